What follows belongs to an exercise in optimizing a design on an open flow for small area; a production flow would make more cautious choices. The RTL was checked by simulation tests, not by an equivalence proof against the original design. Order is by start time. A run may have started before the one above it ended, and the first run may already hold edits. Not every run is shown, and edits may drop behaviour that the tests do not exercise. The clock cells of runs 11 to 18 come from the design's own scripts or RTL, not from TritonCTS. The clock port is modelled as an ideal driver, which makes a skipped or thinned clock tree look cheaper than it is; a real chip needs a root buffer or a tree.

**design/flow/run.sh**
```bash
#!/bin/bash
# synth_recipe.tcl (not shown) runs the flow's synth.tcl, then flattens the netlist and writes it again
# the make line also repeats each setting of config.mk as NAME=value (left out here)
make -C /OpenROAD-flow-scripts/flow DESIGN_CONFIG=/design/flow/config.mk WORK_HOME=/design/flow/orfs CLKGATE_MAP_FILE= SYNTH_SCRIPT=/design/flow/synth_recipe.tcl finish
```
**design/flow/config.mk**
```make
export PLATFORM = sky130hd
export DESIGN_NAME = top
export DESIGN_NICKNAME = top
export VERILOG_FILES = /design/flow/design.v
export SDC_FILE = /design/flow/constraint.sdc
export NUM_CORES = 4
export LEC_CHECK = 0
export CAP_MARGIN = 20
export CORE_MARGIN = 2
export CORE_UTILIZATION = 40
export SLEW_MARGIN = 20
```
**design/flow/constraint.sdc**
```tcl
create_clock -name core_clock -period 10.0 [get_ports {clock}]
set_input_delay 2.0000 -clock core_clock [delete_from_list [all_inputs] [get_ports {clock}]]
set_output_delay 2.0000 -clock core_clock [all_outputs]
set_load 0.01 [all_outputs]
```
**design/flow/design.v**
```verilog
module debounce #(
    parameter [31:0] DELAY = 500000
) (
    input wire clk_i,
    input wire rst_i,         
    input wire key_i,
    output wire debkey_o
);
    typedef enum logic [2:0] {
        IDLE = 0,
        PRESS_WAIT = 1, 
        PRESSED = 2,
        RELEASE_WAIT = 3,
        PULSE = 4
    } state_t;
    state_t state;
    logic intclock;
    logic [31:0] clockdiv;   
    always_ff @(posedge clk_i or posedge rst_i) begin
        if (rst_i) begin   
            state <= IDLE;
        end else begin
            case(state)
                IDLE: begin
                    if (intclock && key_i) begin
                        state <= PRESS_WAIT;
                    end
                end
                PRESS_WAIT: begin
                    if (intclock) begin
                        if (key_i) begin
                            state <= PRESSED;
                        end else begin
                            state <= IDLE;
                        end
                    end
                end
                PRESSED: begin
                    if (intclock && !key_i) begin
                        state <= RELEASE_WAIT;
                    end
                end
                RELEASE_WAIT: begin
                    if (intclock) begin
                        if (!key_i) begin
                            state <= PULSE;
                        end else begin
                            state <= PRESSED;
                        end
                    end
                end
                PULSE: begin
                    state <= IDLE;
                end
                default: state <= IDLE;
            endcase
        end
    end
    always_ff @(posedge clk_i or posedge rst_i) begin
        if (rst_i) begin   
            clockdiv <= 0;
            intclock <= 1'b0;
        end else begin
            if (clockdiv < DELAY) begin   
                clockdiv <= clockdiv + 1;
                intclock <= 1'b0;
            end else begin
                clockdiv <= 0;
                intclock <= 1'b1;   
            end
        end
    end
    assign debkey_o = (state == PULSE);
endmodule
module clock_divisor #(
    parameter int CLK_PER_SEC = 100000000
) (
    input  logic clk,         
    input  logic rst_i,       
    output logic pulse_1hz,   
    output logic pulse_500ms  
);
    localparam int COUNT_MAX    = CLK_PER_SEC - 1;
    localparam int COUNT_500MS  = CLK_PER_SEC / 2 - 1;
    logic [26:0] counter;
    always_ff @(posedge clk or posedge rst_i) begin
        if (rst_i) begin
            counter      <= 0;
            pulse_1hz    <= 0;
            pulse_500ms  <= 0;
        end else begin
            counter <= counter + 1;
            if (counter == COUNT_MAX) begin
                counter <= 0;
                pulse_1hz <= 1;
            end else begin
                pulse_1hz <= 0;
            end
            if (counter == COUNT_500MS || counter == 0) begin
                pulse_500ms <= ~pulse_500ms;
            end
        end
    end
endmodule
module watch_interface ( 
input logic clock,  
input logic reset,  
input logic pulse_1hz,  
input logic pulse_500ms,  
input logic mode_button,
input logic add_button,
input logic sub_button,
output logic[5:0] d1, d2, d3, d4, d5, d6, d7, d8  
);
typedef enum logic [2:0] {  
    RUN,
    SET_HOURS,
    SET_MINUTES,
    SET_SECONDS
} state_t;
state_t EA;
logic [3:0] U_seconds, D_seconds;
logic [3:0] U_minutes, D_minutes;
logic [3:0] U_hours, D_hours;
always_ff @(posedge clock, posedge reset)begin
    if(reset)begin
        EA <= RUN;
    end else begin
        case(EA)
            RUN:begin
                if(mode_button) begin   EA <= SET_HOURS;        
                end else EA <= RUN;
            end
            SET_HOURS:begin
                if(mode_button) begin   EA <= SET_MINUTES;        
                end else EA <= SET_HOURS;
            end
            SET_MINUTES:begin
                if(mode_button) begin   EA <= SET_SECONDS;        
                end else EA <= SET_MINUTES;
            end
            SET_SECONDS:begin
                if(mode_button) begin   EA <= RUN;        
                end else EA <= SET_SECONDS;
            end
        endcase
    end
end
always_ff @(posedge clock, posedge reset) begin  
    if(reset) begin
        U_hours <=0;
        U_minutes <=0;
        U_seconds <=0;
        D_hours <=0;
        D_minutes <=0;
        D_seconds <=0;
    end else begin
        case (EA)
            RUN: begin
                if(pulse_1hz) begin
                if (U_seconds < 9) begin
                    U_seconds <= U_seconds + 1;
                end else begin
                    U_seconds <= 0;
                    if (D_seconds < 5) begin
                        D_seconds <= D_seconds + 1;
                    end else begin
                        D_seconds <= 0;
                        if (U_minutes < 9) begin
                            U_minutes <= U_minutes + 1;
                        end else begin
                            U_minutes <= 0;
                            if (D_minutes < 5) begin
                                D_minutes <= D_minutes + 1;
                            end else begin
                                D_minutes <= 0;
                                if (D_hours < 2 || (D_hours == 2 && U_hours < 3)) begin
                                    if (U_hours < 9) begin
                                        U_hours <= U_hours + 1;
                                    end else begin
                                        U_hours <= 0;
                                        D_hours <= D_hours + 1;
                                    end
                                end else begin
                                    U_hours <= 0;
                                    D_hours <= 0;
                                end
                            end
                        end
                    end
                end
            end
            end
SET_HOURS: begin
    if (add_button) begin
        if (D_hours < 2 || (D_hours == 2 && U_hours < 3)) begin
            if (U_hours < 9)
                U_hours <= U_hours + 1;
            else begin
                U_hours <= 0;
                D_hours <= D_hours + 1;
            end
        end else begin
            U_hours <= 0;
            D_hours <= 0;
        end
    end else if (sub_button) begin
        if (D_hours > 0 || (D_hours == 0 && U_hours > 0)) begin
            if (U_hours > 0)
                U_hours <= U_hours - 1;
            else begin
                U_hours <= 9;
                D_hours <= D_hours - 1;
            end
        end else begin
            U_hours <= 3;
            D_hours <= 2;
        end
    end
end
SET_MINUTES: begin
    if (add_button) begin
        if (D_minutes < 5) begin
            if (U_minutes < 9)
                U_minutes <= U_minutes + 1;
            else begin
                U_minutes <= 0;
                D_minutes <= D_minutes + 1;
            end
        end else begin
            U_minutes <= 0;
            D_minutes <= 0;
        end
    end else if (sub_button) begin
        if (D_minutes > 0 || (D_minutes == 0 && U_minutes > 0)) begin
            if (U_minutes > 0)
                U_minutes <= U_minutes - 1;
            else begin
                U_minutes <= 9;
                D_minutes <= D_minutes - 1;
            end
        end else begin
            U_minutes <= 9;
            D_minutes <= 5;
        end
    end
end
SET_SECONDS: begin
    if (add_button) begin
        if (D_seconds < 5) begin
            if (U_seconds < 9)
                U_seconds <= U_seconds + 1;
            else begin
                U_seconds <= 0;
                D_seconds <= D_seconds + 1;
            end
        end else begin
            U_seconds <= 0;
            D_seconds <= 0;
        end
    end else if (sub_button) begin
        if (D_seconds > 0 || (D_seconds == 0 && U_seconds > 0)) begin
            if (U_seconds > 0)
                U_seconds <= U_seconds - 1;
            else begin
                U_seconds <= 9;
                D_seconds <= D_seconds - 1;
            end
        end else begin
            U_seconds <= 9;
            D_seconds <= 5;
        end
    end
end
            default: ; 
        endcase
    end
end
always_ff @(posedge clock)begin 
    case(EA)
        RUN: begin
            d8 <= {1'b1, D_hours, 1'b1};         
            d7 <= {1'b1, U_hours, 1'b1};         
            d6 <= {1'b0, 4'b0000, 1'b1};               
            d5 <= {1'b1, D_minutes , 1'b1};       
            d4 <= {1'b1, U_minutes , 1'b1};       
            d3 <= {1'b0, 4'b0000, 1'b1};               
            d2 <= {1'b1, D_seconds , 1'b1};       
            d1 <= {1'b1, U_seconds , 1'b1};       
        end
        SET_HOURS: begin
            d8 <= {pulse_500ms, D_hours , 1'b1};         
            d7 <= {pulse_500ms, U_hours , 1'b1};         
            d6 <= {1'b0, 4'b0000, 1'b1};               
            d5 <= {1'b1, D_minutes , 1'b1};       
            d4 <= {1'b1, U_minutes , 1'b1};       
            d3 <= {1'b0, 4'b0000, 1'b1};               
            d2 <= {1'b1, D_seconds , 1'b1};       
            d1 <= {1'b1, U_seconds , 1'b1};       
        end
        SET_MINUTES: begin
            d8 <= {1'b1, D_hours , 1'b1};         
            d7 <= {1'b1, U_hours , 1'b1};         
            d6 <= {1'b0, 4'b0000, 1'b1};               
            d5 <= {pulse_500ms, D_minutes , 1'b1};       
            d4 <= {pulse_500ms, U_minutes , 1'b1};       
            d3 <= {1'b0, 4'b0000, 1'b1};               
            d2 <= {1'b1, D_seconds , 1'b1};       
            d1 <= {1'b1, U_seconds , 1'b1};       
        end
        SET_SECONDS: begin
            d8 <= {1'b1, D_hours , 1'b1};         
            d7 <= {1'b1, U_hours , 1'b1};         
            d6 <= {1'b0, 4'b0000, 1'b1};               
            d5 <= {1'b1, D_minutes , 1'b1};       
            d4 <= {1'b1, U_minutes , 1'b1};       
            d3 <= {1'b0, 4'b0000, 1'b1};               
            d2 <= {pulse_500ms, D_seconds , 1'b1};       
            d1 <= {pulse_500ms, U_seconds , 1'b1};       
        end
    endcase
end
endmodule
module dspl_drv_8dig
(
	input wire clock,
	input wire reset,
	input wire [5:0] d8, d7, d6, d5, d4, d3, d2, d1,
	output reg [7:0] an, dec_ddp
);
	parameter [31:0] HALF_MS_COUNT=50000;
	reg ck_1KHz;
	reg ck_rise;  
	reg [2:0] dig_selection;
	reg [4:0] selected_dig;
	always @(posedge clock, posedge reset) begin : P1
		reg [31:0] count_50K;
		if (reset == 1'b1) begin
			count_50K = 0;
			ck_1KHz <= 1'b0;
			ck_rise <= 1'b0;
		end else begin
			count_50K = count_50K + 1;
			ck_rise <= 1'b0;
			if ((count_50K == (HALF_MS_COUNT - 1))) begin
				count_50K = 0;
				ck_1KHz <=  ~ck_1KHz;
				ck_rise <= ~ck_1KHz;
			end
		end
	end
	always @(posedge clock, posedge reset) begin
		if (reset == 1'b1) begin
			dig_selection <= {3{1'b0}};
			an <= {8{1'b1}};
		end else if (ck_rise) begin
			if (dig_selection == 3'b111) begin
				dig_selection <= {3{1'b0}};
			end
			else begin
				dig_selection <= dig_selection + 1;
			end
			if (dig_selection == 3'b000) begin
				selected_dig <= d1[4:0];
				an <= {7'b1111111, ~d1[5]};
			end
			else if (dig_selection == 3'b001) begin
				selected_dig <= d2[4:0];
				an <= {6'b111111, ~d2[5],1'b1};
			end
			else if (dig_selection == 3'b010) begin
				selected_dig <= d3[4:0];
				an <= {5'b11111, ~d3[5],2'b11};
			end
			else if (dig_selection == 3'b011) begin
				selected_dig <= d4[4:0];
				an <= {4'b1111, ~d4[5],3'b111};
			end
			else if (dig_selection == 3'b100) begin
				selected_dig <= d5[4:0];
				an <= {3'b111, ~d5[5],4'b1111};
			end
			else if (dig_selection == 3'b101) begin
				selected_dig <= d6[4:0];
				an <= {2'b11, ~d6[5],5'b11111};
			end
			else if (dig_selection == 3'b110) begin
				selected_dig <= d7[4:0];
				an <= {1'b1, ~d7[5],6'b111111};
			end
			else begin
				selected_dig <= d8[4:0];
				an <= { ~d8[5],7'b1111111};
			end
		end
	end
	always @(*) begin
		case (selected_dig[4:1])
		4'b0000 : dec_ddp[7:1] <= 7'b0000001;  
		4'b0001 : dec_ddp[7:1] <= 7'b1001111;  
		4'b0010 : dec_ddp[7:1] <= 7'b0010010;  
		4'b0011 : dec_ddp[7:1] <= 7'b0000110;  
		4'b0100 : dec_ddp[7:1] <= 7'b1001100;  
		4'b0101 : dec_ddp[7:1] <= 7'b0100100;  
		4'b0110 : dec_ddp[7:1] <= 7'b0100000;  
		4'b0111 : dec_ddp[7:1] <= 7'b0001111;  
		4'b1000 : dec_ddp[7:1] <= 7'b0000000;  
		4'b1001 : dec_ddp[7:1] <= 7'b0000100;  
		4'b1010 : dec_ddp[7:1] <= 7'b0001000;  
		4'b1011 : dec_ddp[7:1] <= 7'b1100000;  
		4'b1100 : dec_ddp[7:1] <= 7'b0110001;  
		4'b1101 : dec_ddp[7:1] <= 7'b1000010;  
		4'b1110 : dec_ddp[7:1] <= 7'b0110000;  
		default : dec_ddp[7:1] <= 7'b0111000;  
		endcase
		dec_ddp[0] <= selected_dig[0];
	end
endmodule
module top (
input logic clock,  
input logic reset,  
input logic mode_buttonBTNC,  
input logic add_buttonBTNR,  
input logic sub_buttonBTNL,  
output logic [7:0] AN,
output logic [7:0] DIGIT
);
parameter [31:0] DEB_DELAY = 1000;
parameter [31:0] HALF_MS_COUNT=50;
parameter [31:0] CLK_PER_SEC = 10000;
logic[5:0] d1, d2, d3, d4, d5, d6, d7, d8;  
logic pulse_1hz;  
logic pulse_500ms;  
logic mode_buttonDEBOUNCED;
logic add_buttonDEBOUNCED;
logic sub_buttonDEBOUNCED;
debounce #(
    .DELAY(DEB_DELAY)
    ) 
mode(
    .clk_i(clock),
    .rst_i(reset),
    .key_i(mode_buttonBTNC),
    .debkey_o(mode_buttonDEBOUNCED)
);
debounce #(
    .DELAY(DEB_DELAY)
    ) 
add(
    .clk_i(clock),
    .rst_i(reset),
    .key_i(add_buttonBTNR),
    .debkey_o(add_buttonDEBOUNCED)
);
debounce #(
    .DELAY(DEB_DELAY)
    ) 
sub(
    .clk_i(clock),
    .rst_i(reset),
    .key_i(sub_buttonBTNL),
    .debkey_o(sub_buttonDEBOUNCED)
);
dspl_drv_8dig #(
    .HALF_MS_COUNT(HALF_MS_COUNT)
    )
	display(
		.clock(clock),
		.reset(reset),
		.d1(d1),
		.d2(d2),
		.d3(d3),
		.d4(d4),
		.d5(d5),
		.d6(d6),
		.d7(d7),
		.d8(d8),
		.an(AN),
		.dec_ddp(DIGIT)
	);
clock_divisor #(
    .CLK_PER_SEC(CLK_PER_SEC)
    )
    divisor(
    .clk(clock),         
    .rst_i(reset),       
    .pulse_1hz(pulse_1hz),   
    .pulse_500ms(pulse_500ms)  
);
watch_interface  main( 
    .clock(clock),  
    .reset(reset),  
    .pulse_1hz(pulse_1hz),  
    .pulse_500ms(pulse_500ms),  
    .mode_button(mode_buttonDEBOUNCED),
    .add_button(add_buttonDEBOUNCED),
    .sub_button(sub_buttonDEBOUNCED),
    .d1(d1),
    .d2(d2),
    .d3(d3),
    .d4(d4),
    .d5(d5),
    .d6(d6),
    .d7(d7),
    .d8(d8)
);
endmodule
```
==> impl_results.md, run 1 <==
* Run status: finished clean
* Unrepaired setup endpoints after global routing: no
* Most frequent cells after synthesis: sky130_fd_sc_hd__dfrtp_1, sky130_fd_sc_hd__nor2_1, sky130_fd_sc_hd__nand2_1, sky130_fd_sc_hd__nand3_1, sky130_fd_sc_hd__inv_1
* Number of sinks handled by clock tree synthesis at about 240
* Startpoint kind of the worst setup timing path: input port
* Asr flop ratio synth at between 80% and 90%
* Initial antenna violation count at 0
* Post_cts resized at 0
* Max_slew headroom at approximately two fifths
* DR vias at between 7k and 8k
* Tot GR Track Use at 14.5%
* Clock-pin slew reported for the worst setup and hold paths after clock tree synthesis at about 0.06 ns
* Number of detailed-routing iterations run before antenna repair at 5
* Depth of the CTS H-tree at 1
* Netlist area before placement at roughly 11,000 µm²
* Post-synthesis to final-layout area growth at 14.8%
* Register-to-register setup slack at roughly 6.5 ns
* CTS Hold Buffers Added at 0
* Standard cell core area at 27,800 µm²
* Number of DRC markers after the initial detailed-route iteration at 430
* Non-filler cells, final at ~1.5k
* Final hold viol count at 0
* Clock tree from TritonCTS: built
* Most used flip-flop cell after synthesis: sky130_fd_sc_hd__dfrtp_1
* Global-route wire length before repair at 35.5 mm
* Standard cell with the maximum stage delay on the critical path: sky130_fd_sc_hd__o21ai_0
* Clock latency reported for the late side of the worst-skew pair at roughly 0.52 ns
* Number of buffers and inverters on the critical path at 3
* Buffers from clock root to sink, at most at 3
* Buffer cell driving the clock tree root: sky130_fd_sc_hd__clkbuf_16
* Clock Skew at ~0.011 ns
* Launching point of the worst reg2reg path: display.dig_selection[2]$_DFFE_PP0P_
* Die X-Extent at 172 µm
* Placer's final routability congestion estimate at between 0.8 and 0.9
* Capture point of the worst path: DIGIT[4]$_DFF_P_
* Net count reported at finish at about 1.2k
* Worst reg2reg path endpoint: DIGIT[4]$_DFF_P_
* Drt total wl at about 21 mm
* Number of standard cells after synthesis at approximately 1.1k
* Critical-path cell list: clkdlybuf4s50_1, inv_8, nand2_1, o21ai_0, inv_1, ha_1, mux2_2, mux2i_1
* Max-cap check violation count at 0
* Remaining antenna violation count after routing at 0
* Number of global-route vias before repair at 7,297
* Routed len/inst at 13.4 µm
* Mean cell area of the mapped netlist at 10.6 µm²
* Slew Limit Fails at 0
* Starting density of the core at 40.7%
* Die height at 172 µm
* Fin crit share at approximately 44%
* Start point of the worst hold path: display.ck_1KHz$_DFFE_PP0N_
* Cell count of the worst reg-to-reg path at 9
* Start point of the critical path: reset
* Critical path required time at ~10 ns
* Highest fanout seen on the critical path at around 90
* Number of rows in the core area at 61
* Fraction of layout instances using a drive strength above 1 at 6.72%
* Top-area cell type share of the netlist area at between 40 and 50%
* Depth of the critical timing path with buffers and inverters included at 8
* Cell with the most instances after synthesis: sky130_fd_sc_hd__dfrtp_1
* DIE AREA at just under 30,000 µm²
* Per-cell via count in the routed design at a little over 5
* Cell family contributing the most delay on the critical path: buffers and inverters
* Slew at the pin with the worst max-slew slack at approximately 0.9 ns
* Number of clock buffers inserted by TritonCTS at 27
* Number of distinct library cells after synthesis at 78
* Synth area leaders: sky130_fd_sc_hd__dfrtp_1, sky130_fd_sc_hd__edfxtp_1, sky130_fd_sc_hd__ha_1
* Final Critical Period at 4.41 ns
* Maximum number of pins on one net before global-route repair at 93
* WS Path Type: in -> reg
* Diode insertion count for antenna repair at 0
* Grt total ovfl at 0
* Total DRC errors in the routed layout at 0
* Crit path DAT at 4.85 ns
* Sequential cell area fraction in the yosys report at roughly 55%
* Port Buffers at 17
* Post-synthesis register bit count at approximately 240
* Setup Fix Bufs, Post-CTS at 0
* Largest area contributor in the synthesized netlist: sky130_fd_sc_hd__dfrtp_1
* HPWL Detailed at 14.0 mm
* Count of flip-flops with a built-in enable after synthesis at 31
* Total of warnings raised by yosys at 4
* Count of placed standard cells including taps at 1,493
* Final setup fails at 0
* Number of top-level pins at 21
* Max stage delay on crit path at approximately 0.55 ns
* Aggregate negative setup slack at 0 ns
* Tightest Hold Check Type: reg -> reg
* Category of the worst setup path capture point: flip-flop
* Maximum clock frequency at 0.227 GHz
[how the worst min path moves through the flow]
| stage | cells past startpoint | slack, ns | endpoint |
|---|---|---|---|
| floorplan | 1 | 0.42 | display.ck_rise$_DFF_PP0_ |
| global placement | 1 | 0.44 | display.ck_rise$_DFF_PP0_ |
| detailed placement | 1 | 0.44 | display.ck_rise$_DFF_PP0_ |
| CTS | 1 | 0.46 | display.ck_rise$_DFF_PP0_ |
| global route | 1 | 0.49 | display.ck_rise$_DFF_PP0_ |
| finish | 1 | 0.46 | display.ck_rise$_DFF_PP0_ |
[kinds of logic (layout without fill, tap and decap cells)]
kind of cell               Yosys count  in the layout  synth area share [%]
muxes                               13             13                  1.22
xor gates and xnor gates            82             82                  6.36
adders and majority gates           42             42                  4.65
and+or+nand+nor                    412            412                  19.1
other                                2             69                0.0665
AOI/OAI and AO/OA                  181            181                  10.5
buffers and inverters               85            118                  3.02
DFF                                244            244                  55.2
[sequential cells by signal, summed over array words and instances (netlist names), 5 cells and up]
register / cells
main.d2: 5
sub.clockdiv: 32
divisor.counter: 27
add.clockdiv: 32
main.d5: 5
DIGIT: 7
display.P1.count_50K: 32
display.an: 6
mode.clockdiv: 32
main.d8: 5
[metal layers]
| metal | wire [µm] | up-vias | track usage, % |
|---|---|---|---|
| met5 | 0 | - | 0 |
| met4 | 423 | 0 | 3.91 |
| met3 | 829 | 33 | 2.40 |
| met2 | 9370 | 143 | 22.9 |
| met1 | 9990 | 3725 | 20.8 |
| li1 | - | 3851 | - |
[cell usage in the layout (no fill, tap or decap), types with 5 or more instances in the layout]
master                            count
sky130_fd_sc_hd__dfrtp_1            200
sky130_fd_sc_hd__nor2_1              98
sky130_fd_sc_hd__nand2_1             92
sky130_fd_sc_hd__conb_1              69
sky130_fd_sc_hd__nand3_1             57
sky130_fd_sc_hd__inv_1               49
sky130_fd_sc_hd__o21ai_0             46
sky130_fd_sc_hd__a21oi_1             44
sky130_fd_sc_hd__xor2_1              43
sky130_fd_sc_hd__ha_1                42
sky130_fd_sc_hd__xnor2_1             39
sky130_fd_sc_hd__edfxtp_1            31
sky130_fd_sc_hd__clkbuf_16           27
sky130_fd_sc_hd__nor4_1              26
sky130_fd_sc_hd__and3_1              25
sky130_fd_sc_hd__nand4_1             18
sky130_fd_sc_hd__clkdlybuf4s50_1     17
sky130_fd_sc_hd__nor3_1              14
sky130_fd_sc_hd__nand2b_1            11
sky130_fd_sc_hd__o22ai_1             10
sky130_fd_sc_hd__or3_1               10
sky130_fd_sc_hd__a31oi_1              9
sky130_fd_sc_hd__nor2b_1              8
sky130_fd_sc_hd__dfxtp_1              7
sky130_fd_sc_hd__and4_1               7
sky130_fd_sc_hd__a211oi_1             7
sky130_fd_sc_hd__mux2i_1              7
sky130_fd_sc_hd__and2_1               7
sky130_fd_sc_hd__mux2_2               6
sky130_fd_sc_hd__or2_2                6
sky130_fd_sc_hd__nor4b_1              6
sky130_fd_sc_hd__a22oi_1              6
sky130_fd_sc_hd__clkbuf_8             6
sky130_fd_sc_hd__clkbuf_1             6
sky130_fd_sc_hd__dfstp_2              6
sky130_fd_sc_hd__o31ai_1              5
[stage by stage]
stage / util, % / cell area, µm² / hold WS, ns / setup WS [ns]
2_1_floorplan: - / 11600 / 0.422 / 1.10
3_3_place_gp: 43.4 / 12100 / 0.439 / 5.05
3_5_place_dp: 43.5 / 12100 / 0.443 / 5.01
4_1_cts: 46.7 / 13000 / 0.465 / 5.56
5_1_grt: 46.7 / 13000 / 0.487 / 5.22
6_report: 46.7 / 13000 / 0.460 / 5.59
[cell type report]
class                   count  area (µm²)
clock buffers              39         781
clock inverters             7         114
fillers                  2652       14800
inverters                  52         203
multi-input cells         799        4980
flip-flops and latches    244        6230
well taps                 378         473
repair buffers             20         193
Power of run 1 is not shown: the default activity estimate is doubtful for this run.
==> inputs of run 2 (changes only) <==
==> design/flow/design.v (replaced) <==
module debounce_tick (
    input  wire clk_i,
    input  wire rst_i,
    output wire tick,
    output wire tick2
);
    reg [9:0] q;
    assign tick  = (q == 10'b0011010001);
    assign tick2 = (q == 10'b1101000100);
    always @(posedge clk_i or posedge rst_i) begin
        if (rst_i) q <= 10'b1011010001;
        else       q <= {q[8:0], (q[9] ^ q[6]) & ~tick};
    end
endmodule
module debounce (
    input  wire clk_i,
    input  wire rst_i,
    input  wire tick,
    input  wire tick2,
    input  wire key_i,
    output wire debkey_o
);
    reg a, b, f;
    always @(posedge clk_i or posedge rst_i) begin
        if (rst_i) begin
            a <= 1'b0;
            b <= 1'b0;
            f <= 1'b0;
        end else if (tick) begin
            a <= (a & b) | (a & key_i) | (b & key_i);
            b <= key_i;
            f <= a & ~b & ~key_i;
        end
    end
    assign debkey_o = f & tick2;
endmodule
module clock_divisor (
    input  logic clk,
    input  logic rst_i,
    output logic pulse_1hz,
    output logic pulse_500ms
);
    logic [12:0] q;
    logic p, z;
    assign z = (q == 13'b0110111011100);
    assign pulse_1hz = z & ~p;
    assign pulse_500ms = p;
    always_ff @(posedge clk or posedge rst_i) begin
        if (rst_i) begin
            q <= 13'b0111011001110;
            p <= 1'b1;
        end else begin
            q <= {q[11:7], q[6] & ~(z & ~p), q[5:3], q[2] & ~(z & p), q[1], q[0] | z, q[12] ^ q[6]};
            if (z) p <= ~p;
        end
    end
endmodule
module watch_interface (
    input  logic clock,
    input  logic reset,
    input  logic pulse_1hz,
    input  logic mode_button,
    input  logic add_button,
    input  logic sub_button,
    output logic [1:0] EA,           
    output logic [3:0] U_seconds, U_minutes, U_hours,
    output logic [2:0] D_seconds, D_minutes,
    output logic [1:0] D_hours
);
always_ff @(posedge clock, posedge reset) begin
    if (reset) EA <= 2'd0;
    else if (mode_button) EA <= EA + 2'd1;
end
always_ff @(posedge clock, posedge reset) begin
    if (reset) begin
        U_hours <= 0; U_minutes <= 0; U_seconds <= 0;
        D_hours <= 0; D_minutes <= 0; D_seconds <= 0;
    end else begin
        case (EA)
            2'd0: if (pulse_1hz) begin
                if (U_seconds != 9) U_seconds <= U_seconds + 1;
                else begin
                    U_seconds <= 0;
                    if (D_seconds != 5) D_seconds <= D_seconds + 1;
                    else begin
                        D_seconds <= 0;
                        if (U_minutes != 9) U_minutes <= U_minutes + 1;
                        else begin
                            U_minutes <= 0;
                            if (D_minutes != 5) D_minutes <= D_minutes + 1;
                            else begin
                                D_minutes <= 0;
                                if (D_hours == 2 && U_hours == 3) begin
                                    U_hours <= 0; D_hours <= 0;
                                end else if (U_hours != 9) U_hours <= U_hours + 1;
                                else begin
                                    U_hours <= 0; D_hours <= D_hours + 1;
                                end
                            end
                        end
                    end
                end
            end
            2'd1: if (add_button) begin
                if (D_hours == 2 && U_hours == 3) begin
                    U_hours <= 0; D_hours <= 0;
                end else if (U_hours != 9) U_hours <= U_hours + 1;
                else begin
                    U_hours <= 0; D_hours <= D_hours + 1;
                end
            end else if (sub_button) begin
                if (D_hours == 0 && U_hours == 0) begin
                    U_hours <= 3; D_hours <= 2;
                end else if (U_hours != 0) U_hours <= U_hours - 1;
                else begin
                    U_hours <= 9; D_hours <= D_hours - 1;
                end
            end
            2'd2: if (add_button) begin
                if (D_minutes == 5) begin
                    U_minutes <= 0; D_minutes <= 0;
                end else if (U_minutes != 9) U_minutes <= U_minutes + 1;
                else begin
                    U_minutes <= 0; D_minutes <= D_minutes + 1;
                end
            end else if (sub_button) begin
                if (U_minutes != 0) U_minutes <= U_minutes - 1;
                else begin
                    U_minutes <= 9;
                    D_minutes <= (D_minutes == 0) ? 3'd5 : D_minutes - 3'd1;
                end
            end
            default: if (add_button) begin
                if (D_seconds == 5) begin
                    U_seconds <= 0; D_seconds <= 0;
                end else if (U_seconds != 9) U_seconds <= U_seconds + 1;
                else begin
                    U_seconds <= 0; D_seconds <= D_seconds + 1;
                end
            end else if (sub_button) begin
                if (U_seconds != 0) U_seconds <= U_seconds - 1;
                else begin
                    U_seconds <= 9;
                    D_seconds <= (D_seconds == 0) ? 3'd5 : D_seconds - 3'd1;
                end
            end
        endcase
    end
end
endmodule
module dspl_drv_8dig (
    input  wire clock,
    input  wire reset,
    input  wire [1:0] mode,        
    input  wire blink,
    input  wire [3:0] U_seconds, U_minutes, U_hours,
    input  wire [2:0] D_seconds, D_minutes,
    input  wire [1:0] D_hours,
    output wire [7:0] an,
    output reg  [7:0] dec_ddp
);
    reg [6:0] q;
    wire ck_rise = (q == 7'b0001100);
    always @(posedge clock or posedge reset) begin
        if (reset) q <= 7'b0001110;
        else       q <= {q[5:0], (q[6] ^ q[0]) | ck_rise};
    end
    reg [2:0] dig_selection;
    reg en;
    reg [3:0] selected_dig;
    reg [3:0] val;
    reg lit;
    always @(*) begin
        case (dig_selection)
            3'd0: begin val = U_seconds;          lit = blink | (mode != 2'd3); end
            3'd1: begin val = {1'b0, D_seconds};  lit = blink | (mode != 2'd3); end
            3'd3: begin val = U_minutes;          lit = blink | (mode != 2'd2); end
            3'd4: begin val = {1'b0, D_minutes};  lit = blink | (mode != 2'd2); end
            3'd6: begin val = U_hours;            lit = blink | (mode != 2'd1); end
            3'd7: begin val = {2'b00, D_hours};   lit = blink | (mode != 2'd1); end
            default: begin val = U_seconds;       lit = 1'b0; end
        endcase
    end
    always @(posedge clock or posedge reset) begin
        if (reset) begin
            dig_selection <= 3'd0;
            en <= 1'b0;
        end else if (ck_rise) begin
            dig_selection <= dig_selection + 3'd1;
            en <= lit;
        end
    end
    always @(posedge clock) begin
        if (ck_rise) selected_dig <= val;
    end
    genvar i;
    generate
        for (i = 0; i < 8; i = i + 1) begin : g_an
            assign an[i] = ~(en && dig_selection == ((i + 1) % 8));
        end
    endgenerate
    always @(*) begin
        case (selected_dig)
            4'd0: dec_ddp[7:1] = 7'b0000001;
            4'd1: dec_ddp[7:1] = 7'b1001111;
            4'd2: dec_ddp[7:1] = 7'b0010010;
            4'd3: dec_ddp[7:1] = 7'b0000110;
            4'd4: dec_ddp[7:1] = 7'b1001100;
            4'd5: dec_ddp[7:1] = 7'b0100100;
            4'd6: dec_ddp[7:1] = 7'b0100000;
            4'd7: dec_ddp[7:1] = 7'b0001111;
            4'd8: dec_ddp[7:1] = 7'b0000000;
            default: dec_ddp[7:1] = 7'b0000100;
        endcase
        dec_ddp[0] = 1'b1;
    end
endmodule
module top (
    input  logic clock,
    input  logic reset,
    input  logic mode_buttonBTNC,
    input  logic add_buttonBTNR,
    input  logic sub_buttonBTNL,
    output logic [7:0] AN,
    output logic [7:0] DIGIT
);
logic tick, tick2;
logic mode_p, add_p, sub_p;
logic pulse_1hz, pulse_500ms;
logic [1:0] EA;
logic [3:0] U_seconds, U_minutes, U_hours;
logic [2:0] D_seconds, D_minutes;
logic [1:0] D_hours;
debounce_tick dtick (.clk_i(clock), .rst_i(reset), .tick(tick), .tick2(tick2));
debounce mode (.clk_i(clock), .rst_i(reset), .tick(tick), .tick2(tick2), .key_i(mode_buttonBTNC), .debkey_o(mode_p));
debounce add  (.clk_i(clock), .rst_i(reset), .tick(tick), .tick2(tick2), .key_i(add_buttonBTNR),  .debkey_o(add_p));
debounce sub  (.clk_i(clock), .rst_i(reset), .tick(tick), .tick2(tick2), .key_i(sub_buttonBTNL),  .debkey_o(sub_p));
clock_divisor divisor (.clk(clock), .rst_i(reset), .pulse_1hz(pulse_1hz), .pulse_500ms(pulse_500ms));
watch_interface main (
    .clock(clock), .reset(reset), .pulse_1hz(pulse_1hz),
    .mode_button(mode_p), .add_button(add_p), .sub_button(sub_p),
    .EA(EA), .U_seconds(U_seconds), .U_minutes(U_minutes), .U_hours(U_hours),
    .D_seconds(D_seconds), .D_minutes(D_minutes), .D_hours(D_hours)
);
dspl_drv_8dig display (
    .clock(clock), .reset(reset), .mode(EA), .blink(pulse_500ms),
    .U_seconds(U_seconds), .U_minutes(U_minutes), .U_hours(U_hours),
    .D_seconds(D_seconds), .D_minutes(D_minutes), .D_hours(D_hours),
    .an(AN), .dec_ddp(DIGIT)
);
endmodule
==> run 2 against run 1 <==
Net effect: sequential share of layout area is 8.7 points lower; fmax is 3.1% higher; core utilization is 1.2 points lower; clock skew is 0.0021 ns lower; highest routed layer unchanged; first-iteration DRC count is 19% lower; sequential cell count is 167 lower; largest cell class is now multi-input gates.
==> impl_results.md, run 2 <==
* Clock-pin slew reported for the worst setup and hold paths after clock tree synthesis at 0.08 ns (+0.02 ns)
* Global-route wire length before repair at 16.2 mm (-54%)
* Fraction of the mapped netlist area in compound gates at 19.9% (+9.4 points)
* Number of rows in the core area at 38 (-38%)
* Asr flop ratio synth at 85.7% (+1.3 points)
* Clock Skew at 0.00898 ns (-0.00211 ns)
* Net count reported at finish at 488 (-59%)
* Critical-path cell list: inv_1, ha_1, nor2b_1, nand2_1, clkdlybuf4s50_1
* Buffers from clock root to sink, at most at 2 (-1)
* Simple logic cell fraction of the synthesized area at 19.9% (+0.88 points)
* Startpoint kind of the worst setup timing path: flip-flop
* Number of distinct library cells after synthesis at 78 (unchanged)
* Slew at the pin with the worst max-slew slack at 0.950 ns (+0.0399 ns)
* Count of flip-flops with a built-in enable after synthesis at 4 (-87%)
* Number of buffers and inverters on the critical path at 2 (-1)
* Post-synthesis share of cell area spent on full adders, half adders and majority gates at 5.95% (+1.3 points)
* Placed Area at 4700 µm² (-61%)
* Remaining antenna violation count after routing at 0 (unchanged)
* Slew Limit Fails at 0 (unchanged)
* Dominant combinational cell family by area after synthesis: simple AND/OR/NAND/NOR gates
* Tightest Hold Check Type: reg -> reg
* Cells on Worst Hold Path at 0 (-1)
* Netlist area before placement at 4420 µm² (-61%)
* Tot GR Track Use at 17.5% (+3.0 points)
* Placer's final routability congestion estimate at 0.817 (+1.1%)
* Regs by FF count: divisor.q (13), dtick.q (10)
* Sequential cell area at 1930 µm² (-69%)
* Initial antenna violation count at 0 (unchanged)
* Total of warnings raised by yosys at 5 (+1)
* Buffer cell driving the clock tree root: sky130_fd_sc_hd__clkbuf_8
* Worst setup timing slack at the placement stage at 6.11 ns (+1.10 ns)
* Max stage delay on crit path at 0.53 ns (-0.02 ns)
* Depth of the critical timing path with buffers and inverters included at 5 (-3)
* Drt total wl at 9.53 mm (-54%)
* CTS Hold Buffers Added at 0 (unchanged)
* Fin crit share at 42.7% (-1.3 points)
* Number of DRC markers after the initial detailed-route iteration at 350 (-19%)
* Cell with the most instances after synthesis: sky130_fd_sc_hd__dfrtp_1
* Depth of the CTS H-tree at 3 (+2)
* Starting density of the core at 40.9% (+0.24 points)
* Maximum number of pins on one net before global-route repair at 67 (-28%)
* Aggregate negative setup slack at 0 ns (unchanged)
* Post_cts resized at 0 (unchanged)
* Highest-count cells in the layout ignoring fill and taps: sky130_fd_sc_hd__dfrtp_1, sky130_fd_sc_hd__nand2_1, sky130_fd_sc_hd__inv_1
* Clock tree from TritonCTS: built
* Commonest non-fill, non-tap cell in the layout: sky130_fd_sc_hd__dfrtp_1
* Portion of netlist area occupied by mux cells at 3.68% (+2.5 points)
* Largest register by flop count: divisor.q
* Area of all placed cells without fillers at 4910 µm² (-62%)
* Die X-Extent at 109 µm (-37%)
* Fraction of layout instances using a drive strength above 1 at 12.0% (+5.3 points)
* Highest fanout seen on the critical path at 9 (-90%)
* Most used flip-flop cell after synthesis: sky130_fd_sc_hd__dfrtp_1
* Final setup fails at 0 (unchanged)
* Number of clock buffers inserted by TritonCTS at 9 (-67%)
* Largest area contributor in the synthesized netlist: sky130_fd_sc_hd__dfrtp_1
* Final hold viol count at 0 (unchanged)
* Maximum clock frequency at 0.234 GHz (+3.1%)
* Run status: finished clean
* Post-synthesis register bit count at 77 (-68%)
* Critical path required time at 8.00 ns (-2.44 ns)
* Max_slew headroom at 35.9% (-3.0 points)
* Top-area cell type share of the netlist area at 27.8% (-17 points)
* Mean cell area of the mapped netlist at 9.77 µm² (-8.3%)
* Per-cell via count in the routed design at 5.65 (+12%)
* Category of the worst setup path capture point: primary output
* Standard cell core area at 10,800 µm² (-61%)
* Number of top-level pins at 21 (unchanged)
* Unrepaired setup endpoints after global routing: no
* Number of detailed-routing iterations run before antenna repair at 8 (+3)
* Most frequent cells after synthesis: sky130_fd_sc_hd__dfrtp_1, sky130_fd_sc_hd__nand2_1, sky130_fd_sc_hd__inv_1, sky130_fd_sc_hd__nor2_1, sky130_fd_sc_hd__a21oi_1
* Register-to-register setup slack at 7.15 ns (+0.63 ns)
* Routed len/inst at 15.7 µm (+17%)
* Grt total ovfl at 0 (unchanged)
* Synth area leaders: sky130_fd_sc_hd__dfrtp_1, sky130_fd_sc_hd__dfstp_2, sky130_fd_sc_hd__ha_1
* Footprint of the multi-input gates at 2270 µm² (-54%)
* Port Buffers at 19 (+2)
* WS Path Type: reg -> out
* Cell count of the worst reg-to-reg path at 5 (-4)
* Crit path DAT at 2.27 ns (-2.58 ns)
* Fillcell total at 1,020 (-62%)
* Diode insertion count for antenna repair at 0 (unchanged)
* Number of standard cells after synthesis at 452 (-57%)
* Smallest setup slack after layout at 5.73 ns (+0.134 ns)
* XOR/XNOR Fraction of Synth Area at 1.79% (-4.6 points)
* Clock latency reported for the late side of the worst-skew pair at 0.36 ns (-0.16 ns)
* Sequential cell area fraction in the yosys report at 43.8% (-11 points)
* Final Critical Period at 4.27 ns (-0.134 ns)
* Setup Fix Bufs, Post-CTS at 0 (unchanged)
* DR vias at 3,432 (-56%)
* HPWL Detailed at 6.71 mm (-52%)
* Die height at 109 µm (-37%)
* Post-synthesis to final-layout area growth at 11.3%
* Total DRC errors in the routed layout at 0 (unchanged)
* Number of global-route vias before repair at 3,251 (-55%)
* Cell family contributing the most delay on the critical path: simple AND/OR/NAND/NOR gates
* Max-cap check violation count at 0 (unchanged)
* DIE AREA at 11,900 µm² (-60%)
* Standard cell with the maximum stage delay on the critical path: sky130_fd_sc_hd__nor2b_1
* Number of flip-flops in the largest register at 13
* Number of sinks handled by clock tree synthesis at 77 (-68%)
run 2: area by class of cell:
cell class	instances	area share [%]
timing repair buffer	20	4.02
sequential	77	39.3
multi-input combinational	321	46.3
clock buffer	12	3.36
clock inverter	4	0.916
inverter	33	2.52
tap	140	3.56
run 2: cells by family (layout without fill, tap and decap cells):
group	Yosys count	after routing
and+or+nand+nor	152	152
AOI/OAI and AO/OA	124	124
DFF	77	77
buffers and inverters	54	69
adders and majority gates	21	21
muxes	14	14
xor gates and xnor gates	9	9
other	1	1
run 2: final timing paths:
check / startpoint / endpoint
worst max-delay path: display.dig_selection[1]$_DFFE_PP0N_ / AN[0]
worst min-delay path: divisor.q[9]$_DFF_PP1_ / divisor.q[10]$_DFF_PP1_
worst max register to register: dtick.q[6]$_DFF_PP1_ / main.D_seconds[1]$_DFFE_PP0P_
worst min register to register: divisor.q[9]$_DFF_PP1_ / divisor.q[10]$_DFF_PP1_
max in group asynchronous: reset / dtick.q[5]$_DFF_PP0_
min in group asynchronous: reset / divisor.q[4]$_DFF_PP0_
run 2: stage by stage:
step	hold WS [ns]	instances	utilization, %
final	0.360	607	45.5
after global routing	0.363	607	45.5
after CTS	0.359	607	45.5
after detailed placement	0.355	591	43.5
after global placement	0.353	591	43.5
after floorplan	0.348	452	-
run 2: layer usage:
layer  global-route usage [%]  vias to the layer above  wire [µm]
met5                        0                        -          0
met4                     5.86                        0         65
met3                     5.08                        6        470
met2                     26.0                       86       4330
met1                     24.5                     1634       4660
li1                         -                     1706          -
Power of run 2 is not shown: the default activity estimate is doubtful for this run.
==> inputs of run 3 (changes only) <==
--- a/design/flow/design.v
+++ b/design/flow/design.v
@@ -1,38 +1,52 @@
 module debounce_tick (
     input  wire clk_i,
     input  wire rst_i,
-    output wire tick,
-    output wire tick2
+    output wire tick
 );
     reg [9:0] q;
-    assign tick  = (q == 10'b0011010001);
-    assign tick2 = (q == 10'b1101000100);
+    assign tick = (q == 10'b0011010001);
     always @(posedge clk_i or posedge rst_i) begin
         if (rst_i) q <= 10'b1011010001;
         else       q <= {q[8:0], (q[9] ^ q[6]) & ~tick};
     end
 endmodule
-module debounce (
+module debounce #(
+    parameter int DELAY = 0
+) (
     input  wire clk_i,
     input  wire rst_i,
     input  wire tick,
-    input  wire tick2,
     input  wire key_i,
     output wire debkey_o
 );
-    reg a, b, f;
+    reg a, b;
+    wire done = tick & a & ~b & ~key_i;
     always @(posedge clk_i or posedge rst_i) begin
         if (rst_i) begin
             a <= 1'b0;
             b <= 1'b0;
-            f <= 1'b0;
         end else if (tick) begin
             a <= (a & b) | (a & key_i) | (b & key_i);
             b <= key_i;
-            f <= a & ~b & ~key_i;
-        end
-    end
-    assign debkey_o = f & tick2;
+        end
+    end
+    generate
+        if (DELAY == 0) begin : g_now
+            assign debkey_o = done;
+        end else begin : g_late
+            reg f1, f2;
+            always @(posedge clk_i or posedge rst_i) begin
+                if (rst_i) begin
+                    f1 <= 1'b0;
+                    f2 <= 1'b0;
+                end else begin
+                    f1 <= done;
+                    f2 <= f1;
+                end
+            end
+            assign debkey_o = f2;
+        end
+    endgenerate
 endmodule
 module clock_divisor (
     input  logic clk,
@@ -199,19 +213,21 @@
             assign an[i] = ~(en && dig_selection == ((i + 1) % 8));
         end
     endgenerate
+    localparam [15:0] SEG1 = 16'b1000000010000011;
+    localparam [15:0] SEG2 = 16'b1000100010001110;
+    localparam [15:0] SEG3 = 16'b1011101010111010;
+    localparam [15:0] SEG4 = 16'b1000000010010010;
+    localparam [15:0] SEG5 = 16'b0000010000000100;
+    localparam [15:0] SEG6 = 16'b0110000001100000;
+    localparam [15:0] SEG7 = 16'b0000000000010010;
     always @(*) begin
-        case (selected_dig)
-            4'd0: dec_ddp[7:1] = 7'b0000001;
-            4'd1: dec_ddp[7:1] = 7'b1001111;
-            4'd2: dec_ddp[7:1] = 7'b0010010;
-            4'd3: dec_ddp[7:1] = 7'b0000110;
-            4'd4: dec_ddp[7:1] = 7'b1001100;
-            4'd5: dec_ddp[7:1] = 7'b0100100;
-            4'd6: dec_ddp[7:1] = 7'b0100000;
-            4'd7: dec_ddp[7:1] = 7'b0001111;
-            4'd8: dec_ddp[7:1] = 7'b0000000;
-            default: dec_ddp[7:1] = 7'b0000100;
-        endcase
+        dec_ddp[1] = SEG1[selected_dig];
+        dec_ddp[2] = SEG2[selected_dig];
+        dec_ddp[3] = SEG3[selected_dig];
+        dec_ddp[4] = SEG4[selected_dig];
+        dec_ddp[5] = SEG5[selected_dig];
+        dec_ddp[6] = SEG6[selected_dig];
+        dec_ddp[7] = SEG7[selected_dig];
         dec_ddp[0] = 1'b1;
     end
 endmodule
@@ -224,17 +240,17 @@
     output logic [7:0] AN,
     output logic [7:0] DIGIT
 );
-logic tick, tick2;
+logic tick;
 logic mode_p, add_p, sub_p;
 logic pulse_1hz, pulse_500ms;
 logic [1:0] EA;
 logic [3:0] U_seconds, U_minutes, U_hours;
 logic [2:0] D_seconds, D_minutes;
 logic [1:0] D_hours;
-debounce_tick dtick (.clk_i(clock), .rst_i(reset), .tick(tick), .tick2(tick2));
-debounce mode (.clk_i(clock), .rst_i(reset), .tick(tick), .tick2(tick2), .key_i(mode_buttonBTNC), .debkey_o(mode_p));
-debounce add  (.clk_i(clock), .rst_i(reset), .tick(tick), .tick2(tick2), .key_i(add_buttonBTNR),  .debkey_o(add_p));
-debounce sub  (.clk_i(clock), .rst_i(reset), .tick(tick), .tick2(tick2), .key_i(sub_buttonBTNL),  .debkey_o(sub_p));
+debounce_tick dtick (.clk_i(clock), .rst_i(reset), .tick(tick));
+debounce #(.DELAY(2)) mode (.clk_i(clock), .rst_i(reset), .tick(tick), .key_i(mode_buttonBTNC), .debkey_o(mode_p));
+debounce #(.DELAY(0)) add  (.clk_i(clock), .rst_i(reset), .tick(tick), .key_i(add_buttonBTNR),  .debkey_o(add_p));
+debounce #(.DELAY(0)) sub  (.clk_i(clock), .rst_i(reset), .tick(tick), .key_i(sub_buttonBTNL),  .debkey_o(sub_p));
 clock_divisor divisor (.clk(clock), .rst_i(reset), .pulse_1hz(pulse_1hz), .pulse_500ms(pulse_500ms));
 watch_interface main (
     .clock(clock), .reset(reset), .pulse_1hz(pulse_1hz),
==> run 3 against run 2 <==
Net effect: final cell count decreased by 6.6%; die area fell by 10%; register-to-register slack better by 0.47 ns; critical endpoint is now AN[2].
==> impl_results.md, run 3 <==
* Run status: finished clean
* Worst hold margin at 0.366 ns (+0.00577 ns)
* Regs by FF count: divisor.q (13), dtick.q (10), display.q (7)
* Count of placed standard cells including taps at 551 (-6.8%)
* Global-route wire length before repair at 14.3 mm (-12%)
* Number of flip-flops in the largest register at 13 (unchanged)
* Final setup fails at 0 (unchanged)
* Port Buffers at 19 (unchanged)
* Highest Signal Layer: met4
* Starting density of the core at 40.7% (-0.21 points)
* Largest area contributor in the synthesized netlist: sky130_fd_sc_hd__dfrtp_1
* Max stage delay on crit path at 0.63 ns (+0.10 ns)
* Post-synthesis to final-layout area growth at 12.8%
* Sequential cell area at 1770 µm² (-8.5%)
* Final hold viol count at 0 (unchanged)
* Number of detailed-routing iterations run before antenna repair at 4 (-4)
* Mean cell area of the mapped netlist at 9.45 µm² (-3.2%)
* HPWL Detailed at 5.84 mm (-13%)
* Crit path DAT at 2.06 ns (-0.21 ns)
* Clock-pin slew reported for the worst setup and hold paths after clock tree synthesis at 0.07 ns (about the same)
* Buffer cell driving the clock tree root: sky130_fd_sc_hd__clkbuf_8
* Net count reported at finish at 457 (-6.4%)
* Initial antenna violation count at 0 (unchanged)
* Cell with the most instances after synthesis: sky130_fd_sc_hd__dfrtp_1
* Launching point of the worst reg2reg path: main.U_minutes[0]$_DFFE_PP0P_
* Clock latency reported for the late side of the worst-skew pair at 0.36 ns (about the same)
* Asr flop ratio synth at 94.2% (+8.5 points)
* Start point of the critical path: display.dig_selection[2]$_DFFE_PP0P_
* Category of the worst setup path capture point: primary output
* Sequential cell area fraction in the yosys report at 44.9% (+1.1 points)
* Max_slew headroom at 46.1% (+10 points)
* Wire length on met1 at 3.82 mm (-18%)
* Most frequent cells after synthesis: sky130_fd_sc_hd__dfrtp_1, sky130_fd_sc_hd__nor2_1, sky130_fd_sc_hd__o21ai_0, sky130_fd_sc_hd__nand2_1, sky130_fd_sc_hd__a21oi_1
* Number of standard cells after synthesis at 417 (-7.7%)
* Max-cap check violation count at 0 (unchanged)
* Slew at the pin with the worst max-slew slack at 0.809 ns (-0.141 ns)
* Commonest non-fill, non-tap cell in the layout: sky130_fd_sc_hd__dfrtp_1
* Post-synthesis register bit count at 69 (-10%)
* Count of flip-flops with a built-in enable after synthesis at 4 (unchanged)
* Critical-path cell list: inv_1, ha_1, nand2_1, clkdlybuf4s50_1
* Per-cell via count in the routed design at 5.50 (-2.7%)
* Met2 wire len at 4.05 mm (-6.4%)
* Number of distinct library cells after synthesis at 61 (-22%)
* Setup Fix Bufs, Post-CTS at 0 (unchanged)
* Depth of the CTS H-tree at 3 (unchanged)
* Grt total ovfl at 0 (unchanged)
* DR vias at 3,118 (-9.1%)
* Unrepaired setup endpoints after global routing: no
* Number of DRC markers after the initial detailed-route iteration at 178 (-49%)
* Number of global-route vias before repair at 3,005 (-7.6%)
* Post_cts resized at 0 (unchanged)
* Fillcell total at 912 (-11%)
* Fin crit share at 40.6% (-2.2 points)
* Critical path required time at 8.00 ns (about the same)
* Routed len/inst at 14.7 µm (-6.1%)
* Number of top-level pins at 21 (unchanged)
* Maximum clock frequency at 0.247 GHz (+5.3%)
* Number of sinks handled by clock tree synthesis at 69 (-10%)
* Maximum number of pins on one net before global-route repair at 66 (-1.5%)
* Tightest Hold Check Type: reg -> reg
* Aggregate negative setup slack at 0 ns (unchanged)
* Tot GR Track Use at 17.2% (-0.32 points)
* CTS Hold Buffers Added at 0 (unchanged)
* Buffers from clock root to sink, at most at 2 (unchanged)
* WS Path Type: reg -> out
* Die X-Extent at 103 µm (-5.3%)
* Non-filler cells, final at 567 (-6.6%)
* Top-area cell type share of the netlist area at 30.5% (+2.7 points)
* Die height at 103 µm (-5.3%)
* Final Critical Period at 4.06 ns (-0.215 ns)
* Largest register by flop count: divisor.q
* Total DRC errors in the routed layout at 0 (unchanged)
* Final Core Density at 45.9% (+0.38 points)
* Slew Limit Fails at 0 (unchanged)
* Footprint of the multi-input gates at 1990 µm² (-12%)
* Met3 layer wire length in the routed design at 374 µm (-20%)
* Placer's final routability congestion estimate at 0.817 (about the same)
* Standard cell with the maximum stage delay on the critical path: sky130_fd_sc_hd__dfrtp_1
* DIE AREA at 10,700 µm² (-10%)
* Number of clock buffers inserted by TritonCTS at 9 (unchanged)
* Clock Skew at 0.00915 ns (+0.000163 ns)
* Clock tree from TritonCTS: built
* Diode insertion count for antenna repair at 0 (unchanged)
* Most used flip-flop cell after synthesis: sky130_fd_sc_hd__dfrtp_1
* Standard cell core area at 9680 µm² (-10%)
* Netlist area before placement at 3940 µm² (-11%)
* Synth area leaders: sky130_fd_sc_hd__dfrtp_1, sky130_fd_sc_hd__dfstp_2, sky130_fd_sc_hd__ha_1
* Number of rows in the core area at 36 (-5.3%)
* Highest-count cells in the layout ignoring fill and taps: sky130_fd_sc_hd__dfrtp_1, sky130_fd_sc_hd__nor2_1, sky130_fd_sc_hd__o21ai_0
* Total of warnings raised by yosys at 6 (+1)
* Startpoint kind of the worst setup timing path: flip-flop
* Highest fanout seen on the critical path at 17 (+8)
* Register-to-register setup slack at 7.62 ns (+0.47 ns)
* Start point of the worst hold path: display.q[2]$_DFF_PP1_
* Remaining antenna violation count after routing at 0 (unchanged)
* Drt total wl at 8.36 mm (-12%)
* Fraction of layout instances using a drive strength above 1 at 11.3% (-0.70 points)
[run 3: cell types whose count changed after synthesis, sizes merged, moves of 6 or more]
cell,before,now
nor2,24,38
o21ai,24,35
nor3,19,10
nor4,10,1
nand3,10,18
a211oi,8,1
dfxtp,7,0
a21oi,22,28
[run 3: logic make-up after synthesis]
group	share of synthesized area, %
AND/OR/NAND/NOR	19.3
AO/OA/AOI/OAI	19.5
flip-flops	44.9
buffers and inverters	4.63
adder cells (fa/ha/maj)	7.30
XOR/XNOR	2.22
multiplexers	2.13
other	0.0951
[run 3: final timing paths]
kind | endpoint | depth (start not counted)
min in group asynchronous | mode.g_late.f1$_DFF_PP0_ | 3
worst max-delay path | AN[2] | 4
worst max register to register | main.U_hours[2]$_DFFE_PP0P_ | 6
worst min-delay path | display.q[3]$_DFF_PP1_ | 0
worst min register to register | display.q[3]$_DFF_PP1_ | 0
max in group asynchronous | main.U_minutes[3]$_DFFE_PP0P_ | 3
[run 3: layout make-up]
cell class | instances | area share [%]
inverters | 27 | 2.28
well taps | 133 | 3.74
clock buffers | 10 | 2.87
flip-flops and latches | 69 | 39.8
multi-input cells | 302 | 44.8
clock inverters | 6 | 2.14
repair buffers | 20 | 4.45
[run 3: critical path: cells and delay by family, from the launching register on]
kind	cells	cell delay (ns)
and+or+nand+nor	1	0.08
DFF	1	0.63
adders and majority gates	1	0.29
buffers and inverters	2	0.70
[run 3: through the flow]
stage	setup WS (ns)	area, µm²
floorplan	6.40	3940
global placement	5.80	4220
detailed placement	5.71	4220
CTS	5.92	4450
global route	5.78	4450
finish	5.94	4450
[run 3: metal layers]
metal  vias to the layer above  track usage [%]
li1                       1517                -
met1                      1509             21.6
met2                        82             29.2
met3                        10             3.49
met4                         0             6.88
met5                         -                0
Power of run 3 is not shown: the default activity estimate is doubtful for this run.
==> inputs of run 4 (changes only) <==
--- a/design/flow/config.mk
+++ b/design/flow/config.mk
@@ -7,5 +7,5 @@
 export LEC_CHECK = 0
 export CAP_MARGIN = 20
 export CORE_MARGIN = 2
-export CORE_UTILIZATION = 40
+export CORE_UTILIZATION = 65
 export SLEW_MARGIN = 20
==> run 4 against run 3 <==
Net effect: global-route usage increased by 8.2 points; worst hold slack better by 0.00099 ns; setup slack got worse by 0.0036 ns; critical path depth stayed put.
==> impl_results.md, run 4 <==
* Run status: finished clean
* Most frequent cells after synthesis: sky130_fd_sc_hd__dfrtp_1, sky130_fd_sc_hd__nor2_1, sky130_fd_sc_hd__o21ai_0, sky130_fd_sc_hd__nand2_1, sky130_fd_sc_hd__a21oi_1
* Area of all placed cells without fillers at 4380 µm² (-1.6%)
* Final Critical Period at 4.06 ns (+0.00358 ns)
* Port Buffers at 19 (unchanged)
* Startpoint kind of the worst setup timing path: flip-flop
* Diode insertion count for antenna repair at 0 (unchanged)
* Fin crit share at 40.6% (about the same)
* Capture point of the worst path: AN[2]
* Placed Area at 4150 µm² (-1.7%)
* Net count reported at finish at 457 (unchanged)
* Number of detailed-routing iterations run before antenna repair at 4 (unchanged)
* Standard cell core area at 5890 µm² (-39%)
* Commonest non-fill, non-tap cell in the layout: sky130_fd_sc_hd__dfrtp_1
* Depth of the CTS H-tree at 3 (unchanged)
* Slew at the pin with the worst max-slew slack at 0.818 ns (+0.00950 ns)
* DR vias at 3,120 (+0.064%)
* Cell count of the worst reg-to-reg path at 6 (unchanged)
* Maximum clock frequency at 0.246 GHz (about the same)
* Number of flip-flops in the largest register at 13 (unchanged)
* Total DRC errors in the routed layout at 0 (unchanged)
* Maximum number of pins on one net before global-route repair at 66 (unchanged)
* Clock latency reported for the late side of the worst-skew pair at 0.35 ns (about the same)
* Launching point of the worst reg2reg path: main.U_minutes[0]$_DFFE_PP0P_
* Die X-Extent at 81.9 µm (-21%)
* DIE AREA at 6700 µm² (-37%)
* Fraction of layout instances using a drive strength above 1 at 11.3% (unchanged)
* Cell with the most instances after synthesis: sky130_fd_sc_hd__dfrtp_1
* Number of global-route vias before repair at 2,763 (-8.1%)
* Number of top-level pins at 21 (unchanged)
* Sequential cell area fraction in the yosys report at 44.9% (unchanged)
* HPWL Detailed at 5.52 mm (-5.6%)
* Routed len/inst at 16.0 µm (+8.7%)
* Unrepaired setup endpoints after global routing: no
* Highest fanout seen on the critical path at 17 (unchanged)
* Initial antenna violation count at 0 (unchanged)
* Post-synthesis to final-layout area growth at 11.0%
* Critical path required time at 8.00 ns (about the same)
* Regs by FF count: divisor.q (13), dtick.q (10), display.q (7)
* Starting density of the core at 67.0% (+26 points)
* Largest area contributor in the synthesized netlist: sky130_fd_sc_hd__dfrtp_1
* Start point of the critical path: display.dig_selection[2]$_DFFE_PP0P_
* Drt total wl at 8.16 mm (-2.4%)
* Number of distinct library cells after synthesis at 61 (unchanged)
* Max_slew headroom at 45.4% (-0.63 points)
* Buffers from clock root to sink, at most at 2 (unchanged)
* Post_cts resized at 0 (unchanged)
* Number of standard cells after synthesis at 417 (unchanged)
* Clock-pin slew reported for the worst setup and hold paths after clock tree synthesis at 0.07 ns (about the same)
* Per-cell via count in the routed design at 6.13 (+11%)
* Register-to-register setup slack at 7.62 ns (about the same)
* Aggregate negative setup slack at 0 ns (unchanged)
* Grt total ovfl at 0 (unchanged)
* Asr flop ratio synth at 94.2% (unchanged)
* Largest register by flop count: divisor.q
* Mean cell area of the mapped netlist at 9.45 µm² (unchanged)
* Die height at 81.9 µm (-21%)
* WS Path Type: reg -> out
* Number of rows in the core area at 28 (-22%)
* Post-synthesis register bit count at 69 (unchanged)
* Max-cap check violation count at 0 (unchanged)
* Clock tree from TritonCTS: built
* Placer's final routability congestion estimate at 0.910 (+11%)
* Remaining antenna violation count after routing at 0 (unchanged)
* Clock Skew at 0.00841 ns (-0.000740 ns)
* Category of the worst setup path capture point: primary output
* Highest-count cells in the layout ignoring fill and taps: sky130_fd_sc_hd__dfrtp_1, sky130_fd_sc_hd__nor2_1, sky130_fd_sc_hd__o21ai_0
* Tot GR Track Use at 25.4% (+8.2 points)
* Buffer cell driving the clock tree root: sky130_fd_sc_hd__clkbuf_8
* Worst reg2reg path endpoint: main.U_hours[2]$_DFFE_PP0P_
* Final setup fails at 0 (unchanged)
* Netlist area before placement at 3940 µm² (unchanged)
* CTS Hold Buffers Added at 0 (unchanged)
* Start point of the worst hold path: divisor.q[10]$_DFF_PP1_
* Count of flip-flops with a built-in enable after synthesis at 4 (unchanged)
* Most used flip-flop cell after synthesis: sky130_fd_sc_hd__dfrtp_1
* Setup Fix Bufs, Post-CTS at 0 (unchanged)
* Top-area cell type share of the netlist area at 30.5% (unchanged)
* Synth area leaders: sky130_fd_sc_hd__dfrtp_1, sky130_fd_sc_hd__dfstp_2, sky130_fd_sc_hd__ha_1
* Total of warnings raised by yosys at 6 (unchanged)
* Number of sinks handled by clock tree synthesis at 69 (unchanged)
* Slew Limit Fails at 0 (unchanged)
* Global-route wire length before repair at 12.8 mm (-11%)
* Number of DRC markers after the initial detailed-route iteration at 329 (+85%)
* Tightest Hold Check Type: reg -> reg
* Number of clock buffers inserted by TritonCTS at 9 (unchanged)
* Final hold viol count at 0 (unchanged)
* Crit path DAT at 2.06 ns (about the same)
==> run 4: cell counts after synthesis <==
Identical to the previous run, type by type.
==> run 4: metrics by stage <==
stage,worst slack [ns],std cells,hold WS (ns),util [%]
2_1_floorplan,6.40,417,0.331,-
3_3_place_gp,5.84,493,0.354,70.5
5_1_grt,5.83,509,0.375,74.4
6_report,5.94,509,0.367,74.4
4_1_cts,5.94,509,0.369,74.4
3_5_place_dp,5.78,493,0.355,70.5
==> run 4: cell families after synthesis <==
logic type      Yosys count  synth area share, %
xor+xnor                 10                 2.22
fa+ha+maj                23                 7.30
flops                    69                 44.9
mux                       8                 2.13
buf+inv                  46                 4.63
compound gates          119                 19.5
other cells               1               0.0951
simple gates            141                 19.3
==> run 4: area by class of cell <==
type | count | area, µm²
flip-flops and latches | 69 | 1770
well taps | 75 | 93.8
inverters | 27 | 101
multi-input cells | 302 | 1990
clock buffers | 11 | 141
clock inverters | 5 | 83.8
repair buffers | 20 | 198
fillers | 432 | 1510
==> run 4: worst min path at each step <==
stage,to,slack [ns],cells past startpoint
6_report,divisor.q[11]$_DFF_PP1_,0.37,0
5_1_grt,divisor.q[11]$_DFF_PP1_,0.38,0
4_1_cts,divisor.q[11]$_DFF_PP1_,0.37,0
3_5_place_dp,divisor.q[5]$_DFF_PP0_,0.36,0
3_3_place_gp,divisor.q[11]$_DFF_PP1_,0.35,0
2_1_floorplan,mode.g_late.f2$_DFF_PP0_,0.33,0
==> run 4: per-layer routing <==
layer | track usage (%) | up-vias | wire (µm)
met2 | 40.2 | 87 | 3950
met5 | 0 | - | 0
met1 | 34.3 | 1500 | 3730
met3 | 4.07 | 8 | 375
met4 | 12.0 | 0 | 99
li1 | - | 1525 | -
==> run 4: worst max-delay path, stage by stage, from the launching register on <==
cell and delay, ns:
sky130_fd_sc_hd__dfrtp_1 0.64, sky130_fd_sc_hd__inv_1 0.16, sky130_fd_sc_hd__ha_1 0.30, sky130_fd_sc_hd__nand2_1 0.08, sky130_fd_sc_hd__clkdlybuf4s50_1 0.53
Power of run 4 is not shown: the default activity estimate is doubtful for this run.
==> inputs of run 5 (changes only) <==
--- a/design/flow/config.mk
+++ b/design/flow/config.mk
@@ -7,5 +7,6 @@
 export LEC_CHECK = 0
 export CAP_MARGIN = 20
 export CORE_MARGIN = 2
-export CORE_UTILIZATION = 65
+export CORE_UTILIZATION = 40
+export CTS_BUF_LIST = sky130_fd_sc_hd__clkbuf_4 sky130_fd_sc_hd__clkbuf_8
 export SLEW_MARGIN = 20
==> run 5 against run 4 <==
Net effect: still clean on timing, DRC and antenna; synthesized cell count is the same; critical endpoint unchanged; clock skew rose by 0.00054 ns; clock-buffer cell count is 1 lower; sequential share of layout area is 0.67 points lower; via count about the same; first-iteration DRC count is 46% lower; critical path depth unchanged; fmax about the same.
==> impl_results.md, run 5 <==
* Run status: finished clean
* Fin crit share at 40.6% (about the same)
* Total DRC errors in the routed layout at 0 (unchanged)
* Post-synthesis to final-layout area growth at 12.9%
* Total of warnings raised by yosys at 6 (unchanged)
* Port Buffers at 19 (unchanged)
* Setup Fix Bufs, Post-CTS at 0 (unchanged)
* Tot GR Track Use at 17.2% (-8.2 points)
* Number of clock buffers inserted by TritonCTS at 9 (unchanged)
* Grt total ovfl at 0 (unchanged)
* Number of DRC markers after the initial detailed-route iteration at 178 (-46%)
* CTS Hold Buffers Added at 0 (unchanged)
* Cell family contributing the most delay on the critical path: buffers and inverters
* Final Critical Period at 4.06 ns (-0.00358 ns)
* Cell with the most instances after synthesis: sky130_fd_sc_hd__dfrtp_1
* Count of flip-flops with a built-in enable after synthesis at 4 (unchanged)
* Clock tree from TritonCTS: built
* Number of standard cells after synthesis at 417 (unchanged)
* Footprint of the multi-input gates at 1990 µm² (unchanged)
* Net count reported at finish at 457 (unchanged)
* Category of the worst setup path capture point: primary output
* Mean cell area of the mapped netlist at 9.45 µm² (unchanged)
* HPWL Detailed at 5.84 mm (+5.9%)
* Die height at 103 µm (+26%)
* Tightest Hold Check Type: reg -> reg
* Final hold viol count at 0 (unchanged)
* Synth area leaders: sky130_fd_sc_hd__dfrtp_1, sky130_fd_sc_hd__dfstp_2, sky130_fd_sc_hd__ha_1
* WS Path Type: reg -> out
* Most frequent cells after synthesis: sky130_fd_sc_hd__dfrtp_1, sky130_fd_sc_hd__nor2_1, sky130_fd_sc_hd__o21ai_0, sky130_fd_sc_hd__nand2_1, sky130_fd_sc_hd__a21oi_1
* Number of top-level pins at 21 (unchanged)
* Number of detailed-routing iterations run before antenna repair at 4 (unchanged)
* Clock-pin slew reported for the worst setup and hold paths after clock tree synthesis at 0.07 ns (about the same)
* Fillcell total at 911 (+110%)
* Starting density of the core at 40.7% (-26 points)
* Fraction of layout instances using a drive strength above 1 at 11.5% (+0.23 points)
* Slew Limit Fails at 0 (unchanged)
* Remaining antenna violation count after routing at 0 (unchanged)
* Maximum number of pins on one net before global-route repair at 66 (unchanged)
* Sequential cell area fraction in the yosys report at 44.9% (unchanged)
* Max stage delay on crit path at 0.63 ns (about the same)
* Post_cts resized at 0 (unchanged)
* Number of rows in the core area at 36 (+29%)
* Sequential cell area at 1770 µm² (unchanged)
* Clock latency reported for the late side of the worst-skew pair at 0.36 ns (about the same)
* Standard cell with the maximum stage delay on the critical path: sky130_fd_sc_hd__dfrtp_1
* Startpoint kind of the worst setup timing path: flip-flop
* Post-synthesis register bit count at 69 (unchanged)
* Regs by FF count: divisor.q (13), dtick.q (10), display.q (7)
* Largest register by flop count: divisor.q
* Drt total wl at 8.36 mm (+2.4%)
* Depth of the CTS H-tree at 3 (unchanged)
* Netlist area before placement at 3940 µm² (unchanged)
* DR vias at 3,119 (-0.032%)
* Buffer cell driving the clock tree root: sky130_fd_sc_hd__clkbuf_8
* Max_slew headroom at 46.1% (+0.63 points)
* Most used flip-flop cell after synthesis: sky130_fd_sc_hd__dfrtp_1
* DIE AREA at 10,700 µm² (+59%)
* Critical path required time at 8.00 ns (about the same)
* Number of buffers and inverters on the critical path at 2 (unchanged)
* Diode insertion count for antenna repair at 0 (unchanged)
* Unrepaired setup endpoints after global routing: no
* Highest fanout seen on the critical path at 17 (unchanged)
* Per-cell via count in the routed design at 5.50 (-10%)
* Aggregate negative setup slack at 0 ns (unchanged)
* Maximum clock frequency at 0.247 GHz (about the same)
* Number of distinct library cells after synthesis at 61 (unchanged)
* Initial antenna violation count at 0 (unchanged)
* Commonest non-fill, non-tap cell in the layout: sky130_fd_sc_hd__dfrtp_1
* Top-area cell type share of the netlist area at 30.5% (unchanged)
* Final setup fails at 0 (unchanged)
* Placer's final routability congestion estimate at 0.817 (-10%)
* Highest-count cells in the layout ignoring fill and taps: sky130_fd_sc_hd__dfrtp_1, sky130_fd_sc_hd__nor2_1, sky130_fd_sc_hd__o21ai_0
* Max-cap check violation count at 0 (unchanged)
* Number of flip-flops in the largest register at 13 (unchanged)
* Global-route wire length before repair at 14.3 mm (+12%)
* Largest area contributor in the synthesized netlist: sky130_fd_sc_hd__dfrtp_1
* Standard cell core area at 9680 µm² (+65%)
* Routed len/inst at 14.7 µm (-8.1%)
* Buffers from clock root to sink, at most at 2 (unchanged)
* Number of sinks handled by clock tree synthesis at 69 (unchanged)
* Critical-path cell list: inv_1, ha_1, nand2_1, clkdlybuf4s50_1
* Crit path DAT at 2.06 ns (about the same)
* Die X-Extent at 103 µm (+26%)
* Clock Skew at 0.00895 ns (+0.000539 ns)
* Slew at the pin with the worst max-slew slack at 0.809 ns (-0.00950 ns)
* Number of global-route vias before repair at 3,005 (+8.8%)
* Asr flop ratio synth at 94.2% (unchanged)
run 5: final cells by class:
class                      instances  share of cell area [%]
clock inverter                     6                    2.14
sequential                        69                    39.7
timing repair buffer              20                    4.44
inverter                          27                    2.28
clock buffer                      10                    2.95
multi-input combinational        302                    44.7
tap                              133                    3.74
run 5: per-stage QoR:
| stage | utilization [%] | hold WS [ns] | instance area [µm²] | std cells | worst slack [ns] |
|---|---|---|---|---|---|
| after floorplan | - | 0.331 | 3940 | 417 | 6.40 |
| after global placement | 43.6 | 0.337 | 4220 | 551 | 5.80 |
| after detailed placement | 43.6 | 0.355 | 4220 | 551 | 5.71 |
| after CTS | 46.0 | 0.368 | 4450 | 567 | 5.92 |
| after global routing | 46.0 | 0.377 | 4450 | 567 | 5.78 |
| final | 46.0 | 0.366 | 4450 | 567 | 5.94 |
run 5: routing by layer:
layer	part of all wire, %	GRT usage, %
met5	0	0
met1	46	21.6
met3	4.5	3.49
met2	48	29.2
met4	1.3	6.88
run 5: worst paths after layout:
path                                                       from                            end  slack (ns)  depth (start not counted)
max                        display.dig_selection[2]$_DFFE_PP0P_                          AN[2]        5.94                          4
min                                      display.q[2]$_DFF_PP1_         display.q[3]$_DFF_PP1_        0.37                          0
max reg2reg                       main.U_minutes[0]$_DFFE_PP0P_    main.U_hours[2]$_DFFE_PP0P_        7.62                          6
min reg2reg                              display.q[2]$_DFF_PP1_         display.q[3]$_DFF_PP1_        0.37                          0
max in group asynchronous                                 reset  main.U_minutes[3]$_DFFE_PP0P_        7.28                          3
min in group asynchronous                                 reset       mode.g_late.f1$_DFF_PP0_        2.19                          3
run 5: cells by family (layout without fill, tap and decap cells):
| family | count (synthesis) | in the layout | synth area share (%) |
|---|---|---|---|
| and+or+nand+nor | 141 | 141 | 19.3 |
| AOI/OAI and AO/OA | 119 | 119 | 19.5 |
| muxes | 8 | 8 | 2.13 |
| adders and majority gates | 23 | 23 | 7.30 |
| other | 1 | 1 | 0.0951 |
| DFF | 69 | 69 | 44.9 |
| buffers and inverters | 46 | 63 | 4.63 |
| xor gates and xnor gates | 10 | 10 | 2.22 |
run 5: worst register-to-register path: stages, from the launching register on:
cell	delay (ns)
sky130_fd_sc_hd__dfrtp_1	0.60
sky130_fd_sc_hd__nor4bb_1	0.61
sky130_fd_sc_hd__nand3_1	0.13
sky130_fd_sc_hd__nor3_1	0.16
sky130_fd_sc_hd__o21ai_1	0.27
sky130_fd_sc_hd__o31ai_1	0.36
sky130_fd_sc_hd__o31ai_1	0.11
Power of run 5 is not shown: the default activity estimate is doubtful for this run.
==> inputs of run 6 (changes only) <==
--- a/design/flow/design.v
+++ b/design/flow/design.v
@@ -81,84 +81,91 @@
     output logic [2:0] D_seconds, D_minutes,
     output logic [1:0] D_hours
 );
+function automatic [3:0] u_inc(input [3:0] u);
+    u_inc = {u[0] & (u[3] | (u[2] & u[1])), u[1] & u[0], u[0] & ~u[3], 1'b1};
+endfunction
+function automatic [3:0] u_dec(input [3:0] u);
+    u_dec = {~u[0] & (u[3] | ~(u[2] | u[1])), ~u[0] & ~u[1] & (u[3] | u[2]), ~u[0] & (u[3] | u[2] | u[1]), 1'b1};
+endfunction
+function automatic [2:0] t_inc(input [2:0] d);
+    t_inc = {d[0] & (d[2] | d[1]), d[0] & ~d[2], 1'b1};
+endfunction
+function automatic [2:0] t_dec(input [2:0] d);
+    t_dec = {~d[0] & ~d[1], ~d[0] & (d[2] | d[1]), 1'b1};
+endfunction
+wire run   = (EA == 2'd0);
+wire set_h = (EA == 2'd1);
+wire set_m = (EA == 2'd2);
+wire set_s = (EA == 2'd3);
+wire sub_only = sub_button & ~add_button;
+wire s_u9 = U_seconds[3] & U_seconds[0];
+wire s_u0 = ~|U_seconds;
+wire s_d5 = D_seconds[2] & D_seconds[0];
+wire s_d0 = ~|D_seconds;
+wire m_u9 = U_minutes[3] & U_minutes[0];
+wire m_u0 = ~|U_minutes;
+wire m_d5 = D_minutes[2] & D_minutes[0];
+wire m_d0 = ~|D_minutes;
+wire h_u9 = U_hours[3] & U_hours[0];
+wire h_u0 = ~|U_hours;
+wire h_23 = D_hours[1] & U_hours[1] & U_hours[0];
+wire h_d0 = ~|D_hours;
+wire s_tick = run & pulse_1hz;                  
+wire s_add  = set_s & add_button;               
+wire s_sub  = set_s & sub_only;                 
+wire s_clr  = s_d5 & (s_add | (s_tick & s_u9));
+wire s_inc  = s_add | s_tick;
+wire m_tick = s_tick & s_u9 & s_d5;
+wire m_add  = set_m & add_button;
+wire m_sub  = set_m & sub_only;
+wire m_clr  = m_d5 & (m_add | (m_tick & m_u9));
+wire m_inc  = m_add | m_tick;
+wire h_inc  = (m_tick & m_u9 & m_d5) | (set_h & add_button);
+wire h_sub  = set_h & sub_only;
 always_ff @(posedge clock, posedge reset) begin
     if (reset) EA <= 2'd0;
     else if (mode_button) EA <= EA + 2'd1;
 end
 always_ff @(posedge clock, posedge reset) begin
     if (reset) begin
-        U_hours <= 0; U_minutes <= 0; U_seconds <= 0;
-        D_hours <= 0; D_minutes <= 0; D_seconds <= 0;
+        U_seconds <= 0; D_seconds <= 0;
+        U_minutes <= 0; D_minutes <= 0;
+        U_hours <= 0; D_hours <= 0;
     end else begin
-        case (EA)
-            2'd0: if (pulse_1hz) begin
-                if (U_seconds != 9) U_seconds <= U_seconds + 1;
-                else begin
-                    U_seconds <= 0;
-                    if (D_seconds != 5) D_seconds <= D_seconds + 1;
-                    else begin
-                        D_seconds <= 0;
-                        if (U_minutes != 9) U_minutes <= U_minutes + 1;
-                        else begin
-                            U_minutes <= 0;
-                            if (D_minutes != 5) D_minutes <= D_minutes + 1;
-                            else begin
-                                D_minutes <= 0;
-                                if (D_hours == 2 && U_hours == 3) begin
-                                    U_hours <= 0; D_hours <= 0;
-                                end else if (U_hours != 9) U_hours <= U_hours + 1;
-                                else begin
-                                    U_hours <= 0; D_hours <= D_hours + 1;
-                                end
-                            end
-                        end
-                    end
+        if (s_clr) begin
+            U_seconds <= 0; D_seconds <= 0;
+        end else if (s_inc) begin
+            U_seconds <= U_seconds ^ u_inc(U_seconds);
+            if (s_u9) D_seconds <= D_seconds ^ t_inc(D_seconds);
+        end else if (s_sub) begin
+            U_seconds <= U_seconds ^ u_dec(U_seconds);
+            if (s_u0) D_seconds <= D_seconds ^ t_dec(D_seconds);
+        end
+        if (m_clr) begin
+            U_minutes <= 0; D_minutes <= 0;
+        end else if (m_inc) begin
+            U_minutes <= U_minutes ^ u_inc(U_minutes);
+            if (m_u9) D_minutes <= D_minutes ^ t_inc(D_minutes);
+        end else if (m_sub) begin
+            U_minutes <= U_minutes ^ u_dec(U_minutes);
+            if (m_u0) D_minutes <= D_minutes ^ t_dec(D_minutes);
+        end
+        if (h_inc) begin
+            if (h_23) begin
+                U_hours <= 0; D_hours <= 0;
+            end else begin
+                U_hours <= U_hours ^ u_inc(U_hours);
+                if (h_u9) D_hours <= {D_hours[0], ~D_hours[0]};      
+            end
+        end else if (h_sub) begin
+            if (h_u0) begin
+                if (h_d0) begin
+                    U_hours <= 4'd3; D_hours <= 2'd2;                 
+                end else begin
+                    U_hours <= 4'd9; D_hours <= {1'b0, D_hours[1]};  
                 end
-            end
-            2'd1: if (add_button) begin
-                if (D_hours == 2 && U_hours == 3) begin
-                    U_hours <= 0; D_hours <= 0;
-                end else if (U_hours != 9) U_hours <= U_hours + 1;
-                else begin
-                    U_hours <= 0; D_hours <= D_hours + 1;
-                end
-            end else if (sub_button) begin
-                if (D_hours == 0 && U_hours == 0) begin
-                    U_hours <= 3; D_hours <= 2;
-                end else if (U_hours != 0) U_hours <= U_hours - 1;
-                else begin
-                    U_hours <= 9; D_hours <= D_hours - 1;
-                end
-            end
-            2'd2: if (add_button) begin
-                if (D_minutes == 5) begin
-                    U_minutes <= 0; D_minutes <= 0;
-                end else if (U_minutes != 9) U_minutes <= U_minutes + 1;
-                else begin
-                    U_minutes <= 0; D_minutes <= D_minutes + 1;
-                end
-            end else if (sub_button) begin
-                if (U_minutes != 0) U_minutes <= U_minutes - 1;
-                else begin
-                    U_minutes <= 9;
-                    D_minutes <= (D_minutes == 0) ? 3'd5 : D_minutes - 3'd1;
-                end
-            end
-            default: if (add_button) begin
-                if (D_seconds == 5) begin
-                    U_seconds <= 0; D_seconds <= 0;
-                end else if (U_seconds != 9) U_seconds <= U_seconds + 1;
-                else begin
-                    U_seconds <= 0; D_seconds <= D_seconds + 1;
-                end
-            end else if (sub_button) begin
-                if (U_seconds != 0) U_seconds <= U_seconds - 1;
-                else begin
-                    U_seconds <= 9;
-                    D_seconds <= (D_seconds == 0) ? 3'd5 : D_seconds - 3'd1;
-                end
-            end
-        endcase
+            end else U_hours <= U_hours ^ u_dec(U_hours);
+        end
     end
 end
 endmodule
==> design/flow/flow/run.sh (new file) <==
#!/bin/bash
# Own layout flow: the standard synthesis, then the combinational logic
# between the registers is re-mapped by ABC with an area-oriented script
# (registers, their names and cell types are kept as instances), then the standard flow's
# standard layout from that netlist, with the port buffers made of buf_1.
set -euo pipefail
W=$PWD
LIB=$FLOW_HOME/platforms/$FLOW_PLATFORM/lib/sky130_fd_sc_hd__tt_025C_1v80.lib
R=$W/orfs/results/$FLOW_PLATFORM/top/base

# 1. standard synthesis
bash standard.sh synth > $W/synth.log 2>&1

# 2. re-map the combinational logic
mkdir -p $W/reopt
cd $W/reopt
cp $R/1_2_yosys.v std_1_2_yosys.v
cp $R/1_2_yosys.v in.v
python3 $W/flow/mkcells.py $LIB cells.v
DONTUSE=$(grep -oE 'cell *\("?sky130_fd_sc_hd__(lpflow|probe|clk|dly)[a-z0-9_]*' $LIB | sed -E 's/.*\("?//' | sed 's/^/-dont_use /' | tr '\n' ' ')
sed -e "s#@TOP@#$FLOW_TOP#" -e "s#@LIB@#$LIB#g" -e "s#@ABC@#$W/flow/reopt.abc#" -e "s#@DONTUSE@#$DONTUSE#" $W/flow/reopt.ys.in > reopt.ys
yosys -q -l $W/reopt.log reopt.ys > /dev/null 2>&1
cp out.v $R/1_2_yosys.v
touch $R/1_2_yosys.v
cd $W

# 3. standard layout from the re-mapped netlist
export BUFFER_PORTS_ARGS="-buffer_cell sky130_fd_sc_hd__buf_1"
bash standard.sh finish > $W/layout.log 2>&1
==> design/flow/flow/mkcells.py (new file) <==
# Writes Verilog models of the liberty's cells: combinational cells as assigns,
# every other cell as a blackbox (kept as an instance).
import re, sys
lib, out = sys.argv[1], sys.argv[2]
cells = {}
cell = None; pin = None; depth = 0
for line in open(lib):
    m = re.match(r'\s*cell\s*\(\s*"?(\w+)"?\s*\)', line)
    if m:
        cell = m.group(1); cells[cell] = {'pins': {}, 'seq': False}; pin = None; continue
    if cell is None: continue
    if re.match(r'\s*(ff|latch|ff_bank|latch_bank|statetable|clock_gating_integrated_cell)\b', line):
        cells[cell]['seq'] = True
    m = re.match(r'\s*pin\s*\(\s*"?(\w+)"?\s*\)', line)
    if m: pin = m.group(1); cells[cell]['pins'][pin] = {'dir': None, 'fn': None}; continue
    m = re.match(r'\s*direction\s*:\s*"?(\w+)"?', line)
    if m and pin: cells[cell]['pins'][pin]['dir'] = m.group(1)
    m = re.match(r'\s*function\s*:\s*"([^"]*)"', line)
    if m and pin: cells[cell]['pins'][pin]['fn'] = m.group(1)
with open(out, 'w') as f:
    for c, d in cells.items():
        ins = [p for p, v in d['pins'].items() if v['dir'] == 'input']
        outs = [p for p, v in d['pins'].items() if v['dir'] == 'output']
        ports = ins + outs
        comb = (not d['seq']) and outs and all(d['pins'][o]['fn'] for o in outs)
        if not comb:
            f.write('(* blackbox *)\n')
        f.write(f"module {c} ({', '.join(ports)});\n")
        for p in ins: f.write(f"  input {p};\n")
        for p in outs: f.write(f"  output {p};\n")
        if comb:
            for o in outs:
                e = d['pins'][o]['fn'].replace('!', '~').replace('+', '|').replace('*', '&')
                e = re.sub(r'(\w)\s+(?=[\w(~])', r'\1 & ', e)  # implicit AND by juxtaposition
                f.write(f"  assign {o} = {e};\n")
        f.write("endmodule\n")
==> design/flow/flow/reopt.abc (new file) <==
strash
&get -n
&deepsyn -I 10 -J 100
&put
dch -f
amap
topo
==> design/flow/flow/reopt.ys.in (new file) <==
read_verilog cells.v
read_verilog in.v
hierarchy -top @TOP@
flatten
simplemap
opt -fast -purge
tee -o stat_before.txt stat
abc -liberty @LIB@ -script @ABC@ @DONTUSE@
opt_clean -purge
splitnets
opt_clean -purge
hilomap -singleton -hicell sky130_fd_sc_hd__conb_1 HI -locell sky130_fd_sc_hd__conb_1 LO
insbuf -buf sky130_fd_sc_hd__buf_4 A X
tee -o stat_after.txt stat -liberty @LIB@
write_verilog -noattr -nohex -nodec out.v
==> design/flow/standard.sh (new file) <==
#!/bin/bash
# synth_recipe.tcl (not shown) runs the flow's synth.tcl, then flattens the netlist and writes it again
# the make line also repeats each setting of config.mk as NAME=value (left out here)
make -C /OpenROAD-flow-scripts/flow DESIGN_CONFIG=/design/flow/config.mk WORK_HOME=/design/flow/orfs CLKGATE_MAP_FILE= SYNTH_SCRIPT=/design/flow/synth_recipe.tcl "${@:-finish}"
--- a/design/flow/config.mk
+++ b/design/flow/config.mk
@@ -8,5 +8,4 @@
 export CAP_MARGIN = 20
 export CORE_MARGIN = 2
 export CORE_UTILIZATION = 40
-export CTS_BUF_LIST = sky130_fd_sc_hd__clkbuf_4 sky130_fd_sc_hd__clkbuf_8
 export SLEW_MARGIN = 20
removed: design/flow/run.sh
==> run 6 against run 5 <==
Net effect: still clean; clock skew fell by 0.0016 ns; setup slack improved by 0.33 ns; register-to-register slack got worse by 1.3 ns; routed wire length fell by 27%; first-iteration DRC count fell by 10%; worst hold slack got worse by 0.012 ns; sequential cell count did not move; non-clock buffer count did not move; critical endpoint is now DIGIT[4].
==> impl_results.md, run 6 <==
* Drt total wl at 6.12 mm (-27%)
* Largest register by flop count: divisor.q
* Met3 layer wire length in the routed design at 243 µm (-35%)
* Mean cell area of the mapped netlist at 9.29 µm² (-1.8%)
* Slew Limit Fails at 0 (unchanged)
* Tightest Hold Check Type: reg -> reg
* Highest-count cells in the layout ignoring fill and taps: sky130_fd_sc_hd__inv_1, sky130_fd_sc_hd__dfrtp_1, sky130_fd_sc_hd__nor2_1
* Buffer cell driving the clock tree root: sky130_fd_sc_hd__clkbuf_8
* Clock Skew at 0.00735 ns (-0.00159 ns)
* Sequential cell area at 1770 µm² (unchanged)
* Number of rows in the core area at 31 (-14%)
* Number of flip-flops in the largest register at 13 (unchanged)
* Start point of the worst hold path: mode.g_late.f1$_DFF_PP0_
* Wire length on met1 at 3.08 mm (-19%)
* Run status: finished clean
* Net count reported at finish at 365 (-20%)
* Final setup fails at 0 (unchanged)
* Maximum clock frequency at 0.268 GHz (+8.8%)
* Smallest setup slack after layout at 6.27 ns (+0.327 ns)
* Number of detailed-routing iterations run before antenna repair at 4 (unchanged)
* Unrepaired setup endpoints after global routing: no
* Highest Signal Layer: met4
* Total of warnings raised by yosys at 6 (unchanged)
* Placed Area at 3260 µm² (-23%)
* Fin crit share at 37.3% (-3.3 points)
* Worst reg2reg path endpoint: main.D_seconds[2]$_DFFE_PP0P_
* Routed len/inst at 13.2 µm (-11%)
* Per-cell via count in the routed design at 5.14 (-6.5%)
* DR vias at 2,386 (-24%)
* Maximum number of pins on one net before global-route repair at 66 (unchanged)
* DIE AREA at 8380 µm² (-21%)
* Netlist area before placement at 3060 µm² (-22%)
* CTS Hold Buffers Added at 0 (unchanged)
* End point of the worst hold path: mode.g_late.f2$_DFF_PP0_
* Crit path DAT at 1.73 ns (-0.33 ns)
* Launching point of the worst reg2reg path: dtick.q[6]$_DFF_PP1_
* Highest fanout seen on the critical path at 5 (-12)
* Starting density of the core at 41.8% (+1.1 points)
* Area of all placed cells without fillers at 3470 µm² (-22%)
* Clock-pin slew reported for the worst setup and hold paths after clock tree synthesis at 0.07 ns (about the same)
* Post-synthesis to final-layout area growth at 13.4%
* Worst setup timing slack at the placement stage at 5.99 ns (+0.277 ns)
* Max-cap check violation count at 0 (unchanged)
* HPWL Detailed at 4.48 mm (-23%)
* Number of clock buffers inserted by TritonCTS at 9 (unchanged)
* Global-route wire length before repair at 10.5 mm (-27%)
* Max_slew headroom at 48.9% (+2.9 points)
* Footprint of the multi-input gates at 1100 µm² (-45%)
* Buffers from clock root to sink, at most at 2 (unchanged)
* Remaining antenna violation count after routing at 0 (unchanged)
* Cells on Worst Hold Path at 0 (unchanged)
* Regs by FF count: divisor.q (13), dtick.q (10), display.q (7)
* Slew at the pin with the worst max-slew slack at 0.766 ns (-0.0428 ns)
* Post_cts resized at 0 (unchanged)
* Register-to-register setup slack at 6.32 ns (-1.30 ns)
* Fillcell total at 719 (-21%)
* Grt total ovfl at 0 (unchanged)
* Final Core Density at 47.4% (+1.4 points)
* Number of global-route vias before repair at 2,289 (-24%)
* Die X-Extent at 91.5 µm (-11%)
* Clock tree from TritonCTS: built
* Number of DRC markers after the initial detailed-route iteration at 160 (-10%)
* Number of standard cells after synthesis at 330 (-21%)
* WS Path Type: reg -> out
* Diode insertion count for antenna repair at 0 (unchanged)
* Critical path required time at 8.00 ns (about the same)
* Number of top-level pins at 21 (unchanged)
* Tot GR Track Use at 15.8% (-1.4 points)
* Commonest non-fill, non-tap cell in the layout: sky130_fd_sc_hd__inv_1
* Fraction of layout instances using a drive strength above 1 at 9.04% (-2.5 points)
* Number of sinks handled by clock tree synthesis at 69 (unchanged)
* Total DRC errors in the routed layout at 0 (unchanged)
* Placer's final routability congestion estimate at 0.837 (+2.5%)
* Aggregate negative setup slack at 0 ns (unchanged)
* Final hold viol count at 0 (unchanged)
* Final Critical Period at 3.73 ns (-0.327 ns)
* Startpoint kind of the worst setup timing path: flip-flop
* Port Buffers at 19 (unchanged)
* Depth of the CTS H-tree at 3 (unchanged)
* Initial antenna violation count at 0 (unchanged)
* Standard cell core area at 7330 µm² (-24%)
* Cell count of the worst reg-to-reg path at 13 (+7)
* Setup Fix Bufs, Post-CTS at 0 (unchanged)
* Clock latency reported for the late side of the worst-skew pair at 0.34 ns (-0.02 ns)
* Category of the worst setup path capture point: primary output
* Die height at 91.5 µm (-11%)
* Met2 wire len at 2.67 mm (-34%)
==> run 6: cell types whose count changed in the layout (fill, tap and decap cells not counted), moves of 13 or more <==
cell,previous run,this run
sky130_fd_sc_hd__o21ai_0,34,19
sky130_fd_sc_hd__ha_1,23,0
sky130_fd_sc_hd__buf_1,0,19
sky130_fd_sc_hd__a21oi_1,28,15
sky130_fd_sc_hd__clkdlybuf4s50_1,19,0
sky130_fd_sc_hd__inv_1,26,50
==> run 6: worst max-delay path, cell delays in order, from the launching register on <==
cell,delay (ns)
sky130_fd_sc_hd__edfxtp_1,0.43
sky130_fd_sc_hd__inv_1,0.14
sky130_fd_sc_hd__nor2_1,0.06
sky130_fd_sc_hd__a2111oi_0,0.47
sky130_fd_sc_hd__a21o_1,0.15
sky130_fd_sc_hd__buf_1,0.14
==> run 6: metrics by stage <==
step / hold slack (ns) / std cells
3_3_place_gp: 0.334 / 448
2_1_floorplan: 0.331 / 330
5_1_grt: 0.359 / 464
4_1_cts: 0.357 / 464
3_5_place_dp: 0.340 / 448
6_report: 0.353 / 464
==> run 6: worst max-delay path by stage <==
stage	start	to	slack, ns	cells after the start
floorplan	sub_buttonBTNL	main.D_seconds[2]$_DFFE_PP0P_	6.39	9
global placement	sub_buttonBTNL	main.D_minutes[1]$_DFFE_PP0P_	6.07	10
detailed placement	sub_buttonBTNL	main.D_minutes[1]$_DFFE_PP0P_	5.99	10
CTS	display.selected_dig[2]$_DFFE_PP_	DIGIT[4]	6.29	5
global route	dtick.q[6]$_DFF_PP1_	main.D_seconds[1]$_DFFE_PP0P_	5.88	13
finish	display.selected_dig[2]$_DFFE_PP_	DIGIT[4]	6.27	5
==> run 6: layer usage <==
metal  GRT usage [%]  vias up
li1                -     1204
met1            21.7     1123
met2            23.0       45
met3            3.57       14
met4            8.96        0
met5               0        -
==> run 6: layout make-up <==
class | instances | area share, %
flip-flops and latches | 69 | 50.9
multi-input cells | 209 | 31.6
inverters | 51 | 5.51
clock buffers | 11 | 3.78
well taps | 99 | 3.57
clock inverters | 5 | 2.38
repair buffers | 20 | 2.27
Power of run 6 is not shown: the default activity estimate is doubtful for this run.
==> inputs of run 7 (changes only) <==
--- a/design/flow/flow/run.sh
+++ b/design/flow/flow/run.sh
@@ -26,4 +26,5 @@
 
 # 3. standard layout from the re-mapped netlist
 export BUFFER_PORTS_ARGS="-buffer_cell sky130_fd_sc_hd__buf_1"
+export CTS_ARGS="-sink_clustering_enable -repair_clock_nets -dont_use_dummy_load"
 bash standard.sh finish > $W/layout.log 2>&1
==> design/flow/flow/reopt.abc (replaced) <==
strash
&get -n
&deepsyn -I 2 -J 30
&put
dch -f
amap
topo
==> run 7 against run 6 <==
Net effect: via count rose by 1.4%; final cell count fell by 0.22%; fmax fell by 9.3%; first-iteration DRC count fell by 37%; synthesized cell count rose by 0.91%; non-clock buffer count did not move; die area rose by 1.6%.
==> impl_results.md, run 7 <==
* Max stage delay on crit path at 0.72 ns (+0.25 ns)
* Maximum number of pins on one net before global-route repair at 66 (unchanged)
* Number of rows in the core area at 32 (+3.2%)
* Fin crit share at 41.1% (+3.8 points)
* Number of flip-flops in the largest register at 13 (unchanged)
* Number of global-route vias before repair at 2,277 (-0.52%)
* Mean cell area of the mapped netlist at 9.36 µm² (+0.76%)
* Top cell by count, worst path: sky130_fd_sc_hd__nor2_1
* Total DRC errors in the routed layout at 0 (unchanged)
* Number of top-level pins at 21 (unchanged)
* Critical-path cell list: buf_1, or4_1, nor4_1, nor2_1, o2111a_1, a22oi_1, nor2_1, a2111oi_0
* Number of DRC markers after the initial detailed-route iteration at 101 (-37%)
* Cell count of the worst reg-to-reg path at 10 (-3)
* Maximum clock frequency at 0.243 GHz (-9.3%)
* Setup Fix Bufs, Post-CTS at 0 (unchanged)
* Clock tree from TritonCTS: built
* Clock latency reported for the late side of the worst-skew pair at 0.34 ns (about the same)
* Final Critical Period at 4.11 ns (+0.381 ns)
* Global-route wire length before repair at 10.5 mm (+0.46%)
* Remaining antenna violation count after routing at 0 (unchanged)
* Launching point of the worst reg2reg path: dtick.q[0]$_DFF_PP1_
* Total of warnings raised by yosys at 6 (unchanged)
* Run status: finished clean
* Startpoint kind of the worst setup timing path: input port
* Category of the worst setup path capture point: flip-flop
* DIE AREA at 8510 µm² (+1.6%)
* Diode insertion count for antenna repair at 0 (unchanged)
* DR vias at 2,419 (+1.4%)
* Initial antenna violation count at 0 (unchanged)
* Max_slew headroom at 44.8% (-4.1 points)
* Netlist area before placement at 3120 µm² (+1.7%)
* Highest-count cells in the layout ignoring fill and taps: sky130_fd_sc_hd__nor2_1, sky130_fd_sc_hd__inv_1, sky130_fd_sc_hd__dfrtp_1
* Final setup fails at 0 (unchanged)
* Number of detailed-routing iterations run before antenna repair at 4 (unchanged)
* Per-cell via count in the routed design at 5.22 (+1.6%)
* HPWL Detailed at 4.49 mm (+0.18%)
* Standard cell with the maximum stage delay on the critical path: sky130_fd_sc_hd__nor4_1
* Worst hold margin at 0.361 ns (+0.00783 ns)
* Crit path DAT at 4.31 ns (+2.58 ns)
* Routed len/inst at 13.2 µm (+0.28%)
* Final hold viol count at 0 (unchanged)
* Slew at the pin with the worst max-slew slack at 0.820 ns (+0.0541 ns)
* Number of sinks handled by clock tree synthesis at 69 (unchanged)
* Fraction of layout instances using a drive strength above 1 at 7.76% (-1.3 points)
* Buffers from clock root to sink, at most at 2 (unchanged)
* Start point of the critical path: add_buttonBTNR
* Unrepaired setup endpoints after global routing: no
* Register-to-register setup slack at 6.22 ns (-0.10 ns)
* Worst reg2reg path endpoint: main.U_seconds[2]$_DFFE_PP0P_
* Cell family contributing the most delay on the critical path: simple AND/OR/NAND/NOR gates
* Drt total wl at 6.12 mm (about the same)
* Tot GR Track Use at 15.8% (-0.045 points)
* Post_cts resized at 0 (unchanged)
* Number of clock buffers inserted by TritonCTS at 9 (unchanged)
* Die X-Extent at 92.3 µm (+0.80%)
* WS Path Type: in -> reg
* Post-synthesis to final-layout area growth at 10.4%
* Highest fanout seen on the critical path at 5 (unchanged)
* Clock-pin slew reported for the worst setup and hold paths after clock tree synthesis at 0.07 ns (about the same)
* Number of standard cells after synthesis at 333 (+0.91%)
* Commonest non-fill, non-tap cell in the layout: sky130_fd_sc_hd__nor2_1
* Max-cap check violation count at 0 (unchanged)
* Starting density of the core at 40.7% (-1.1 points)
* CTS Hold Buffers Added at 0 (unchanged)
* Slew Limit Fails at 0 (unchanged)
* Standard cell core area at 7650 µm² (+4.3%)
* Aggregate negative setup slack at 0 ns (unchanged)
* Port Buffers at 19 (unchanged)
* Die height at 92.3 µm (+0.80%)
* Placer's final routability congestion estimate at 0.842 (+0.61%)
* Regs by FF count: divisor.q (13), dtick.q (10), display.q (7)
* Clock Skew at 0.0275 ns (+0.0201 ns)
* Start point of the worst hold path: display.q[4]$_DFF_PP0_
* Cells on Worst Hold Path at 0 (unchanged)
* Final Core Density at 45.0% (-2.4 points)
* Depth of the CTS H-tree at 3 (unchanged)
* Grt total ovfl at 0 (unchanged)
* Critical path required time at 10.20 ns (+2.20 ns)
* Largest register by flop count: divisor.q
* Net count reported at finish at 368 (+0.82%)
* Number of buffers and inverters on the critical path at 1 (-1)
* Buffer cell driving the clock tree root: sky130_fd_sc_hd__clkbuf_8
* End point of the worst hold path: display.q[5]$_DFF_PP0_
* Tightest Hold Check Type: reg -> reg
==> run 7: cell types whose count changed in the layout (fill, tap and decap cells not counted), sizes merged, moves of 4 or more <==
cell	before	now
nand3	16	11
nor2	47	57
o32ai	2	6
a21oi	15	8
inv	53	49
==> run 7: worst reg2reg max path: stages (launching register included) <==
cell	delay, ns
sky130_fd_sc_hd__dfstp_2	0.53
sky130_fd_sc_hd__inv_1	0.04
sky130_fd_sc_hd__or4_1	0.44
sky130_fd_sc_hd__or3_1	0.41
sky130_fd_sc_hd__or4_1	0.62
sky130_fd_sc_hd__nor4_1	0.72
sky130_fd_sc_hd__nor2_1	0.14
sky130_fd_sc_hd__o2111a_1	0.19
sky130_fd_sc_hd__a22oi_1	0.21
sky130_fd_sc_hd__nor2_1	0.06
sky130_fd_sc_hd__a2111oi_0	0.27
==> run 7: worst max path at each step <==
stage / endpoint / slack (ns) / cells past startpoint
after global placement: main.U_seconds[2]$_DFFE_PP0P_ / 5.71 / 8
after floorplan: main.U_seconds[2]$_DFFE_PP0P_ / 6.06 / 7
after global routing: main.U_seconds[2]$_DFFE_PP0P_ / 5.81 / 8
after detailed placement: main.U_seconds[2]$_DFFE_PP0P_ / 5.65 / 8
after CTS: main.U_seconds[2]$_DFFE_PP0P_ / 5.99 / 8
final: main.U_seconds[2]$_DFFE_PP0P_ / 5.89 / 8
==> run 7: final cells by class <==
cell class	count	area [µm²]
fillers	748	4210
multi-input cells	214	1160
repair buffers	20	78.8
clock buffers	9	124
inverters	49	184
well taps	102	128
flip-flops and latches	69	1770
==> run 7: routing by layer <==
metal	part of all wire (%)	vias to the layer above	GRT usage, %	wire (µm)
met5	0	-	0	0
met4	0.59	0	4.48	36
met3	4.5	2	5.59	275
met2	46	48	24.6	2800
met1	49	1148	20.9	3000
li1	-	1221	-	-
==> run 7: metrics by stage <==
stage | instances | setup slack [ns] | instance area (µm²)
floorplan | 333 | 6.06 | 3120
global placement | 454 | 5.71 | 3310
detailed placement | 454 | 5.65 | 3310
CTS | 463 | 5.99 | 3440
global route | 463 | 5.81 | 3440
finish | 463 | 5.89 | 3440
Power of run 7 is not shown: the default activity estimate is doubtful for this run.
==> inputs of run 8 (changes only) <==
--- a/design/flow/flow/run.sh
+++ b/design/flow/flow/run.sh
@@ -26,5 +26,5 @@
 
 # 3. standard layout from the re-mapped netlist
 export BUFFER_PORTS_ARGS="-buffer_cell sky130_fd_sc_hd__buf_1"
-export CTS_ARGS="-sink_clustering_enable -repair_clock_nets -dont_use_dummy_load"
+export CTS_ARGS="-sink_clustering_enable -repair_clock_nets -dont_use_dummy_load -sink_clustering_size 24 -sink_clustering_max_diameter 300 -buf_list \"sky130_fd_sc_hd__clkbuf_8 sky130_fd_sc_hd__clkbuf_16\""
 bash standard.sh finish > $W/layout.log 2>&1
==> run 8 against run 7 <==
Net effect: clock skew unchanged; setup slack unchanged; worst hold slack stayed put; still clean.
==> impl_results.md, run 8 <==
* Slew at the pin with the worst max-slew slack at 0.820 ns (unchanged)
* Buffers from clock root to sink, at most at 2 (unchanged)
* Top cell by count, worst path: sky130_fd_sc_hd__nor2_1
* Maximum number of pins on one net before global-route repair at 66 (unchanged)
* Final setup fails at 0 (unchanged)
* Routed len/inst at 13.2 µm (unchanged)
* Netlist area before placement at 3120 µm² (unchanged)
* Commonest non-fill, non-tap cell in the layout: sky130_fd_sc_hd__nor2_1
* Clock Skew at 0.0275 ns (unchanged)
* Setup Fix Bufs, Post-CTS at 0 (unchanged)
* Crit path DAT at 4.31 ns (about the same)
* DIE AREA at 8510 µm² (unchanged)
* Clock tree from TritonCTS: built
* Unrepaired setup endpoints after global routing: no
* Tightest Hold Check Type: reg -> reg
* Highest-count cells in the layout ignoring fill and taps: sky130_fd_sc_hd__nor2_1, sky130_fd_sc_hd__inv_1, sky130_fd_sc_hd__dfrtp_1
* Depth of the CTS H-tree at 3 (unchanged)
* Critical-path cell list: buf_1, or4_1, nor4_1, nor2_1, o2111a_1, a22oi_1, nor2_1, a2111oi_0
* Fin crit share at 41.1% (unchanged)
* Startpoint kind of the worst setup timing path: input port
* Sequential cell area at 1770 µm² (unchanged)
* Number of top-level pins at 21 (unchanged)
* Max_slew headroom at 44.8% (unchanged)
* Mean cell area of the mapped netlist at 9.36 µm² (unchanged)
* Category of the worst setup path capture point: flip-flop
* Non-filler cells, final at 463 (unchanged)
* Number of global-route vias before repair at 2,277 (unchanged)
* Total of warnings raised by yosys at 6 (unchanged)
* Final hold viol count at 0 (unchanged)
* Largest register by flop count: divisor.q
* Footprint of the multi-input gates at 1160 µm² (unchanged)
* Max stage delay on crit path at 0.72 ns (about the same)
* Clock latency reported for the late side of the worst-skew pair at 0.34 ns (about the same)
* Initial antenna violation count at 0 (unchanged)
* Number of detailed-routing iterations run before antenna repair at 4 (unchanged)
* Post_cts resized at 0 (unchanged)
* Die height at 92.3 µm (unchanged)
* Remaining antenna violation count after routing at 0 (unchanged)
* Count of placed standard cells including taps at 454 (unchanged)
* Diode insertion count for antenna repair at 0 (unchanged)
* Regs by FF count: divisor.q (13), dtick.q (10), display.q (7)
* Die X-Extent at 92.3 µm (unchanged)
* Maximum clock frequency at 0.243 GHz (unchanged)
* Highest fanout seen on the critical path at 5 (unchanged)
* Grt total ovfl at 0 (unchanged)
* DR vias at 2,419 (unchanged)
* Aggregate negative setup slack at 0 ns (unchanged)
* Placer's final routability congestion estimate at 0.842 (unchanged)
* Slew Limit Fails at 0 (unchanged)
* Clock-pin slew reported for the worst setup and hold paths after clock tree synthesis at 0.07 ns (about the same)
* Tot GR Track Use at 15.8% (unchanged)
* Fillcell total at 748 (unchanged)
* Standard cell core area at 7650 µm² (unchanged)
* Smallest setup slack after layout at 5.89 ns (unchanged)
* Max-cap check violation count at 0 (unchanged)
* Number of rows in the core area at 32 (unchanged)
* HPWL Detailed at 4.49 mm (unchanged)
* Number of DRC markers after the initial detailed-route iteration at 101 (unchanged)
* Register-to-register setup slack at 6.22 ns (about the same)
* CTS Hold Buffers Added at 0 (unchanged)
* Starting density of the core at 40.7% (unchanged)
* Number of buffers and inverters on the critical path at 1 (unchanged)
* Run status: finished clean
* Total DRC errors in the routed layout at 0 (unchanged)
* Worst setup timing slack at the placement stage at 5.65 ns (unchanged)
* Per-cell via count in the routed design at 5.22 (unchanged)
* Number of sinks handled by clock tree synthesis at 69 (unchanged)
* Number of clock buffers inserted by TritonCTS at 9 (unchanged)
* Global-route wire length before repair at 10.5 mm (unchanged)
* Fraction of layout instances using a drive strength above 1 at 7.76% (unchanged)
* Final Core Density at 45.0% (unchanged)
* WS Path Type: in -> reg
* Number of flip-flops in the largest register at 13 (unchanged)
* Buffer cell driving the clock tree root: sky130_fd_sc_hd__clkbuf_8
* Critical path required time at 10.20 ns (about the same)
* Post-synthesis to final-layout area growth at 10.4% (unchanged)
* Port Buffers at 19 (unchanged)
* Final Critical Period at 4.11 ns (unchanged)
* Number of standard cells after synthesis at 333 (unchanged)
* Standard cell with the maximum stage delay on the critical path: sky130_fd_sc_hd__nor4_1
* Net count reported at finish at 368 (unchanged)
* Cell family contributing the most delay on the critical path: simple AND/OR/NAND/NOR gates
* Drt total wl at 6.12 mm (unchanged)
## run 8: stage by stage
stage | hold slack (ns) | cell area, µm²
after floorplan | 0.331 | 3120
after global placement | 0.338 | 3310
after detailed placement | 0.355 | 3310
after CTS | 0.368 | 3440
after global routing | 0.372 | 3440
final | 0.361 | 3440
## run 8: layer usage
layer  global-route usage, %  vias up  wire length, µm
met5                       0        -                0
met4                    4.48        0               36
met2                    24.6       48             2800
li1                        -     1221                -
met1                    20.9     1148             3000
met3                    5.59        2              275
## run 8: layout make-up
class                           instances  area share, %
Tap cell                              102           3.71
Multi-Input combinational cell        214           33.6
Clock buffer                            9           3.60
Inverter                               49           5.35
Timing Repair Buffer                   20           2.29
Sequential cell                        69           51.4
## run 8: worst reg2reg max path: cells and delay by family, from the launching register on
kind	cells	cell delay (ns)
and+or+nand+nor	6	2.39
buffers and inverters	1	0.04
DFF	1	0.53
AOI/OAI and AO/OA	3	0.67
## run 8: path summary, 6_finish.rpt
check	startpoint	end	cells after the start
worst max-delay path	add_buttonBTNR	main.U_seconds[2]$_DFFE_PP0P_	8
worst min-delay path	display.q[4]$_DFF_PP0_	display.q[5]$_DFF_PP0_	0
worst max register to register	dtick.q[0]$_DFF_PP1_	main.U_seconds[2]$_DFFE_PP0P_	10
worst min register to register	display.q[4]$_DFF_PP0_	display.q[5]$_DFF_PP0_	0
max in group asynchronous	reset	main.U_minutes[2]$_DFFE_PP0P_	3
min in group asynchronous	reset	dtick.q[3]$_DFF_PP0_	3
Power of run 8 is not shown: the default activity estimate is doubtful for this run.
==> inputs of run 9 (changes only) <==
--- a/design/flow/flow/run.sh
+++ b/design/flow/flow/run.sh
@@ -26,5 +26,5 @@
 
 # 3. standard layout from the re-mapped netlist
 export BUFFER_PORTS_ARGS="-buffer_cell sky130_fd_sc_hd__buf_1"
-export CTS_ARGS="-sink_clustering_enable -repair_clock_nets -dont_use_dummy_load -sink_clustering_size 24 -sink_clustering_max_diameter 300 -buf_list \"sky130_fd_sc_hd__clkbuf_8 sky130_fd_sc_hd__clkbuf_16\""
+export CTS_ARGS="-sink_clustering_enable -repair_clock_nets -dont_use_dummy_load -sink_clustering_size 35 -sink_clustering_max_diameter 300 -buf_list sky130_fd_sc_hd__clkbuf_16"
 bash standard.sh finish > $W/layout.log 2>&1
==> run 9 against run 8 <==
Net effect: still clean on timing, DRC and antenna; fmax increased by 1.1%; core utilization increased by 1.3 points; via count increased by 0.21%; sequential cell count unchanged; synthesized cell count unchanged; critical path depth unchanged; cell area increased by 2.9%; global-route usage increased by 0.34 points; area after synthesis unchanged; clock skew decreased by 0.0065 ns; first-iteration DRC count decreased by 11%; largest cell class unchanged.
==> impl_results.md, run 9 <==
* Run status: finished clean
* Number of detailed-routing iterations run before antenna repair at 4 (unchanged)
* Highest fanout seen on the critical path at 5 (unchanged)
* Footprint of the multi-input gates at 1160 µm² (unchanged)
* Critical-path cell list: buf_1, or4_1, nor4_1, nor2_1, o2111a_1, a22oi_1, nor2_1, a2111oi_0
* WS Path Type: in -> reg
* DR vias at 2,424 (+0.21%)
* Placer's final routability congestion estimate at 0.842 (unchanged)
* Maximum number of pins on one net before global-route repair at 66 (unchanged)
* Top cell by count, worst path: sky130_fd_sc_hd__nor2_1
* Final setup fails at 0 (unchanged)
* Buffer cell driving the clock tree root: sky130_fd_sc_hd__clkbuf_16
* Netlist area before placement at 3120 µm² (unchanged)
* Unrepaired setup endpoints after global routing: no
* Die X-Extent at 92.3 µm (unchanged)
* Max_slew headroom at 47.6% (+2.8 points)
* Fraction of layout instances using a drive strength above 1 at 7.76% (unchanged)
* Starting density of the core at 40.7% (unchanged)
* Max-cap check violation count at 0 (unchanged)
* Fin crit share at 40.7% (-0.45 points)
* Number of top-level pins at 21 (unchanged)
* Tightest Hold Check Type: reg -> reg
* Aggregate negative setup slack at 0 ns (unchanged)
* Number of rows in the core area at 32 (unchanged)
* DIE AREA at 8510 µm² (unchanged)
* Final hold viol count at 0 (unchanged)
* Tot GR Track Use at 16.1% (+0.34 points)
* Startpoint kind of the worst setup timing path: input port
* Grt total ovfl at 0 (unchanged)
* HPWL Detailed at 4.49 mm (unchanged)
* Sequential cell area at 1770 µm² (unchanged)
* Number of DRC markers after the initial detailed-route iteration at 90 (-11%)
* Buffers from clock root to sink, at most at 2 (unchanged)
* Clock latency reported for the late side of the worst-skew pair at 0.33 ns (about the same)
* Total DRC errors in the routed layout at 0 (unchanged)
* Clock Skew at 0.0209 ns (-0.00652 ns)
* Setup Fix Bufs, Post-CTS at 0 (unchanged)
* Remaining antenna violation count after routing at 0 (unchanged)
* Drt total wl at 6.17 mm (+0.87%)
* Port Buffers at 19 (unchanged)
* Number of sinks handled by clock tree synthesis at 69 (unchanged)
* Commonest non-fill, non-tap cell in the layout: sky130_fd_sc_hd__nor2_1
* Final Core Density at 46.3% (+1.3 points)
* Per-cell via count in the routed design at 5.24 (+0.21%)
* Post_cts resized at 0 (unchanged)
* Clock tree from TritonCTS: built
* Number of global-route vias before repair at 2,286 (+0.40%)
* Cell family contributing the most delay on the critical path: simple AND/OR/NAND/NOR gates
* Final Critical Period at 4.07 ns (-0.0453 ns)
* CTS Hold Buffers Added at 0 (unchanged)
* Net count reported at finish at 368 (unchanged)
* Number of buffers and inverters on the critical path at 1 (unchanged)
* Clock-pin slew reported for the worst setup and hold paths after clock tree synthesis at 0.06 ns (about the same)
* Number of flip-flops in the largest register at 13 (unchanged)
* Slew at the pin with the worst max-slew slack at 0.786 ns (-0.0341 ns)
* Global-route wire length before repair at 10.7 mm (+1.4%)
* Largest register by flop count: divisor.q
* Critical path required time at 10.20 ns (about the same)
* Fillcell total at 736 (-1.6%)
* Initial antenna violation count at 0 (unchanged)
* Die height at 92.3 µm (unchanged)
* Max stage delay on crit path at 0.68 ns (-0.04 ns)
* Diode insertion count for antenna repair at 0 (unchanged)
* Routed len/inst at 13.3 µm (+0.87%)
* Slew Limit Fails at 0 (unchanged)
* Worst hold margin at 0.360 ns (-0.00160 ns)
* Depth of the CTS H-tree at 3 (unchanged)
* Post-synthesis to final-layout area growth at 13.6%
* Maximum clock frequency at 0.246 GHz (+1.1%)
* Number of standard cells after synthesis at 333 (unchanged)
* Category of the worst setup path capture point: flip-flop
* Regs by FF count: divisor.q (13), dtick.q (10), display.q (7)
* Number of clock buffers inserted by TritonCTS at 9 (unchanged)
* Standard cell with the maximum stage delay on the critical path: sky130_fd_sc_hd__nor4_1
* Crit path DAT at 4.26 ns (-0.05 ns)
* Standard cell core area at 7650 µm² (unchanged)
* Total of warnings raised by yosys at 6 (unchanged)
* Mean cell area of the mapped netlist at 9.36 µm² (unchanged)
* Highest-count cells in the layout ignoring fill and taps: sky130_fd_sc_hd__nor2_1, sky130_fd_sc_hd__inv_1, sky130_fd_sc_hd__dfrtp_1
-- run 9: cell type report --
type / count / share of cell area, %
Tap cell: 102 / 3.61
Inverter: 49 / 5.20
Timing Repair Buffer: 20 / 2.23
Sequential cell: 69 / 49.9
Multi-Input combinational cell: 214 / 32.7
Clock buffer: 9 / 6.36
-- run 9: path summary, 6_finish.rpt --
path,slack [ns],to,cells past startpoint,from
max in group asynchronous,7.59,main.U_minutes[2]$_DFFE_PP0P_,3,reset
min in group asynchronous,1.88,dtick.q[3]$_DFF_PP0_,3,reset
max,5.93,main.U_seconds[2]$_DFFE_PP0P_,8,add_buttonBTNR
min,0.36,mode.g_late.f2$_DFF_PP0_,0,mode.g_late.f1$_DFF_PP0_
max reg2reg,6.26,main.U_hours[1]$_DFFE_PP0P_,16,dtick.q[6]$_DFF_PP1_
min reg2reg,0.36,mode.g_late.f2$_DFF_PP0_,0,mode.g_late.f1$_DFF_PP0_
-- run 9: worst reg2reg max path: cells and delay by family, from the launching register on --
| kind | cells | cell delay [ns] |
|---|---|---|
| AOI/OAI and AO/OA | 3 | 0.48 |
| buffers and inverters | 3 | 0.44 |
| DFF | 1 | 0.53 |
| and+or+nand+nor | 10 | 2.20 |
-- run 9: per-stage QoR --
stage	std cells	worst slack (ns)	instance area [µm²]
2_1_floorplan	333	6.06	3120
3_3_place_gp	454	5.71	3310
3_5_place_dp	454	5.65	3310
4_1_cts	463	5.98	3540
5_1_grt	463	5.79	3540
6_report	463	5.93	3540
-- run 9: routing by layer --
metal | up-vias | wire length, µm | track usage [%]
met1 | 1138 | 3030 | 21.1
met5 | - | 0 | 0
met4 | 0 | 77 | 5.22
met3 | 7 | 311 | 6.08
li1 | 1223 | - | -
met2 | 56 | 2750 | 24.8
Power of run 9 is not shown: the default activity estimate is doubtful for this run.
==> inputs of run 10 (changes only) <==
--- a/design/flow/flow/run.sh
+++ b/design/flow/flow/run.sh
@@ -2,7 +2,8 @@
 # Own layout flow: the standard synthesis, then the combinational logic
 # between the registers is re-mapped by ABC with an area-oriented script
 # (registers, their names and cell types are kept as instances), then the standard flow's
-# standard layout from that netlist, with the port buffers made of buf_1.
+# standard layout from that netlist, with the port buffers made of buf_1
+# and no dummy loads in the clock tree.
 set -euo pipefail
 W=$PWD
 LIB=$FLOW_HOME/platforms/$FLOW_PLATFORM/lib/sky130_fd_sc_hd__tt_025C_1v80.lib
@@ -26,5 +27,6 @@
 
 # 3. standard layout from the re-mapped netlist
 export BUFFER_PORTS_ARGS="-buffer_cell sky130_fd_sc_hd__buf_1"
-export CTS_ARGS="-sink_clustering_enable -repair_clock_nets -dont_use_dummy_load -sink_clustering_size 35 -sink_clustering_max_diameter 300 -buf_list sky130_fd_sc_hd__clkbuf_16"
+# clock tree: ORFS defaults, without the dummy loads that only balance load
+export CTS_ARGS="-sink_clustering_enable -repair_clock_nets -dont_use_dummy_load"
 bash standard.sh finish > $W/layout.log 2>&1
==> design/flow/flow/reopt.abc (replaced) <==
strash
&get -n
&deepsyn -I 10 -J 100
&put
dch -f
amap
topo
==> run 10 against run 9 <==
Net effect: critical endpoint is now main.D_minutes[1]$_DFFE_PP0P_; clock skew is 0.0031 ns higher; worst hold slack lost 0.0089 ns; die area fell by 1.6%; routed wire length is 1.8% lower; sequential cell count is the same; first-iteration DRC count rose by 54%; final cell count is 1.3% lower; setup slack improved by 0.31 ns; core utilization shrank 0.13 points; clock-buffer cell count did not move.
==> impl_results.md, run 10 <==
* Worst reg2reg path endpoint: main.D_seconds[1]$_DFFE_PP0P_
* Fin crit share at 37.6% (-3.1 points)
* Unrepaired setup endpoints after global routing: no
* Buffers from clock root to sink, at most at 2 (unchanged)
* Buffer cell driving the clock tree root: sky130_fd_sc_hd__clkbuf_8
* Number of sinks handled by clock tree synthesis at 69 (unchanged)
* Drt total wl at 6.06 mm (-1.8%)
* Tot GR Track Use at 15.7% (-0.45 points)
* DR vias at 2,392 (-1.3%)
* Clock-pin slew reported for the worst setup and hold paths after clock tree synthesis at 0.06 ns (about the same)
* Total DRC errors in the routed layout at 0 (unchanged)
* Maximum number of pins on one net before global-route repair at 66 (unchanged)
* Post_cts resized at 0 (unchanged)
* Number of clock buffers inserted by TritonCTS at 9 (unchanged)
* Met3 layer wire length in the routed design at 287 µm (-7.7%)
* Cell count of the worst reg-to-reg path at 13 (-3)
* Depth of the CTS H-tree at 3 (unchanged)
* Die height at 91.5 µm (-0.79%)
* Number of standard cells after synthesis at 330 (-0.90%)
* Net count reported at finish at 365 (-0.82%)
* Regs by FF count: divisor.q (13), dtick.q (10), display.q (7)
* Routed len/inst at 13.3 µm (-0.51%)
* Met2 wire len at 2.62 mm (-4.7%)
* DIE AREA at 8380 µm² (-1.6%)
* Sequential cell area at 1770 µm² (unchanged)
* Commonest non-fill, non-tap cell in the layout: sky130_fd_sc_hd__inv_1
* Placed Area at 3260 µm² (-1.7%)
* Aggregate negative setup slack at 0 ns (unchanged)
* Final Critical Period at 3.76 ns (-0.309 ns)
* Highest fanout seen on the critical path at 4 (-1)
* Starting density of the core at 41.8% (+1.1 points)
* Number of DRC markers after the initial detailed-route iteration at 139 (+54%)
* Highest-count cells in the layout ignoring fill and taps: sky130_fd_sc_hd__inv_1, sky130_fd_sc_hd__dfrtp_1, sky130_fd_sc_hd__nor2_1
* Per-cell via count in the routed design at 5.23 (about the same)
* Crit path DAT at 3.99 ns (-0.27 ns)
* Max_slew headroom at 48.9% (+1.3 points)
* Final setup fails at 0 (unchanged)
* Area of all placed cells without fillers at 3380 µm² (-4.4%)
* Tightest Hold Check Type: reg -> reg
* Start point of the worst hold path: mode.g_late.f1$_DFF_PP0_
* Clock latency reported for the late side of the worst-skew pair at 0.34 ns (about the same)
* Standard cell core area at 7330 µm² (-4.1%)
* Run status: finished clean
* Fraction of layout instances using a drive strength above 1 at 7.82% (+0.065 points)
* Footprint of the multi-input gates at 1100 µm² (-5.1%)
* Clock tree from TritonCTS: built
* Register-to-register setup slack at 6.34 ns (+0.08 ns)
* Total of warnings raised by yosys at 6 (unchanged)
* Clock Skew at 0.0240 ns (+0.00310 ns)
* Slew Limit Fails at 0 (unchanged)
* CTS Hold Buffers Added at 0 (unchanged)
* Mean cell area of the mapped netlist at 9.29 µm² (-0.75%)
* Remaining antenna violation count after routing at 0 (unchanged)
* Category of the worst setup path capture point: flip-flop
* Grt total ovfl at 0 (unchanged)
* Highest Signal Layer: met4
* Die X-Extent at 91.5 µm (-0.79%)
* Initial antenna violation count at 0 (unchanged)
* Number of detailed-routing iterations run before antenna repair at 4 (unchanged)
* Final Core Density at 46.2% (-0.13 points)
* Placer's final routability congestion estimate at 0.837 (-0.61%)
* Wire length on met1 at 3.01 mm (-0.59%)
* Critical path required time at 10.23 ns (+0.03 ns)
* Number of rows in the core area at 31 (-3.1%)
* Global-route wire length before repair at 10.5 mm (-2.1%)
* WS Path Type: in -> reg
* Fillcell total at 724 (-1.6%)
* Number of global-route vias before repair at 2,287 (+0.044%)
* Post-synthesis to final-layout area growth at 10.4%
* Number of top-level pins at 21 (unchanged)
* End point of the worst hold path: mode.g_late.f2$_DFF_PP0_
* Launching point of the worst reg2reg path: dtick.q[6]$_DFF_PP1_
* Port Buffers at 19 (unchanged)
* Netlist area before placement at 3060 µm² (-1.6%)
* Largest register by flop count: divisor.q
* Diode insertion count for antenna repair at 0 (unchanged)
* Number of flip-flops in the largest register at 13 (unchanged)
* Setup Fix Bufs, Post-CTS at 0 (unchanged)
* Cells on Worst Hold Path at 0 (unchanged)
* Maximum clock frequency at 0.266 GHz (+8.2%)
* Startpoint kind of the worst setup timing path: input port
* HPWL Detailed at 4.48 mm (-0.18%)
* Slew at the pin with the worst max-slew slack at 0.767 ns (-0.0190 ns)
* Final hold viol count at 0 (unchanged)
* Max-cap check violation count at 0 (unchanged)
-- run 10: layout make-up --
cell class	instances	share of cell area [%]
Inverter	51	5.66
Sequential cell	69	52.3
Timing Repair Buffer	20	2.33
Clock buffer	9	3.66
Tap cell	99	3.66
Multi-Input combinational cell	209	32.4
-- run 10: how the worst max path moves through the flow --
stage                          from                       endpoint  slack (ns)  cells after the start
6_report             sub_buttonBTNL  main.D_minutes[1]$_DFFE_PP0P_        6.24                     10
2_1_floorplan        sub_buttonBTNL  main.D_seconds[2]$_DFFE_PP0P_        6.39                      9
3_3_place_gp         sub_buttonBTNL  main.D_minutes[1]$_DFFE_PP0P_        6.07                     10
5_1_grt        dtick.q[6]$_DFF_PP1_  main.D_seconds[1]$_DFFE_PP0P_        5.86                     13
3_5_place_dp         sub_buttonBTNL  main.D_minutes[1]$_DFFE_PP0P_        5.99                     10
4_1_cts              sub_buttonBTNL  main.D_minutes[1]$_DFFE_PP0P_        6.30                     10
-- run 10: stage by stage --
step                      cells  worst slack, ns  hold WS, ns
after detailed placement    448             5.99        0.340
after floorplan             330             6.39        0.331
after global placement      448             6.07        0.334
after global routing        457             5.86        0.356
after CTS                   457             6.30        0.354
final                       457             6.24        0.351
-- run 10: worst max-delay path, stage by stage --
cell                      delay, ns
sky130_fd_sc_hd__buf_1         0.10
sky130_fd_sc_hd__nor4_1        0.42
sky130_fd_sc_hd__nand2_1       0.16
sky130_fd_sc_hd__nor3_1        0.31
sky130_fd_sc_hd__nand2_1       0.16
sky130_fd_sc_hd__nor2_1        0.21
sky130_fd_sc_hd__nand2_1       0.10
sky130_fd_sc_hd__o31ai_1       0.31
sky130_fd_sc_hd__a21oi_1       0.08
sky130_fd_sc_hd__nor3_1        0.13
-- run 10: layer usage --
layer,global-route usage [%],vias up
met2,22.6,53
met5,0,-
met4,8.21,0
li1,-,1194
met1,22.1,1131
met3,3.32,14
Power of run 10 is not shown: the default activity estimate is doubtful for this run.
==> inputs of run 11 (changes only) <==
--- a/design/flow/flow/run.sh
+++ b/design/flow/flow/run.sh
@@ -28,5 +28,7 @@
 # 3. standard layout from the re-mapped netlist
 export BUFFER_PORTS_ARGS="-buffer_cell sky130_fd_sc_hd__buf_1"
 # clock tree: ORFS defaults, without the dummy loads that only balance load
-export CTS_ARGS="-sink_clustering_enable -repair_clock_nets -dont_use_dummy_load"
+export PRE_CTS_TCL=$W/flow/manual_cts.tcl
+export MANUAL_CTS_GROUPS=4
+export MANUAL_CTS_BUF=sky130_fd_sc_hd__clkbuf_8
 bash standard.sh finish > $W/layout.log 2>&1
==> design/flow/flow/manual_cts.tcl (new file) <==
# Manual clock tree, sourced by ORFS's cts.tcl before its CTS (PRE_CTS_TCL).
# The registers' clock pins are split into NCLK groups by position (k-means),
# each group is driven by one clock buffer placed at its centre, and the
# clock port drives the NCLK buffers. ORFS's clock_tree_synthesis is then
# skipped; the rest of cts.tcl (legalization, timing repair) runs as usual.
set ncl $::env(MANUAL_CTS_GROUPS)
set bufname $::env(MANUAL_CTS_BUF)
set block [ord::get_db_block]
set db [ord::get_db]
set clk_net [$block findNet clock]
set sinks {}
foreach it [$clk_net getITerms] {
  if { [$it isInputSignal] || [$it getIoType] == "INPUT" } {
    set inst [$it getInst]
    set bb [$inst getBBox]
    lappend sinks [list $it [expr {([$bb xMin] + [$bb xMax]) / 2.0}] [expr {([$bb yMin] + [$bb yMax]) / 2.0}]]
  }
}
set n [llength $sinks]
puts "manual CTS: $n clock sinks, $ncl groups of $bufname"
# k-means, seeded with sinks spread along x then y order
set sorted [lsort -real -index 1 $sinks]
set cx {}; set cy {}
for {set k 0} {$k < $ncl} {incr k} {
  set s [lindex $sorted [expr {int(($k + 0.5) * $n / $ncl)}]]
  lappend cx [lindex $s 1]; lappend cy [lindex $s 2]
}
set cap [expr {int(ceil(double($n) / $ncl)) + 2}]
for {set iter 0} {$iter < 50} {incr iter} {
  # capacitated assignment: sinks in order of their best distance, each to the nearest group with room
  set cand {}
  foreach s $sinks {
    set best 1e18
    for {set k 0} {$k < $ncl} {incr k} {
      set d [expr {abs([lindex $s 1] - [lindex $cx $k]) + abs([lindex $s 2] - [lindex $cy $k])}]
      if {$d < $best} { set best $d }
    }
    lappend cand [list $s $best]
  }
  set cnt [lrepeat $ncl 0]
  set asg {}
  foreach c [lsort -real -index 1 $cand] {
    set s [lindex $c 0]
    set bk -1; set bd 1e18
    for {set k 0} {$k < $ncl} {incr k} {
      if {[lindex $cnt $k] >= $cap} continue
      set d [expr {abs([lindex $s 1] - [lindex $cx $k]) + abs([lindex $s 2] - [lindex $cy $k])}]
      if {$d < $bd} { set bd $d; set bk $k }
    }
    lset cnt $bk [expr {[lindex $cnt $bk] + 1}]
    lappend asg [list $s $bk]
  }
  set sx [lrepeat $ncl 0.0]; set sy [lrepeat $ncl 0.0]
  foreach a $asg {
    set k [lindex $a 1]; set s [lindex $a 0]
    lset sx $k [expr {[lindex $sx $k] + [lindex $s 1]}]
    lset sy $k [expr {[lindex $sy $k] + [lindex $s 2]}]
  }
  for {set k 0} {$k < $ncl} {incr k} {
    if {[lindex $cnt $k] > 0} {
      lset cx $k [expr {[lindex $sx $k] / [lindex $cnt $k]}]
      lset cy $k [expr {[lindex $sy $k] / [lindex $cnt $k]}]
    }
  }
}
set master [$db findMaster $bufname]
for {set k 0} {$k < $ncl} {incr k} {
  set inst [odb::dbInst_create $block $master "clkbuf_manual_$k"]
  set net [odb::dbNet_create $block "clknet_manual_$k"]
  $net setSigType CLOCK
  [$inst findITerm A] connect $clk_net
  [$inst findITerm X] connect $net
  $inst setLocation [expr {int([lindex $cx $k])}] [expr {int([lindex $cy $k])}]
  $inst setPlacementStatus PLACED
  lappend bufnets $net
}
foreach a $asg {
  set it [lindex [lindex $a 0] 0]
  set k [lindex $a 1]
  $it disconnect
  $it connect [lindex $bufnets $k]
}
puts "manual CTS: group sizes $cnt"
rename clock_tree_synthesis __orfs_clock_tree_synthesis
proc clock_tree_synthesis { args } {
  puts "manual CTS: clock_tree_synthesis skipped"
  set_propagated_clock [all_clocks]
}
==> design/flow/flow/reopt.abc (replaced) <==
strash
&get -n
&deepsyn -I 2 -J 30
&put
dch -f
amap
topo
==> run 11 against run 10 <==
Net effect: still clean; via count grew 1.4%; routed wire length fell by 0.76%; sequential cell count unchanged; die area up 1.6%.
==> impl_results.md, run 11 <==
* Routed len/inst at 13.1 µm (-0.98%)
* Final Critical Period at 4.21 ns (+0.458 ns)
* Diode insertion count for antenna repair at 0 (unchanged)
* Post_cts resized at 0 (unchanged)
* Number of global-route vias before repair at 2,229 (-2.5%)
* WS Path Type: in -> reg
* Die X-Extent at 92.3 µm (+0.80%)
* HPWL Detailed at 4.49 mm (+0.18%)
* Commonest non-fill, non-tap cell in the layout: sky130_fd_sc_hd__nor2_1
* DIE AREA at 8510 µm² (+1.6%)
* CTS Hold Buffers Added at 0 (unchanged)
* Start point of the critical path: add_buttonBTNR
* Netlist area before placement at 3120 µm² (+1.7%)
* Post-synthesis to final-layout area growth at 8.15%
* Maximum clock frequency at 0.237 GHz (-11%)
* Fin crit share at 42.1% (+4.6 points)
* Run status: finished clean
* Slew Limit Fails at 0 (unchanged)
* Drt total wl at 6.02 mm (-0.76%)
* Clock Skew at 0.0187 ns (-0.00537 ns)
* Clock-pin slew reported for the worst setup and hold paths after clock tree synthesis at 0.10 ns (+0.04 ns)
* Number of rows in the core area at 32 (+3.2%)
* Number of DRC markers after the initial detailed-route iteration at 84 (-40%)
* Number of flip-flops in the largest register at 13 (unchanged)
* Initial antenna violation count at 0 (unchanged)
* Standard cell core area at 7650 µm² (+4.3%)
* Setup Fix Bufs, Post-CTS at 0 (unchanged)
* Grt total ovfl at 0 (unchanged)
* Start point of the worst hold path: mode.g_late.f1$_DFF_PP0_
* Clock latency reported for the late side of the worst-skew pair at 0.17 ns (-0.17 ns)
* Fraction of layout instances using a drive strength above 1 at 6.46% (-1.4 points)
* Number of standard cells after synthesis at 333 (+0.91%)
* Slew at the pin with the worst max-slew slack at 0.780 ns (+0.0128 ns)
* Tot GR Track Use at 14.4% (-1.2 points)
* Remaining antenna violation count after routing at 0 (unchanged)
* Max_slew headroom at 48.0% (-0.85 points)
* Per-cell via count in the routed design at 5.30 (+1.2%)
* Startpoint kind of the worst setup timing path: input port
* Total of warnings raised by yosys at 6 (unchanged)
* Final hold viol count at 0 (unchanged)
* Highest-count cells in the layout ignoring fill and taps: sky130_fd_sc_hd__nor2_1, sky130_fd_sc_hd__inv_1, sky130_fd_sc_hd__dfrtp_1
* Number of top-level pins at 21 (unchanged)
* Unrepaired setup endpoints after global routing: no
* Highest fanout seen on the critical path at 5 (+1)
* Die height at 92.3 µm (+0.80%)
* Tightest Hold Check Type: reg -> reg
* Aggregate negative setup slack at 0 ns (unchanged)
* Largest register by flop count: divisor.q
* Critical path required time at 10.04 ns (-0.19 ns)
* Final setup fails at 0 (unchanged)
* Regs by FF count: divisor.q (13), dtick.q (10), display.q (7)
* Launching point of the worst reg2reg path: dtick.q[6]$_DFF_PP1_
* Number of detailed-routing iterations run before antenna repair at 4 (unchanged)
* Total DRC errors in the routed layout at 0 (unchanged)
* Net count reported at finish at 363 (-0.55%)
* Placer's final routability congestion estimate at 0.842 (+0.61%)
* Max-cap check violation count at 0 (unchanged)
* Category of the worst setup path capture point: flip-flop
* Port Buffers at 19 (unchanged)
* Starting density of the core at 40.7% (-1.1 points)
* Maximum number of pins on one net before global-route repair at 66 (unchanged)
* Crit path DAT at 4.26 ns (+0.27 ns)
* DR vias at 2,426 (+1.4%)
* Mean cell area of the mapped netlist at 9.36 µm² (+0.76%)
* Global-route wire length before repair at 10.3 mm (-1.3%)
[run 11: through the flow]
stage	hold WS (ns)	utilization [%]	instances	setup WS, ns	cell area (µm²)
6_report	0.369	44.1	458	5.79	3370
5_1_grt	0.378	44.1	458	5.63	3370
4_1_cts	0.373	44.1	458	5.82	3370
3_5_place_dp	0.355	43.3	454	5.65	3310
3_3_place_gp	0.338	43.3	454	5.71	3310
2_1_floorplan	0.331	-	333	6.06	3120
[run 11: critical path, cell delays in order]
cell	delay [ns]
sky130_fd_sc_hd__buf_1	0.09
sky130_fd_sc_hd__or4_1	0.62
sky130_fd_sc_hd__nor4_1	0.68
sky130_fd_sc_hd__nor2_1	0.14
sky130_fd_sc_hd__o2111a_1	0.19
sky130_fd_sc_hd__a22oi_1	0.20
sky130_fd_sc_hd__nor2_1	0.06
sky130_fd_sc_hd__a2111oi_0	0.28
[run 11: cell type report]
cell class,instances,area (µm²)
Buffer,4,55.1
Fill cell,750,4280
Inverter,49,184
Multi-Input combinational cell,214,1160
Sequential cell,69,1770
Tap cell,102,128
Timing Repair Buffer,20,78.8
[run 11: worst paths after layout]
path                                                  to  slack [ns]  cells after the start
setup / recovery           main.U_seconds[2]$_DFFE_PP0P_        5.79                      8
hold / removal                  mode.g_late.f2$_DFF_PP0_        0.37                      0
setup reg to reg             main.U_hours[1]$_DFFE_PP0P_        6.22                     16
hold reg to reg                 mode.g_late.f2$_DFF_PP0_        0.37                      0
max in group asynchronous         divisor.q[8]$_DFF_PP0_        7.46                      3
min in group asynchronous           dtick.q[3]$_DFF_PP0_        2.03                      3
[run 11: metal layers]
metal,global-route usage [%],part of all wire [%]
met3,1.64,5.5
met4,1.99,1.4
met1,20.7,49
met2,24.3,44
met5,0,0
Power of run 11 is not shown: the default activity estimate is doubtful for this run.
==> inputs of run 12 (changes only) <==
--- a/design/flow/flow/run.sh
+++ b/design/flow/flow/run.sh
@@ -3,7 +3,7 @@
 # between the registers is re-mapped by ABC with an area-oriented script
 # (registers, their names and cell types are kept as instances), then the standard flow's
 # standard layout from that netlist, with the port buffers made of buf_1
-# and no dummy loads in the clock tree.
+# and a one-level clock tree of 4 buffers (flow/manual_cts.tcl).
 set -euo pipefail
 W=$PWD
 LIB=$FLOW_HOME/platforms/$FLOW_PLATFORM/lib/sky130_fd_sc_hd__tt_025C_1v80.lib
@@ -27,7 +27,8 @@
 
 # 3. standard layout from the re-mapped netlist
 export BUFFER_PORTS_ARGS="-buffer_cell sky130_fd_sc_hd__buf_1"
-# clock tree: ORFS defaults, without the dummy loads that only balance load
+# clock tree: the clock port drives 4 clkbuf_8, each driving the clock pins
+# of one group of nearby registers (flow/manual_cts.tcl, run before ORFS CTS)
 export PRE_CTS_TCL=$W/flow/manual_cts.tcl
 export MANUAL_CTS_GROUPS=4
 export MANUAL_CTS_BUF=sky130_fd_sc_hd__clkbuf_8
--- a/design/flow/flow/manual_cts.tcl
+++ b/design/flow/flow/manual_cts.tcl
@@ -25,7 +25,7 @@
   set s [lindex $sorted [expr {int(($k + 0.5) * $n / $ncl)}]]
   lappend cx [lindex $s 1]; lappend cy [lindex $s 2]
 }
-set cap [expr {int(ceil(double($n) / $ncl)) + 2}]
+set cap [expr {int(ceil(double($n) / $ncl))}]
 for {set iter 0} {$iter < 50} {incr iter} {
   # capacitated assignment: sinks in order of their best distance, each to the nearest group with room
   set cand {}
==> design/flow/flow/reopt.abc (replaced) <==
strash
&get -n
&deepsyn -I 10 -J 100
&put
dch -f
amap
topo
==> run 12 against run 11 <==
Net effect: fmax increased by 8.0%; core utilization increased by 1.2 points; still clean on timing, DRC and antenna; routed wire length decreased by 1.5%; largest cell class unchanged; setup slack improved by 0.31 ns; register-to-register slack improved by 0.11 ns; critical path depth increased by 2.
==> impl_results.md, run 12 <==
* Starting density of the core at 41.8% (+1.1 points)
* Port Buffers at 19 (unchanged)
* Critical path required time at 10.08 ns (+0.04 ns)
* Area of all placed cells without fillers at 3310 µm² (-1.6%)
* Initial antenna violation count at 0 (unchanged)
* Fin crit share at 39.0% (-3.1 points)
* Number of global-route vias before repair at 2,239 (+0.45%)
* Smallest setup slack after layout at 6.10 ns (+0.313 ns)
* Commonest non-fill, non-tap cell in the layout: sky130_fd_sc_hd__inv_1
* Max_slew headroom at 48.3% (+0.25 points)
* Unrepaired setup endpoints after global routing: no
* WS Path Type: in -> reg
* Total DRC errors in the routed layout at 0 (unchanged)
* Worst setup timing slack at the placement stage at 5.99 ns (+0.334 ns)
* Highest-count cells in the layout ignoring fill and taps: sky130_fd_sc_hd__inv_1, sky130_fd_sc_hd__dfrtp_1, sky130_fd_sc_hd__nor2_1
* Routed len/inst at 13.1 µm (-0.17%)
* Drt total wl at 5.93 mm (-1.5%)
* Max-cap check violation count at 0 (unchanged)
* Die X-Extent at 91.5 µm (-0.79%)
* Cells on Worst Hold Path at 0 (unchanged)
* Clock latency reported for the late side of the worst-skew pair at 0.16 ns (about the same)
* Diode insertion count for antenna repair at 0 (unchanged)
* Launching point of the worst reg2reg path: dtick.q[6]$_DFF_PP1_
* HPWL Detailed at 4.48 mm (-0.18%)
* Number of detailed-routing iterations run before antenna repair at 5 (+1)
* End point of the worst hold path: mode.g_late.f2$_DFF_PP0_
* Worst hold margin at 0.361 ns (-0.00833 ns)
* Start point of the worst hold path: mode.g_late.f1$_DFF_PP0_
* Clock Skew at 0.00927 ns (-0.00941 ns)
* Startpoint kind of the worst setup timing path: input port
* Register-to-register setup slack at 6.33 ns (+0.11 ns)
* CTS Hold Buffers Added at 0 (unchanged)
* Tightest Hold Check Type: reg -> reg
* Highest Signal Layer: met4
* Mean cell area of the mapped netlist at 9.29 µm² (-0.75%)
* Global-route wire length before repair at 10.4 mm (+0.40%)
* Per-cell via count in the routed design at 5.18 (-2.3%)
* Met3 layer wire length in the routed design at 210 µm (-36%)
* Total of warnings raised by yosys at 6 (unchanged)
* Slew at the pin with the worst max-slew slack at 0.776 ns (-0.00380 ns)
* Setup Fix Bufs, Post-CTS at 0 (unchanged)
* Number of flip-flops in the largest register at 13 (unchanged)
* Final Critical Period at 3.90 ns (-0.313 ns)
* Clock-pin slew reported for the worst setup and hold paths after clock tree synthesis at 0.10 ns (about the same)
* DR vias at 2,340 (-3.5%)
* Post_cts resized at 0 (unchanged)
* Worst reg2reg path endpoint: main.D_seconds[2]$_DFFE_PP0P_
* Die height at 91.5 µm (-0.79%)
* Largest register by flop count: divisor.q
* Run status: finished clean
* Tot GR Track Use at 14.5% (+0.095 points)
* Standard cell core area at 7330 µm² (-4.1%)
* DIE AREA at 8380 µm² (-1.6%)
* Maximum clock frequency at 0.256 GHz (+8.0%)
* Placed Area at 3260 µm² (-1.7%)
* Aggregate negative setup slack at 0 ns (unchanged)
* Wire length on met1 at 3.01 mm (+2.7%)
* Regs by FF count: divisor.q (13), dtick.q (10), display.q (7)
* Placer's final routability congestion estimate at 0.837 (-0.61%)
* Cell count of the worst reg-to-reg path at 13 (-3)
* Final setup fails at 0 (unchanged)
* Number of standard cells after synthesis at 330 (-0.90%)
* Number of DRC markers after the initial detailed-route iteration at 149 (+77%)
* Category of the worst setup path capture point: flip-flop
* Grt total ovfl at 0 (unchanged)
* Fraction of layout instances using a drive strength above 1 at 6.52% (+0.055 points)
* Netlist area before placement at 3060 µm² (-1.6%)
* Slew Limit Fails at 0 (unchanged)
* Crit path DAT at 3.98 ns (-0.28 ns)
* Highest fanout seen on the critical path at 4 (-1)
* Met2 wire len at 2.63 mm (-1.4%)
* Remaining antenna violation count after routing at 0 (unchanged)
* Post-synthesis to final-layout area growth at 8.17% (about the same)
* Maximum number of pins on one net before global-route repair at 66 (unchanged)
* Number of rows in the core area at 31 (-3.1%)
* Net count reported at finish at 360 (-0.83%)
* Final hold viol count at 0 (unchanged)
* Number of top-level pins at 21 (unchanged)
## run 12: layer usage
layer | vias up | global-route usage, %
li1 | 1187 | -
met1 | 1110 | 22.1
met2 | 37 | 22.7
met3 | 6 | 1.99
met4 | 0 | 1.77
met5 | - | 0
## run 12: worst max-delay path, stage by stage
cell and delay (ns):
sky130_fd_sc_hd__buf_1 0.10, sky130_fd_sc_hd__nor4_1 0.42, sky130_fd_sc_hd__nand2_1 0.16, sky130_fd_sc_hd__nor3_1 0.31, sky130_fd_sc_hd__nand2_1 0.16, sky130_fd_sc_hd__nor2_1 0.21, sky130_fd_sc_hd__nand2_1 0.10, sky130_fd_sc_hd__o31ai_1 0.31
sky130_fd_sc_hd__a21oi_1 0.08, sky130_fd_sc_hd__nor3_1 0.13
## run 12: through the flow
stage | utilization [%] | instances
after CTS | 45.2 | 452
after global routing | 45.2 | 452
after floorplan | - | 330
final | 45.2 | 452
after global placement | 44.5 | 448
after detailed placement | 44.5 | 448
## run 12: area by class of cell
cell class / count / area, µm²
tap: 99 / 124
multi-input combinational: 209 / 1100
fill: 731 / 4020
sequential: 69 / 1770
timing repair buffer: 20 / 78.8
inverter: 51 / 191
buffer: 4 / 55.1
## run 12: worst max path at each step
stage	start	to	slack [ns]	cells after the start
floorplan	sub_buttonBTNL	main.D_seconds[2]$_DFFE_PP0P_	6.39	9
global placement	sub_buttonBTNL	main.D_minutes[1]$_DFFE_PP0P_	6.07	10
detailed placement	sub_buttonBTNL	main.D_minutes[1]$_DFFE_PP0P_	5.99	10
CTS	sub_buttonBTNL	main.D_minutes[1]$_DFFE_PP0P_	6.15	10
global route	sub_buttonBTNL	main.D_minutes[1]$_DFFE_PP0P_	5.77	10
finish	sub_buttonBTNL	main.D_minutes[1]$_DFFE_PP0P_	6.10	10
Power of run 12 is not shown: the default activity estimate is doubtful for this run.
==> inputs of run 13 (changes only) <==
--- a/design/flow/design.v
+++ b/design/flow/design.v
@@ -199,7 +199,8 @@
             3'd4: begin val = {1'b0, D_minutes};  lit = blink | (mode != 2'd2); end
             3'd6: begin val = U_hours;            lit = blink | (mode != 2'd1); end
             3'd7: begin val = {2'b00, D_hours};   lit = blink | (mode != 2'd1); end
-            default: begin val = U_seconds;       lit = 1'b0; end
+            3'd2: begin val = U_minutes;          lit = 1'b0; end
+            default: begin val = {1'b0, D_minutes}; lit = 1'b0; end
         endcase
     end
     always @(posedge clock or posedge reset) begin
@@ -217,7 +218,11 @@
     genvar i;
     generate
         for (i = 0; i < 8; i = i + 1) begin : g_an
-            assign an[i] = ~(en && dig_selection == ((i + 1) % 8));
+            if (i == 2 || i == 5) begin : g_dark
+                assign an[i] = 1'b1;
+            end else begin : g_lit
+                assign an[i] = ~(en && dig_selection == ((i + 1) % 8));
+            end
         end
     endgenerate
     localparam [15:0] SEG1 = 16'b1000000010000011;
==> run 13 against run 12 <==
Net effect: first-iteration DRC count down 15%; worst hold slack lost 0.0021 ns; area after synthesis is 1.5% lower; clock skew down 0.0025 ns; sequential cell count did not move; routed wire length down 3.5%; cell area fell by 1.8%; core utilization fell by 0.60 points; register-to-register slack worse by 0.74 ns; final cell count fell by 3.5%; die area down 1.4%; highest routed layer unchanged.
==> impl_results.md, run 13 <==
* Run status: finished clean
* Drt total wl at 5.72 mm (-3.5%)
* Category of the worst setup path capture point: flip-flop
* Port Buffers at 17 (-2)
* Fraction of layout instances using a drive strength above 1 at 6.82% (+0.31 points)
* Die X-Extent at 90.9 µm (-0.73%)
* Max_slew headroom at 47.0% (-1.3 points)
* Highest fanout seen on the critical path at 5 (+1)
* Largest register by flop count: divisor.q
* Starting density of the core at 41.4% (-0.41 points)
* Slew Limit Fails at 0 (unchanged)
* Remaining antenna violation count after routing at 0 (unchanged)
* Final hold viol count at 0 (unchanged)
* Unrepaired setup endpoints after global routing: no
* Number of standard cells after synthesis at 316 (-4.2%)
* Slew at the pin with the worst max-slew slack at 0.795 ns (+0.0192 ns)
* Total DRC errors in the routed layout at 0 (unchanged)
* Max-cap check violation count at 0 (unchanged)
* DIE AREA at 8260 µm² (-1.4%)
* Per-cell via count in the routed design at 5.22 (+0.88%)
* Number of flip-flops in the largest register at 13 (unchanged)
* Post-synthesis to final-layout area growth at 7.79%
* Tot GR Track Use at 14.0% (-0.50 points)
* Net count reported at finish at 344 (-4.4%)
* Critical-path cell list: buf_1, inv_1, nand4_1, nor3_1, or2_0, nand2_1, o21ai_0, nand2_1, o22ai_1, nor2_1, nor2_1, nand2_1, nor2_1, nand4_1, a21oi_1, o21bai_1, a21oi_1, a31o_1
* Diode insertion count for antenna repair at 0 (unchanged)
* DR vias at 2,277 (-2.7%)
* Number of buffers and inverters on the critical path at 2 (+1)
* Standard cell core area at 7290 µm² (-0.53%)
* Clock Skew at 0.00677 ns (-0.00250 ns)
* Mean cell area of the mapped netlist at 9.55 µm² (+2.9%)
* CTS Hold Buffers Added at 0 (unchanged)
* HPWL Detailed at 4.12 mm (-8.1%)
* Footprint of the multi-input gates at 1050 µm² (-4.2%)
* Number of top-level pins at 21 (unchanged)
* Tightest Hold Check Type: reg -> reg
* Max stage delay on crit path at 0.29 ns (-0.13 ns)
* Number of DRC markers after the initial detailed-route iteration at 126 (-15%)
* Clock latency reported for the late side of the worst-skew pair at 0.16 ns (about the same)
* Maximum number of pins on one net before global-route repair at 66 (unchanged)
* Area of all placed cells without fillers at 3250 µm² (-1.8%)
* Placer's final routability congestion estimate at 0.817 (-2.4%)
* Number of global-route vias before repair at 2,128 (-5.0%)
* Placed Area at 3200 µm² (-1.9%)
* Crit path DAT at 4.99 ns (+1.01 ns)
* Global-route wire length before repair at 9.92 mm (-4.3%)
* Maximum clock frequency at 0.203 GHz (-21%)
* Number of rows in the core area at 31 (unchanged)
* Initial antenna violation count at 0 (unchanged)
* Final setup fails at 0 (unchanged)
* Aggregate negative setup slack at 0 ns (unchanged)
* Cell family contributing the most delay on the critical path: simple AND/OR/NAND/NOR gates
* Regs by FF count: divisor.q (13), dtick.q (10), display.q (7)
* Critical path required time at 10.05 ns (-0.03 ns)
* Post_cts resized at 0 (unchanged)
* WS Path Type: in -> reg
* Die height at 90.9 µm (-0.73%)
* Highest-count cells in the layout ignoring fill and taps: sky130_fd_sc_hd__nor2_1, sky130_fd_sc_hd__inv_1, sky130_fd_sc_hd__dfrtp_1
* Grt total ovfl at 0 (unchanged)
* Commonest non-fill, non-tap cell in the layout: sky130_fd_sc_hd__nor2_1
* Routed len/inst at 13.1 µm (about the same)
* Setup Fix Bufs, Post-CTS at 0 (unchanged)
* Clock-pin slew reported for the worst setup and hold paths after clock tree synthesis at 0.10 ns (about the same)
* Startpoint kind of the worst setup timing path: input port
* Sequential cell area at 1770 µm² (unchanged)
* Number of detailed-routing iterations run before antenna repair at 4 (-1)
* Final Critical Period at 4.94 ns (+1.03 ns)
* Fillcell total at 718 (-1.8%)
* Netlist area before placement at 3020 µm² (-1.5%)
* Standard cell with the maximum stage delay on the critical path: sky130_fd_sc_hd__nor3_1
* Fin crit share at 49.4% (+10 points)
* Total of warnings raised by yosys at 6 (unchanged)
run 13: cell count changes in the layout (fill, tap and decap cells not counted), moves of 4 or more:
| cell | previous run | this run |
|---|---|---|
| sky130_fd_sc_hd__nand2_1 | 28 | 20 |
| sky130_fd_sc_hd__a21oi_1 | 15 | 10 |
| sky130_fd_sc_hd__nor2_1 | 47 | 51 |
| sky130_fd_sc_hd__a22oi_1 | 0 | 4 |
| sky130_fd_sc_hd__o21ai_0 | 19 | 15 |
| sky130_fd_sc_hd__a31oi_1 | 3 | 7 |
| sky130_fd_sc_hd__nor3_1 | 18 | 7 |
run 13: area by class of cell:
| cell class | instances | area share (%) |
|---|---|---|
| Multi-Input combinational cell | 197 | 32.3 |
| Tap cell | 99 | 3.81 |
| Buffer | 4 | 1.69 |
| Sequential cell | 69 | 54.3 |
| Inverter | 49 | 5.65 |
| Timing Repair Buffer | 18 | 2.19 |
run 13: metal layers:
metal	wire length (µm)	global-route usage [%]	share of wire, %
met3	262	1.34	4.6
met5	0	0	0
met2	2520	22.9	44
met1	2830	20.7	50
met4	106	2.27	1.9
run 13: path summary, 6_finish.rpt:
path,from,endpoint,slack (ns),cells past startpoint
worst max-delay path,add_buttonBTNR,main.D_hours[1]$_DFFE_PP0P_,5.06,18
worst min-delay path,mode.g_late.f1$_DFF_PP0_,mode.g_late.f2$_DFF_PP0_,0.36,0
worst max register to register,divisor.q[3]$_DFF_PP1_,main.D_hours[1]$_DFFE_PP0P_,5.59,21
worst min register to register,mode.g_late.f1$_DFF_PP0_,mode.g_late.f2$_DFF_PP0_,0.36,0
max in group asynchronous,reset,main.D_hours[1]$_DFFE_PP0P_,7.45,3
min in group asynchronous,reset,dtick.q[8]$_DFF_PP0_,2.05,3
run 13: per-stage QoR:
step           hold WS, ns  util [%]  worst slack (ns)  instances
2_1_floorplan        0.331         -              5.61        318
3_3_place_gp         0.334      43.9              5.17        432
3_5_place_dp         0.338      43.9              4.98        432
4_1_cts              0.363      44.6              5.14        436
5_1_grt              0.373      44.6              4.64        436
6_report             0.359      44.6              5.06        436
Power of run 13 is not shown: the default activity estimate is doubtful for this run.
==> inputs of run 14 (changes only) <==
==> design/flow/design.v (replaced) <==
module debounce_tick (
    input  wire clk_i,
    input  wire rst_i,
    output wire tick
);
    reg [9:0] q;
    assign tick = (q == 10'b0011010001);
    always @(posedge clk_i or posedge rst_i) begin
        if (rst_i) q <= 10'b1011010001;
        else       q <= {q[8:0], (q[9] ^ q[6]) & ~tick};
    end
endmodule
module debounce #(
    parameter int DELAY = 0
) (
    input  wire clk_i,
    input  wire rst_i,
    input  wire tick,
    input  wire key_i,
    output wire debkey_o
);
    reg a, b;
    wire done = tick & a & ~b & ~key_i;
    always @(posedge clk_i or posedge rst_i) begin
        if (rst_i) begin
            a <= 1'b0;
            b <= 1'b0;
        end else if (tick) begin
            a <= (a & b) | (a & key_i) | (b & key_i);
            b <= key_i;
        end
    end
    generate
        if (DELAY == 0) begin : g_now
            assign debkey_o = done;
        end else begin : g_late
            reg f1, f2;
            always @(posedge clk_i or posedge rst_i) begin
                if (rst_i) begin
                    f1 <= 1'b0;
                    f2 <= 1'b0;
                end else begin
                    f1 <= done;
                    f2 <= f1;
                end
            end
            assign debkey_o = f2;
        end
    endgenerate
endmodule
module clock_divisor (
    input  logic clk,
    input  logic rst_i,
    output logic pulse_1hz,
    output logic pulse_500ms
);
    logic [12:0] q;
    logic p, z;
    assign z = (q == 13'b0110111011100);
    assign pulse_1hz = z & ~p;
    assign pulse_500ms = p;
    always_ff @(posedge clk or posedge rst_i) begin
        if (rst_i) begin
            q <= 13'b0111011001110;
            p <= 1'b1;
        end else begin
            q <= {q[11:7], q[6] & ~(z & ~p), q[5:3], q[2] & ~(z & p), q[1], q[0] | z, q[12] ^ q[6]};
            if (z) p <= ~p;
        end
    end
endmodule
module watch_interface (
    input  logic clock,
    input  logic reset,
    input  logic pulse_1hz,
    input  logic mode_button,
    input  logic add_button,
    input  logic sub_button,
    output logic [1:0] EA,           
    output logic [5:0] seconds, minutes,
    output logic [4:0] hours
);
wire run   = (EA == 2'd0);
wire set_h = (EA == 2'd1);
wire set_m = (EA == 2'd2);
wire set_s = (EA == 2'd3);
wire sub_only = sub_button & ~add_button;
wire s59 = seconds[5] & seconds[4] & seconds[3] & seconds[1] & seconds[0];
wire s0  = ~|seconds;
wire s50 = seconds[5] & seconds[4] & (seconds[3] | seconds[2] | seconds[1]);    
wire m59 = minutes[5] & minutes[4] & minutes[3] & minutes[1] & minutes[0];
wire m0  = ~|minutes;
wire m50 = minutes[5] & minutes[4] & (minutes[3] | minutes[2] | minutes[1]);
wire h23 = hours[4] & hours[2] & hours[1] & hours[0];
wire h0  = ~|hours;
wire s_tick = run & pulse_1hz;
wire s_add  = set_s & add_button;
wire s_sub  = set_s & sub_only;
wire m_tick = s_tick & s59;
wire m_add  = set_m & add_button;
wire m_sub  = set_m & sub_only;
wire h_inc  = (m_tick & m59) | (set_h & add_button);
wire h_sub  = set_h & sub_only;
always_ff @(posedge clock, posedge reset) begin
    if (reset) EA <= 2'd0;
    else if (mode_button) EA <= EA + 2'd1;
end
always_ff @(posedge clock, posedge reset) begin
    if (reset) begin
        seconds <= 0; minutes <= 0; hours <= 0;
    end else begin
        if ((s_add & s50) | (s_tick & s59)) seconds <= 6'd0;
        else if (s_add | s_tick) seconds <= seconds + 6'd1;
        else if (s_sub) seconds <= s0 ? 6'd59 : seconds - 6'd1;
        if ((m_add & m50) | (m_tick & m59)) minutes <= 6'd0;
        else if (m_add | m_tick) minutes <= minutes + 6'd1;
        else if (m_sub) minutes <= m0 ? 6'd59 : minutes - 6'd1;
        if (h_inc) hours <= h23 ? 5'd0 : hours + 5'd1;
        else if (h_sub) hours <= h0 ? 5'd23 : hours - 5'd1;
    end
end
endmodule
module dspl_drv_8dig (
    input  wire clock,
    input  wire reset,
    input  wire [1:0] mode,        
    input  wire blink,
    input  wire [5:0] seconds, minutes,
    input  wire [4:0] hours,
    output wire [7:0] an,
    output reg  [7:0] dec_ddp
);
    reg [6:0] q;
    wire ck_rise = (q == 7'b0001100);
    always @(posedge clock or posedge reset) begin
        if (reset) q <= 7'b0001110;
        else       q <= {q[5:0], (q[6] ^ q[0]) | ck_rise};
    end
    reg [2:0] dig_selection;
    reg en;
    reg [3:0] selected_dig;
    reg [5:0] field;
    reg tens;
    reg lit;
    always @(*) begin
        case (dig_selection)
            3'd0: begin field = seconds;         tens = 1'b0; lit = blink | (mode != 2'd3); end
            3'd1: begin field = seconds;         tens = 1'b1; lit = blink | (mode != 2'd3); end
            3'd3: begin field = minutes;         tens = 1'b0; lit = blink | (mode != 2'd2); end
            3'd4: begin field = minutes;         tens = 1'b1; lit = blink | (mode != 2'd2); end
            3'd6: begin field = {1'b0, hours};   tens = 1'b0; lit = blink | (mode != 2'd1); end
            3'd7: begin field = {1'b0, hours};   tens = 1'b1; lit = blink | (mode != 2'd1); end
            3'd2: begin field = minutes;         tens = 1'b0; lit = 1'b0; end
            default: begin field = minutes;      tens = 1'b1; lit = 1'b0; end
        endcase
    end
    localparam [63:0] TENS0 = 64'b0000111111111100000000001111111111000000000011111111110000000000;
    localparam [63:0] TENS1 = 64'b1111000000000000000000001111111111111111111100000000000000000000;
    localparam [63:0] TENS2 = 64'b1111111111111111111111110000000000000000000000000000000000000000;
    localparam [63:0] UNITS0 = 64'b1010101010101010101010101010101010101010101010101010101010101010;
    localparam [63:0] UNITS1 = 64'b1100001100110000110011000011001100001100110000110011000011001100;
    localparam [63:0] UNITS2 = 64'b0000001111000000111100000011110000001111000000111100000011110000;
    localparam [63:0] UNITS3 = 64'b0000110000000011000000001100000000110000000011000000001100000000;
    wire [6:0] bcd = {TENS2[field], TENS1[field], TENS0[field], UNITS3[field], UNITS2[field], UNITS1[field], UNITS0[field]};
    wire [3:0] val = tens ? {1'b0, bcd[6:4]} : bcd[3:0];
    always @(posedge clock or posedge reset) begin
        if (reset) begin
            dig_selection <= 3'd0;
            en <= 1'b0;
        end else if (ck_rise) begin
            dig_selection <= dig_selection + 3'd1;
            en <= lit;
        end
    end
    always @(posedge clock) begin
        if (ck_rise) selected_dig <= val;
    end
    genvar i;
    generate
        for (i = 0; i < 8; i = i + 1) begin : g_an
            if (i == 2 || i == 5) begin : g_dark
                assign an[i] = 1'b1;
            end else begin : g_lit
                assign an[i] = ~(en && dig_selection == ((i + 1) % 8));
            end
        end
    endgenerate
    localparam [15:0] SEG1 = 16'b1000000010000011;
    localparam [15:0] SEG2 = 16'b1000100010001110;
    localparam [15:0] SEG3 = 16'b1011101010111010;
    localparam [15:0] SEG4 = 16'b1000000010010010;
    localparam [15:0] SEG5 = 16'b0000010000000100;
    localparam [15:0] SEG6 = 16'b0110000001100000;
    localparam [15:0] SEG7 = 16'b0000000000010010;
    always @(*) begin
        dec_ddp[1] = SEG1[selected_dig];
        dec_ddp[2] = SEG2[selected_dig];
        dec_ddp[3] = SEG3[selected_dig];
        dec_ddp[4] = SEG4[selected_dig];
        dec_ddp[5] = SEG5[selected_dig];
        dec_ddp[6] = SEG6[selected_dig];
        dec_ddp[7] = SEG7[selected_dig];
        dec_ddp[0] = 1'b1;
    end
endmodule
module top (
    input  logic clock,
    input  logic reset,
    input  logic mode_buttonBTNC,
    input  logic add_buttonBTNR,
    input  logic sub_buttonBTNL,
    output logic [7:0] AN,
    output logic [7:0] DIGIT
);
logic tick;
logic mode_p, add_p, sub_p;
logic pulse_1hz, pulse_500ms;
logic [1:0] EA;
logic [5:0] seconds, minutes;
logic [4:0] hours;
debounce_tick dtick (.clk_i(clock), .rst_i(reset), .tick(tick));
debounce #(.DELAY(2)) mode (.clk_i(clock), .rst_i(reset), .tick(tick), .key_i(mode_buttonBTNC), .debkey_o(mode_p));
debounce #(.DELAY(0)) add  (.clk_i(clock), .rst_i(reset), .tick(tick), .key_i(add_buttonBTNR),  .debkey_o(add_p));
debounce #(.DELAY(0)) sub  (.clk_i(clock), .rst_i(reset), .tick(tick), .key_i(sub_buttonBTNL),  .debkey_o(sub_p));
clock_divisor divisor (.clk(clock), .rst_i(reset), .pulse_1hz(pulse_1hz), .pulse_500ms(pulse_500ms));
watch_interface main (
    .clock(clock), .reset(reset), .pulse_1hz(pulse_1hz),
    .mode_button(mode_p), .add_button(add_p), .sub_button(sub_p),
    .EA(EA), .seconds(seconds), .minutes(minutes), .hours(hours)
);
dspl_drv_8dig display (
    .clock(clock), .reset(reset), .mode(EA), .blink(pulse_500ms),
    .seconds(seconds), .minutes(minutes), .hours(hours),
    .an(AN), .dec_ddp(DIGIT)
);
endmodule
==> run 14 against run 13 <==
Net effect: largest cell class unchanged; critical path depth is 5 lower; critical path type unchanged; first-iteration DRC count is 5.6% lower; sequential share of layout area is 2.0 points lower.
==> impl_results.md, run 14 <==
* Net count reported at finish at 353 (+2.6%)
* Unrepaired setup endpoints after global routing: no
* Number of top-level pins at 21 (unchanged)
* Slew Limit Fails at 0 (unchanged)
* CTS Hold Buffers Added at 0 (unchanged)
* Final hold viol count at 0 (unchanged)
* Fraction of layout instances using a drive strength above 1 at 6.65% (-0.18 points)
* Die height at 90.6 µm (-0.32%)
* Total of warnings raised by yosys at 6 (unchanged)
* Crit path DAT at 4.24 ns (-0.75 ns)
* HPWL Detailed at 4.12 mm (about the same)
* Regs by FF count: divisor.q (13), dtick.q (10), display.q (7)
* Standard cell core area at 7250 µm² (-0.53%)
* Slew at the pin with the worst max-slew slack at 0.778 ns (-0.0168 ns)
* DR vias at 2,302 (+1.1%)
* Commonest non-fill, non-tap cell in the layout: sky130_fd_sc_hd__nor2_1
* Tot GR Track Use at 13.9% (-0.15 points)
* WS Path Type: in -> reg
* Drt total wl at 5.60 mm (-2.2%)
* Post-synthesis to final-layout area growth at 7.85% (about the same)
* Mean cell area of the mapped netlist at 9.22 µm² (-3.4%)
* Clock latency reported for the late side of the worst-skew pair at 0.17 ns (about the same)
* Maximum clock frequency at 0.240 GHz (+18%)
* Critical path required time at 10.06 ns (about the same)
* Number of detailed-routing iterations run before antenna repair at 4 (unchanged)
* Total DRC errors in the routed layout at 0 (unchanged)
* Placer's final routability congestion estimate at 0.985 (+20%)
* Tightest Hold Check Type: reg -> reg
* Fin crit share at 41.7% (-7.6 points)
* Routed len/inst at 12.6 µm (-4.1%)
* Highest fanout seen on the critical path at 6 (+1)
* Diode insertion count for antenna repair at 0 (unchanged)
* Grt total ovfl at 0 (unchanged)
* Aggregate negative setup slack at 0 ns (unchanged)
* Port Buffers at 17 (unchanged)
* Number of DRC markers after the initial detailed-route iteration at 119 (-5.6%)
* Global-route wire length before repair at 9.83 mm (-0.98%)
* Maximum number of pins on one net before global-route repair at 63 (-4.5%)
* Largest register by flop count: divisor.q
* Highest-count cells in the layout ignoring fill and taps: sky130_fd_sc_hd__nor2_1, sky130_fd_sc_hd__inv_1, sky130_fd_sc_hd__dfrtp_1
* Final setup fails at 0 (unchanged)
* Post_cts resized at 0 (unchanged)
* Number of standard cells after synthesis at 325 (+2.8%)
* Clock-pin slew reported for the worst setup and hold paths after clock tree synthesis at 0.12 ns (+0.02 ns)
* Number of flip-flops in the largest register at 13 (unchanged)
* Max stage delay on crit path at 0.32 ns (+0.03 ns)
* Number of rows in the core area at 31 (unchanged)
* Number of global-route vias before repair at 2,185 (+2.7%)
* Per-cell via count in the routed design at 5.17 (-0.95%)
* Register-to-register setup slack at 6.22 ns (+0.63 ns)
* Critical-path cell list: buf_1, nor3_1, inv_1, nor2_1, a21oi_1, o21ai_0, o221ai_1, inv_1, o221ai_1, o21ai_0, o221ai_1, nand2_1, o21ai_0
* Startpoint kind of the worst setup timing path: input port
* Initial antenna violation count at 0 (unchanged)
* Category of the worst setup path capture point: flip-flop
* Standard cell with the maximum stage delay on the critical path: sky130_fd_sc_hd__nor3_1
* Die X-Extent at 90.6 µm (-0.32%)
* DIE AREA at 8200 µm² (-0.64%)
* Netlist area before placement at 3000 µm² (-0.66%)
* Starting density of the core at 41.3% (-0.055 points)
* Run status: finished clean
* Final Critical Period at 4.17 ns (-0.761 ns)
* Max-cap check violation count at 0 (unchanged)
* Remaining antenna violation count after routing at 0 (unchanged)
* Setup Fix Bufs, Post-CTS at 0 (unchanged)
* Clock Skew at 0.0265 ns (+0.0197 ns)
* Max_slew headroom at 47.7% (+0.72 points)
run 14: cell count changes in the layout (fill, tap and decap cells not counted), sizes merged, moves of 3 or more:
cell    delta
o21ai     +11
nand3      -5
o31ai      -3
or3        -4
o22a       +4
nor3       +7
dfrtp      -3
o221ai     +3
o21bai     -3
nand2      +7
run 14: final cells by class:
cell class,instances,area (µm²)
Buffer,4,55.1
Fill cell,729,4020
Multi-Input combinational cell,210,1110
Sequential cell,66,1690
Inverter,48,180
Timing Repair Buffer,18,71.3
Tap cell,99,124
run 14: metrics by stage:
| stage | setup WS, ns | utilization, % | hold WS (ns) | cell area [µm²] | std cells |
|---|---|---|---|---|---|
| global route | 5.42 | 44.6 | 0.378 | 3230 | 445 |
| floorplan | 6.07 | - | 0.331 | 3010 | 327 |
| detailed placement | 5.64 | 43.8 | 0.338 | 3180 | 441 |
| CTS | 5.83 | 44.6 | 0.361 | 3230 | 445 |
| global placement | 5.72 | 43.8 | 0.337 | 3180 | 441 |
| finish | 5.83 | 44.6 | 0.357 | 3230 | 445 |
run 14: per-layer routing:
metal / wire length [µm] / vias up / global-route usage [%]
li1: - / 1168 / -
met1: 2820 / 1068 / 21.0
met2: 2400 / 57 / 21.9
met3: 285 / 9 / 1.25
met4: 99 / 0 / 2.69
met5: 0 / - / 0
run 14: worst paths after layout:
| kind | depth (start not counted) | endpoint | start |
|---|---|---|---|
| hold reg to reg | 0 | mode.g_late.f2$_DFF_PP0_ | mode.g_late.f1$_DFF_PP0_ |
| setup reg to reg | 13 | main.seconds[5]$_DFFE_PP0P_ | dtick.q[7]$_DFF_PP1_ |
| hold / removal | 0 | mode.g_late.f2$_DFF_PP0_ | mode.g_late.f1$_DFF_PP0_ |
| setup / recovery | 13 | main.seconds[5]$_DFFE_PP0P_ | add_buttonBTNR |
| min in group asynchronous | 3 | main.seconds[5]$_DFFE_PP0P_ | reset |
| max in group asynchronous | 3 | divisor.q[12]$_DFF_PP0_ | reset |
run 14: critical path: cells and delay by family:
kind                   cells  cell delay, ns
AND/OR/NAND/NOR            3            0.73
buffers and inverters      3            0.31
AO/OA/AOI/OAI              7            1.20
Power of run 14 is not shown: the default activity estimate is doubtful for this run.
==> inputs of run 15 (changes only) <==
==> design/flow/flow/reopt.abc (replaced) <==
strash
&get -n
&deepsyn -I 10 -J 100
&put
dch
amap
topo
==> run 15 against run 14 <==
Net effect: die area down 0.44%; register-to-register slack better by 0.42 ns; sequential cell count unchanged; sequential share of layout area up 0.10 points; setup slack worse by 0.083 ns; routed wire length up 2.9%; fmax down 1.9%; global-route usage up 0.29 points; worst hold slack worse by 0.00064 ns.
==> impl_results.md, run 15 <==
* Run status: finished clean
* Tot GR Track Use at 14.2% (+0.29 points)
* Largest register by flop count: divisor.q
* Total DRC errors in the routed layout at 0 (unchanged)
* Launching point of the worst reg2reg path: dtick.q[7]$_DFF_PP1_
* Per-cell via count in the routed design at 5.25 (+1.6%)
* HPWL Detailed at 4.24 mm (+3.0%)
* Register-to-register setup slack at 6.64 ns (+0.42 ns)
* Remaining antenna violation count after routing at 0 (unchanged)
* Placer's final routability congestion estimate at 0.878 (-11%)
* Number of flip-flops in the largest register at 13 (unchanged)
* DIE AREA at 8170 µm² (-0.44%)
* Aggregate negative setup slack at 0 ns (unchanged)
* Clock latency reported for the late side of the worst-skew pair at 0.16 ns (about the same)
* Fin crit share at 42.6% (+0.83 points)
* Max_slew headroom at 50.6% (+2.9 points)
* Post_cts resized at 0 (unchanged)
* Number of global-route vias before repair at 2,185 (unchanged)
* Grt total ovfl at 0 (unchanged)
* Slew Limit Fails at 0 (unchanged)
* Commonest non-fill, non-tap cell in the layout: sky130_fd_sc_hd__inv_1
* Post-synthesis to final-layout area growth at 8.13%
* Number of DRC markers after the initial detailed-route iteration at 173 (+45%)
* Initial antenna violation count at 0 (unchanged)
* Standard cell core area at 7250 µm² (unchanged)
* Diode insertion count for antenna repair at 0 (unchanged)
* Drt total wl at 5.76 mm (+2.9%)
* Max stage delay on crit path at 0.40 ns (+0.08 ns)
* Cell family contributing the most delay on the critical path: compound AO/OA/AOI/OAI gates
* Start point of the worst hold path: mode.g_late.f1$_DFF_PP0_
* Port Buffers at 17 (unchanged)
* Number of buffers and inverters on the critical path at 3 (unchanged)
* Highest fanout seen on the critical path at 4 (-2)
* Critical-path cell list: buf_1, nor3_1, nand2_1, inv_1, a21oi_1, o21ai_0, o221ai_1, inv_1, o221ai_1, o21ai_0, o221ai_1, nor2_1, a21oi_1
* Standard cell with the maximum stage delay on the critical path: sky130_fd_sc_hd__nor3_1
* Die X-Extent at 90.4 µm (-0.22%)
* Global-route wire length before repair at 9.95 mm (+1.3%)
* CTS Hold Buffers Added at 0 (unchanged)
* Mean cell area of the mapped netlist at 9.21 µm² (-0.15%)
* DR vias at 2,338 (+1.6%)
* Final Critical Period at 4.26 ns (+0.0829 ns)
* WS Path Type: in -> reg
* Number of top-level pins at 21 (unchanged)
* Total of warnings raised by yosys at 6 (unchanged)
* Routed len/inst at 12.9 µm (+2.9%)
* End point of the worst hold path: mode.g_late.f2$_DFF_PP0_
* Clock-pin slew reported for the worst setup and hold paths after clock tree synthesis at 0.10 ns (-0.02 ns)
* Number of standard cells after synthesis at 324 (-0.31%)
* Starting density of the core at 41.1% (-0.19 points)
* Maximum clock frequency at 0.235 GHz (-1.9%)
* Cells on Worst Hold Path at 0 (unchanged)
* Number of detailed-routing iterations run before antenna repair at 4 (unchanged)
* Maximum number of pins on one net before global-route repair at 63 (unchanged)
* Fillcell total at 699 (-4.1%)
* Cell count of the worst reg-to-reg path at 14 (+1)
* Final hold viol count at 0 (unchanged)
* Max-cap check violation count at 0 (unchanged)
* Regs by FF count: divisor.q (13), dtick.q (10), display.q (7)
* Slew at the pin with the worst max-slew slack at 0.741 ns (-0.0370 ns)
* Highest-count cells in the layout ignoring fill and taps: sky130_fd_sc_hd__inv_1, sky130_fd_sc_hd__nor2_1, sky130_fd_sc_hd__dfrtp_1
* Setup Fix Bufs, Post-CTS at 0 (unchanged)
* Fraction of layout instances using a drive strength above 1 at 6.94% (+0.29 points)
* Number of rows in the core area at 31 (unchanged)
* Unrepaired setup endpoints after global routing: no
* Tightest Hold Check Type: reg -> reg
* Category of the worst setup path capture point: flip-flop
* Netlist area before placement at 2980 µm² (-0.46%)
* Critical path required time at 10.05 ns (about the same)
* Worst reg2reg path endpoint: main.seconds[5]$_DFFE_PP0P_
* Top cell by count, worst path: sky130_fd_sc_hd__o221ai_1
* Die height at 90.4 µm (-0.22%)
* Final setup fails at 0 (unchanged)
* Crit path DAT at 4.30 ns (+0.06 ns)
* Startpoint kind of the worst setup timing path: input port
* Net count reported at finish at 353 (unchanged)
* Clock Skew at 0.0111 ns (-0.0154 ns)
* Depth of the critical timing path with buffers and inverters included at 13 (unchanged)
[run 15: per-stage QoR]
step | instances | worst slack, ns | util (%) | hold WS, ns | area (µm²)
floorplan | 326 | 6.04 | - | 0.331 | 2990
global placement | 441 | 5.72 | 43.7 | 0.335 | 3170
detailed placement | 441 | 5.61 | 43.7 | 0.337 | 3170
CTS | 445 | 5.78 | 44.5 | 0.360 | 3230
global route | 445 | 5.42 | 44.5 | 0.377 | 3230
finish | 445 | 5.74 | 44.5 | 0.356 | 3230
[run 15: how the worst max path moves through the flow]
stage	startpoint	end	slack, ns
6_report	add_buttonBTNR	main.seconds[5]$_DFFE_PP0P_	5.74
5_1_grt	add_buttonBTNR	main.seconds[5]$_DFFE_PP0P_	5.42
4_1_cts	add_buttonBTNR	main.seconds[5]$_DFFE_PP0P_	5.78
3_5_place_dp	add_buttonBTNR	main.seconds[5]$_DFFE_PP0P_	5.61
3_3_place_gp	add_buttonBTNR	main.seconds[5]$_DFFE_PP0P_	5.72
2_1_floorplan	add_buttonBTNR	main.seconds[5]$_DFFE_PP0P_	6.04
[run 15: cell type report]
class / count / area, µm² / share of cell area, %
multi-input cells: 204 / 1080 / 33.4
inverters: 53 / 199 / 6.17
flip-flops and latches: 66 / 1690 / 52.5
plain buffers: 4 / 55.1 / 1.71
repair buffers: 19 / 78.8 / 2.44
well taps: 99 / 124 / 3.84
[run 15: per-layer routing]
metal	part of all wire (%)	routed length, µm	global-route usage (%)
met4	1.7	96	2.56
met1	50	2860	21.2
met3	5.9	339	2.09
met5	0	0	0
met2	43	2470	22.2
Power of run 15 is not shown: the default activity estimate is doubtful for this run.
==> inputs of run 16 (changes only) <==
==> design/flow/flow/reopt.abc (replaced) <==
strash
&get -n
&deepsyn -I 10 -J 100
&put
dch
amap -m
topo
==> run 16 against run 15 <==
Net effect: still clean on timing, DRC and antenna; area after synthesis down 0.25%; worst hold slack gained 0.011 ns; clock skew down 0.0025 ns; sequential share of layout area increased by 0.12 points; global-route usage down 0.56 points; cell area fell by 0.23%; critical path depth is the same; register-to-register slack worse by 0.13 ns; via count shrank 3.8%; setup slack worse by 0.010 ns; critical path type unchanged; highest routed layer unchanged.
==> impl_results.md, run 16 <==
* Run status: finished clean
* Drt total wl at 5.56 mm (-3.5%)
* Number of DRC markers after the initial detailed-route iteration at 101 (-42%)
* Tightest Hold Check Type: reg -> reg
* Tot GR Track Use at 13.6% (-0.56 points)
* Highest-count cells in the layout ignoring fill and taps: sky130_fd_sc_hd__inv_1, sky130_fd_sc_hd__dfrtp_1, sky130_fd_sc_hd__nor2_1
* DR vias at 2,248 (-3.8%)
* Unrepaired setup endpoints after global routing: no
* Regs by FF count: divisor.q (13), dtick.q (10), display.q (7)
* Commonest non-fill, non-tap cell in the layout: sky130_fd_sc_hd__inv_1
* Standard cell with the maximum stage delay on the critical path: sky130_fd_sc_hd__nor3_1
* Slew Limit Fails at 0 (unchanged)
* Remaining antenna violation count after routing at 0 (unchanged)
* Grt total ovfl at 0 (unchanged)
* Category of the worst setup path capture point: flip-flop
* Max_slew headroom at 50.7% (+0.10 points)
* HPWL Detailed at 4.18 mm (-1.4%)
* Setup Fix Bufs, Post-CTS at 0 (unchanged)
* Aggregate negative setup slack at 0 ns (unchanged)
* CTS Hold Buffers Added at 0 (unchanged)
* Clock-pin slew reported for the worst setup and hold paths after clock tree synthesis at 0.10 ns (about the same)
* Standard cell core area at 7210 µm² (-0.53%)
* Max-cap check violation count at 0 (unchanged)
* Critical-path cell list: buf_1, nor3_1, nand2_1, inv_1, a21oi_1, o21ai_0, o221ai_1, inv_1, o221ai_1, o21ai_0, o221ai_1, nor2_1, a21oi_1
* Fin crit share at 42.7% (+0.10 points)
* Fraction of layout instances using a drive strength above 1 at 7.04% (+0.10 points)
* Starting density of the core at 41.3% (+0.12 points)
* Port Buffers at 17 (unchanged)
* Total of warnings raised by yosys at 6 (unchanged)
* Maximum clock frequency at 0.234 GHz (-0.24%)
* Slew at the pin with the worst max-slew slack at 0.740 ns (-0.00152 ns)
* Placer's final routability congestion estimate at 0.834 (-5.0%)
* Number of top-level pins at 21 (unchanged)
* Total DRC errors in the routed layout at 0 (unchanged)
* Max stage delay on crit path at 0.38 ns (-0.02 ns)
* Routed len/inst at 12.6 µm (-2.4%)
* Die height at 90.3 µm (-0.12%)
* Number of standard cells after synthesis at 319 (-1.5%)
* Crit path DAT at 4.32 ns (+0.02 ns)
* WS Path Type: in -> reg
* DIE AREA at 8150 µm² (-0.23%)
* Die X-Extent at 90.3 µm (-0.12%)
* Initial antenna violation count at 0 (unchanged)
* Post_cts resized at 0 (unchanged)
* Largest register by flop count: divisor.q
* Startpoint kind of the worst setup timing path: input port
* Number of rows in the core area at 31 (unchanged)
* Mean cell area of the mapped netlist at 9.33 µm² (+1.3%)
* Number of global-route vias before repair at 2,071 (-5.2%)
* Maximum number of pins on one net before global-route repair at 63 (unchanged)
* Clock latency reported for the late side of the worst-skew pair at 0.16 ns (about the same)
* Final Critical Period at 4.27 ns (+0.0104 ns)
* Final setup fails at 0 (unchanged)
* Final hold viol count at 0 (unchanged)
* Number of flip-flops in the largest register at 13 (unchanged)
* Highest fanout seen on the critical path at 4 (unchanged)
* Number of detailed-routing iterations run before antenna repair at 4 (unchanged)
* Post-synthesis to final-layout area growth at 8.15% (about the same)
* Net count reported at finish at 348 (-1.4%)
* Per-cell via count in the routed design at 5.11 (-2.8%)
* Global-route wire length before repair at 9.54 mm (-4.1%)
* Netlist area before placement at 2980 µm² (-0.25%)
* Clock Skew at 0.00865 ns (-0.00246 ns)
* Diode insertion count for antenna repair at 0 (unchanged)
* Top cell by count, worst path: sky130_fd_sc_hd__o221ai_1
* Critical path required time at 10.05 ns (about the same)
run 16: per-stage QoR:
step | instances | hold slack, ns | utilization [%] | worst slack [ns] | area [µm²]
6_report | 440 | 0.367 | 44.6 | 5.73 | 3220
5_1_grt | 440 | 0.375 | 44.6 | 5.27 | 3220
4_1_cts | 440 | 0.369 | 44.6 | 5.77 | 3220
3_5_place_dp | 436 | 0.347 | 43.9 | 5.61 | 3160
3_3_place_gp | 436 | 0.335 | 43.9 | 5.74 | 3160
2_1_floorplan | 321 | 0.331 | - | 6.04 | 2980
run 16: area by class of cell:
cell class / count / area [µm²]
Buffer: 4 / 55.1
Multi-Input combinational cell: 200 / 1070
Sequential cell: 66 / 1690
Tap cell: 99 / 124
Fill cell: 704 / 4000
Inverter: 52 / 195
Timing Repair Buffer: 19 / 78.8
run 16: final timing paths:
| kind | start | endpoint | slack (ns) | cells past startpoint |
|---|---|---|---|---|
| min in group asynchronous | reset | divisor.q[8]$_DFF_PP0_ | 2.03 | 3 |
| setup reg to reg | divisor.q[10]$_DFF_PP1_ | main.minutes[4]$_DFFE_PP0P_ | 6.51 | 14 |
| hold reg to reg | mode.g_late.f1$_DFF_PP0_ | mode.g_late.f2$_DFF_PP0_ | 0.37 | 0 |
| hold / removal | mode.g_late.f1$_DFF_PP0_ | mode.g_late.f2$_DFF_PP0_ | 0.37 | 0 |
| max in group asynchronous | reset | main.minutes[5]$_DFFE_PP0P_ | 7.49 | 3 |
| setup / recovery | add_buttonBTNR | main.seconds[5]$_DFFE_PP0P_ | 5.73 | 13 |
run 16: layer usage:
metal / up-vias / wire (µm) / GRT usage [%]
met5: - / 0 / 0
met1: 1053 / 2870 / 21.2
li1: 1153 / - / -
met4: 0 / 87 / 1.67
met3: 6 / 188 / 0.835
met2: 36 / 2420 / 21.6
run 16: worst max-delay path: cells and delay by family:
family / cells / cell delay, ns
simple gates: 3 / 0.65
buf+inv: 3 / 0.36
compound gates: 7 / 1.29
Power of run 16 is not shown: the default activity estimate is doubtful for this run.
==> inputs of run 17 (changes only) <==
==> design/flow/flow/reopt.abc (replaced) <==
strash
&get -n
&deepsyn -I 10 -J 100 -t
&put
dch
amap -m
topo
==> run 17 against run 16 <==
Net effect: area after synthesis shrank 0.46%; setup slack gained 0.11 ns; global-route usage grew 0.56 points; clock skew grew 0.0017 ns; via count grew 1.1%; final cell count shrank 1.8%; routed wire length grew 1.9%; fmax grew 2.7%; sequential share of layout area grew 0.23 points.
==> impl_results.md, run 17 <==
* DIE AREA at 8110 µm² (-0.44%)
* Diode insertion count for antenna repair at 0 (unchanged)
* Run status: finished clean
* Remaining antenna violation count after routing at 0 (unchanged)
* CTS Hold Buffers Added at 0 (unchanged)
* Tightest Hold Check Type: reg -> reg
* Global-route wire length before repair at 9.98 mm (+4.6%)
* Fraction of layout instances using a drive strength above 1 at 7.21% (+0.17 points)
* Startpoint kind of the worst setup timing path: input port
* Post-synthesis to final-layout area growth at 8.19% (about the same)
* Placer's final routability congestion estimate at 0.866 (+3.7%)
* Cell count of the worst reg-to-reg path at 13 (-1)
* Footprint of the multi-input gates at 1090 µm² (+1.5%)
* Standard cell core area at 7210 µm² (unchanged)
* Die X-Extent at 90.1 µm (-0.22%)
* Clock Skew at 0.0103 ns (+0.00167 ns)
* Number of global-route vias before repair at 2,145 (+3.6%)
* Number of top-level pins at 21 (unchanged)
* HPWL Detailed at 4.13 mm (-1.2%)
* Highest-count cells in the layout ignoring fill and taps: sky130_fd_sc_hd__nor2_1, sky130_fd_sc_hd__dfrtp_1, sky130_fd_sc_hd__inv_1
* Maximum number of pins on one net before global-route repair at 63 (unchanged)
* Slew Limit Fails at 0 (unchanged)
* Unrepaired setup endpoints after global routing: no
* Top cell by count, worst path: sky130_fd_sc_hd__o21ai_0
* WS Path Type: in -> reg
* Port Buffers at 17 (unchanged)
* Fillcell total at 755 (+7.2%)
* Highest fanout seen on the critical path at 4 (unchanged)
* Cells on Worst Hold Path at 0 (unchanged)
* Setup Fix Bufs, Post-CTS at 0 (unchanged)
* Standard cell with the maximum stage delay on the critical path: sky130_fd_sc_hd__o21ai_0
* Worst reg2reg path endpoint: display.selected_dig[3]$_SDFFCE_PP0P_
* Number of standard cells after synthesis at 311 (-2.5%)
* Critical path required time at 10.08 ns (+0.03 ns)
* Maximum clock frequency at 0.241 GHz (+2.7%)
* Per-cell via count in the routed design at 5.26 (+3.0%)
* Sequential cell area at 1690 µm² (unchanged)
* End point of the worst hold path: mode.g_late.f2$_DFF_PP0_
* Post_cts resized at 0 (unchanged)
* Max_slew headroom at 47.5% (-3.2 points)
* Final hold viol count at 0 (unchanged)
* Total of warnings raised by yosys at 6 (unchanged)
* Number of DRC markers after the initial detailed-route iteration at 156 (+54%)
* Largest register by flop count: divisor.q
* Number of rows in the core area at 31 (unchanged)
* Die height at 90.1 µm (-0.22%)
* Max-cap check violation count at 0 (unchanged)
* Critical-path cell list: buf_1, nor3_1, nand2_1, inv_1, a21oi_1, o21ai_0, o221ai_1, a221oi_1, o21ai_0, a211oi_1
* Number of flip-flops in the largest register at 13 (unchanged)
* Clock-pin slew reported for the worst setup and hold paths after clock tree synthesis at 0.11 ns (about the same)
* Aggregate negative setup slack at 0 ns (unchanged)
* Register-to-register setup slack at 6.32 ns (-0.19 ns)
* Mean cell area of the mapped netlist at 9.53 µm² (+2.1%)
* Routed len/inst at 13.1 µm (+3.8%)
* Tot GR Track Use at 14.2% (+0.56 points)
* Final Critical Period at 4.15 ns (-0.114 ns)
* Drt total wl at 5.67 mm (+1.9%)
* Final setup fails at 0 (unchanged)
* Crit path DAT at 4.24 ns (-0.08 ns)
* Slew at the pin with the worst max-slew slack at 0.785 ns (+0.0453 ns)
* Initial antenna violation count at 0 (unchanged)
* Clock latency reported for the late side of the worst-skew pair at 0.16 ns (about the same)
* Start point of the worst hold path: mode.g_late.f1$_DFF_PP0_
* Fin crit share at 41.5% (-1.1 points)
* Category of the worst setup path capture point: flip-flop
* Grt total ovfl at 0 (unchanged)
* Netlist area before placement at 2960 µm² (-0.46%)
* Commonest non-fill, non-tap cell in the layout: sky130_fd_sc_hd__nor2_1
* Count of placed standard cells including taps at 428 (-1.8%)
* Starting density of the core at 41.1% (-0.19 points)
* Max stage delay on crit path at 0.39 ns (about the same)
* Total DRC errors in the routed layout at 0 (unchanged)
* Non-filler cells, final at 432 (-1.8%)
* Launching point of the worst reg2reg path: display.dig_selection[1]$_DFFE_PP0P_
* Number of detailed-routing iterations run before antenna repair at 4 (unchanged)
* DR vias at 2,273 (+1.1%)
* Regs by FF count: divisor.q (13), dtick.q (10), display.q (7)
* Net count reported at finish at 340 (-2.3%)
run 17: worst max-delay path, delay by kind of cell:
| kind | cells | cell delay (ns) |
|---|---|---|
| buffers and inverters | 2 | 0.19 |
| AND/OR/NAND/NOR | 2 | 0.49 |
| AO/OA/AOI/OAI | 6 | 1.55 |
run 17: how the worst max path moves through the flow:
stage / start / slack (ns) / to / depth (start not counted)
detailed placement: add_buttonBTNR / 5.69 / main.minutes[4]$_DFFE_PP0P_ / 10
floorplan: add_buttonBTNR / 6.13 / main.minutes[4]$_DFFE_PP0P_ / 9
global route: add_buttonBTNR / 5.50 / main.minutes[3]$_DFFE_PP0P_ / 10
global placement: add_buttonBTNR / 5.80 / main.minutes[4]$_DFFE_PP0P_ / 10
finish: add_buttonBTNR / 5.85 / main.minutes[4]$_DFFE_PP0P_ / 10
CTS: add_buttonBTNR / 5.85 / main.minutes[4]$_DFFE_PP0P_ / 10
run 17: layout make-up:
type / instances / area share (%)
inverters: 44 / 5.15
multi-input cells: 200 / 34.0
well taps: 99 / 3.86
flip-flops and latches: 66 / 52.8
plain buffers: 4 / 1.72
repair buffers: 19 / 2.46
run 17: through the flow:
stage | hold WS [ns] | utilization [%] | area (µm²) | setup slack, ns
2_1_floorplan | 0.331 | - | 2970 | 6.13
3_3_place_gp | 0.335 | 43.7 | 3150 | 5.80
3_5_place_dp | 0.338 | 43.7 | 3150 | 5.69
4_1_cts | 0.362 | 44.4 | 3210 | 5.85
5_1_grt | 0.374 | 44.4 | 3210 | 5.50
6_report | 0.360 | 44.4 | 3210 | 5.85
run 17: routing by layer:
layer / global-route usage [%] / vias up / share of wire (%)
met4: 1.67 / 0 / 1.1
met2: 22.6 / 45 / 44
met5: 0 / - / 0
li1: - / 1131 / -
met3: 1.59 / 3 / 4.6
met1: 21.5 / 1094 / 51
Power of run 17 is not shown: the default activity estimate is doubtful for this run.
==> inputs of run 18 (changes only) <==
==> design/flow/flow/reopt.abc (replaced) <==
strash
&get -n
&deepsyn -I 20 -J 200 -t
&put
dch
amap -m
topo
==> run 18 against run 17 <==
Net effect: still clean; sequential cell count is the same; via count shrank 1.4%; core utilization decreased by 0.11 points; final cell count fell by 0.69%; worst hold slack improved by 0.00062 ns; synthesized cell count is 0.64% lower; fmax is 8.9% lower; first-iteration DRC count grew 5.8%; critical path depth is 5 higher; clock skew is 0.0078 ns higher; area after synthesis down 0.59%; die area is 0.57% lower; largest cell class unchanged; highest routed layer unchanged.
==> impl_results.md, run 18 <==
* Worst hold margin at 0.360 ns (+0.000625 ns)
* CTS Hold Buffers Added at 0 (unchanged)
* Port Buffers at 17 (unchanged)
* Setup Fix Bufs, Post-CTS at 0 (unchanged)
* Top cell by count, worst path: sky130_fd_sc_hd__nor2_1
* Critical path required time at 10.08 ns (about the same)
* Per-cell via count in the routed design at 5.22 (-0.72%)
* Run status: finished clean
* Critical-path cell list: buf_1, inv_1, nand3_1, nor2_1, a21oi_1, o21ai_0, o221ai_1, nor3_1, o22ai_1, nor2_1, nor2_1, or2_0, a21oi_1, nor2_1, a211oi_1
* Tightest Hold Check Type: reg -> reg
* Area of all placed cells without fillers at 3180 µm² (-0.78%)
* Final Critical Period at 4.56 ns (+0.405 ns)
* Number of standard cells after synthesis at 309 (-0.64%)
* Slew Limit Fails at 0 (unchanged)
* Standard cell core area at 7180 µm² (-0.54%)
* Final setup fails at 0 (unchanged)
* Number of top-level pins at 21 (unchanged)
* Fraction of layout instances using a drive strength above 1 at 6.97% (-0.24 points)
* Number of global-route vias before repair at 2,139 (-0.28%)
* Maximum number of pins on one net before global-route repair at 63 (unchanged)
* Final hold viol count at 0 (unchanged)
* Largest register by flop count: divisor.q
* Global-route wire length before repair at 9.74 mm (-2.4%)
* Net count reported at finish at 337 (-0.88%)
* Mean cell area of the mapped netlist at 9.53 µm² (about the same)
* Max stage delay on crit path at 0.31 ns (-0.08 ns)
* Placed Area at 3130 µm² (-0.79%)
* Routed len/inst at 12.7 µm (-2.9%)
* Unrepaired setup endpoints after global routing: no
* Max-cap check violation count at 0 (unchanged)
* Number of rows in the core area at 31 (unchanged)
* Commonest non-fill, non-tap cell in the layout: sky130_fd_sc_hd__nor2_1
* Placer's final routability congestion estimate at 0.795 (-8.2%)
* Slew at the pin with the worst max-slew slack at 0.796 ns (+0.0109 ns)
* Diode insertion count for antenna repair at 0 (unchanged)
* Max_slew headroom at 46.5% (-0.94 points)
* Post_cts resized at 0 (unchanged)
* WS Path Type: in -> reg
* Highest fanout seen on the critical path at 4 (unchanged)
* Tot GR Track Use at 13.7% (-0.44 points)
* Clock Skew at 0.0181 ns (+0.00778 ns)
* Category of the worst setup path capture point: flip-flop
* Initial antenna violation count at 0 (unchanged)
* Grt total ovfl at 0 (unchanged)
* Number of DRC markers after the initial detailed-route iteration at 165 (+5.8%)
* Startpoint kind of the worst setup timing path: input port
* Standard cell with the maximum stage delay on the critical path: sky130_fd_sc_hd__o21ai_0
* Netlist area before placement at 2950 µm² (-0.59%)
* Die height at 89.8 µm (-0.28%)
* Die X-Extent at 89.8 µm (-0.28%)
* Aggregate negative setup slack at 0 ns (unchanged)
* Maximum clock frequency at 0.219 GHz (-8.9%)
* Cell family contributing the most delay on the critical path: compound AO/OA/AOI/OAI gates
* DIE AREA at 8070 µm² (-0.57%)
* Regs by FF count: divisor.q (13), dtick.q (10), display.q (7)
* Total DRC errors in the routed layout at 0 (unchanged)
* Number of flip-flops in the largest register at 13 (unchanged)
* Remaining antenna violation count after routing at 0 (unchanged)
* Starting density of the core at 41.0% (about the same)
* Highest-count cells in the layout ignoring fill and taps: sky130_fd_sc_hd__nor2_1, sky130_fd_sc_hd__dfrtp_1, sky130_fd_sc_hd__inv_1
* Number of detailed-routing iterations run before antenna repair at 7 (+3)
* Total of warnings raised by yosys at 6 (unchanged)
* Clock latency reported for the late side of the worst-skew pair at 0.17 ns (about the same)
* HPWL Detailed at 3.95 mm (-4.5%)
* Crit path DAT at 4.63 ns (+0.39 ns)
* Post-synthesis to final-layout area growth at 7.99%
* Fin crit share at 45.6% (+4.0 points)
* Clock-pin slew reported for the worst setup and hold paths after clock tree synthesis at 0.11 ns (about the same)
* Number of buffers and inverters on the critical path at 2 (unchanged)
* Drt total wl at 5.46 mm (-3.6%)
* DR vias at 2,241 (-1.4%)
run 18: changes by cell type in the layout (fill, tap and decap cells not counted), moves of 2 or more:
cell	change
sky130_fd_sc_hd__a21oi_1	+6
sky130_fd_sc_hd__nand2_1	+6
sky130_fd_sc_hd__nand3_1	-5
sky130_fd_sc_hd__o21ai_0	-5
sky130_fd_sc_hd__a211oi_1	-4
sky130_fd_sc_hd__nand4_1	+4
sky130_fd_sc_hd__nor2_1	-4
sky130_fd_sc_hd__nor3_1	-3
sky130_fd_sc_hd__a22oi_1	+2
sky130_fd_sc_hd__nand2b_1	+2
sky130_fd_sc_hd__nor4b_1	-2
sky130_fd_sc_hd__o22a_1	-2
sky130_fd_sc_hd__o22ai_1	+2
run 18: final timing paths:
kind                                          startpoint                           to  depth (start not counted)  slack, ns
worst min-delay path            mode.g_late.f1$_DFF_PP0_     mode.g_late.f2$_DFF_PP0_                          0       0.36
worst max-delay path                      add_buttonBTNR  main.seconds[2]$_DFFE_PP0P_                         15       5.44
worst min register to register  mode.g_late.f1$_DFF_PP0_     mode.g_late.f2$_DFF_PP0_                          0       0.36
min in group asynchronous                          reset       main.EA[1]$_DFFE_PP0P_                          3       2.03
max in group asynchronous                          reset  main.seconds[5]$_DFFE_PP0P_                          3       7.47
worst max register to register      dtick.q[7]$_DFF_PP1_  main.seconds[2]$_DFFE_PP0P_                         15       5.74
run 18: layer usage:
metal	global-route usage (%)	up-vias	routed length (µm)	share of wire, %
met5	0	-	0	0
met3	1.17	4	264	4.8
met1	20.5	1070	2710	50
li1	-	1120	-	-
met4	1.41	0	61	1.1
met2	22.9	47	2430	44
run 18: metrics by stage:
stage	setup WS (ns)	utilization, %	cells
global route	5.00	44.3	429
detailed placement	5.35	43.6	425
finish	5.44	44.3	429
global placement	5.61	43.6	425
CTS	5.52	44.3	429
floorplan	5.89	-	311
run 18: area by class of cell:
| cell class | instances | area, µm² |
|---|---|---|
| flip-flops and latches | 66 | 1690 |
| fillers | 675 | 4000 |
| plain buffers | 4 | 55.1 |
| repair buffers | 18 | 71.3 |
| well taps | 99 | 124 |
| multi-input cells | 198 | 1070 |
| inverters | 44 | 165 |
run 18: worst reg2reg max path: cells and delay by family, from the launching register on:
kind / cells / cell delay, ns
and+or+nand+nor: 8 / 2.13
DFF: 1 / 0.54
buffers and inverters: 1 / 0.24
AOI/OAI and AO/OA: 6 / 1.27
Power of run 18 is not shown: the default activity estimate is doubtful for this run.

## separate check: timing with driven ports
The results above use ideal ports. As a check the final layouts listed here were re-extracted and re-timed, cells and wires unchanged.
Step 1 assumes that a clkbuf_16 drives the clock port and a buf_2 every other input.
Step 2, shift: input delay + t, output delay - t, t = (earliest + latest rising clock arrival at the registers) / 2. This alone moves slack from input paths to output paths.
a / b / c = ideal / step 1 / step 2; a / b = the first two.
| run | t (ns) | setup slack, ns | worst data-port slew with drivers (ns) |
|---|---|---|---|
| run 1 | 0.564 | 5.595 / 5.623 / 5.059 | 0.03 |
| run 2 | 0.387 | 5.729 / 5.698 / 6.084 | 0.03 |
| run 3 | 0.384 | 5.944 / 5.911 / 5.841 | 0.03 |
| run 4 | 0.379 | 5.940 / 5.908 / 5.872 | 0.03 |
| run 5 | 0.384 | 5.944 / 5.911 / 5.841 | 0.03 |
| run 6 | 0.369 | 6.271 / 6.242 / 5.927 | 0.03 |
| run 7 | 0.354 | 5.889 / 5.900 / 5.547 | 0.03 |
| run 8 | 0.354 | 5.889 / 5.900 / 5.547 | 0.03 |
| run 9 | 0.356 | 5.934 / 5.950 / 5.594 | 0.03 |
| run 10 | 0.358 | 6.243 / 6.251 / 5.893 | 0.03 |
| run 11 | 0.215 | 5.785 / 5.823 / 5.607 | 0.03 |
| run 12 | 0.216 | 6.098 / 6.138 / 5.921 | 0.03 |
| run 13 | 0.220 | 5.064 / 5.108 / 4.889 | 0.03 |
| run 14 | 0.216 | 5.826 / 5.865 / 5.649 | 0.03 |
| run 15 | 0.214 | 5.743 / 5.780 / 5.565 | 0.03 |
| run 16 | 0.214 | 5.732 / 5.773 / 5.558 | 0.03 |
| run 17 | 0.215 | 5.846 / 5.885 / 5.670 | 0.03 |
| run 18 | 0.217 | 5.442 / 5.483 / 5.266 | 0.03 |
After both steps every run listed still meets setup and hold. For run 1, which loses most, drivers alone change the setup slack by +0.028 ns; drivers and shift together by -0.536 ns.
